From an optimization exercise on the open Yosys and OpenROAD flow, aimed at small area; shortcuts taken in it are not production practice. Only simulation tests tie the RTL to the original design; equivalence was not proved. Order is by start time. A run may have started before the one above it ended, and the first run may already hold edits. Not every run is shown, and edits may drop behaviour that the tests do not exercise. No driver is modelled on the clock port, so clock power and skew are understated where the tree is cut down; a real chip needs a root buffer or a tree. Power is estimated from default activity; no workload was simulated.

===== flow/config.mk =====
export PLATFORM = sky130hd
export DESIGN_NAME = clock
export DESIGN_NICKNAME = clock
export VERILOG_FILES = /design/flow/design.v
export SDC_FILE = /design/flow/constraint.sdc
export NUM_CORES = 4
export LEC_CHECK = 0
export CAP_MARGIN = 20
export CORE_MARGIN = 2
export CORE_UTILIZATION = 40
export SLEW_MARGIN = 20

===== flow/constraint.sdc =====
create_clock -name core_clock -period 10.0 [get_ports {clk}]
set_input_delay 2.0000 -clock core_clock [delete_from_list [all_inputs] [get_ports {clk}]]
set_output_delay 2.0000 -clock core_clock [all_outputs]
set_load 0.01 [all_outputs]

===== flow/design.v =====
`timescale 1ns / 1ps
module counter10(en,clr,clk,q);
input en,clr,clk;
output [3:0] q;
reg [3:0] q;
always@(posedge clk)
begin
if(clr) q<=4'd0; 
else if(~en) q<=q; 
else if (q==4'b1001) q<=4'b0000;
else q<=q+1; 
end
endmodule
`timescale 1ns / 1ps
module counter6(en,clr,clk,q);
input en,clr,clk;
output [3:0] q;
reg [3:0] q;
always@(posedge clk)
begin
if(clr) q<=4'b0000; 
else if(~en) q<=q; 
else if(q==4'b0101) q<=4'b0000;
else q<=q+1'b1; 
end
endmodule
`timescale 1ns / 1ps
module counter10_h(en,clr,clk,q,p);
input en,clr,clk;
input [3:0]p;
output [3:0] q;
reg [3:0] q;
always@(posedge clk)
begin
if(clr) q<=4'd0; 
else if(~en) q<=q; 
else if(p==4'b0010&q==4'b0011) q<=4'b0000;
else if ((q==4'b1001)&~(p==4'b0010)) q<=4'b0000;
else q<=q+1; 
end
endmodule
`timescale 1ns / 1ps
module counter3(en,ncr,clk,q);
input en,ncr,clk;
output [3:0] q;
reg [3:0] q;
always@(posedge clk)
begin
if(ncr) q<=4'b0000; 
else if(en==0) q<=q; 
else if(q==4'd2) q<=4'b0000;
else q<=q+1'b1; 
end
endmodule
`timescale 1ns / 1ps
module in50MHz_out1Hz(in_50MHz,clr,out_1Hz,tick);
input in_50MHz;
input clr;
output out_1Hz;
output tick;
reg out_1Hz;
reg [31:0]cnt;  
assign tick = (cnt == 32'd49) & ~out_1Hz;
always@(posedge in_50MHz)
if(clr) begin
cnt <= 32'b0;
out_1Hz <= 1'b0;
end
else begin if(cnt != 32'd49)
begin
cnt <= cnt + 1'B1;
end
else begin cnt <= 32'b0;
out_1Hz <= ~out_1Hz;
end
end
endmodule
`timescale 1ns / 1ps
module in50MHz_out_8MHz(in_50MHz,clr,out_500hz,tick);
input in_50MHz;
input clr;
output out_500hz;
output tick;
reg out_500hz;
reg [31:0]cnt;  
assign tick = (cnt == 32'd4) & ~out_500hz;
always@(posedge in_50MHz)
if(clr) begin
cnt <= 32'b0;
out_500hz <= 1'b0;
end
else begin if(cnt != 32'd4)
begin
cnt <= cnt + 1'B1;
end
else begin cnt <= 32'b0;
out_500hz <= ~out_500hz;
end
end
endmodule
`timescale 1ns / 1ps
module clock(clk,clr,switch,ad,adj,o_seg,a);
input clk,clr,switch,ad;
input [3:0]adj;
output [6:0]o_seg; 
output [3:0]a; 
reg [6:0]segs;
reg [3:0]a;
reg [15:0] temp;
wire [23:0] cnt;
wire[23:0] cnt1;
wire en0,enp1,enp2,enp3,enp4,enp5,cp1hz,cp,out_500hz;
wire tick_1hz,tick_scan;
assign cp=cp1hz, 
en0=(~ad)|(switch&adj[0]),
enp1=~ad?(cnt[3:0]==4'd9):(adj[1]&switch),
enp2=~ad?(cnt[7:4]==4'd5)&(cnt[3:0]==4'd9):(adj[0]&switch==0),
enp3=~ad?(enp2&(cnt[11:8]==4'd9)):(adj[1]&switch==0),
enp4=~ad?(enp3&(cnt[15:12]==4'd5)):(adj[2]&switch==0),
enp5=~ad?(enp4&((cnt[19:16]==4'd9)|(cnt[23:20]==4'b0010&cnt[19:16]==4'd3))):(adj[3]&switch==0),
o_seg=segs;
in50MHz_out1Hz u0(clk,clr,cp1hz,tick_1hz); 
in50MHz_out_8MHz u7(clk,clr,out_500hz,tick_scan); 
counter10 u1(en0&tick_1hz,clr,clk,cnt[3:0]);  
counter6 u2(enp1&tick_1hz,clr,clk,cnt[7:4]); 
counter10 u3(enp2&tick_1hz,clr,clk,cnt[11:8]); 
counter6 u4(enp3&tick_1hz,clr,clk,cnt[15:12]); 
counter10_h u5(enp4&tick_1hz,clr,clk,cnt[19:16],cnt[23:20]); 
counter3 u6(enp5&tick_1hz,clr,clk,cnt[23:20]);  
always@(posedge clk)
begin
if(clr)
temp<=16'd0;
else if(switch==1'b0)
temp<=cnt[23:8];
else if(switch==1'b1)
temp<=cnt[15:0];
end
always@(posedge clk)
begin
if(clr)
a<=4'b1110;
else if(~tick_scan)
a<=a;
else if(a==4'b1110)
a<=4'b1101; 
else if(a==4'b1101)
a<=4'b1011; 
else if(a==4'b1011)
a<=4'b0111; 
else
a<=4'b1110; 
end
always@(posedge clk) 
if(clr)
segs <= 7'b1111111;
else if(switch==1'b0)
begin
if(a==4'b1110) 
begin
case(temp[3:0])
4'd0: segs <= 7'b1000000; 
4'd1: segs <= 7'b1111001; 
4'd2: segs <= 7'b0100100;
4'd3: segs <= 7'b0110000;
4'd4: segs <= 7'b0011001;
4'd5: segs <= 7'b0010010;
4'd6: segs <= 7'b0000010;
4'd7: segs <= 7'b1111000;
4'd8: segs <= 7'b0000000;
4'd9: segs <= 7'b0010000; 
default segs <= 7'b1111111;
endcase
end
else if(a==4'b1101) 
begin
case(temp[7:4])
4'd0: segs <= 7'b1000000;
4'd1: segs <= 7'b1111001;
4'd2: segs <= 7'b0100100;
4'd3: segs <= 7'b0110000;
4'd4: segs <= 7'b0011001;
4'd5: segs <= 7'b0010010;
default segs <= 7'b1111111;
endcase
end
else if(a==4'b1011)
begin
case(temp[11:8]) 
4'h0: segs <= 7'b1000000;
4'h1: segs <= 7'b1111001;
4'h2: segs <= 7'b0100100;
4'h3: segs <= 7'b0110000;
4'h4: segs <= 7'b0011001;
4'h5: segs <= 7'b0010010;
4'h6: segs <= 7'b0000010;
4'h7: segs <= 7'b1111000;
4'h8: segs <= 7'b0000000;
4'h9: segs <= 7'b0010000;
4'ha: segs <= 7'b0001000;
default segs <= 7'b1111111;
endcase
end
else if(a==4'b0111)
begin
case(temp[15:12]) 
4'h0: segs <= 7'b1000000;
4'h1: segs <= 7'b1111001;
default segs <= 7'b1111111;
endcase
end
end
else if(switch==1)
begin
if(a==4'b1110)
begin
case(temp[3:0])
4'd0: segs <= 7'b1000000;
4'd1: segs <= 7'b1111001;
4'd2: segs <= 7'b0100100;
4'd3: segs <= 7'b0110000;
4'd4: segs <= 7'b0011001;
4'd5: segs <= 7'b0010010;
4'd6: segs <= 7'b0000010;
4'd7: segs <= 7'b1111000;
4'd8: segs <= 7'b0000000;
4'd9: segs <= 7'b0010000;
default segs <= 7'b1111111;
endcase
end
else if(a==4'b1101)
begin
case(temp[7:4])
4'd0: segs <= 7'b1000000;
4'd1: segs <= 7'b1111001;
4'd2: segs <= 7'b0100100;
4'd3: segs <= 7'b0110000;
4'd4: segs <= 7'b0011001;
4'd5: segs <= 7'b0010010;
default segs <= 7'b1111111;
endcase
end
else if(a==4'b1011)
begin
case(temp[11:8])
4'd0: segs <= 7'b1000000;
4'd1: segs <= 7'b1111001;
4'd2: segs <= 7'b0100100;
4'd3: segs <= 7'b0110000;
4'd4: segs <= 7'b0011001;
4'd5: segs <= 7'b0010010;
4'd6: segs <= 7'b0000010;
4'd7: segs <= 7'b1111000;
4'd8: segs <= 7'b0000000;
4'd9: segs <= 7'b0010000;
default segs <= 7'b1111111;
endcase
end
else if(a==4'b0111)
begin
case(temp[15:12])
4'd0: segs <= 7'b1000000;
4'd1: segs <= 7'b1111001;
4'd2: segs <= 7'b0100100;
4'd3: segs <= 7'b0110000;
4'd4: segs <= 7'b0011001;
4'd5: segs <= 7'b0010010;
default segs <= 7'b1111111;
endcase
end
end
endmodule

===== flow/run.sh =====
#!/bin/bash
# synth_recipe.tcl (not shown) runs the flow's synth.tcl, then flattens the netlist and writes it again
# the make line also repeats each setting of config.mk as NAME=value (left out here)
make -C /OpenROAD-flow-scripts/flow DESIGN_CONFIG=/design/flow/config.mk WORK_HOME=/design/flow/orfs CLKGATE_MAP_FILE= SYNTH_SCRIPT=/design/flow/synth_recipe.tcl finish

==> key figures, run 1 <==
Global route
  • First-pass GRT wire length: 22.6 mm
  • Vias in the first global route: 4906
  • Remaining global-route overflow: 0
  • Antenna violations before repair: 0
  • Largest net degree at the start of global routing: 62
  • Total GRT Usage: 16.4%

STA
  • Finish-stage setup viols: 0
  • Max_slew headroom: 35.1%
  • Min Tclk post-route: 3.83 ns
  • Max Freq: 261 MHz
  • Final Hold Fails: 0
  • Final period util: 38.3%
  • Total negative slack: 0 ns
  • Final slew viol count: 0
  • Worst-Margin Slew: 0.966 ns
  • Worst Slack Setup Final: 6.17 ns
  • Unrepaired setup endpoints after global routing: no
  • Layout Skew: 0.00893 ns

Clock tree
  • CTS Buf Count: 17
  • CTS tree: done
  • Setup repair bufs after CTS: 0
  • Post-CTS sizing: 0
  • Deepest clock path buffer count: 2
  • Root buffer cell: clkbuf_16
  • Clk slew on worst S/H paths: 0.05 ns
  • Worst skew pair latency: 0.41 ns
  • Hold-fix buffer count after cts: 0
  • H-tree depth: 4
  • Clock sinks: 129

Setup path
  • Crit path max fanout: 33
  • WP buf/inv: 3
  • R2R depth: 7
  • R2R Setup Slk: 7.25 ns
  • Crit start category: input pin
  • CP Data Arrival Time: 4.13 ns
  • Crit path cell chain: clkdlybuf4s50_1 > buf_4 > mux2i_1 > nor2_1 > inv_1 > ha_1 > nor2_1 > o21ai_0 > o21a_1
  • R2r startpoint: u0.cnt[0]$_SDFF_PP0_
  • Critical path type: in2reg
  • Slowest CP cell: clkdlybuf4s50_1
  • Critical Path Sink Type: register
  • CP startpoint: switch
  • Crit path top cell by count: nor2_1
  • CP required: 10.30 ns
  • Family with the most delay on the worst path: buffers and inverters
  • Logic depth of the worst path, buffers included: 9
  • Max incr delay on CP: 0.45 ns
  • FF-to-FF End: u5.q[2]$_SDFFE_PP0P_

Floorplanning
  • DIE AREA: 0.0171 mm^2
  • Die Y-Extent: 131 um
  • Initial Utilization: 40.6%
  • Core Rows: 46
  • Core area: 0.0158 mm^2
  • Die Wd: 131 um
  • IO Count: 19

Route
  • Via count: 5250
  • DRC errors left: 0
  • Detailed-route wire length: 13.3 mm
  • Avg Vias per Cell: 5.27
  • Routed len/inst: 13.3 um
  • Pre-antenna DRT Iters: 5
  • Final ANT Viol Nets: 0
  • DRT iter0 DRCs: 250

Outcome
  • Outcome: timing/DRC/antenna clean

Synth
  • Ranking of synthesized cells by area: dfxtp_1, nor2_1, xnor2_1
  • Count leader, synth: dfxtp_1
  • Ys flop type: dfxtp_1
  • Distinct cell type count after synthesis: 62
  • Register area share after synthesis: 40.3%
  • Synth top area share: 40.3%
  • Syn Inst Count: 764
  • Post-synth EDFFs: 0
  • Syn. warnings: 7
  • Commonest cells post-synth: dfxtp_1, nor2_1, nand2_1, a21oi_1, o21ai_0
  • Async S/R FF share, synth: 0%
  • FF+latch count, synth: 129
  • Post-synthesis cell area: 0.00641 mm^2
  • Area leader, netlist: dfxtp_1
  • Avg Cell Area, Syn: 8.39 um^2
  • Syn_nets: 788

Worst hold path
  • Hold WC Path Type: reg2reg
  • Hold depth: 1

Power and ir drop
  • Leakage: 0.00263 uW
  • P per Cell Area: 163 mW/mm^2
  • Maximum vdd drop: 0.117 mV

Layout
  • # fillers: 1521
  • Share of cells above drive strength 1: 6.91%
  • Antenna fix cells: 0
  • Final #Nets: 792
  • Post-route design area: 0.00731 mm^2
  • Area delta synth->final: 14.0%

Place
  • # port buffers: 18
  • Post-DP HPWL: 9.36 mm
  • Routability cong.: 0.815
  • Area after DPL: 0.00674 mm^2
  • Dpl ws: 5.75 ns

Job
  • Max Cap Viol: 0
[layout make-up]
class | count | area [um^2] | share of cell area (%)
Sequential cell | 129 | 2580 | 35.3
Timing Repair Buffer | 20 | 190 | 2.60
Multi-Input combinational cell | 574 | 3590 | 49.2
Clock buffer | 22 | 464 | 6.35
Inverter | 26 | 97.6 | 1.34
Tap cell | 216 | 270 | 3.70
Clock inverter | 10 | 110 | 1.51
[layout by cell type, fill, tap and decap left out, types with 14 or more instances in the layout]
| cell type | count |
|---|---|
| a21oi_1 | 43 |
| nand2_1 | 52 |
| xor2_1 | 31 |
| nand4_1 | 16 |
| nor2_1 | 116 |
| clkbuf_16 | 17 |
| nand3_1 | 26 |
| dfxtp_1 | 129 |
| and3_1 | 14 |
| clkdlybuf4s50_1 | 17 |
| xnor2_1 | 32 |
| nor3_1 | 19 |
| or3_1 | 21 |
| ha_1 | 16 |
| inv_1 | 26 |
| o21ai_0 | 37 |
| nor4_1 | 16 |
| mux2i_1 | 26 |
[per-layer routing]
metal  global-route usage (%)  vias to the layer above  share of wire (%)
met4                     5.76                        0                2.0
met1                     20.1                     2476                 47
met2                     27.5                       63                 48
met5                        0                        -                  0
met3                     4.97                       20                2.8
li1                         -                     2691                  -
[through the flow]
step	hold WS, ns	utilization, %	power, uW	instances
global placement	0.460	42.7	604	965
global route	0.507	46.4	1240	997
detailed placement	0.478	42.7	606	965
CTS	0.491	46.4	1210	997
finish	0.486	46.4	1190	997
floorplan	0.444	-	580	764
[logic make-up after synthesis]
family / synth area share, %
AO/OA/AOI/OAI: 12.2
XOR/XNOR: 8.61
adder cells (fa/ha/maj): 3.12
buffers and inverters: 3.63
flip-flops: 40.3
multiplexers: 4.06
AND/OR/NAND/NOR: 28.1
[report_power, final]
group	leakage, uW	switching [uW]	internal, uW	total (uW)
Sequential	0.00104	7.95	523	531
Clock	0.000284	220	378	598
Combinational	0.00131	35.6	28.0	63.5
[worst min path at each step]
stage,to,startpoint
after floorplan,u0.cnt[0]$_SDFF_PP0_,u0.cnt[0]$_SDFF_PP0_
after global placement,u0.cnt[0]$_SDFF_PP0_,u0.cnt[0]$_SDFF_PP0_
after detailed placement,u0.cnt[0]$_SDFF_PP0_,u0.cnt[0]$_SDFF_PP0_
after CTS,u0.cnt[0]$_SDFF_PP0_,u0.cnt[0]$_SDFF_PP0_
after global routing,segs[4]$_SDFFE_PP1P_,segs[4]$_SDFFE_PP1P_
final,u0.cnt[0]$_SDFF_PP0_,u0.cnt[0]$_SDFF_PP0_
==> inputs of run 2 (changes only) <==
==> flow/design.v (replaced) <==
module clock(clk,clr,switch,ad,adj,o_seg,a);
input clk,clr,switch,ad;
input [3:0] adj;
output [6:0] o_seg;
output [3:0] a;
reg [3:0] f;
reg [2:0] b;
reg [1:0] s;
wire tick_scan = (f == 4'd4);
wire tick_s = (f == 4'd9) & (b == 3'd0) & s[0];
wire [1:0] s_nx = s + {1'b0, tick_scan};
always @(posedge clk)
if (clr) begin
  f <= 4'd0;
  b <= 3'd0;
  s <= 2'd0;
end else begin
  f <= (f == 4'd9) ? 4'd0 : f + 4'd1;
  if (tick_scan) b <= (b == 3'd4) ? 3'd0 : b + 3'd1;
  s <= s_nx;
end
reg [3:0] so;    
reg [2:0] st;    
reg [3:0] mo;    
reg [2:0] mt;    
reg [3:0] ho;    
reg [1:0] ht;    
wire so9 = so[3] & so[0];
wire st5 = st[2] & st[0];
wire mo9 = mo[3] & mo[0];
wire mt5 = mt[2] & mt[0];
wire ht2 = ht[1];
wire run = ~ad;
wire c1 = so9;
wire c2 = c1 & st5;
wire c3 = c2 & mo9;
wire c4 = c3 & mt5;
wire c5 = c4 & ((ho == 4'd9) | (ht2 & (ho == 4'd3)));
wire en_so = tick_s & (run | (switch & adj[0]));
wire en_st = tick_s & (run ? c1 : (switch & adj[1]));
wire en_mo = tick_s & (run ? c2 : (~switch & adj[0]));
wire en_mt = tick_s & (run ? c3 : (~switch & adj[1]));
wire en_ho = tick_s & (run ? c4 : (~switch & adj[2]));
wire en_ht = tick_s & (run ? c5 : (~switch & adj[3]));
always @(posedge clk)
if (clr) begin
  so <= 4'd0; st <= 3'd0; mo <= 4'd0; mt <= 3'd0; ho <= 4'd0; ht <= 2'd0;
end else begin
  if (en_so) so <= so9 ? 4'd0 : so + 4'd1;
  if (en_st) st <= st5 ? 3'd0 : st + 3'd1;
  if (en_mo) mo <= mo9 ? 4'd0 : mo + 4'd1;
  if (en_mt) mt <= mt5 ? 3'd0 : mt + 3'd1;
  if (en_ho) ho <= ((ht2 & (ho == 4'd3)) | (~ht2 & (ho == 4'd9))) ? 4'd0 : ho + 4'd1;
  if (en_ht) ht <= ht2 ? 2'd0 : ht + 2'd1;
end
reg [3:0] q;
reg [3:0] p;
reg [3:0] fld;
always @* begin
  case ({switch, s_nx})
    3'b000: fld = mo;
    3'b001: fld = {1'b0, mt};
    3'b010: fld = ho;
    3'b011: fld = {2'b00, ht};
    3'b100: fld = so;
    3'b101: fld = {1'b0, st};
    3'b110: fld = mo;
    default: fld = {1'b0, mt};
  endcase
end
reg vld;
always @* begin
  case (s)
    2'd2: vld = ~q[3] | (~q[2] & ~q[1]) | (~switch & ~q[2] & q[1] & ~q[0]);
    2'd3: vld = switch | (~q[2] & ~q[1]);
    default: vld = 1'b1;
  endcase
end
always @(posedge clk)
if (clr) begin
  q <= 4'd0;
  p <= 4'd15;
end else begin
  q <= fld;
  p <= vld ? q : 4'd15;
end
reg [6:0] seg;
always @* begin
  case (p)
    4'd0: seg = 7'b1000000;
    4'd1: seg = 7'b1111001;
    4'd2: seg = 7'b0100100;
    4'd3: seg = 7'b0110000;
    4'd4: seg = 7'b0011001;
    4'd5: seg = 7'b0010010;
    4'd6: seg = 7'b0000010;
    4'd7: seg = 7'b1111000;
    4'd8: seg = 7'b0000000;
    4'd9: seg = 7'b0010000;
    4'd10: seg = 7'b0001000;
    default: seg = 7'b1111111;
  endcase
end
assign o_seg = seg;
assign a = {~(s == 2'd3), ~(s == 2'd2), ~(s == 2'd1), ~(s == 2'd0)};
endmodule
==> run 2 against run 1 <==
Utilization grew 1.1 points; die area shrank 63%; routed wire length shrank 63%; sequential share of layout area shrank 4.7 points; combinational power shrank 43%.
==> key figures, run 2 <==
Clock tree
  • Deepest clock path buffer count: 2 (unchanged)
  • Worst skew pair latency: 0.30 ns (-0.11 ns)
  • Clock sinks: 40 (-69%)
  • Clk slew on worst S/H paths: 0.08 ns (+0.03 ns)
  • Root buffer cell: clkbuf_8
  • Post-CTS sizing: 0 (unchanged)
  • H-tree depth: 2 (-2)
  • CTS Buf Count: 5 (-12)
  • Setup repair bufs after CTS: 0 (unchanged)
  • CTS tree: done
  • Hold-fix buffer count after cts: 0 (unchanged)

Layout
  • Final #Nets: 306 (-61%)
  • Finished Layout Cells: 358 (-64%)
  • Commonest non-fill, non-tap cells in the layout: dfxtp_1, a21oi_1, o21ai_0, nor2_1, clkdlybuf4s50_1
  • Post-route design area: 0.00262 mm^2 (-64%)
  • # fillers: 531 (-65%)
  • Max reg flops: 7
  • Area delta synth->final: 14.5%
  • Most common cell after layout, fill and taps aside: dfxtp_1
  • Antenna fix cells: 0 (unchanged)
  • Share of cells above drive strength 1: 8.04% (+1.1 points)

Setup path
  • Max incr delay on CP: 0.67 ns (+0.22 ns)
  • Crit start category: input pin
  • WP buf/inv: 1 (-2)
  • CP Data Arrival Time: 4.63 ns (+0.50 ns)
  • Crit path top cell by count: nand2b_1
  • Slowest CP cell: clkdlybuf4s50_1
  • Family with the most delay on the worst path: compound AO/OA/AOI/OAI gates
  • Critical Path Sink Type: register
  • CP required: 10.17 ns (-0.13 ns)
  • Crit path max fanout: 17 (-48%)
  • Critical path type: in2reg
  • Crit path cell chain: clkdlybuf4s50_1 > a211o_1 > a21o_1 > a21oi_1 > nand2b_1 > ha_1 > nand2b_1 > o21a_1 > o22ai_1 > nand2_1
  • R2R Setup Slk: 7.60 ns (+0.35 ns)

Synth
  • Commonest cells post-synth: dfxtp_1, a21oi_1, nor2_1, o21ai_0, nand2_1
  • Async S/R FF share, synth: 0% (unchanged)
  • Syn Inst Count: 270 (-65%)
  • Post-synth EDFFs: 0 (unchanged)
  • Syn. warnings: 1 (-6)
  • Post-synthesis cell area: 0.00228 mm^2 (-64%)
  • Synth top area share: 35.0% (-5.2 points)
  • Syn_nets: 291 (-63%)
  • Ranking of synthesized cells by area: dfxtp_1, ha_1, a21oi_1
  • Avg Cell Area, Syn: 8.46 um^2 (+0.86%)
  • FF+latch count, synth: 40 (-69%)
  • Area leader, netlist: dfxtp_1
  • Ys flop type: dfxtp_1
  • Distinct cell type count after synthesis: 51 (-18%)
  • Register area share after synthesis: 35.0% (-5.2 points)
  • Count leader, synth: dfxtp_1

STA
  • Worst Slack Setup Final: 5.53 ns (-0.638 ns)
  • Min Tclk post-route: 4.47 ns (+0.638 ns)
  • Finish-stage setup viols: 0 (unchanged)
  • Final slew viol count: 0 (unchanged)
  • Max_slew headroom: 57.3% (+22 points)
  • Final Hold Fails: 0 (unchanged)
  • Final period util: 44.7% (+6.4 points)
  • Worst-Margin Slew: 0.641 ns (-0.326 ns)
  • Total negative slack: 0 ns (unchanged)
  • Layout Skew: 0.00633 ns (-0.00260 ns)
  • Unrepaired setup endpoints after global routing: no
  • Max Freq: 224 MHz (-14%)

Floorplanning
  • Die Wd: 79.6 um (-39%)
  • Core area: 0.00551 mm^2 (-65%)
  • Die Y-Extent: 79.6 um (-39%)
  • Core Rows: 27 (-41%)
  • Initial Utilization: 41.5% (+0.84 points)
  • IO Count: 19 (unchanged)
  • DIE AREA: 0.00633 mm^2 (-63%)

Global route
  • Largest net degree at the start of global routing: 40 (-35%)
  • Antenna violations before repair: 0 (unchanged)
  • First-pass GRT wire length: 8.38 mm (-63%)
  • Remaining global-route overflow: 0 (unchanged)
  • Total GRT Usage: 16.6% (+0.16 points)
  • Vias in the first global route: 1770 (-64%)

Route
  • Pre-antenna DRT Iters: 4 (-1)
  • Final ANT Viol Nets: 0 (unchanged)
  • Detailed-route wire length: 4.87 mm (-63%)
  • Routed len/inst: 13.6 um (+2.3%)
  • Avg Vias per Cell: 5.51 (+4.7%)
  • DRC errors left: 0 (unchanged)
  • Via count: 1974 (-62%)
  • DRT iter0 DRCs: 95 (-62%)

Place
  • Post-DP HPWL: 3.41 mm (-64%)
  • Area after DPL: 0.00251 mm^2 (-63%)
  • # port buffers: 18 (unchanged)
  • Dpl ws: 5.29 ns (-0.459 ns)
  • Cells after DPL: 350 (-64%)
  • Routability cong.: 0.840 (+3.2%)

Power and ir drop
  • Leakage: 0.000962 uW (-63%)
  • Pwr Total: 336 uW (-72%)
  • P per Cell Area: 129 mW/mm^2 (-21%)
  • Maximum vdd drop: 0.0733 mV (-37%)

Outcome
  • Outcome: timing/DRC/antenna clean

Worst hold path
  • Hold WC Path Type: reg2reg

Job
  • Max Cap Viol: 0 (unchanged)
-- run 2: cell count changes after synthesis, sizes merged, moves of 22 or more --
| cell | before | now |
|---|---|---|
| clkbuf | 29 | 6 |
| dfxtp | 129 | 40 |
| mux2i | 26 | 3 |
| nand2 | 52 | 17 |
| nor2 | 116 | 18 |
| o21ai | 40 | 18 |
| xnor2 | 32 | 2 |
| xor2 | 31 | 0 |
-- run 2: final timing paths --
path                            depth (start not counted)                 end               start
worst max register to register                          9    o_seg[0]$_DFF_P_     s[0]$_SDFF_PP0_
worst min register to register                          2  so[1]$_SDFFE_PP0P_  so[1]$_SDFFE_PP0P_
worst max-delay path                                   10    o_seg[0]$_DFF_P_              switch
worst min-delay path                                    2  so[1]$_SDFFE_PP0P_  so[1]$_SDFFE_PP0P_
-- run 2: worst register-to-register path: stages, from the launching register on --
cell and delay, ns:
dfxtp_1 0.38, a211o_1 0.31, a21o_1 0.17, a21oi_1 0.50, nand2b_1 0.14, ha_1 0.25, nand2b_1 0.19, o21a_1 0.14
o22ai_1 0.12, nand2_1 0.06
-- run 2: routing by layer --
metal,up-vias,GRT usage [%],share of wire [%]
met1,925,22.1,49
met2,28,26.5,47
li1,1019,-,-
met5,-,0,0
met3,2,3.39,3.4
met4,0,5.69,0.35
-- run 2: final cells by class --
class | count | area [um^2] | share of cell area [%]
tap | 72 | 90.1 | 3.44
timing repair buffer | 20 | 195 | 7.46
multi-input combinational | 207 | 1380 | 52.8
clock inverter | 2 | 35.0 | 1.34
sequential | 40 | 801 | 30.6
clock buffer | 6 | 72.6 | 2.78
inverter | 11 | 41.3 | 1.58
-- run 2: logic make-up (layout without fill, tap and decap cells) --
family | after synthesis | count (layout) | synth area share, %
AO/OA/AOI/OAI | 76 | 76 | 21.1
XOR/XNOR | 3 | 3 | 1.75
adder cells (fa/ha/maj) | 13 | 13 | 7.12
buffers and inverters | 23 | 39 | 4.55
flip-flops | 40 | 40 | 35.0
multiplexers | 6 | 6 | 2.79
AND/OR/NAND/NOR | 109 | 109 | 27.6
-- run 2: report_power, final --
part | leakage, uW | total, uW | internal, uW | switching (uW)
clock | 0.0000552 | 132 | 74.1 | 58.3
sequential | 0.000326 | 168 | 164 | 4.01
combinational | 0.000581 | 35.9 | 18.1 | 17.8
total | 0.000962 | 336 | 256 | 80.1
-- run 2: per-stage QoR --
step	utilization, %	hold slack [ns]
floorplan	-	0.462
global placement	45.5	0.482
detailed placement	45.5	0.492
CTS	47.5	0.505
global route	47.5	0.520
finish	47.5	0.503
==> inputs of run 3 (changes only) <==
--- a/flow/design.v
+++ b/flow/design.v
@@ -42,16 +42,20 @@
 wire en_mt = tick_s & (run ? c3 : (~switch & adj[1]));
 wire en_ho = tick_s & (run ? c4 : (~switch & adj[2]));
 wire en_ht = tick_s & (run ? c5 : (~switch & adj[3]));
-always @(posedge clk)
-if (clr) begin
-  so <= 4'd0; st <= 3'd0; mo <= 4'd0; mt <= 3'd0; ho <= 4'd0; ht <= 2'd0;
-end else begin
-  if (en_so) so <= so9 ? 4'd0 : so + 4'd1;
-  if (en_st) st <= st5 ? 3'd0 : st + 3'd1;
-  if (en_mo) mo <= mo9 ? 4'd0 : mo + 4'd1;
-  if (en_mt) mt <= mt5 ? 3'd0 : mt + 3'd1;
-  if (en_ho) ho <= ((ht2 & (ho == 4'd3)) | (~ht2 & (ho == 4'd9))) ? 4'd0 : ho + 4'd1;
-  if (en_ht) ht <= ht2 ? 2'd0 : ht + 2'd1;
+wire [3:0] t_so = {so[0] & (so[3] | (so[2] & so[1])), so[1] & so[0], so[0] & ~so[3], 1'b1};
+wire [2:0] t_st = {st[0] & (st[1] | st[2]), st[0] & ~st[2], 1'b1};
+wire [3:0] t_mo = {mo[0] & (mo[3] | (mo[2] & mo[1])), mo[1] & mo[0], mo[0] & ~mo[3], 1'b1};
+wire [2:0] t_mt = {mt[0] & (mt[1] | mt[2]), mt[0] & ~mt[2], 1'b1};
+wire w3 = ht2 & (ho == 4'd3);
+wire w9 = ~ht2 & (ho == 4'd9);
+wire [3:0] t_ho = {(ho[0] & ho[1] & ho[2]) | w9, ho[0] & ho[1] & ~w3, ho[0] & ~w9, 1'b1};
+always @(posedge clk) begin
+  so <= {4{~clr}} & (so ^ ({4{en_so}} & t_so));
+  st <= {3{~clr}} & (st ^ ({3{en_st}} & t_st));
+  mo <= {4{~clr}} & (mo ^ ({4{en_mo}} & t_mo));
+  mt <= {3{~clr}} & (mt ^ ({3{en_mt}} & t_mt));
+  ho <= {4{~clr}} & (ho ^ ({4{en_ho}} & t_ho));
+  ht <= {2{~clr}} & (en_ht ? {ht[0], ~ht[1] & ~ht[0]} : ht);
 end
 reg [3:0] q;
 reg [3:0] p;
@@ -82,25 +86,16 @@
   p <= 4'd15;
 end else begin
   q <= fld;
-  p <= vld ? q : 4'd15;
+  p <= q | {4{~vld}};
 end
-reg [6:0] seg;
-always @* begin
-  case (p)
-    4'd0: seg = 7'b1000000;
-    4'd1: seg = 7'b1111001;
-    4'd2: seg = 7'b0100100;
-    4'd3: seg = 7'b0110000;
-    4'd4: seg = 7'b0011001;
-    4'd5: seg = 7'b0010010;
-    4'd6: seg = 7'b0000010;
-    4'd7: seg = 7'b1111000;
-    4'd8: seg = 7'b0000000;
-    4'd9: seg = 7'b0010000;
-    4'd10: seg = 7'b0001000;
-    default: seg = 7'b1111111;
-  endcase
-end
+wire [6:0] seg;
+assign seg[0] = (~p[3] & ~p[2] & ~p[1] & p[0]) | (p[3] & p[2]) | (p[2] & ~p[1] & ~p[0]);
+assign seg[1] = (p[2] & p[1] & ~p[0]) | (p[3] & p[2]) | (p[2] & ~p[1] & p[0]);
+assign seg[2] = (~p[3] & ~p[2] & p[1] & ~p[0]) | (p[3] & p[2]);
+assign seg[3] = (p[3] & p[1]) | (p[2] & ~p[1] & ~p[0]) | (~p[3] & ~p[2] & ~p[1] & p[0]) | (p[2] & p[1] & p[0]);
+assign seg[4] = (p[2] & ~p[1]) | p[0];
+assign seg[5] = (p[1] & p[0]) | (~p[3] & ~p[2] & p[0]) | (~p[3] & ~p[2] & p[1]);
+assign seg[6] = (~p[3] & ~p[2] & ~p[1]) | (p[2] & p[1] & p[0]);
 assign o_seg = seg;
 assign a = {~(s == 2'd3), ~(s == 2'd2), ~(s == 2'd1), ~(s == 2'd0)};
 endmodule
==> flow/flow/run.sh (new file) <==
#!/bin/bash
# Standard ORFS layout, with minimum-size port buffers and a small clock tree.
set -euo pipefail
export BUFFER_PORTS_ARGS="-buffer_cell sky130_fd_sc_hd__buf_1"
export CTS_ARGS="-buf_list sky130_fd_sc_hd__clkbuf_4 -root_buf sky130_fd_sc_hd__clkbuf_4 -dont_use_dummy_load -repair_clock_nets"
bash standard.sh > standard.log 2>&1
==> flow/standard.sh (new file) <==
#!/bin/bash
# synth_recipe.tcl (not shown) runs the flow's synth.tcl, then flattens the netlist and writes it again
# the make line also repeats each setting of config.mk as NAME=value (left out here)
make -C /OpenROAD-flow-scripts/flow DESIGN_CONFIG=/design/flow/config.mk WORK_HOME=/design/flow/orfs CLKGATE_MAP_FILE= SYNTH_SCRIPT=/design/flow/synth_recipe.tcl "${@:-finish}"
removed: flow/run.sh
==> run 3 against run 2 <==
Routed wire length fell by 12%; final cell count fell by 4.7%; clock-buffer cell count fell by 1; synthesized cell count fell by 4.1%; critical endpoint is now so[2]$_DFF_P_; largest cell class unchanged; largest power group unchanged.
==> key figures, run 3 <==
Outcome
  • Outcome: timing/DRC/antenna clean

Floorplanning
  • Die Wd: 77.3 um (-2.9%)
  • Initial Utilization: 41.8% (+0.33 points)
  • Core Rows: 26 (-3.7%)
  • Core area: 0.00514 mm^2 (-6.7%)
  • IO Count: 19 (unchanged)
  • Die Y-Extent: 77.3 um (-2.9%)
  • DIE AREA: 0.00598 mm^2 (-5.6%)

Route
  • Via count: 1838 (-6.9%)
  • DRC errors left: 0 (unchanged)
  • Routed length on met1: 2.10 mm (-12%)
  • DRT iter0 DRCs: 81 (-15%)
  • Final ANT Viol Nets: 0 (unchanged)
  • Detailed-route wire length: 4.31 mm (-12%)
  • Top routing layer used: met4
  • Avg Vias per Cell: 5.39 (-2.2%)
  • Wire length on met2: 1.90 mm (-18%)
  • Routed len/inst: 12.6 um (-7.1%)
  • Pre-antenna DRT Iters: 6 (+2)
  • Met3 wire length: 245 um (+48%)

Worst hold path
  • Hold WC Path Type: reg2reg
  • Hold depth: 2 (unchanged)

Layout
  • Area delta synth->final: 6.75%
  • Final #Nets: 287 (-6.2%)
  • Share of cells above drive strength 1: 7.38% (-0.66 points)
  • Most common cell after layout, fill and taps aside: dfxtp_1
  • Antenna fix cells: 0 (unchanged)
  • Finished Layout Cells: 341 (-4.7%)
  • Commonest non-fill, non-tap cells in the layout: dfxtp_1, nand2_1, nor2_1

Clock tree
  • Root buffer cell: clkbuf_4
  • Clock sinks: 37 (-7.5%)
  • Clk slew on worst S/H paths: 0.11 ns (+0.03 ns)
  • Hold-fix buffer count after cts: 0 (unchanged)
  • Worst skew pair latency: 0.34 ns (+0.04 ns)
  • H-tree depth: 2 (unchanged)
  • CTS tree: done
  • Setup repair bufs after CTS: 0 (unchanged)
  • CTS Buf Count: 5 (unchanged)
  • Post-CTS sizing: 0 (unchanged)
  • Deepest clock path buffer count: 2 (unchanged)

Setup path
  • WP buf/inv: 1 (unchanged)
  • Max incr delay on CP: 0.64 ns (-0.03 ns)
  • Crit start category: input pin
  • Logic depth of the worst path, buffers included: 5 (-5)
  • CP required: 10.23 ns (+0.06 ns)
  • CP Data Arrival Time: 3.83 ns (-0.80 ns)
  • Slowest CP cell: buf_1
  • Crit path cell chain: buf_1 > nand2_1 > a211oi_1 > and3_1 > mux2_2
  • Crit path max fanout: 22 (+5)
  • Critical Path Sink Type: register
  • Family with the most delay on the worst path: buffers and inverters
  • R2R depth: 9 (unchanged)
  • Critical path type: in2reg

Synth
  • Count leader, synth: dfxtp_1
  • Post-synthesis cell area: 0.00215 mm^2 (-5.9%)
  • Ys flop type: dfxtp_1
  • Syn Inst Count: 259 (-4.1%)
  • Adder-Cell Fraction of Synth Area: 3.49% (-3.6 points)
  • Synth Area in Compound Gates: 18.1% (-3.0 points)
  • Post-synth EDFFs: 0 (unchanged)
  • Synth top area share: 34.5% (-0.59 points)
  • FF+latch count, synth: 37 (-7.5%)
  • Syn_nets: 273 (-6.2%)
  • Largest family of logic cells by synthesized area: simple AND/OR/NAND/NOR gates
  • Post-Synth XOR/XNOR Area: 2.79% (+1.0 points)
  • Avg Cell Area, Syn: 8.30 um^2 (-1.9%)
  • Distinct cell type count after synthesis: 56 (+9.8%)
  • Mux share of post-synthesis cell area: 7.80% (+5.0 points)
  • Ranking of synthesized cells by area: dfxtp_1, mux2i_1, nand2_1
  • Area leader, netlist: dfxtp_1
  • Syn. warnings: 1 (unchanged)
  • Simple-Gate Fraction of Synth Area: 28.0% (+0.40 points)
  • Async S/R FF share, synth: 0% (unchanged)
  • Commonest cells post-synth: dfxtp_1, nand2_1, nor2_1, inv_1, nand2b_1
  • Register area share after synthesis: 34.5% (-0.59 points)

Power and ir drop
  • P per Cell Area: 110 mW/mm^2 (-14%)
  • Combinational Power Share: 11.7% (+1.0 points)
  • Leakage: 0.000866 uW (-9.9%)
  • Clock network power share: 27.0% (-12 points)
  • Maximum vdd drop: 0.0522 mV (-29%)
  • Switch Pwr: 66.8 uW (-17%)
  • Switching share of power: 26.4% (+2.6 points)
  • Sequential group share of total power: 61.3% (+11 points)
  • Cell internal pwr: 186 uW (-27%)

Global route
  • Vias in the first global route: 1658 (-6.3%)
  • First-pass GRT wire length: 7.58 mm (-9.5%)
  • Largest net degree at the start of global routing: 38 (-5.0%)
  • Antenna violations before repair: 0 (unchanged)
  • Remaining global-route overflow: 0 (unchanged)
  • Total GRT Usage: 15.5% (-1.1 points)

STA
  • Final Hold Fails: 0 (unchanged)
  • Final period util: 36.0% (-8.7 points)
  • Layout Skew: 0.0114 ns (+0.00503 ns)
  • Max Freq: 278 MHz (+24%)
  • Unrepaired setup endpoints after global routing: no
  • Finish-stage setup viols: 0 (unchanged)
  • Total negative slack: 0 ns (unchanged)
  • Final slew viol count: 0 (unchanged)
  • Min Tclk post-route: 3.60 ns (-0.867 ns)
  • Max_slew headroom: 41.3% (-16 points)
  • Worst-Margin Slew: 0.881 ns (+0.240 ns)

Place
  • # port buffers: 18 (unchanged)
  • Cells after DPL: 336 (-4.0%)
  • Routability cong.: 0.790 (-6.0%)
  • Post-DP HPWL: 3.08 mm (-9.6%)

Job
  • Max Cap Viol: 0 (unchanged)
[run 3: final timing paths]
kind	endpoint	from	slack (ns)
hold / removal	p[3]$_SDFF_PP1_	q[3]$_SDFF_PP0_	0.43
setup / recovery	so[2]$_DFF_P_	switch	6.40
hold reg to reg	p[3]$_SDFF_PP1_	q[3]$_SDFF_PP0_	0.43
setup reg to reg	q[1]$_SDFF_PP0_	f[0]$_SDFF_PP0_	7.50
[run 3: stage by stage]
| stage | setup WS [ns] | instance area [um^2] | util, % | hold WS (ns) | total power (uW) |
|---|---|---|---|---|---|
| after floorplan | 6.68 | 2150 | - | 0.392 | 180 |
| after global placement | 6.10 | 2260 | 43.9 | 0.414 | 188 |
| after detailed placement | 6.08 | 2260 | 43.9 | 0.406 | 188 |
| after CTS | 6.44 | 2290 | 44.6 | 0.432 | 256 |
| after global routing | 6.23 | 2290 | 44.6 | 0.459 | 267 |
| final | 6.40 | 2290 | 44.6 | 0.430 | 253 |
[run 3: routing by layer]
| metal | global-route usage [%] | vias to the layer above |
|---|---|---|
| met2 | 24.5 | 39 |
| li1 | - | 947 |
| met5 | 0 | - |
| met3 | 4.12 | 8 |
| met1 | 20.5 | 844 |
| met4 | 4.82 | 0 |
[run 3: power groups by stage]
| stage | Clock, uW | Combinational (uW) | Sequential (uW) |
|---|---|---|---|
| after floorplan | 0 | 23.4 | 157 |
| after global placement | 0 | 29.2 | 159 |
| after detailed placement | 0 | 29.4 | 159 |
| after CTS | 71.3 | 29.5 | 155 |
| after global routing | 78.1 | 33.1 | 156 |
| final | 68.3 | 29.5 | 155 |
[run 3: final cells by class]
class / count / area [um^2]
multi-input cells: 194 / 1290
fillers: 548 / 2850
flip-flops and latches: 37 / 741
well taps: 70 / 87.6
repair buffers: 19 / 75.1
clock buffers: 5 / 37.5
inverters: 16 / 60.1
[run 3: kinds of logic (layout without fill, tap and decap cells)]
family                     Yosys count  count (layout)
adders and majority gates            6               6
buffers and inverters               28              40
xor gates and xnor gates             6               6
AOI/OAI and AO/OA                   54              54
and+or+nand+nor                    112             112
muxes                               16              16
DFF                                 37              37
[run 3: worst register-to-register path, stage by stage, from the launching register on]
cell and delay (ns):
dfxtp_1 0.39, inv_1 0.07, ha_1 0.20, nand3b_1 0.19, inv_1 0.10, ha_1 0.24
xor2_1 0.56, mux2i_1 0.26, a22oi_1 0.10, a221oi_1 0.30
==> inputs of run 4 (changes only) <==
==> flow/flow/run.sh (replaced) <==
#!/bin/bash
# Standard ORFS layout with three changes: the synthesized netlist's
# combinational logic is re-mapped for area (registers untouched, proven
# equivalent), ports get minimum-size buffers, and the clock tree uses
# small buffers.
set -euo pipefail
W=$PWD
R=$W/orfs/results/sky130hd/clock/base
export BUFFER_PORTS_ARGS="-buffer_cell sky130_fd_sc_hd__buf_1"
export CTS_ARGS="-buf_list sky130_fd_sc_hd__clkbuf_4 -root_buf sky130_fd_sc_hd__clkbuf_4 -dont_use_dummy_load -repair_clock_nets"
bash standard.sh synth > synth.log 2>&1
cp $R/1_2_yosys.v $W/synth_std.v
if bash flow/reopt.sh $W/synth_std.v $W/synth_reopt.v > reopt.log 2>&1; then
  cp $W/synth_reopt.v $R/1_2_yosys.v
  rm -f $R/1_synth.odb $R/1_synth.sdc
  echo "re-mapped netlist in use" >> reopt.log
else
  echo "re-mapping failed or not proven; standard netlist kept" >> reopt.log
fi
bash standard.sh > layout.log 2>&1
==> flow/flow/deep.abc (new file) <==
strash
&get -n
&deepsyn -T 60
&put
dch -f
map -a
mfs2 -a
strash
dch -f
map -a
==> flow/flow/reopt.sh (new file) <==
#!/bin/bash
# reopt.sh IN.v OUT.v : re-map the combinational logic of a synthesized
# netlist for area with ABC; registers (instances, names, cell types) are kept.
set -euo pipefail
IN=$1; OUT=$2; HERE=$(cd "$(dirname "$0")" && pwd)
LIB=$FLOW_HOME/platforms/sky130hd/lib/sky130_fd_sc_hd__tt_025C_1v80.lib
DU=$(sed -n '/DONT_USE_CELLS/,/^#/p' $FLOW_HOME/platforms/sky130hd/config.mk | grep -o 'sky130_fd_sc_hd__[a-z0-9_]*' | sed 's/^/-dont_use /' | tr '\n' ' ')
cat > reopt.ys <<EOY
read_liberty -ignore_miss_func $LIB
read_verilog $IN
hierarchy -top clock
setattr -mod -set keep_hierarchy 1 sky130_fd_sc_hd__*df* sky130_fd_sc_hd__*dl*
flatten
delete t:\$scopeinfo
opt_clean
select -module clock
abc -liberty $LIB $DU -script $HERE/deep.abc
opt_clean
rename -hide w:*.*
opt_clean -purge
hilomap -singleton -hicell sky130_fd_sc_hd__conb_1 HI -locell sky130_fd_sc_hd__conb_1 LO
opt_clean -purge
write_verilog -noattr -nohex -nodec -selected $OUT
EOY
yosys -l reopt_yosys.log reopt.ys > /dev/null
# prove the new netlist equal to the old one, register by register
cat > reopt_eq.ys <<EOY
read_liberty -ignore_miss_func $LIB
read_verilog $IN
rename clock gold
read_verilog $OUT
rename clock gate
rename -hide gold/w:_* gate/w:_* gold/c:* gate/c:*
flatten gold gate
delete t:\$scopeinfo
opt_clean
equiv_make gold gate eq
hierarchy -top eq
equiv_simple -seq 2
equiv_induct -seq 2
equiv_status -assert
EOY
yosys -l reopt_eq.log reopt_eq.ys > /dev/null
==> run 4 against run 3 <==
Via count fell by 15%; non-clock buffer count fell by 1; cell area fell by 21%; clock-buffer cell count did not move; routed wire length fell by 18%; still clean on timing, DRC and antenna; sequential share of layout area rose by 8.4 points; area after synthesis fell by 23%; utilization rose by 0.93 points; register-to-register slack got worse by 0.49 ns.
==> key figures, run 4 <==
Outcome
  • Outcome: timing/DRC/antenna clean

STA
  • Max Freq: 240 MHz (-13%)
  • Worst-Margin Slew: 0.949 ns (+0.0680 ns)
  • Max_slew headroom: 35.1% (-6.2 points)
  • Layout Skew: 0.0128 ns (+0.00149 ns)
  • Final Hold Fails: 0 (unchanged)
  • Finish-stage setup viols: 0 (unchanged)
  • Unrepaired setup endpoints after global routing: no
  • Final slew viol count: 0 (unchanged)
  • Final period util: 41.6% (+5.6 points)
  • Total negative slack: 0 ns (unchanged)
  • Min Tclk post-route: 4.16 ns (+0.560 ns)
  • Hold WS: 0.433 ns (+0.00294 ns)

Layout
  • Finished Layout Cells: 311 (-8.8%)
  • Share of cells above drive strength 1: 3.83% (-3.5 points)
  • Most common cell after layout, fill and taps aside: nand2_1
  • Antenna fix cells: 0 (unchanged)
  • # fillers: 419 (-24%)
  • Commonest non-fill, non-tap cells in the layout: nand2_1, nor2_1, clkinv_1, dfxtp_1, a21oi_1
  • Area delta synth->final: 10.1%
  • Final #Nets: 271 (-5.6%)
  • Post-route design area: 0.00182 mm^2 (-21%)

Power and ir drop
  • Leakage: 0.000670 uW (-23%)
  • Sequential group share of total power: 60.4% (-0.9 points)
  • Switching share of power: 28.0% (+1.7 points)
  • Cell internal pwr: 184 uW (-1.1%)
  • P per Cell Area: 140 mW/mm^2 (+27%)
  • Switch Pwr: 71.8 uW (+7.5%)
  • Clock network power share: 26.9% (about the same)
  • Combinational Power Share: 12.6% (+0.9 points)
  • Maximum vdd drop: 0.0644 mV (+23%)

Route
  • Final ANT Viol Nets: 0 (unchanged)
  • Detailed-route wire length: 3.54 mm (-18%)
  • Avg Vias per Cell: 5.01 (-7.1%)
  • Routed len/inst: 11.4 um (-9.9%)
  • Via count: 1557 (-15%)
  • DRC errors left: 0 (unchanged)
  • DRT iter0 DRCs: 90 (+11%)
  • Pre-antenna DRT Iters: 4 (-2)

Floorplanning
  • Initial Utilization: 41.4% (-0.44 points)
  • Die Y-Extent: 68.3 um (-12%)
  • DIE AREA: 0.00467 mm^2 (-22%)
  • Core area: 0.00400 mm^2 (-22%)
  • IO Count: 19 (unchanged)
  • Die Wd: 68.3 um (-12%)
  • Core Rows: 23 (-12%)

Synth
  • Syn_nets: 246 (-9.9%)
  • Syn. warnings: 1 (unchanged)
  • Avg Cell Area, Syn: 6.96 um^2 (-16%)
  • Syn Inst Count: 238 (-8.1%)
  • Post-synthesis cell area: 0.00166 mm^2 (-23%)

Setup path
  • Critical Path Sink Type: register
  • CP Data Arrival Time: 4.38 ns (+0.55 ns)
  • Crit start category: input pin
  • Crit path top cell by count: nor2_1
  • Crit path max fanout: 16 (-27%)
  • FF-to-FF End: ho[3]$_DFF_P_
  • R2R depth: 15 (+6)
  • Slowest CP cell: buf_1
  • Family with the most delay on the worst path: buffers and inverters
  • Critical path type: in2reg
  • Max incr delay on CP: 0.57 ns (-0.07 ns)
  • WP buf/inv: 4 (+3)
  • Crit path cell chain: buf_1 > nor2_1 > nand3_1 > clkinv_1 > nor2_1 > nor2_1 > o32ai_1 > clkinv_1 > nor2_1 > clkinv_1 > nand2_1 > nor2_1 > a22oi_1 > nand3_1
  • R2r startpoint: s[0]$_SDFF_PP0_
  • Critical Path End: q[1]$_SDFF_PP0_
  • CP startpoint: clr
  • R2R Setup Slk: 7.01 ns (-0.49 ns)
  • CP required: 10.22 ns (about the same)
  • Logic depth of the worst path, buffers included: 14 (+9)

Clock tree
  • Clk slew on worst S/H paths: 0.10 ns (about the same)
  • Clock sinks: 37 (unchanged)
  • Hold-fix buffer count after cts: 0 (unchanged)
  • Deepest clock path buffer count: 2 (unchanged)
  • CTS tree: done
  • Setup repair bufs after CTS: 0 (unchanged)
  • CTS Buf Count: 5 (unchanged)
  • Root buffer cell: clkbuf_4
  • Worst skew pair latency: 0.34 ns (about the same)
  • H-tree depth: 2 (unchanged)
  • Post-CTS sizing: 0 (unchanged)

Global route
  • First-pass GRT wire length: 6.24 mm (-18%)
  • Vias in the first global route: 1437 (-13%)
  • Antenna violations before repair: 0 (unchanged)
  • Remaining global-route overflow: 0 (unchanged)
  • Total GRT Usage: 18.2% (+2.8 points)
  • Largest net degree at the start of global routing: 17 (-55%)

Place
  • Cells after DPL: 306 (-8.9%)
  • Post-DP HPWL: 2.74 mm (-11%)
  • Area after DPL: 0.00179 mm^2 (-21%)
  • # port buffers: 18 (unchanged)
  • Routability cong.: 0.891 (+13%)

Job
  • Max Cap Viol: 0 (unchanged)

Worst hold path
  • Hold WC Path Type: reg2reg
## run 4: cell type report
cell class | instances | area [um^2] | area share (%)
multi-input cells | 164 | 776 | 42.6
flip-flops and latches | 37 | 741 | 40.6
inverters | 37 | 139 | 7.62
repair buffers | 18 | 67.6 | 3.71
well taps | 50 | 62.6 | 3.43
clock buffers | 5 | 37.5 | 2.06
## run 4: stage by stage
step,utilization [%],setup WS [ns],total power (uW)
finish,45.6,5.84,256
global route,45.6,5.49,271
CTS,45.6,5.84,259
detailed placement,44.6,5.48,191
global placement,44.6,5.58,191
floorplan,-,6.42,179
## run 4: worst min path at each step
| stage | startpoint | end | cells past startpoint | slack, ns |
|---|---|---|---|---|
| 2_1_floorplan | f[0]$_SDFF_PP0_ | f[0]$_SDFF_PP0_ | 1 | 0.41 |
| 3_3_place_gp | q[2]$_SDFF_PP0_ | p[2]$_SDFF_PP1_ | 2 | 0.42 |
| 3_5_place_dp | q[2]$_SDFF_PP0_ | p[2]$_SDFF_PP1_ | 2 | 0.42 |
| 4_1_cts | q[2]$_SDFF_PP0_ | p[2]$_SDFF_PP1_ | 2 | 0.44 |
| 5_1_grt | q[3]$_SDFF_PP0_ | p[3]$_SDFF_PP1_ | 2 | 0.45 |
| 6_report | q[2]$_SDFF_PP0_ | p[2]$_SDFF_PP1_ | 2 | 0.43 |
## run 4: power by group through the flow
stage / clock network, uW / logic [uW] / registers (uW)
6_report: 69.0 / 32.4 / 155
3_3_place_gp: 0 / 32.8 / 158
4_1_cts: 71.4 / 32.8 / 155
5_1_grt: 77.4 / 38.4 / 156
2_1_floorplan: 0 / 22.1 / 157
3_5_place_dp: 0 / 32.5 / 158
## run 4: worst register-to-register path, cell delays in order, from the launching register on
cell      delay, ns
dfxtp_1        0.39
clkinv_1       0.15
nor3_1         0.15
nand2_1        0.08
nor3_1         0.24
clkinv_1       0.17
nor4_1         0.33
clkinv_1       0.12
nor3_1         0.21
and3_2         0.25
nand3_1        0.09
a21oi_1        0.23
nand2_1        0.10
nor2_1         0.17
nor2_1         0.06
nor3b_1        0.17
## run 4: routing by layer
layer / routed length [um] / vias up / global-route usage, %
met3: 162 / 7 / 5.43
met4: 86 / 0 / 7.75
met1: 1710 / 676 / 22.1
li1: - / 837 / -
met2: 1580 / 37 / 29.9
met5: 0 / - / 0
==> inputs of run 5 (changes only) <==
--- a/flow/flow/run.sh
+++ b/flow/flow/run.sh
@@ -7,7 +7,7 @@
 W=$PWD
 R=$W/orfs/results/sky130hd/clock/base
 export BUFFER_PORTS_ARGS="-buffer_cell sky130_fd_sc_hd__buf_1"
-export CTS_ARGS="-buf_list sky130_fd_sc_hd__clkbuf_4 -root_buf sky130_fd_sc_hd__clkbuf_4 -dont_use_dummy_load -repair_clock_nets"
+export CTS_ARGS="-buf_list sky130_fd_sc_hd__clkbuf_8 -root_buf sky130_fd_sc_hd__clkbuf_8 -sink_clustering_enable -sink_clustering_size 40 -sink_clustering_max_diameter 300 -dont_use_dummy_load -repair_clock_nets"
 bash standard.sh synth > synth.log 2>&1
 cp $R/1_2_yosys.v $W/synth_std.v
 if bash flow/reopt.sh $W/synth_std.v $W/synth_reopt.v > reopt.log 2>&1; then
==> run 5 against run 4 <==
Routed wire length rose by 0.82%; combinational power barely moved; sequential share of layout area fell by 0.69 points; register-to-register slack barely moved; via count fell by 0.19%; clock-buffer cell count did not move; utilization rose by 0.78 points; highest routed layer unchanged.
==> key figures, run 5 <==
Global route
  • Total GRT Usage: 18.3% (+0.10 points)
  • First-pass GRT wire length: 6.23 mm (-0.22%)
  • Remaining global-route overflow: 0 (unchanged)
  • Vias in the first global route: 1427 (-0.70%)
  • Antenna violations before repair: 0 (unchanged)
  • Largest net degree at the start of global routing: 17 (unchanged)

Layout
  • Final #Nets: 271 (unchanged)
  • Antenna fix cells: 0 (unchanged)
  • Commonest non-fill, non-tap cells in the layout: nand2_1, nor2_1, clkinv_1, dfxtp_1, a21oi_1
  • Most common cell after layout, fill and taps aside: nand2_1
  • Share of cells above drive strength 1: 3.83% (unchanged)
  • Area delta synth->final: 12.0%

Floorplanning
  • Core Rows: 23 (unchanged)
  • IO Count: 19 (unchanged)
  • DIE AREA: 0.00467 mm^2 (unchanged)
  • Initial Utilization: 41.4% (unchanged)
  • Die Wd: 68.3 um (unchanged)
  • Die Y-Extent: 68.3 um (unchanged)
  • Core area: 0.00400 mm^2 (unchanged)

Route
  • Detailed-route wire length: 3.57 mm (+0.82%)
  • Final ANT Viol Nets: 0 (unchanged)
  • Wire length on met2: 1.57 mm (-1.1%)
  • Top routing layer used: met4
  • Avg Vias per Cell: 5.00 (-0.19%)
  • Via count: 1554 (-0.19%)
  • Pre-antenna DRT Iters: 4 (unchanged)
  • Met3 wire length: 160 um (-1.2%)
  • Routed len/inst: 11.5 um (+0.82%)
  • DRT iter0 DRCs: 62 (-31%)
  • Routed length on met1: 1.77 mm (+3.5%)
  • DRC errors left: 0 (unchanged)

Setup path
  • R2R depth: 15 (unchanged)
  • Critical path type: in2reg
  • Critical Path Sink Type: register
  • Crit start category: input pin
  • CP Data Arrival Time: 4.39 ns (about the same)
  • Crit path max fanout: 16 (unchanged)
  • CP required: 10.16 ns (-0.06 ns)

STA
  • Final slew viol count: 0 (unchanged)
  • Unrepaired setup endpoints after global routing: no
  • Total negative slack: 0 ns (unchanged)
  • Max Freq: 237 MHz (-1.5%)
  • Layout Skew: 0.00763 ns (-0.00522 ns)
  • Worst-Margin Slew: 0.921 ns (-0.0272 ns)
  • Hold WS: 0.428 ns (-0.00507 ns)
  • Final Hold Fails: 0 (unchanged)
  • Max_slew headroom: 37.0% (+1.9 points)
  • Finish-stage setup viols: 0 (unchanged)
  • Min Tclk post-route: 4.23 ns (+0.0652 ns)
  • Final period util: 42.3% (+0.65 points)

Clock tree
  • CTS tree: done
  • Root buffer cell: clkbuf_8
  • Post-CTS sizing: 0 (unchanged)
  • Hold-fix buffer count after cts: 0 (unchanged)
  • Clock sinks: 37 (unchanged)
  • H-tree depth: 2 (unchanged)
  • Clk slew on worst S/H paths: 0.06 ns (-0.04 ns)
  • Setup repair bufs after CTS: 0 (unchanged)
  • CTS Buf Count: 5 (unchanged)
  • Worst skew pair latency: 0.29 ns (-0.05 ns)
  • Deepest clock path buffer count: 2 (unchanged)

Power and ir drop
  • Clock network power share: 33.0% (+6.1 points)
  • Leakage: 0.000683 uW (+1.9%)
  • Sequential group share of total power: 55.3% (-5.1 points)
  • Combinational Power Share: 11.6% (-1.0 points)
  • P per Cell Area: 151 mW/mm^2 (+7.4%)
  • Cell internal pwr: 206 uW (+12%)
  • Switching share of power: 26.5% (-1.6 points)
  • Maximum vdd drop: 0.0609 mV (-5.4%)
  • Switch Pwr: 74.1 uW (+3.2%)

Worst hold path
  • Hold WC Path Type: reg2reg
  • Hold depth: 2 (unchanged)

Synth
  • Avg Cell Area, Syn: 6.96 um^2 (unchanged)
  • Syn_nets: 246 (unchanged)
  • Syn. warnings: 1 (unchanged)
  • Post-synthesis cell area: 0.00166 mm^2 (unchanged)
  • Syn Inst Count: 238 (unchanged)

Place
  • Routability cong.: 0.891 (unchanged)
  • # port buffers: 18 (unchanged)
  • Post-DP HPWL: 2.74 mm (unchanged)

Job
  • Max Cap Viol: 0 (unchanged)

Outcome
  • Outcome: timing/DRC/antenna clean
==> run 5: power by group through the flow <==
| stage | Sequential, uW | Clock [uW] | Combinational [uW] |
|---|---|---|---|
| after floorplan | 157 | 0 | 22.1 |
| after global placement | 158 | 0 | 32.8 |
| after detailed placement | 158 | 0 | 32.5 |
| after CTS | 155 | 96.5 | 32.7 |
| after global routing | 155 | 102 | 38.3 |
| final | 155 | 92.4 | 32.5 |
==> run 5: final timing paths <==
check,start,endpoint,slack (ns)
max reg2reg,s[0]$_SDFF_PP0_,ho[3]$_DFF_P_,7.02
max,clr,q[1]$_SDFF_PP0_,5.77
min,q[2]$_SDFF_PP0_,p[2]$_SDFF_PP1_,0.43
min reg2reg,q[2]$_SDFF_PP0_,p[2]$_SDFF_PP1_,0.43
==> run 5: worst max-delay path, stage by stage <==
cell and delay, ns:
buf_1 0.58, nor2_1 0.14, nand3_1 0.20, clkinv_1 0.11, nor2_1 0.14, nor2_1 0.08, o32ai_1 0.36, clkinv_1 0.12
nor2_1 0.11, clkinv_1 0.10, nand2_1 0.09, nor2_1 0.07, a22oi_1 0.20, nand3_1 0.09
==> run 5: metrics by stage <==
step / utilization [%] / area [um^2] / setup WS (ns) / power (uW) / std cells
4_1_cts: 46.4 / 1850 / 5.77 / 284 / 311
6_report: 46.4 / 1850 / 5.77 / 280 / 311
2_1_floorplan: - / 1660 / 6.42 / 179 / 238
5_1_grt: 46.4 / 1850 / 5.42 / 296 / 311
3_5_place_dp: 44.6 / 1790 / 5.48 / 191 / 306
3_3_place_gp: 44.6 / 1790 / 5.58 / 191 / 306
==> run 5: metal layers <==
layer / vias up / track usage (%)
met5: - / 0
li1: 837 / -
met2: 36 / 29.9
met1: 672 / 22.2
met4: 0 / 7.75
met3: 9 / 5.76
==> run 5: cell type report <==
class / instances / area (um^2)
Timing Repair Buffer: 18 / 67.6
Tap cell: 50 / 62.6
Clock buffer: 5 / 68.8
Fill cell: 415 / 2150
Multi-Input combinational cell: 164 / 776
Inverter: 37 / 139
Sequential cell: 37 / 741
==> inputs of run 6 (changes only) <==
--- a/flow/flow/run.sh
+++ b/flow/flow/run.sh
@@ -7,7 +7,7 @@
 W=$PWD
 R=$W/orfs/results/sky130hd/clock/base
 export BUFFER_PORTS_ARGS="-buffer_cell sky130_fd_sc_hd__buf_1"
-export CTS_ARGS="-buf_list sky130_fd_sc_hd__clkbuf_8 -root_buf sky130_fd_sc_hd__clkbuf_8 -sink_clustering_enable -sink_clustering_size 40 -sink_clustering_max_diameter 300 -dont_use_dummy_load -repair_clock_nets"
+export CTS_ARGS="-buf_list sky130_fd_sc_hd__clkbuf_4 -root_buf sky130_fd_sc_hd__clkbuf_4 -sink_clustering_enable -sink_clustering_size 20 -sink_clustering_max_diameter 300 -dont_use_dummy_load -repair_clock_nets"
 bash standard.sh synth > synth.log 2>&1
 cp $R/1_2_yosys.v $W/synth_std.v
 if bash flow/reopt.sh $W/synth_std.v $W/synth_reopt.v > reopt.log 2>&1; then
==> run 6 against run 5 <==
First-iteration DRC count increased by 45%; routed wire length decreased by 0.81%; cell area decreased by 1.7%; still clean; largest cell class unchanged; register-to-register slack about the same; critical endpoint unchanged; worst setup slack improved by 0.065 ns; die area unchanged; combinational power about the same.
==> key figures, run 6 <==
Setup path
  • Crit start category: input pin
  • Critical Path Sink Type: register
  • R2R Setup Slk: 7.01 ns (about the same)
  • CP Data Arrival Time: 4.38 ns (about the same)
  • CP required: 10.22 ns (+0.06 ns)
  • Crit path max fanout: 16 (unchanged)
  • Critical path type: in2reg

STA
  • Worst Slack Setup Final: 5.84 ns (+0.0652 ns)
  • Hold WS: 0.433 ns (+0.00507 ns)
  • Final Hold Fails: 0 (unchanged)
  • Layout Skew: 0.0128 ns (+0.00522 ns)
  • Final slew viol count: 0 (unchanged)
  • Finish-stage setup viols: 0 (unchanged)
  • Worst-Margin Slew: 0.949 ns (+0.0272 ns)
  • Min Tclk post-route: 4.16 ns (-0.0652 ns)
  • Total negative slack: 0 ns (unchanged)
  • Max Freq: 240 MHz (+1.6%)
  • Max_slew headroom: 35.1% (-1.9 points)
  • Final period util: 41.6% (-0.65 points)
  • Unrepaired setup endpoints after global routing: no

Route
  • Via count: 1557 (+0.19%)
  • DRT iter0 DRCs: 90 (+45%)
  • DRC errors left: 0 (unchanged)
  • Final ANT Viol Nets: 0 (unchanged)
  • Routed len/inst: 11.4 um (-0.81%)
  • Avg Vias per Cell: 5.01 (+0.19%)
  • Detailed-route wire length: 3.54 mm (-0.81%)
  • Pre-antenna DRT Iters: 4 (unchanged)

Global route
  • Largest net degree at the start of global routing: 17 (unchanged)
  • Antenna violations before repair: 0 (unchanged)
  • First-pass GRT wire length: 6.24 mm (+0.22%)
  • Vias in the first global route: 1437 (+0.70%)
  • Remaining global-route overflow: 0 (unchanged)
  • Total GRT Usage: 18.2% (-0.10 points)

Floorplanning
  • Core area: 0.00400 mm^2 (unchanged)
  • IO Count: 19 (unchanged)
  • DIE AREA: 0.00467 mm^2 (unchanged)
  • Die Wd: 68.3 um (unchanged)
  • Die Y-Extent: 68.3 um (unchanged)
  • Initial Utilization: 41.4% (unchanged)
  • Core Rows: 23 (unchanged)

Clock tree
  • CTS tree: done
  • Clk slew on worst S/H paths: 0.10 ns (+0.04 ns)
  • Worst skew pair latency: 0.34 ns (+0.05 ns)
  • Root buffer cell: clkbuf_4
  • Post-CTS sizing: 0 (unchanged)
  • Hold-fix buffer count after cts: 0 (unchanged)
  • Setup repair bufs after CTS: 0 (unchanged)
  • H-tree depth: 2 (unchanged)
  • Deepest clock path buffer count: 2 (unchanged)
  • CTS Buf Count: 5 (unchanged)
  • Clock sinks: 37 (unchanged)

Power and ir drop
  • Switching share of power: 28.0% (+1.6 points)
  • Sequential group share of total power: 60.4% (+5.1 points)
  • Cell internal pwr: 184 uW (-10%)
  • Switch Pwr: 71.8 uW (-3.1%)
  • Combinational Power Share: 12.6% (+1.0 points)
  • Clock network power share: 26.9% (-6.1 points)
  • Pwr Total: 256 uW (-8.5%)
  • Maximum vdd drop: 0.0644 mV (+5.7%)
  • P per Cell Area: 140 mW/mm^2 (-6.9%)
  • Leakage: 0.000670 uW (-1.9%)

Layout
  • Share of cells above drive strength 1: 3.83% (unchanged)
  • Final #Nets: 271 (unchanged)
  • Commonest non-fill, non-tap cells in the layout: nand2_1, nor2_1, clkinv_1, dfxtp_1, a21oi_1
  • Antenna fix cells: 0 (unchanged)
  • Area delta synth->final: 10.1%
  • Finished Layout Cells: 311 (unchanged)
  • # fillers: 419 (+0.96%)
  • Most common cell after layout, fill and taps aside: nand2_1

Place
  • Cells after DPL: 306 (unchanged)
  • Post-DP HPWL: 2.74 mm (unchanged)
  • Dpl ws: 5.48 ns (unchanged)
  • # port buffers: 18 (unchanged)
  • Routability cong.: 0.891 (unchanged)

Outcome
  • Outcome: timing/DRC/antenna clean

Synth
  • Syn_nets: 246 (unchanged)
  • Syn. warnings: 1 (unchanged)
  • Post-synthesis cell area: 0.00166 mm^2 (unchanged)
  • Avg Cell Area, Syn: 6.96 um^2 (unchanged)
  • Syn Inst Count: 238 (unchanged)

Worst hold path
  • Hold WC Path Type: reg2reg

Job
  • Max Cap Viol: 0 (unchanged)
[run 6: final timing paths]
| path | startpoint | endpoint | cells past startpoint |
|---|---|---|---|
| worst max-delay path | clr | q[1]$_SDFF_PP0_ | 14 |
| worst min-delay path | q[2]$_SDFF_PP0_ | p[2]$_SDFF_PP1_ | 2 |
| worst max register to register | s[0]$_SDFF_PP0_ | ho[3]$_DFF_P_ | 15 |
| worst min register to register | q[2]$_SDFF_PP0_ | p[2]$_SDFF_PP1_ | 2 |
[run 6: power groups by stage]
| stage | Sequential (uW) | Combinational, uW | Clock (uW) |
|---|---|---|---|
| global route | 156 | 38.4 | 77.4 |
| floorplan | 157 | 22.1 | 0 |
| finish | 155 | 32.4 | 69.0 |
| global placement | 158 | 32.8 | 0 |
| CTS | 155 | 32.8 | 71.4 |
| detailed placement | 158 | 32.5 | 0 |
[run 6: cell type report]
cell class / instances / area, um^2 / share of cell area, %
clock buffers: 5 / 37.5 / 2.06
inverters: 37 / 139 / 7.62
multi-input cells: 164 / 776 / 42.6
flip-flops and latches: 37 / 741 / 40.6
well taps: 50 / 62.6 / 3.43
repair buffers: 18 / 67.6 / 3.71
[run 6: layer usage]
| layer | part of all wire [%] | global-route usage (%) |
|---|---|---|
| met1 | 48 | 22.1 |
| met2 | 45 | 29.9 |
| met3 | 4.6 | 5.43 |
| met4 | 2.4 | 7.75 |
| met5 | 0 | 0 |
[run 6: worst max-delay path: stages]
cell	delay, ns
buf_1	0.57
nor2_1	0.14
nand3_1	0.19
clkinv_1	0.11
nor2_1	0.14
nor2_1	0.07
o32ai_1	0.36
clkinv_1	0.12
nor2_1	0.11
clkinv_1	0.11
nand2_1	0.09
nor2_1	0.07
a22oi_1	0.20
nand3_1	0.09
[run 6: per-stage QoR]
step                cell area (um^2)  utilization [%]
floorplan                       1660                -
global placement                1790             44.6
detailed placement              1790             44.6
CTS                             1820             45.6
global route                    1820             45.6
finish                          1820             45.6
==> inputs of run 7 (changes only) <==
--- a/flow/design.v
+++ b/flow/design.v
@@ -3,21 +3,21 @@
 input [3:0] adj;
 output [6:0] o_seg;
 output [3:0] a;
-reg [3:0] f;
+reg ph;
+reg [2:0] c5;
 reg [2:0] b;
 reg [1:0] s;
-wire tick_scan = (f == 4'd4);
-wire tick_s = (f == 4'd9) & (b == 3'd0) & s[0];
-wire [1:0] s_nx = s + {1'b0, tick_scan};
-always @(posedge clk)
-if (clr) begin
-  f <= 4'd0;
-  b <= 3'd0;
-  s <= 2'd0;
-end else begin
-  f <= (f == 4'd9) ? 4'd0 : f + 4'd1;
-  if (tick_scan) b <= (b == 3'd4) ? 3'd0 : b + 3'd1;
-  s <= s_nx;
+wire c54 = c5[2];                        
+wire tick_scan = c54 & ~ph;
+wire tick_s = c54 & ph & ~b[2] & ~b[1] & ~b[0] & s[0];
+wire [1:0] s_nx = {s[1] ^ (s[0] & tick_scan), s[0] ^ tick_scan};
+wire [2:0] t_c5 = {c5[2] | (c5[1] & c5[0]), c5[0], ~c5[2]};
+wire [2:0] t_b = {b[2] | (b[1] & b[0]), b[0], ~b[2]};
+always @(posedge clk) begin
+  ph <= ~clr & ~ph;
+  c5 <= {3{~clr}} & (c5 ^ t_c5);
+  b <= {3{~clr}} & (b ^ ({3{tick_scan}} & t_b));
+  s <= {2{~clr}} & s_nx;
 end
 reg [3:0] so;    
 reg [2:0] st;    
@@ -31,17 +31,17 @@
 wire mt5 = mt[2] & mt[0];
 wire ht2 = ht[1];
 wire run = ~ad;
-wire c1 = so9;
-wire c2 = c1 & st5;
-wire c3 = c2 & mo9;
-wire c4 = c3 & mt5;
-wire c5 = c4 & ((ho == 4'd9) | (ht2 & (ho == 4'd3)));
+wire k1 = so9;
+wire k2 = k1 & st5;
+wire k3 = k2 & mo9;
+wire k4 = k3 & mt5;
+wire k5 = k4 & ((ho == 4'd9) | (ht2 & (ho == 4'd3)));
 wire en_so = tick_s & (run | (switch & adj[0]));
-wire en_st = tick_s & (run ? c1 : (switch & adj[1]));
-wire en_mo = tick_s & (run ? c2 : (~switch & adj[0]));
-wire en_mt = tick_s & (run ? c3 : (~switch & adj[1]));
-wire en_ho = tick_s & (run ? c4 : (~switch & adj[2]));
-wire en_ht = tick_s & (run ? c5 : (~switch & adj[3]));
+wire en_st = tick_s & (run ? k1 : (switch & adj[1]));
+wire en_mo = tick_s & (run ? k2 : (~switch & adj[0]));
+wire en_mt = tick_s & (run ? k3 : (~switch & adj[1]));
+wire en_ho = tick_s & (run ? k4 : (~switch & adj[2]));
+wire en_ht = tick_s & (run ? k5 : (~switch & adj[3]));
 wire [3:0] t_so = {so[0] & (so[3] | (so[2] & so[1])), so[1] & so[0], so[0] & ~so[3], 1'b1};
 wire [2:0] t_st = {st[0] & (st[1] | st[2]), st[0] & ~st[2], 1'b1};
 wire [3:0] t_mo = {mo[0] & (mo[3] | (mo[2] & mo[1])), mo[1] & mo[0], mo[0] & ~mo[3], 1'b1};
--- a/flow/flow/run.sh
+++ b/flow/flow/run.sh
@@ -7,7 +7,7 @@
 W=$PWD
 R=$W/orfs/results/sky130hd/clock/base
 export BUFFER_PORTS_ARGS="-buffer_cell sky130_fd_sc_hd__buf_1"
-export CTS_ARGS="-buf_list sky130_fd_sc_hd__clkbuf_4 -root_buf sky130_fd_sc_hd__clkbuf_4 -sink_clustering_enable -sink_clustering_size 20 -sink_clustering_max_diameter 300 -dont_use_dummy_load -repair_clock_nets"
+export CTS_ARGS="-buf_list sky130_fd_sc_hd__clkbuf_4 -root_buf sky130_fd_sc_hd__clkbuf_4 -dont_use_dummy_load -repair_clock_nets"
 bash standard.sh synth > synth.log 2>&1
 cp $R/1_2_yosys.v $W/synth_std.v
 if bash flow/reopt.sh $W/synth_std.v $W/synth_reopt.v > reopt.log 2>&1; then
==> flow/flow/reopt.sh (replaced) <==
#!/bin/bash
# reopt.sh IN.v OUT.v : re-map the combinational logic of a synthesized
# netlist for area with ABC; registers (instances, names, cell types) are
# kept. Several ABC seeds are tried; the smallest result that yosys proves
# equivalent to IN.v (register by register) is written to OUT.v.
set -uo pipefail
IN=$(readlink -f $1); OUT=$2
SEEDS=${REOPT_SEEDS:-"0 1 2 3 4 5 6 7"}
JOBS=${NUM_CORES:-4}
LIB=$FLOW_HOME/platforms/sky130hd/lib/sky130_fd_sc_hd__tt_025C_1v80.lib
DU=$(sed -n '/DONT_USE_CELLS/,/^#/p' $FLOW_HOME/platforms/sky130hd/config.mk | grep -o 'sky130_fd_sc_hd__[a-z0-9_]*' | sed 's/^/-dont_use /' | tr '\n' ' ')
mkdir -p reopt
one() {
  local S=$1 D=reopt/s$1
  mkdir -p $D
  cat > $D/deep.abc <<EOA
strash
&get -n
&deepsyn -T 60 -S $S
&put
&get -n
&nf -R 1000
&put
EOA
  cat > $D/map.ys <<EOY
read_liberty -ignore_miss_func $LIB
read_verilog $IN
hierarchy -top clock
setattr -mod -set keep_hierarchy 1 sky130_fd_sc_hd__*df* sky130_fd_sc_hd__*dl*
flatten
delete t:\$scopeinfo
opt_clean
select -module clock
abc -liberty $LIB $DU -script $D/deep.abc
opt_clean
rename -hide w:*.*
opt_clean -purge
hilomap -singleton -hicell sky130_fd_sc_hd__conb_1 HI -locell sky130_fd_sc_hd__conb_1 LO
opt_clean -purge
write_verilog -noattr -nohex -nodec -selected $D/out.v
select -clear
EOY
  cat > $D/eq.ys <<EOY
read_liberty -ignore_miss_func $LIB
read_verilog $IN
rename clock gold
read_verilog $D/out.v
rename clock gate
rename -hide gold/w:_* gate/w:_* gold/c:* gate/c:*
flatten gold gate
delete t:\$scopeinfo
opt_clean
equiv_make gold gate eq
hierarchy -top eq
equiv_simple -seq 2
equiv_induct -seq 2
equiv_status -assert
EOY
  cat > $D/area.ys <<EOY
read_liberty -lib $LIB
read_verilog $D/out.v
hierarchy -top clock
tee -o $D/area.txt stat -liberty $LIB
EOY
  yosys -l $D/map.log $D/map.ys > /dev/null 2>&1 || { echo "seed $S: mapping failed"; return; }
  yosys -l $D/eq.log $D/eq.ys > /dev/null 2>&1 || { echo "seed $S: not proven"; return; }
  yosys -l $D/area.log $D/area.ys > /dev/null 2>&1 || { echo "seed $S: no area"; return; }
  echo "seed $S: proven, area $(grep 'Chip area' $D/area.txt | awk '{print $NF}')"
  grep 'Chip area' $D/area.txt | awk '{print $NF}' > $D/ok
}
n=0
for S in $SEEDS; do
  one $S &
  n=$((n+1)); if [ $n -ge $JOBS ]; then wait -n; n=$((n-1)); fi
done
wait
best=""; barea=""
for S in $SEEDS; do
  f=reopt/s$S/ok; [ -f $f ] || continue
  a=$(cat $f)
  if [ -z "$best" ] || awk "BEGIN{exit !($a < $barea)}"; then best=$S; barea=$a; fi
done
[ -n "$best" ] || { echo "no proven result"; exit 1; }
echo "best: seed $best, area $barea"
cp reopt/s$best/out.v $OUT
removed: flow/flow/deep.abc
==> run 7 against run 6 <==
Still clean; global-route usage decreased by 2.9 points; clock power down 3.5%; sequential power about the same; total power shrank 8.7%; worst setup slack gained 0.71 ns; largest cell class unchanged; highest routed layer unchanged.
==> key figures, run 7 <==
Setup path
  • R2r startpoint: c5[2]$_DFF_P_
  • Max incr delay on CP: 0.26 ns (-0.31 ns)
  • Critical Path Sink Type: register
  • Crit path top cell by count: and3_1
  • Crit start category: input pin
  • CP required: 10.22 ns (about the same)
  • Crit path cell chain: buf_1 > nor3_1 > and3_1 > and3_1 > and3_1 > a21o_1 > and2_0 > and3_1 > xnor2_1 > nor2_1
  • Slowest CP cell: and2_0
  • Critical path type: in2reg
  • Crit path max fanout: 5 (-11)
  • CP Data Arrival Time: 3.68 ns (-0.70 ns)
  • R2R depth: 12 (-3)
  • FF-to-FF End: ho[3]$_DFF_P_
  • R2R Setup Slk: 7.36 ns (+0.35 ns)

Clock tree
  • Deepest clock path buffer count: 2 (unchanged)
  • Root buffer cell: clkbuf_4
  • Clk slew on worst S/H paths: 0.10 ns (about the same)
  • Worst skew pair latency: 0.34 ns (about the same)
  • H-tree depth: 2 (unchanged)
  • Setup repair bufs after CTS: 0 (unchanged)
  • CTS Buf Count: 5 (unchanged)
  • CTS tree: done
  • Hold-fix buffer count after cts: 0 (unchanged)
  • Post-CTS sizing: 0 (unchanged)
  • Clock sinks: 37 (unchanged)

Global route
  • Antenna violations before repair: 0 (unchanged)
  • Remaining global-route overflow: 0 (unchanged)
  • Largest net degree at the start of global routing: 31 (+14)
  • Total GRT Usage: 15.3% (-2.9 points)
  • First-pass GRT wire length: 5.18 mm (-17%)
  • Vias in the first global route: 1211 (-16%)

Worst hold path
  • Hold WC Path Type: reg2reg
  • Worst Hold Path EP: p[3]$_SDFF_PP1_
  • Hold depth: 2 (unchanged)
  • HP Start: q[3]$_SDFF_PP0_

Route
  • DRC errors left: 0 (unchanged)
  • Pre-antenna DRT Iters: 5 (+1)
  • Final ANT Viol Nets: 0 (unchanged)
  • Avg Vias per Cell: 5.19 (+3.8%)
  • DRT iter0 DRCs: 52 (-42%)
  • Detailed-route wire length: 3.13 mm (-12%)
  • Via count: 1413 (-9.2%)
  • Routed len/inst: 11.5 um (+1.1%)

Place
  • Post-DP HPWL: 2.39 mm (-13%)
  • Routability cong.: 0.776 (-13%)
  • Dpl ws: 6.21 ns (+0.730 ns)
  • # port buffers: 18 (unchanged)

Floorplanning
  • IO Count: 19 (unchanged)
  • Core area: 0.00394 mm^2 (-1.4%)
  • Die Y-Extent: 67.4 um (-1.4%)
  • Die Wd: 67.4 um (-1.4%)
  • Core Rows: 23 (unchanged)
  • Initial Utilization: 40.7% (-0.63 points)
  • DIE AREA: 0.00454 mm^2 (-2.8%)

Synth
  • Syn. warnings: 1 (unchanged)
  • Syn_nets: 206 (-16%)
  • Avg Cell Area, Syn: 8.11 um^2 (+17%)
  • Syn Inst Count: 198 (-17%)
  • Post-synthesis cell area: 0.00161 mm^2 (-2.9%)

STA
  • Final slew viol count: 0 (unchanged)
  • Layout Skew: 0.0199 ns (+0.00704 ns)
  • Unrepaired setup endpoints after global routing: no
  • Final period util: 34.5% (-7.1 points)
  • Max_slew headroom: 65.7% (+31 points)
  • Worst Slack Setup Final: 6.55 ns (+0.710 ns)
  • Total negative slack: 0 ns (unchanged)
  • Min Tclk post-route: 3.45 ns (-0.710 ns)
  • Max Freq: 290 MHz (+21%)
  • Worst-Margin Slew: 0.512 ns (-0.437 ns)
  • Final Hold Fails: 0 (unchanged)
  • Finish-stage setup viols: 0 (unchanged)

Layout
  • Most common cell after layout, fill and taps aside: dfxtp_1
  • Share of cells above drive strength 1: 2.70% (-1.1 points)
  • Final #Nets: 232 (-14%)
  • # fillers: 410 (-2.1%)
  • Area delta synth->final: 10.9%
  • Antenna fix cells: 0 (unchanged)
  • Commonest non-fill, non-tap cells in the layout: dfxtp_1, nor2_1, a21oi_1, nand2_1, buf_1

Job
  • Max Cap Viol: 0 (unchanged)

Power and ir drop
  • Leakage: 0.000712 uW (+6.2%)
  • Maximum vdd drop: 0.0832 mV (+29%)
  • P per Cell Area: 131 mW/mm^2 (-6.6%)

Outcome
  • Outcome: timing/DRC/antenna clean
## run 7: power breakdown
part | switching [uW] | internal [uW]
logic | 9.67 | 5.55
clock network | 43.1 | 23.5
registers | 2.33 | 150
total | 55.1 | 179
## run 7: layout make-up
cell class / count / area, um^2 / share of cell area [%]
Clock buffer: 5 / 37.5 / 2.11
Inverter: 12 / 45.0 / 2.53
Multi-Input combinational cell: 149 / 821 / 46.1
Sequential cell: 37 / 741 / 41.6
Tap cell: 50 / 62.6 / 3.51
Timing Repair Buffer: 19 / 75.1 / 4.21
## run 7: metrics by stage
step / std cells / power, uW / instance area [um^2] / utilization (%) / hold slack, ns
after floorplan: 198 / 164 / 1610 / - / 0.393
after global placement: 267 / 171 / 1740 / 44.2 / 0.406
after detailed placement: 267 / 171 / 1740 / 44.2 / 0.417
after CTS: 272 / 237 / 1780 / 45.2 / 0.433
after global routing: 272 / 244 / 1780 / 45.2 / 0.457
final: 272 / 234 / 1780 / 45.2 / 0.429
## run 7: how the worst max path moves through the flow
| stage | startpoint | endpoint | slack (ns) | depth (start not counted) |
|---|---|---|---|---|
| 2_1_floorplan | ad | ho[3]$_DFF_P_ | 6.49 | 9 |
| 3_3_place_gp | ad | ho[3]$_DFF_P_ | 6.25 | 10 |
| 3_5_place_dp | ad | ho[3]$_DFF_P_ | 6.21 | 10 |
| 4_1_cts | ad | ho[3]$_DFF_P_ | 6.56 | 10 |
| 5_1_grt | ad | ho[3]$_DFF_P_ | 6.42 | 10 |
| 6_report | ad | ho[3]$_DFF_P_ | 6.55 | 10 |
## run 7: critical path, delay by kind of cell
family                    cells  cell delay (ns)
and+or+nand+nor               7             1.33
xor gates and xnor gates      1             0.12
buffers and inverters         1             0.11
AOI/OAI and AO/OA             1             0.10
## run 7: layer usage
metal | wire (um) | share of wire [%] | global-route usage [%]
met5 | 0 | 0 | 0
met4 | 52 | 1.7 | 6.12
met3 | 120 | 3.8 | 5.50
met2 | 1330 | 42 | 23.1
met1 | 1630 | 52 | 19.8
==> inputs of run 8 (changes only) <==
--- a/flow/design.v
+++ b/flow/design.v
@@ -3,21 +3,21 @@
 input [3:0] adj;
 output [6:0] o_seg;
 output [3:0] a;
-reg ph;
-reg [2:0] c5;
+reg [3:0] f;
 reg [2:0] b;
 reg [1:0] s;
-wire c54 = c5[2];                        
-wire tick_scan = c54 & ~ph;
-wire tick_s = c54 & ph & ~b[2] & ~b[1] & ~b[0] & s[0];
-wire [1:0] s_nx = {s[1] ^ (s[0] & tick_scan), s[0] ^ tick_scan};
-wire [2:0] t_c5 = {c5[2] | (c5[1] & c5[0]), c5[0], ~c5[2]};
-wire [2:0] t_b = {b[2] | (b[1] & b[0]), b[0], ~b[2]};
-always @(posedge clk) begin
-  ph <= ~clr & ~ph;
-  c5 <= {3{~clr}} & (c5 ^ t_c5);
-  b <= {3{~clr}} & (b ^ ({3{tick_scan}} & t_b));
-  s <= {2{~clr}} & s_nx;
+wire tick_scan = (f == 4'd4);
+wire tick_s = (f == 4'd9) & (b == 3'd0) & s[0];
+wire [1:0] s_nx = s + {1'b0, tick_scan};
+always @(posedge clk)
+if (clr) begin
+  f <= 4'd0;
+  b <= 3'd0;
+  s <= 2'd0;
+end else begin
+  f <= (f == 4'd9) ? 4'd0 : f + 4'd1;
+  if (tick_scan) b <= (b == 3'd4) ? 3'd0 : b + 3'd1;
+  s <= s_nx;
 end
 reg [3:0] so;    
 reg [2:0] st;    
@@ -31,17 +31,17 @@
 wire mt5 = mt[2] & mt[0];
 wire ht2 = ht[1];
 wire run = ~ad;
-wire k1 = so9;
-wire k2 = k1 & st5;
-wire k3 = k2 & mo9;
-wire k4 = k3 & mt5;
-wire k5 = k4 & ((ho == 4'd9) | (ht2 & (ho == 4'd3)));
+wire c1 = so9;
+wire c2 = c1 & st5;
+wire c3 = c2 & mo9;
+wire c4 = c3 & mt5;
+wire c5 = c4 & ((ho == 4'd9) | (ht2 & (ho == 4'd3)));
 wire en_so = tick_s & (run | (switch & adj[0]));
-wire en_st = tick_s & (run ? k1 : (switch & adj[1]));
-wire en_mo = tick_s & (run ? k2 : (~switch & adj[0]));
-wire en_mt = tick_s & (run ? k3 : (~switch & adj[1]));
-wire en_ho = tick_s & (run ? k4 : (~switch & adj[2]));
-wire en_ht = tick_s & (run ? k5 : (~switch & adj[3]));
+wire en_st = tick_s & (run ? c1 : (switch & adj[1]));
+wire en_mo = tick_s & (run ? c2 : (~switch & adj[0]));
+wire en_mt = tick_s & (run ? c3 : (~switch & adj[1]));
+wire en_ho = tick_s & (run ? c4 : (~switch & adj[2]));
+wire en_ht = tick_s & (run ? c5 : (~switch & adj[3]));
 wire [3:0] t_so = {so[0] & (so[3] | (so[2] & so[1])), so[1] & so[0], so[0] & ~so[3], 1'b1};
 wire [2:0] t_st = {st[0] & (st[1] | st[2]), st[0] & ~st[2], 1'b1};
 wire [3:0] t_mo = {mo[0] & (mo[3] | (mo[2] & mo[1])), mo[1] & mo[0], mo[0] & ~mo[3], 1'b1};
--- a/flow/flow/run.sh
+++ b/flow/flow/run.sh
@@ -7,7 +7,7 @@
 W=$PWD
 R=$W/orfs/results/sky130hd/clock/base
 export BUFFER_PORTS_ARGS="-buffer_cell sky130_fd_sc_hd__buf_1"
-export CTS_ARGS="-buf_list sky130_fd_sc_hd__clkbuf_4 -root_buf sky130_fd_sc_hd__clkbuf_4 -dont_use_dummy_load -repair_clock_nets"
+export CTS_ARGS="-buf_list sky130_fd_sc_hd__clkbuf_2 -root_buf sky130_fd_sc_hd__clkbuf_4 -dont_use_dummy_load -repair_clock_nets"
 bash standard.sh synth > synth.log 2>&1
 cp $R/1_2_yosys.v $W/synth_std.v
 if bash flow/reopt.sh $W/synth_std.v $W/synth_reopt.v > reopt.log 2>&1; then
==> flow/flow/deep.abc (new file) <==
strash
&get -n
&deepsyn -T 60
&put
dch -f
map -a
mfs2 -a
strash
dch -f
map -a
==> flow/flow/reopt.sh (replaced) <==
#!/bin/bash
# reopt.sh IN.v OUT.v : re-map the combinational logic of a synthesized
# netlist for area with ABC; registers (instances, names, cell types) are kept.
set -euo pipefail
IN=$1; OUT=$2; HERE=$(cd "$(dirname "$0")" && pwd)
LIB=$FLOW_HOME/platforms/sky130hd/lib/sky130_fd_sc_hd__tt_025C_1v80.lib
DU=$(sed -n '/DONT_USE_CELLS/,/^#/p' $FLOW_HOME/platforms/sky130hd/config.mk | grep -o 'sky130_fd_sc_hd__[a-z0-9_]*' | sed 's/^/-dont_use /' | tr '\n' ' ')
cat > reopt.ys <<EOY
read_liberty -ignore_miss_func $LIB
read_verilog $IN
hierarchy -top clock
setattr -mod -set keep_hierarchy 1 sky130_fd_sc_hd__*df* sky130_fd_sc_hd__*dl*
flatten
delete t:\$scopeinfo
opt_clean
select -module clock
abc -liberty $LIB $DU -script $HERE/deep.abc
opt_clean
rename -hide w:*.*
opt_clean -purge
hilomap -singleton -hicell sky130_fd_sc_hd__conb_1 HI -locell sky130_fd_sc_hd__conb_1 LO
opt_clean -purge
write_verilog -noattr -nohex -nodec -selected $OUT
EOY
yosys -l reopt_yosys.log reopt.ys > /dev/null
# prove the new netlist equal to the old one, register by register
cat > reopt_eq.ys <<EOY
read_liberty -ignore_miss_func $LIB
read_verilog $IN
rename clock gold
read_verilog $OUT
rename clock gate
rename -hide gold/w:_* gate/w:_* gold/c:* gate/c:*
flatten gold gate
delete t:\$scopeinfo
opt_clean
equiv_make gold gate eq
hierarchy -top eq
equiv_simple -seq 2
equiv_induct -seq 2
equiv_status -assert
EOY
yosys -l reopt_eq.log reopt_eq.ys > /dev/null
==> run 8 against run 7 <==
Combinational power up 110%; utilization up 0.38 points; die area up 2.9%; worst setup slack worse by 0.71 ns; total power up 9.5%; largest power group unchanged; non-clock buffer count down 1; register-to-register slack worse by 0.35 ns; final cell count up 14%; sequential power about the same; cell area up 2.3%; critical endpoint is now q[1]$_SDFF_PP0_; highest routed layer unchanged; synthesized cell count up 20%.
==> key figures, run 8 <==
Layout
  • Most common cell after layout, fill and taps aside: nand2_1
  • Area delta synth->final: 10.1%
  • Antenna fix cells: 0 (unchanged)
  • # fillers: 419 (+2.2%)
  • Final Util: 45.6% (+0.38 points)
  • Commonest non-fill, non-tap cells in the layout: nand2_1, nor2_1, clkinv_1, dfxtp_1, a21oi_1
  • Share of cells above drive strength 1: 3.83% (+1.1 points)
  • Final #Nets: 271 (+17%)
  • Register Area: 741 um^2 (unchanged)
  • Multi-input logic area: 776 um^2 (-5.5%)

Route
  • Avg Vias per Cell: 5.01 (-3.6%)
  • Detailed-route wire length: 3.54 mm (+13%)
  • Pre-antenna DRT Iters: 4 (-1)
  • Via count: 1557 (+10%)
  • Final ANT Viol Nets: 0 (unchanged)
  • Routed len/inst: 11.4 um (-1.1%)
  • DRT iter0 DRCs: 90 (+73%)
  • DRC errors left: 0 (unchanged)

Clock tree
  • Hold-fix buffer count after cts: 0 (unchanged)
  • Clk slew on worst S/H paths: 0.10 ns (about the same)
  • Deepest clock path buffer count: 2 (unchanged)
  • Setup repair bufs after CTS: 0 (unchanged)
  • CTS tree: done
  • Root buffer cell: clkbuf_4
  • H-tree depth: 2 (unchanged)
  • Post-CTS sizing: 0 (unchanged)
  • Clock sinks: 37 (unchanged)
  • Worst skew pair latency: 0.34 ns (about the same)
  • CTS Buf Count: 5 (unchanged)

Setup path
  • CP required: 10.22 ns (about the same)
  • Crit path cell chain: buf_1 > nor2_1 > nand3_1 > clkinv_1 > nor2_1 > nor2_1 > o32ai_1 > clkinv_1 > nor2_1 > clkinv_1 > nand2_1 > nor2_1 > a22oi_1 > nand3_1
  • Crit start category: input pin
  • Critical Path Sink Type: register
  • Crit path max fanout: 16 (+11)
  • Critical path type: in2reg
  • Max incr delay on CP: 0.57 ns (+0.31 ns)
  • Crit path top cell by count: nor2_1
  • CP Data Arrival Time: 4.38 ns (+0.70 ns)
  • Slowest CP cell: buf_1

STA
  • Layout Skew: 0.0128 ns (-0.00704 ns)
  • Total negative slack: 0 ns (unchanged)
  • Final Hold Fails: 0 (unchanged)
  • Final slew viol count: 0 (unchanged)
  • Final period util: 41.6% (+7.1 points)
  • Max Freq: 240 MHz (-17%)
  • Unrepaired setup endpoints after global routing: no
  • Worst-Margin Slew: 0.949 ns (+0.437 ns)
  • Finish-stage setup viols: 0 (unchanged)
  • Worst Slack Setup Final: 5.84 ns (-0.710 ns)
  • Max_slew headroom: 35.1% (-31 points)
  • Min Tclk post-route: 4.16 ns (+0.710 ns)

Floorplanning
  • Core area: 0.00400 mm^2 (+1.5%)
  • Die Y-Extent: 68.3 um (+1.4%)
  • DIE AREA: 0.00467 mm^2 (+2.9%)
  • Initial Utilization: 41.4% (+0.63 points)
  • Core Rows: 23 (unchanged)
  • IO Count: 19 (unchanged)
  • Die Wd: 68.3 um (+1.4%)

Synth
  • Post-synthesis cell area: 0.00166 mm^2 (+3.0%)
  • Syn. warnings: 1 (unchanged)
  • Avg Cell Area, Syn: 6.96 um^2 (-14%)
  • Syn_nets: 246 (+19%)
  • Syn Inst Count: 238 (+20%)

Place
  • Routability cong.: 0.891 (+15%)
  • # port buffers: 18 (unchanged)
  • Dpl ws: 5.48 ns (-0.730 ns)
  • Post-DP HPWL: 2.74 mm (+15%)

Global route
  • Largest net degree at the start of global routing: 17 (-45%)
  • Total GRT Usage: 18.2% (+2.9 points)
  • Antenna violations before repair: 0 (unchanged)
  • First-pass GRT wire length: 6.24 mm (+21%)
  • Vias in the first global route: 1437 (+19%)
  • Remaining global-route overflow: 0 (unchanged)

Power and ir drop
  • Pwr Total: 256 uW (+9.5%)
  • Maximum vdd drop: 0.0644 mV (-23%)
  • Leakage: 0.000670 uW (-5.9%)
  • P per Cell Area: 140 mW/mm^2 (+7.1%)

Outcome
  • Outcome: timing/DRC/antenna clean

Job
  • Max Cap Viol: 0 (unchanged)

Worst hold path
  • Hold WC Path Type: reg2reg
run 8: worst paths after layout:
check | endpoint | depth (start not counted) | start | slack, ns
min reg2reg | p[2]$_SDFF_PP1_ | 2 | q[2]$_SDFF_PP0_ | 0.43
max | q[1]$_SDFF_PP0_ | 14 | clr | 5.84
max reg2reg | ho[3]$_DFF_P_ | 15 | s[0]$_SDFF_PP0_ | 7.01
min | p[2]$_SDFF_PP1_ | 2 | q[2]$_SDFF_PP0_ | 0.43
run 8: per-layer routing:
layer,GRT usage [%],share of wire (%),vias to the layer above
li1,-,-,837
met1,22.1,48,676
met2,29.9,45,37
met3,5.43,4.6,7
met4,7.75,2.4,0
met5,0,0,-
run 8: where the power goes:
part | leakage, uW | switching, uW | internal, uW | total [uW]
Sequential | 0.000300 | 3.45 | 151 | 155
Combinational | 0.000347 | 22.9 | 9.49 | 32.4
Clock | 0.0000230 | 45.5 | 23.5 | 69.0
Total | 0.000670 | 71.8 | 184 | 256
run 8: metrics by stage:
stage / hold WS [ns] / instances / cell area [um^2]
floorplan: 0.406 / 238 / 1660
global placement: 0.415 / 306 / 1790
detailed placement: 0.423 / 306 / 1790
CTS: 0.437 / 311 / 1820
global route: 0.455 / 311 / 1820
finish: 0.433 / 311 / 1820
run 8: worst max-delay path: cells and delay by family:
kind / cells / cell delay (ns)
simple gates: 8 / 0.90
compound gates: 2 / 0.56
buf+inv: 4 / 0.91
run 8: area by class of cell:
| cell class | count | area share, % |
|---|---|---|
| timing repair buffer | 18 | 3.71 |
| clock buffer | 5 | 2.06 |
| multi-input combinational | 164 | 42.6 |
| tap | 50 | 3.43 |
| sequential | 37 | 40.6 |
| inverter | 37 | 7.62 |
==> inputs of run 9 (changes only) <==
--- a/flow/flow/run.sh
+++ b/flow/flow/run.sh
@@ -7,7 +7,9 @@
 W=$PWD
 R=$W/orfs/results/sky130hd/clock/base
 export BUFFER_PORTS_ARGS="-buffer_cell sky130_fd_sc_hd__buf_1"
-export CTS_ARGS="-buf_list sky130_fd_sc_hd__clkbuf_2 -root_buf sky130_fd_sc_hd__clkbuf_4 -dont_use_dummy_load -repair_clock_nets"
+export CTS_ARGS="-buf_list sky130_fd_sc_hd__clkbuf_4 -root_buf sky130_fd_sc_hd__clkbuf_4 -dont_use_dummy_load -repair_clock_nets"
+export POST_CTS_TCL=$W/flow/post_cts.tcl
+export CLOCK_ROOT_BUF=sky130_fd_sc_hd__clkbuf_16
 bash standard.sh synth > synth.log 2>&1
 cp $R/1_2_yosys.v $W/synth_std.v
 if bash flow/reopt.sh $W/synth_std.v $W/synth_reopt.v > reopt.log 2>&1; then
==> flow/flow/post_cts.tcl (new file) <==
# After CTS: fold the leaf clock buffers into the root buffer, so one
# buffer drives every register clock pin, and size that buffer.
set db [ord::get_db]
set block [ord::get_db_block]
set clk_net [[$block findBTerm clk] getNet]
set root ""
foreach it [$clk_net getITerms] {
  set inst [$it getInst]
  if {[string match "sky130_fd_sc_hd__clkbuf_*" [[$inst getMaster] getName]]} { set root $inst }
}
if {$root ne ""} {
  set root_out [[$root findITerm X] getNet]
  set leaves {}
  foreach it [$root_out getITerms] {
    set inst [$it getInst]
    if {$inst ne $root && [string match "sky130_fd_sc_hd__clkbuf_*" [[$inst getMaster] getName]]} { lappend leaves $inst }
  }
  foreach leaf $leaves {
    set out [[$leaf findITerm X] getNet]
    foreach it [$out getITerms] {
      if {[$it getInst] eq $leaf} { continue }
      $it disconnect
      $it connect $root_out
    }
    puts "removed clock buffer [$leaf getName]"
    odb::dbInst_destroy $leaf
    odb::dbNet_destroy $out
  }
  $root swapMaster [$db findMaster $::env(CLOCK_ROOT_BUF)]
  puts "clock root [$root getName] is $::env(CLOCK_ROOT_BUF)"
  detailed_placement
  estimate_parasitics -placement
  report_clock_min_period
  report_check_types -max_slew -max_capacitance
}
--- a/flow/config.mk
+++ b/flow/config.mk
@@ -7,5 +7,5 @@
 export LEC_CHECK = 0
 export CAP_MARGIN = 20
 export CORE_MARGIN = 2
-export CORE_UTILIZATION = 40
+export CORE_UTILIZATION = 55
 export SLEW_MARGIN = 20
==> run 9 against run 8 <==
Global-route usage rose by 4.9 points; worst hold slack about the same; critical path depth stayed put; utilization grew 18 points; worst setup slack improved by 0.27 ns; area after synthesis unchanged; non-clock buffer count grew 1; critical endpoint unchanged; largest power group unchanged.
==> key figures, run 9 <==
Outcome
  • Outcome: timing/DRC/antenna clean

STA
  • Max Freq: 257 MHz (+7.0%)
  • Finish-stage setup viols: 0 (unchanged)
  • Min Tclk post-route: 3.89 ns (-0.273 ns)
  • Total negative slack: 0 ns (unchanged)
  • Final period util: 38.9% (-2.7 points)
  • Final slew viol count: 0 (unchanged)
  • Final Hold Fails: 0 (unchanged)
  • Hold WS: 0.433 ns (+0.000394 ns)
  • Max_slew headroom: 42.2% (+7.1 points)
  • Worst-Margin Slew: 0.845 ns (-0.103 ns)
  • Unrepaired setup endpoints after global routing: no
  • Layout Skew: 0.00545 ns (-0.00739 ns)

Worst hold path
  • Hold WC Path Type: reg2reg

Layout
  • Final Util: 64.0% (+18 points)
  • Post-route design area: 0.00179 mm^2 (-1.6%)
  • Area delta synth->final: 8.39%
  • Antenna fix cells: 0 (unchanged)
  • Commonest non-fill, non-tap cells in the layout: nand2_1, nor2_1, clkinv_1, dfxtp_1, a21oi_1
  • Final #Nets: 268 (-1.1%)
  • Share of cells above drive strength 1: 2.71% (-1.1 points)
  • Most common cell after layout, fill and taps aside: nand2_1

Power and ir drop
  • Switch Pwr: 61.9 uW (-14%)
  • Pwr Total: 242 uW (-5.5%)
  • Clock network power share: 22.5% (-4.4 points)
  • Leakage: 0.000665 uW (-0.88%)
  • Sequential group share of total power: 64.0% (+3.6 points)
  • Combinational Power Share: 13.5% (+0.9 points)
  • P per Cell Area: 135 mW/mm^2 (-4.0%)
  • Maximum vdd drop: 0.0846 mV (+31%)
  • Cell internal pwr: 180 uW (-2.3%)
  • Switching share of power: 25.6% (-2.4 points)

Route
  • Routed length on met1: 1.56 mm (-8.8%)
  • Avg Vias per Cell: 5.21 (+4.1%)
  • Top routing layer used: met4
  • Via count: 1506 (-3.3%)
  • Detailed-route wire length: 3.20 mm (-9.6%)
  • Met3 wire length: 211 um (+30%)
  • Final ANT Viol Nets: 0 (unchanged)
  • Routed len/inst: 11.1 um (-2.8%)
  • Pre-antenna DRT Iters: 16 (+12)
  • Wire length on met2: 1.41 mm (-11%)
  • DRC errors left: 0 (unchanged)
  • DRT iter0 DRCs: 118 (+31%)

Setup path
  • Crit path max fanout: 16 (unchanged)
  • Critical path type: in2reg
  • CP required: 10.13 ns (-0.09 ns)
  • Critical Path End: q[1]$_SDFF_PP0_
  • R2R Setup Slk: 7.03 ns (+0.02 ns)
  • CP startpoint: clr
  • CP Data Arrival Time: 4.02 ns (-0.36 ns)
  • R2R depth: 15 (unchanged)
  • R2r startpoint: s[0]$_SDFF_PP0_
  • FF-to-FF End: ho[3]$_DFF_P_
  • Critical Path Sink Type: register
  • Crit start category: input pin

Global route
  • First-pass GRT wire length: 5.33 mm (-15%)
  • Vias in the first global route: 1250 (-13%)
  • Antenna violations before repair: 0 (unchanged)
  • Total GRT Usage: 23.1% (+4.9 points)
  • Largest net degree at the start of global routing: 38 (+21)
  • Remaining global-route overflow: 0 (unchanged)

Floorplanning
  • Core Rows: 19 (-17%)
  • Die Y-Extent: 58.9 um (-14%)
  • IO Count: 19 (unchanged)
  • Die Wd: 58.9 um (-14%)
  • DIE AREA: 0.00346 mm^2 (-26%)
  • Initial Utilization: 59.0% (+18 points)
  • Core area: 0.00281 mm^2 (-30%)

Place
  • Area after DPL: 0.00177 mm^2 (-0.91%)
  • Routability cong.: 0.858 (-3.7%)
  • Post-DP HPWL: 2.51 mm (-8.5%)
  • # port buffers: 18 (unchanged)

Clock tree
  • Clk slew on worst S/H paths: 0.12 ns (+0.02 ns)
  • Clock sinks: 37 (unchanged)
  • Worst skew pair latency: 0.18 ns (-0.16 ns)

Synth
  • Syn. warnings: 1 (unchanged)
  • Syn_nets: 246 (unchanged)
  • Post-synthesis cell area: 0.00166 mm^2 (unchanged)
  • Avg Cell Area, Syn: 6.96 um^2 (unchanged)
  • Syn Inst Count: 238 (unchanged)

Job
  • Max Cap Viol: 0 (unchanged)
[run 9: changes by cell type in the layout (fill, tap and decap cells not counted), sizes merged]
cell    delta
clkbuf     -4
buf        +1
[run 9: how the worst min path moves through the flow]
stage	start	end	slack, ns	cells after the start
floorplan	f[0]$_SDFF_PP0_	f[0]$_SDFF_PP0_	0.41	1
global placement	q[2]$_SDFF_PP0_	p[2]$_SDFF_PP1_	0.42	2
detailed placement	q[2]$_SDFF_PP0_	p[2]$_SDFF_PP1_	0.42	2
global route	q[2]$_SDFF_PP0_	p[2]$_SDFF_PP1_	0.46	2
finish	q[2]$_SDFF_PP0_	p[2]$_SDFF_PP1_	0.43	2
[run 9: final cells by class]
cell class / instances / area, um^2
Sequential cell: 37 / 741
Inverter: 37 / 139
Clock buffer: 1 / 25.0
Multi-Input combinational cell: 164 / 776
Timing Repair Buffer: 19 / 75.1
Tap cell: 31 / 38.8
Fill cell: 288 / 1010
[run 9: critical path: stages]
cell      delay, ns
buf_1          0.06
buf_4          0.21
nor2_1         0.08
nand3_1        0.16
clkinv_1       0.11
nor2_1         0.13
nor2_1         0.07
o32ai_1        0.37
clkinv_1       0.11
nor2_1         0.11
clkinv_1       0.10
nor2_1         0.25
a22oi_1        0.14
nand3_1        0.10
[run 9: layer usage]
metal  track usage, %  vias up
met3             3.08        2
met5                0        -
met4             3.90        0
met2             39.5       45
li1                 -      824
met1             31.7      635
[run 9: power by group through the flow]
| stage | logic (uW) | registers [uW] | clock network (uW) |
|---|---|---|---|
| after detailed placement | 32.5 | 158 | 0 |
| after global routing | 36.0 | 155 | 61.4 |
| after floorplan | 22.1 | 157 | 0 |
| after global placement | 32.6 | 158 | 0 |
| final | 32.6 | 155 | 54.5 |
[run 9: per-stage QoR]
| stage | cells | setup slack [ns] |
|---|---|---|
| after global placement | 288 | 5.99 |
| after global routing | 289 | 5.78 |
| after detailed placement | 288 | 5.92 |
| after floorplan | 238 | 6.42 |
| final | 289 | 6.11 |
==> inputs of run 10 (changes only) <==
--- a/flow/design.v
+++ b/flow/design.v
@@ -3,21 +3,21 @@
 input [3:0] adj;
 output [6:0] o_seg;
 output [3:0] a;
-reg [3:0] f;
+reg ph;
+reg [2:0] c5;
 reg [2:0] b;
 reg [1:0] s;
-wire tick_scan = (f == 4'd4);
-wire tick_s = (f == 4'd9) & (b == 3'd0) & s[0];
-wire [1:0] s_nx = s + {1'b0, tick_scan};
-always @(posedge clk)
-if (clr) begin
-  f <= 4'd0;
-  b <= 3'd0;
-  s <= 2'd0;
-end else begin
-  f <= (f == 4'd9) ? 4'd0 : f + 4'd1;
-  if (tick_scan) b <= (b == 3'd4) ? 3'd0 : b + 3'd1;
-  s <= s_nx;
+wire c54 = c5[2];                        
+wire tick_scan = c54 & ~ph;
+wire tick_s = c54 & ph & ~b[2] & ~b[1] & ~b[0] & s[0];
+wire [1:0] s_nx = {s[1] ^ (s[0] & tick_scan), s[0] ^ tick_scan};
+wire [2:0] t_c5 = {c5[2] | (c5[1] & c5[0]), c5[0], ~c5[2]};
+wire [2:0] t_b = {b[2] | (b[1] & b[0]), b[0], ~b[2]};
+always @(posedge clk) begin
+  ph <= ~clr & ~ph;
+  c5 <= {3{~clr}} & (c5 ^ t_c5);
+  b <= {3{~clr}} & (b ^ ({3{tick_scan}} & t_b));
+  s <= {2{~clr}} & s_nx;
 end
 reg [3:0] so;    
 reg [2:0] st;    
@@ -31,17 +31,17 @@
 wire mt5 = mt[2] & mt[0];
 wire ht2 = ht[1];
 wire run = ~ad;
-wire c1 = so9;
-wire c2 = c1 & st5;
-wire c3 = c2 & mo9;
-wire c4 = c3 & mt5;
-wire c5 = c4 & ((ho == 4'd9) | (ht2 & (ho == 4'd3)));
+wire k1 = so9;
+wire k2 = k1 & st5;
+wire k3 = k2 & mo9;
+wire k4 = k3 & mt5;
+wire k5 = k4 & ((ho == 4'd9) | (ht2 & (ho == 4'd3)));
 wire en_so = tick_s & (run | (switch & adj[0]));
-wire en_st = tick_s & (run ? c1 : (switch & adj[1]));
-wire en_mo = tick_s & (run ? c2 : (~switch & adj[0]));
-wire en_mt = tick_s & (run ? c3 : (~switch & adj[1]));
-wire en_ho = tick_s & (run ? c4 : (~switch & adj[2]));
-wire en_ht = tick_s & (run ? c5 : (~switch & adj[3]));
+wire en_st = tick_s & (run ? k1 : (switch & adj[1]));
+wire en_mo = tick_s & (run ? k2 : (~switch & adj[0]));
+wire en_mt = tick_s & (run ? k3 : (~switch & adj[1]));
+wire en_ho = tick_s & (run ? k4 : (~switch & adj[2]));
+wire en_ht = tick_s & (run ? k5 : (~switch & adj[3]));
 wire [3:0] t_so = {so[0] & (so[3] | (so[2] & so[1])), so[1] & so[0], so[0] & ~so[3], 1'b1};
 wire [2:0] t_st = {st[0] & (st[1] | st[2]), st[0] & ~st[2], 1'b1};
 wire [3:0] t_mo = {mo[0] & (mo[3] | (mo[2] & mo[1])), mo[1] & mo[0], mo[0] & ~mo[3], 1'b1};
--- a/flow/flow/run.sh
+++ b/flow/flow/run.sh
@@ -8,8 +8,6 @@
 R=$W/orfs/results/sky130hd/clock/base
 export BUFFER_PORTS_ARGS="-buffer_cell sky130_fd_sc_hd__buf_1"
 export CTS_ARGS="-buf_list sky130_fd_sc_hd__clkbuf_4 -root_buf sky130_fd_sc_hd__clkbuf_4 -dont_use_dummy_load -repair_clock_nets"
-export POST_CTS_TCL=$W/flow/post_cts.tcl
-export CLOCK_ROOT_BUF=sky130_fd_sc_hd__clkbuf_16
 bash standard.sh synth > synth.log 2>&1
 cp $R/1_2_yosys.v $W/synth_std.v
 if bash flow/reopt.sh $W/synth_std.v $W/synth_reopt.v > reopt.log 2>&1; then
==> flow/flow/reopt.sh (replaced) <==
#!/bin/bash
# reopt.sh IN.v OUT.v : re-map the combinational logic of a synthesized
# netlist for area with ABC; registers (instances, names, cell types) are
# kept. Several ABC seeds are tried; the smallest result that yosys proves
# equivalent to IN.v (register by register) is written to OUT.v.
set -uo pipefail
IN=$(readlink -f $1); OUT=$2
SEEDS=${REOPT_SEEDS:-"0 1 2 3 4 5 6 7 8 9 10 11"}
JOBS=${NUM_CORES:-4}
LIB=$FLOW_HOME/platforms/sky130hd/lib/sky130_fd_sc_hd__tt_025C_1v80.lib
DU=$(sed -n '/DONT_USE_CELLS/,/^#/p' $FLOW_HOME/platforms/sky130hd/config.mk | grep -o 'sky130_fd_sc_hd__[a-z0-9_]*' | sed 's/^/-dont_use /' | tr '\n' ' ')
mkdir -p reopt
one() {
  local S=$1 D=reopt/s$1
  mkdir -p $D
  cat > $D/deep.abc <<EOA
strash
&get -n
&deepsyn -T 60 -S $S
&put
&get -n
&nf -R 1000
&put
EOA
  cat > $D/map.ys <<EOY
read_liberty -ignore_miss_func $LIB
read_verilog $IN
hierarchy -top clock
setattr -mod -set keep_hierarchy 1 sky130_fd_sc_hd__*df* sky130_fd_sc_hd__*dl*
flatten
delete t:\$scopeinfo
opt_clean
select -module clock
abc -liberty $LIB $DU -script $D/deep.abc
opt_clean
rename -hide w:*.*
opt_clean -purge
hilomap -singleton -hicell sky130_fd_sc_hd__conb_1 HI -locell sky130_fd_sc_hd__conb_1 LO
opt_clean -purge
write_verilog -noattr -nohex -nodec -selected $D/out.v
select -clear
EOY
  cat > $D/eq.ys <<EOY
read_liberty -ignore_miss_func $LIB
read_verilog $IN
rename clock gold
read_verilog $D/out.v
rename clock gate
rename -hide gold/w:_* gate/w:_* gold/c:* gate/c:*
flatten gold gate
delete t:\$scopeinfo
opt_clean
equiv_make gold gate eq
hierarchy -top eq
equiv_simple -seq 2
equiv_induct -seq 2
equiv_status -assert
EOY
  cat > $D/area.ys <<EOY
read_liberty -lib $LIB
read_verilog $D/out.v
hierarchy -top clock
tee -o $D/area.txt stat -liberty $LIB
EOY
  yosys -l $D/map.log $D/map.ys > /dev/null 2>&1 || { echo "seed $S: mapping failed"; return; }
  yosys -l $D/eq.log $D/eq.ys > /dev/null 2>&1 || { echo "seed $S: not proven"; return; }
  yosys -l $D/area.log $D/area.ys > /dev/null 2>&1 || { echo "seed $S: no area"; return; }
  echo "seed $S: proven, area $(grep 'Chip area' $D/area.txt | awk '{print $NF}')"
  grep 'Chip area' $D/area.txt | awk '{print $NF}' > $D/ok
}
n=0
for S in $SEEDS; do
  one $S &
  n=$((n+1)); if [ $n -ge $JOBS ]; then wait -n; n=$((n-1)); fi
done
wait
best=""; barea=""
for S in $SEEDS; do
  f=reopt/s$S/ok; [ -f $f ] || continue
  a=$(cat $f)
  if [ -z "$best" ] || awk "BEGIN{exit !($a < $barea)}"; then best=$S; barea=$a; fi
done
[ -n "$best" ] || { echo "no proven result"; exit 1; }
echo "best: seed $best, area $barea"
cp reopt/s$best/out.v $OUT
==> flow/config.mk (replaced) <==
export PLATFORM = sky130hd
export DESIGN_NAME = clock
export DESIGN_NICKNAME = clock
export VERILOG_FILES = /design/flow/design.v
export SDC_FILE = /design/flow/constraint.sdc
export NUM_CORES = 4
export LEC_CHECK = 0
export CAP_MARGIN = 0
export CORE_MARGIN = 2
export CORE_UTILIZATION = 40
export SLEW_MARGIN = 0
removed: flow/flow/deep.abc
removed: flow/flow/post_cts.tcl
==> run 10 against run 9 <==
Clock power up 22%; combinational power shrank 53%; fmax increased by 13%; first-iteration DRC count decreased by 56%; total power down 3.4%; utilization down 19 points; critical endpoint is now ho[3]$_DFF_P_; largest cell class unchanged.
==> key figures, run 10 <==
Floorplanning
  • DIE AREA: 0.00454 mm^2 (+31%)
  • IO Count: 19 (unchanged)
  • Die Wd: 67.4 um (+14%)
  • Core area: 0.00394 mm^2 (+41%)
  • Core Rows: 23 (+4)
  • Initial Utilization: 40.7% (-18 points)
  • Die Y-Extent: 67.4 um (+14%)

Synth
  • Post-synthesis cell area: 0.00161 mm^2 (-2.9%)
  • Syn Inst Count: 198 (-17%)
  • Avg Cell Area, Syn: 8.11 um^2 (+17%)
  • Syn_nets: 206 (-16%)
  • Syn. warnings: 1 (unchanged)

Setup path
  • Critical path type: in2reg
  • Critical Path Sink Type: register
  • WP buf/inv: 1 (-4)
  • Crit path cell chain: buf_1 > nor3_1 > and3_1 > and3_1 > and3_1 > a21o_1 > and2_0 > and3_1 > xnor2_1 > nor2_1
  • R2r startpoint: c5[2]$_DFF_P_
  • Crit path max fanout: 5 (-11)
  • Max incr delay on CP: 0.26 ns (-0.11 ns)
  • CP required: 10.22 ns (+0.09 ns)
  • Family with the most delay on the worst path: simple AND/OR/NAND/NOR gates
  • R2R depth: 12 (-3)
  • CP Data Arrival Time: 3.68 ns (-0.34 ns)
  • Crit start category: input pin
  • Crit path top cell by count: and3_1
  • R2R Setup Slk: 7.36 ns (+0.33 ns)
  • FF-to-FF End: ho[3]$_DFF_P_
  • Slowest CP cell: and2_0

Place
  • Routability cong.: 0.776 (-9.6%)
  • # port buffers: 18 (unchanged)
  • Post-DP HPWL: 2.39 mm (-5.0%)

Clock tree
  • Clk slew on worst S/H paths: 0.10 ns (-0.02 ns)
  • Hold-fix buffer count after cts: 0
  • Root buffer cell: clkbuf_4
  • Clock sinks: 37 (unchanged)
  • Post-CTS sizing: 0
  • CTS Buf Count: 5
  • CTS tree: done
  • Setup repair bufs after CTS: 0
  • H-tree depth: 2
  • Deepest clock path buffer count: 2
  • Worst skew pair latency: 0.34 ns (+0.16 ns)

Layout
  • Antenna fix cells: 0 (unchanged)
  • Final #Nets: 232 (-13%)
  • Area delta synth->final: 10.9%
  • # fillers: 410 (+42%)
  • Commonest non-fill, non-tap cells in the layout: dfxtp_1, nor2_1, a21oi_1, nand2_1, buf_1
  • Most common cell after layout, fill and taps aside: dfxtp_1
  • Share of cells above drive strength 1: 2.70% (-0.010 points)

Route
  • Pre-antenna DRT Iters: 5 (-11)
  • Detailed-route wire length: 3.13 mm (-2.2%)
  • Final ANT Viol Nets: 0 (unchanged)
  • DRT iter0 DRCs: 52 (-56%)
  • Routed len/inst: 11.5 um (+3.9%)
  • Via count: 1413 (-6.2%)
  • DRC errors left: 0 (unchanged)
  • Avg Vias per Cell: 5.19 (-0.31%)

STA
  • Max Freq: 290 MHz (+13%)
  • Max_slew headroom: 65.7% (+24 points)
  • Layout Skew: 0.0199 ns (+0.0144 ns)
  • Unrepaired setup endpoints after global routing: no
  • Worst-Margin Slew: 0.512 ns (-0.333 ns)
  • Total negative slack: 0 ns (unchanged)
  • Finish-stage setup viols: 0 (unchanged)
  • Final Hold Fails: 0 (unchanged)
  • Final period util: 34.5% (-4.4 points)
  • Hold WS: 0.429 ns (-0.00382 ns)
  • Final slew viol count: 0 (unchanged)
  • Min Tclk post-route: 3.45 ns (-0.437 ns)

Worst hold path
  • HP Start: q[3]$_SDFF_PP0_
  • Hold depth: 2 (unchanged)
  • Worst Hold Path EP: p[3]$_SDFF_PP1_
  • Hold WC Path Type: reg2reg

Power and ir drop
  • Maximum vdd drop: 0.0832 mV (-1.6%)
  • Leakage: 0.000712 uW (+7.2%)
  • P per Cell Area: 131 mW/mm^2 (-2.7%)
  • Pwr Total: 234 uW (-3.4%)

Global route
  • First-pass GRT wire length: 5.18 mm (-2.8%)
  • Total GRT Usage: 15.3% (-7.9 points)
  • Largest net degree at the start of global routing: 31 (-18%)
  • Remaining global-route overflow: 0 (unchanged)
  • Vias in the first global route: 1211 (-3.1%)
  • Antenna violations before repair: 0 (unchanged)

Outcome
  • Outcome: timing/DRC/antenna clean

Job
  • Max Cap Viol: 0 (unchanged)
## run 10: worst max-delay path by stage
stage               start            end  slack (ns)  cells after the start
CTS                    ad  ho[3]$_DFF_P_        6.56                     10
floorplan              ad  ho[3]$_DFF_P_        6.49                      9
detailed placement     ad  ho[3]$_DFF_P_        6.21                     10
finish                 ad  ho[3]$_DFF_P_        6.55                     10
global route           ad  ho[3]$_DFF_P_        6.42                     10
global placement       ad  ho[3]$_DFF_P_        6.25                     10
## run 10: stage by stage
stage	instances	worst slack, ns	utilization, %	area, um^2
6_report	272	6.55	45.2	1780
5_1_grt	272	6.42	45.2	1780
4_1_cts	272	6.56	45.2	1780
3_5_place_dp	267	6.21	44.2	1740
3_3_place_gp	267	6.25	44.2	1740
2_1_floorplan	198	6.49	-	1610
## run 10: worst register-to-register path: stages, from the launching register on
cell and delay, ns:
dfxtp_1 0.35, clkinv_1 0.11, nor4b_1 0.29, nand3_1 0.19, nor3_1 0.26, and3_1 0.20
and3_1 0.18, and3_1 0.18, a21o_1 0.10, and2_0 0.26, and3_1 0.23, xnor2_1 0.12
nor2_1 0.05
## run 10: routing by layer
| layer | global-route usage (%) | part of all wire, % |
|---|---|---|
| met1 | 19.8 | 52 |
| met2 | 23.1 | 42 |
| met3 | 5.50 | 3.8 |
| met4 | 6.12 | 1.7 |
| met5 | 0 | 0 |
## run 10: area by class of cell
cell class / count / area [um^2] / area share [%]
clock buffer: 5 / 37.5 / 2.11
inverter: 12 / 45.0 / 2.53
multi-input combinational: 149 / 821 / 46.1
sequential: 37 / 741 / 41.6
tap: 50 / 62.6 / 3.51
timing repair buffer: 19 / 75.1 / 4.21
## run 10: power breakdown
group / internal (uW) / switching, uW
Combinational: 5.55 / 9.67
Sequential: 150 / 2.33
Clock: 23.5 / 43.1
Total: 179 / 55.1
==> inputs of run 11 (changes only) <==
--- a/flow/flow/reopt.sh
+++ b/flow/flow/reopt.sh
@@ -5,7 +5,7 @@
 # equivalent to IN.v (register by register) is written to OUT.v.
 set -uo pipefail
 IN=$(readlink -f $1); OUT=$2
-SEEDS=${REOPT_SEEDS:-"0 1 2 3 4 5 6 7 8 9 10 11"}
+SEEDS=${REOPT_SEEDS:-"0 1 2 3 4 5 6 7"}
 JOBS=${NUM_CORES:-4}
 LIB=$FLOW_HOME/platforms/sky130hd/lib/sky130_fd_sc_hd__tt_025C_1v80.lib
 DU=$(sed -n '/DONT_USE_CELLS/,/^#/p' $FLOW_HOME/platforms/sky130hd/config.mk | grep -o 'sky130_fd_sc_hd__[a-z0-9_]*' | sed 's/^/-dont_use /' | tr '\n' ' ')
--- a/flow/config.mk
+++ b/flow/config.mk
@@ -8,4 +8,5 @@
 export CAP_MARGIN = 0
 export CORE_MARGIN = 2
 export CORE_UTILIZATION = 40
+export GPL_TIMING_DRIVEN = 0
 export SLEW_MARGIN = 0
==> run 11 against run 10 <==
Largest cell class unchanged; first-iteration DRC count grew 96%; clock power grew 2%; area after synthesis is the same; highest routed layer unchanged; worst hold slack lost 0.015 ns; worst setup slack lost 0.0089 ns; flip-flop and latch count is the same.
==> key figures, run 11 <==
Outcome
  • Outcome: timing/DRC/antenna clean

Setup path
  • WP buf/inv: 1 (unchanged)
  • Crit start category: input pin
  • Crit path top cell by count: and3_1
  • Crit path cell chain: buf_1 > nor3_1 > and3_1 > and3_1 > and3_1 > a21o_1 > and2_0 > and3_1 > xnor2_1 > nor2_1
  • Critical Path Sink Type: register
  • Crit path max fanout: 5 (unchanged)
  • Max incr delay on CP: 0.26 ns (about the same)
  • Slowest CP cell: and2_0
  • Critical path type: in2reg
  • CP required: 10.24 ns (+0.02 ns)
  • CP Data Arrival Time: 3.70 ns (+0.02 ns)
  • Family with the most delay on the worst path: simple AND/OR/NAND/NOR gates

Layout
  • Most common cell after layout, fill and taps aside: dfxtp_1
  • Final #Nets: 231 (-0.43%)
  • Finished Layout Cells: 271 (-0.37%)
  • # fillers: 417 (+1.7%)
  • Area delta synth->final: 10.5%
  • Antenna fix cells: 0 (unchanged)
  • Share of cells above drive strength 1: 2.71% (+0.012 points)
  • Commonest non-fill, non-tap cells in the layout: dfxtp_1, nor2_1, a21oi_1, nand2_1, buf_1
  • Final Util: 45.0% (-0.16 points)

Place
  • Post-DP HPWL: 2.40 mm (+0.42%)
  • Routability cong.: 0.731 (-5.8%)
  • Cells after DPL: 266 (-0.37%)
  • # port buffers: 18 (unchanged)

STA
  • Max_slew headroom: 59.2% (-6.5 points)
  • Final slew viol count: 0 (unchanged)
  • Final Hold Fails: 0 (unchanged)
  • Max Freq: 289 MHz (-0.26%)
  • Final period util: 34.6% (+0.089 points)
  • Unrepaired setup endpoints after global routing: no
  • Hold WS: 0.415 ns (-0.0146 ns)
  • Min Tclk post-route: 3.46 ns (+0.00895 ns)
  • Finish-stage setup viols: 0 (unchanged)
  • Total negative slack: 0 ns (unchanged)
  • Layout Skew: 0.0349 ns (+0.0150 ns)
  • Worst-Margin Slew: 0.612 ns (+0.100 ns)

Worst hold path
  • Hold WC Path Type: reg2reg

Global route
  • Vias in the first global route: 1152 (-4.9%)
  • Remaining global-route overflow: 0 (unchanged)
  • M2 GR Usage: 24.8% (+1.6 points)
  • Grt met1 use: 21.2% (+1.5 points)
  • Largest net degree at the start of global routing: 31 (unchanged)
  • Busiest grt layer: met2
  • First-pass GRT wire length: 5.35 mm (+3.5%)
  • Total GRT Usage: 16.2% (+0.95 points)
  • Met3 usage: 5.50% (unchanged)
  • Antenna violations before repair: 0 (unchanged)

Synth
  • Post-synthesis cell area: 0.00161 mm^2 (unchanged)
  • Syn. warnings: 1 (unchanged)
  • Syn_nets: 206 (unchanged)
  • Syn Inst Count: 198 (unchanged)
  • Avg Cell Area, Syn: 8.11 um^2 (unchanged)

Clock tree
  • Post-CTS sizing: 0 (unchanged)
  • Deepest clock path buffer count: 2 (unchanged)
  • H-tree depth: 2 (unchanged)
  • CTS Buf Count: 5 (unchanged)
  • Hold-fix buffer count after cts: 0 (unchanged)
  • Clk slew on worst S/H paths: 0.12 ns (+0.02 ns)
  • CTS tree: done
  • Root buffer cell: clkbuf_4
  • Worst skew pair latency: 0.35 ns (about the same)
  • Clock sinks: 37 (unchanged)
  • Setup repair bufs after CTS: 0 (unchanged)

Floorplanning
  • Die Wd: 67.4 um (unchanged)
  • Core area: 0.00394 mm^2 (unchanged)
  • Initial Utilization: 40.7% (unchanged)
  • IO Count: 19 (unchanged)
  • Core Rows: 23 (unchanged)
  • Die Y-Extent: 67.4 um (unchanged)
  • DIE AREA: 0.00454 mm^2 (unchanged)

Job
  • Max Cap Viol: 0 (unchanged)

Route
  • Via count: 1413 (unchanged)
  • Detailed-route wire length: 3.30 mm (+5.4%)
  • Pre-antenna DRT Iters: 5 (unchanged)
  • Routed len/inst: 12.2 um (+5.8%)
  • Avg Vias per Cell: 5.21 (+0.37%)
  • DRT iter0 DRCs: 102 (+96%)
  • Final ANT Viol Nets: 0 (unchanged)
  • DRC errors left: 0 (unchanged)

Power and ir drop
  • P per Cell Area: 132 mW/mm^2 (+0.92%)
  • Switching share of power: 24.1% (+0.50 points)
  • Sequential group share of total power: 64.7% (-0.3 points)
  • Cell internal pwr: 178 uW (about the same)
  • Leakage: 0.000710 uW (-0.26%)
  • Maximum vdd drop: 0.0687 mV (-17%)
  • Pwr Total: 235 uW (+0.57%)
  • Switch Pwr: 56.6 uW (+2.7%)
  • Combinational Power Share: 6.4% (about the same)
  • Clock network power share: 28.9% (+0.4 points)
-- run 11: per-stage QoR --
stage	setup WS, ns	cell area (um^2)
4_1_cts	6.21	1770
6_report	6.54	1780
3_3_place_gp	5.85	1740
5_1_grt	6.34	1780
2_1_floorplan	6.49	1610
3_5_place_dp	5.83	1740
-- run 11: power groups by stage --
stage / clock [uW] / sequential (uW) / combinational, uW
floorplan: 0 / 155 / 9.01
global placement: 0 / 155 / 15.1
detailed placement: 0 / 155 / 15.2
CTS: 71.0 / 152 / 15.2
global route: 76.5 / 152 / 17.5
finish: 67.9 / 152 / 15.0
-- run 11: cell type report --
| type | count | area [um^2] | area share (%) |
|---|---|---|---|
| multi-input combinational | 149 | 821 | 46.2 |
| clock buffer | 5 | 37.5 | 2.11 |
| sequential | 37 | 741 | 41.7 |
| tap | 50 | 62.6 | 3.52 |
| timing repair buffer | 18 | 68.8 | 3.88 |
| inverter | 12 | 45.0 | 2.54 |
-- run 11: worst register-to-register path, cell delays in order, from the launching register on --
cell and delay, ns:
dfxtp_1 0.34, clkinv_1 0.11, nor4b_1 0.32, nand3_1 0.19
nor3_1 0.26, and3_1 0.20, and3_1 0.17, and3_1 0.20
a21o_1 0.11, and2_0 0.26, and3_1 0.24, xnor2_1 0.12
nor2_1 0.05
-- run 11: final timing paths --
| kind | startpoint | cells after the start | slack [ns] | to |
|---|---|---|---|---|
| setup reg to reg | c5[2]$_DFF_P_ | 12 | 7.34 | ho[3]$_DFF_P_ |
| hold / removal | q[3]$_SDFF_PP0_ | 2 | 0.41 | p[3]$_SDFF_PP1_ |
| hold reg to reg | q[3]$_SDFF_PP0_ | 2 | 0.41 | p[3]$_SDFF_PP1_ |
| setup / recovery | ad | 10 | 6.54 | ho[3]$_DFF_P_ |
-- run 11: metal layers --
layer,routed length (um),vias to the layer above
li1,-,756
met3,148,5
met4,53,0
met2,1440,31
met1,1660,621
met5,0,-
==> inputs of run 12 (changes only) <==
--- a/flow/design.v
+++ b/flow/design.v
@@ -7,16 +7,15 @@
 reg [2:0] c5;
 reg [2:0] b;
 reg [1:0] s;
-wire c54 = c5[2];                        
-wire tick_scan = c54 & ~ph;
-wire tick_s = c54 & ph & ~b[2] & ~b[1] & ~b[0] & s[0];
+wire c5_last = c5[2] & ~c5[0];           
+wire b_first = ~b[1] & ~b[0];            
+wire tick_scan = c5_last & ~ph;
+wire tick_s = c5_last & ph & b_first & s[0];
 wire [1:0] s_nx = {s[1] ^ (s[0] & tick_scan), s[0] ^ tick_scan};
-wire [2:0] t_c5 = {c5[2] | (c5[1] & c5[0]), c5[0], ~c5[2]};
-wire [2:0] t_b = {b[2] | (b[1] & b[0]), b[0], ~b[2]};
 always @(posedge clk) begin
   ph <= ~clr & ~ph;
-  c5 <= {3{~clr}} & (c5 ^ t_c5);
-  b <= {3{~clr}} & (b ^ ({3{tick_scan}} & t_b));
+  c5 <= {3{~clr}} & {c5[1] & c5[0], c5[0], ~c5[2]};
+  b <= {3{~clr}} & (tick_scan ? {b[1] & b[0], b[0], ~b[2]} : b);
   s <= {2{~clr}} & s_nx;
 end
 reg [3:0] so;    
==> flow/config.mk (replaced) <==
export PLATFORM = sky130hd
export DESIGN_NAME = clock
export DESIGN_NICKNAME = clock
export VERILOG_FILES = /design/flow/design.v
export SDC_FILE = /design/flow/constraint.sdc
export NUM_CORES = 4
export LEC_CHECK = 0
export CAP_MARGIN = 20
export CORE_MARGIN = 2
export CORE_UTILIZATION = 40
export SLEW_MARGIN = 20
==> run 12 against run 11 <==
Global-route usage rose by 1.4 points; clock-buffer cell count did not move; synthesized cell count fell by 6.6%; fmax fell by 15%; clock power fell by 1%; routed wire length fell by 0.36%; critical path type unchanged; total power rose by 5.2%; clock skew fell by 0.014 ns; final cell count fell by 5.2%; still clean; first-iteration DRC count fell by 8.8%; sequential share of layout area rose by 1.1 points.
==> key figures, run 12 <==
Floorplanning
  • Initial Utilization: 42.0% (+1.2 points)
  • Die Y-Extent: 66.4 um (-1.4%)
  • IO Count: 19 (unchanged)
  • Die Wd: 66.4 um (-1.4%)
  • Core area: 0.00372 mm^2 (-5.7%)
  • Core Rows: 22 (-4.3%)
  • DIE AREA: 0.00441 mm^2 (-2.8%)

STA
  • Total negative slack: 0 ns (unchanged)
  • Worst-Margin Slew: 0.591 ns (-0.0210 ns)
  • Final slew viol count: 0 (unchanged)
  • Final Hold Fails: 0 (unchanged)
  • Final period util: 40.7% (+6.0 points)
  • Worst Slack Setup Final: 5.93 ns (-0.605 ns)
  • Finish-stage setup viols: 0 (unchanged)
  • Min Tclk post-route: 4.07 ns (+0.605 ns)
  • Layout Skew: 0.0204 ns (-0.0145 ns)
  • Max Freq: 246 MHz (-15%)
  • Max_slew headroom: 60.2% (+1.0 points)
  • Unrepaired setup endpoints after global routing: no

Route
  • Final ANT Viol Nets: 0 (unchanged)
  • Pre-antenna DRT Iters: 5 (unchanged)
  • DRT iter0 DRCs: 93 (-8.8%)
  • Routed len/inst: 12.8 um (+5.1%)
  • Detailed-route wire length: 3.29 mm (-0.36%)
  • Avg Vias per Cell: 5.42 (+4.0%)
  • DRC errors left: 0 (unchanged)
  • Via count: 1393 (-1.4%)

Clock tree
  • CTS tree: done
  • CTS Buf Count: 5 (unchanged)
  • H-tree depth: 2 (unchanged)
  • Clk slew on worst S/H paths: 0.11 ns (about the same)
  • Deepest clock path buffer count: 2 (unchanged)
  • Hold-fix buffer count after cts: 0 (unchanged)
  • Post-CTS sizing: 0 (unchanged)
  • Clock sinks: 37 (unchanged)
  • Root buffer cell: clkbuf_4
  • Worst skew pair latency: 0.34 ns (about the same)
  • Setup repair bufs after CTS: 0 (unchanged)

Layout
  • Area delta synth->final: 11.1%
  • Commonest non-fill, non-tap cells in the layout: dfxtp_1, nor2_1, a21oi_1, buf_1, nand2_1
  • Most common cell after layout, fill and taps aside: dfxtp_1
  • Antenna fix cells: 0 (unchanged)
  • Final #Nets: 219 (-5.2%)
  • Share of cells above drive strength 1: 2.87% (+0.16 points)
  • Final Util: 46.6% (+1.6 points)

Place
  • # port buffers: 18 (unchanged)
  • Routability cong.: 0.823 (+13%)
  • Dpl ws: 5.61 ns (-0.224 ns)
  • Post-DP HPWL: 2.46 mm (+2.8%)

Synth
  • Syn. warnings: 1 (unchanged)
  • Syn_nets: 193 (-6.3%)
  • Syn Inst Count: 185 (-6.6%)
  • Post-synthesis cell area: 0.00156 mm^2 (-3.0%)
  • Avg Cell Area, Syn: 8.43 um^2 (+3.9%)

Setup path
  • Crit start category: input pin
  • Critical path type: in2reg
  • Crit path cell chain: buf_1 > buf_4 > nor3_1 > o21ai_0 > a31oi_1 > and2_0 > nor4_1 > a222oi_1 > o21ai_0
  • CP Data Arrival Time: 4.27 ns (+0.57 ns)
  • Critical Path Sink Type: register
  • WP buf/inv: 2 (+1)
  • Family with the most delay on the worst path: simple AND/OR/NAND/NOR gates
  • Slowest CP cell: nor3_1
  • Max incr delay on CP: 0.52 ns (+0.26 ns)
  • Crit path top cell by count: o21ai_0
  • CP required: 10.20 ns (-0.04 ns)
  • Crit path max fanout: 27 (+22)

Worst hold path
  • Hold WC Path Type: reg2reg

Global route
  • Largest net degree at the start of global routing: 28 (-9.7%)
  • First-pass GRT wire length: 5.82 mm (+8.6%)
  • Vias in the first global route: 1325 (+15%)
  • Total GRT Usage: 17.6% (+1.4 points)
  • Antenna violations before repair: 0 (unchanged)
  • Remaining global-route overflow: 0 (unchanged)

Job
  • Max Cap Viol: 0 (unchanged)

Power and ir drop
  • Maximum vdd drop: 0.0587 mV (-15%)
  • P per Cell Area: 143 mW/mm^2 (+7.9%)
  • Leakage: 0.000666 uW (-6.3%)

Outcome
  • Outcome: timing/DRC/antenna clean
run 12: cell types whose count changed in the layout (fill, tap and decap cells not counted), moves of 3 or more:
cell,previous run,this run
nand2_1,21,14
o21ai_0,4,10
a22oi_1,5,1
nand3_1,4,0
nor2b_1,1,5
a211oi_1,2,5
a21oi_1,21,18
a22o_1,0,3
and2_0,2,5
nor2_1,29,26
run 12: stage by stage:
step / cells / hold slack [ns] / cell area [um^2] / total power [uW]
6_report: 257 / 0.430 / 1730 / 247
5_1_grt: 257 / 0.449 / 1730 / 262
4_1_cts: 257 / 0.428 / 1730 / 250
3_5_place_dp: 252 / 0.401 / 1690 / 184
3_3_place_gp: 252 / 0.407 / 1690 / 183
2_1_floorplan: 185 / 0.386 / 1560 / 173
run 12: area by class of cell:
| type | count | area [um^2] |
|---|---|---|
| Sequential cell | 37 | 741 |
| Timing Repair Buffer | 19 | 75.1 |
| Tap cell | 48 | 60.1 |
| Clock buffer | 5 | 37.5 |
| Fill cell | 398 | 1980 |
| Inverter | 10 | 37.5 |
| Multi-Input combinational cell | 138 | 781 |
run 12: power breakdown:
group	switching [uW]	internal, uW
registers	4.59	151
logic	16.5	8.43
clock network	43.6	23.5
run 12: path summary, 6_finish.rpt:
kind            startpoint              end  slack [ns]  cells past startpoint
min          c5[2]$_DFF_P_    c5[0]$_DFF_P_        0.43                      1
max reg2reg   s[0]$_DFF_P_    ho[3]$_DFF_P_        7.38                     11
max                    clr  q[2]$_SDFF_PP0_        5.93                      9
min reg2reg  c5[2]$_DFF_P_    c5[0]$_DFF_P_        0.43                      1
run 12: layer usage:
layer	global-route usage (%)	vias to the layer above	routed length, um
met5	0	-	0
met4	8.42	0	62
met3	4.26	7	178
met2	31.4	43	1540
met1	19.5	621	1500
li1	-	722	-
==> inputs of run 13 (changes only) <==
--- a/flow/flow/reopt.sh
+++ b/flow/flow/reopt.sh
@@ -9,10 +9,16 @@
 JOBS=${NUM_CORES:-4}
 LIB=$FLOW_HOME/platforms/sky130hd/lib/sky130_fd_sc_hd__tt_025C_1v80.lib
 DU=$(sed -n '/DONT_USE_CELLS/,/^#/p' $FLOW_HOME/platforms/sky130hd/config.mk | grep -o 'sky130_fd_sc_hd__[a-z0-9_]*' | sed 's/^/-dont_use /' | tr '\n' ' ')
-mkdir -p reopt
+rm -rf reopt; mkdir -p reopt
 one() {
   local S=$1 D=reopt/s$1
   mkdir -p $D
+  mapone $S $D "mfs3 -ae -H 6 -K 8" && return
+  echo "seed $S: retrying without mfs3"
+  mapone $S $D "" && return
+}
+mapone() {
+  local S=$1 D=$2 POST=$3
   cat > $D/deep.abc <<EOA
 strash
 &get -n
@@ -21,6 +27,7 @@
 &get -n
 &nf -R 1000
 &put
+$POST
 EOA
   cat > $D/map.ys <<EOY
 read_liberty -ignore_miss_func $LIB
@@ -62,9 +69,9 @@
 hierarchy -top clock
 tee -o $D/area.txt stat -liberty $LIB
 EOY
-  yosys -l $D/map.log $D/map.ys > /dev/null 2>&1 || { echo "seed $S: mapping failed"; return; }
-  yosys -l $D/eq.log $D/eq.ys > /dev/null 2>&1 || { echo "seed $S: not proven"; return; }
-  yosys -l $D/area.log $D/area.ys > /dev/null 2>&1 || { echo "seed $S: no area"; return; }
+  yosys -l $D/map.log $D/map.ys > /dev/null 2>&1 || { echo "seed $S: mapping failed"; return 1; }
+  yosys -l $D/eq.log $D/eq.ys > /dev/null 2>&1 || { echo "seed $S: not proven"; return 1; }
+  yosys -l $D/area.log $D/area.ys > /dev/null 2>&1 || { echo "seed $S: no area"; return 1; }
   echo "seed $S: proven, area $(grep 'Chip area' $D/area.txt | awk '{print $NF}')"
   grep 'Chip area' $D/area.txt | awk '{print $NF}' > $D/ok
 }
==> run 13 against run 12 <==
Sequential share of layout area up 0.37 points; synthesized cell count down 1.6%; area after synthesis down 0.96%.
==> key figures, run 13 <==
Clock tree
  • H-tree depth: 2 (unchanged)
  • Deepest clock path buffer count: 2 (unchanged)
  • Post-CTS sizing: 0 (unchanged)
  • Clock sinks: 37 (unchanged)
  • CTS tree: done
  • Root buffer cell: clkbuf_4
  • Worst skew pair latency: 0.33 ns (about the same)
  • Hold-fix buffer count after cts: 0 (unchanged)
  • CTS Buf Count: 5 (unchanged)
  • Setup repair bufs after CTS: 0 (unchanged)
  • Clk slew on worst S/H paths: 0.10 ns (about the same)

Global route
  • Antenna violations before repair: 0 (unchanged)
  • Total GRT Usage: 16.0% (-1.6 points)
  • Remaining global-route overflow: 0 (unchanged)
  • Busiest grt layer: met2
  • Vias in the first global route: 1183 (-11%)
  • Grt met1 use: 19.0% (-0.45 points)
  • First-pass GRT wire length: 5.22 mm (-10%)
  • Met3 usage: 6.13% (+1.9 points)
  • M2 GR Usage: 26.1% (-5.2 points)
  • Largest net degree at the start of global routing: 28 (unchanged)

Layout
  • Antenna fix cells: 0 (unchanged)
  • Area delta synth->final: 11.2% (about the same)
  • Most common cell after layout, fill and taps aside: dfxtp_1
  • Commonest non-fill, non-tap cells in the layout: dfxtp_1, nor2_1, buf_1
  • Finished Layout Cells: 254 (-1.2%)
  • Share of cells above drive strength 1: 2.91% (+0.042 points)
  • Final #Nets: 216 (-1.4%)
  • Post-route design area: 0.00172 mm^2 (-0.87%)

Place
  • Area after DPL: 0.00168 mm^2 (-0.89%)
  • # port buffers: 18 (unchanged)
  • Post-DP HPWL: 2.33 mm (-5.3%)
  • Cells after DPL: 249 (-1.2%)
  • Routability cong.: 0.750 (-8.9%)

Floorplanning
  • Core area: 0.00369 mm^2 (-0.74%)
  • Die Y-Extent: 66.1 um (-0.45%)
  • Die Wd: 66.1 um (-0.45%)
  • IO Count: 19 (unchanged)
  • DIE AREA: 0.00437 mm^2 (-0.90%)
  • Core Rows: 22 (unchanged)
  • Initial Utilization: 41.9% (-0.094 points)

Route
  • Detailed-route wire length: 3.06 mm (-6.9%)
  • Final ANT Viol Nets: 0 (unchanged)
  • DRC errors left: 0 (unchanged)
  • Avg Vias per Cell: 5.29 (-2.5%)
  • Pre-antenna DRT Iters: 6 (+1)
  • Routed len/inst: 12.0 um (-5.8%)
  • DRT iter0 DRCs: 76 (-18%)
  • Via count: 1343 (-3.6%)

Power and ir drop
  • Pwr Total: 245 uW (-1.1%)
  • P per Cell Area: 143 mW/mm^2 (-0.19%)
  • Maximum vdd drop: 0.0732 mV (+25%)
  • Leakage: 0.000655 uW (-1.6%)

Worst hold path
  • Hold WC Path Type: reg2reg

Synth
  • Syn. warnings: 1 (unchanged)
  • Avg Cell Area, Syn: 8.48 um^2 (+0.67%)
  • Post-synthesis cell area: 0.00154 mm^2 (-0.96%)
  • Syn_nets: 190 (-1.6%)
  • Syn Inst Count: 182 (-1.6%)

Setup path
  • CP Data Arrival Time: 4.44 ns (+0.17 ns)
  • Critical Path Sink Type: register
  • Crit start category: input pin
  • CP required: 10.26 ns (+0.06 ns)
  • Critical path type: in2reg
  • Crit path max fanout: 27 (unchanged)

Outcome
  • Outcome: timing/DRC/antenna clean

STA
  • Final period util: 41.8% (+1.1 points)
  • Max Freq: 239 MHz (-2.6%)
  • Finish-stage setup viols: 0 (unchanged)
  • Final Hold Fails: 0 (unchanged)
  • Max_slew headroom: 55.5% (-4.7 points)
  • Total negative slack: 0 ns (unchanged)
  • Final slew viol count: 0 (unchanged)
  • Worst-Margin Slew: 0.661 ns (+0.0699 ns)
  • Layout Skew: 0.0127 ns (-0.00778 ns)
  • Min Tclk post-route: 4.18 ns (+0.109 ns)
  • Unrepaired setup endpoints after global routing: no

Job
  • Max Cap Viol: 0 (unchanged)
[run 13: power breakdown]
group | total [uW] | switching (uW) | internal [uW]
clock network | 64.4 | 40.9 | 23.5
registers | 155 | 4.75 | 151
logic | 24.9 | 16.5 | 8.34
[run 13: final timing paths]
kind | from | endpoint | slack (ns) | cells after the start
max | clr | q[2]$_SDFF_PP0_ | 5.82 | 9
min | c5[2]$_DFF_P_ | c5[0]$_DFF_P_ | 0.42 | 1
max reg2reg | c5[0]$_DFF_P_ | q[2]$_SDFF_PP0_ | 7.35 | 8
min reg2reg | c5[2]$_DFF_P_ | c5[0]$_DFF_P_ | 0.42 | 1
[run 13: final cells by class]
class / count / area (um^2)
Timing Repair Buffer: 19 / 75.1
Tap cell: 48 / 60.1
Clock buffer: 5 / 37.5
Fill cell: 393 / 1970
Sequential cell: 37 / 741
Inverter: 8 / 30.0
Multi-Input combinational cell: 137 / 773
[run 13: per-stage QoR]
step | hold WS, ns | setup slack [ns] | utilization [%]
final | 0.420 | 5.82 | 46.5
after global routing | 0.443 | 5.42 | 46.5
after CTS | 0.421 | 5.92 | 46.5
after detailed placement | 0.406 | 5.54 | 45.5
after global placement | 0.396 | 5.72 | 45.5
after floorplan | 0.386 | 6.23 | -
[run 13: per-layer routing]
layer	wire (um)	vias to the layer above
met2	1400	24
li1	-	710
met5	0	-
met1	1450	603
met4	48	0
met3	156	6
[run 13: worst max-delay path, stage by stage]
cell	delay [ns]
buf_1	0.07
buf_4	0.21
nor3_1	0.54
o21ai_0	0.19
a31oi_1	0.36
nor2_1	0.14
nor4_1	0.59
a222oi_1	0.23
o21ai_0	0.11
==> inputs of run 14 (changes only) <==
--- a/flow/flow/run.sh
+++ b/flow/flow/run.sh
@@ -8,6 +8,8 @@
 R=$W/orfs/results/sky130hd/clock/base
 export BUFFER_PORTS_ARGS="-buffer_cell sky130_fd_sc_hd__buf_1"
 export CTS_ARGS="-buf_list sky130_fd_sc_hd__clkbuf_4 -root_buf sky130_fd_sc_hd__clkbuf_4 -dont_use_dummy_load -repair_clock_nets"
+export POST_CTS_TCL=$W/flow/post_cts.tcl
+export CLOCK_ROOT_BUF=sky130_fd_sc_hd__clkbuf_1
 bash standard.sh synth > synth.log 2>&1
 cp $R/1_2_yosys.v $W/synth_std.v
 if bash flow/reopt.sh $W/synth_std.v $W/synth_reopt.v > reopt.log 2>&1; then
==> flow/flow/post_cts.tcl (new file) <==
# After CTS: the root clock buffer drives only the leaf clock buffers, so
# give it the smallest clock buffer.
set db [ord::get_db]
set block [ord::get_db_block]
set clk_net [[$block findBTerm clk] getNet]
foreach it [$clk_net getITerms] {
  set inst [$it getInst]
  if {![string match "sky130_fd_sc_hd__clkbuf_*" [[$inst getMaster] getName]]} { continue }
  set out [[$inst findITerm X] getNet]
  set only_bufs 1
  foreach o [$out getITerms] {
    if {[$o getInst] eq $inst} { continue }
    if {![string match "sky130_fd_sc_hd__clkbuf_*" [[[$o getInst] getMaster] getName]]} { set only_bufs 0 }
  }
  if {$only_bufs} {
    $inst swapMaster [$db findMaster $::env(CLOCK_ROOT_BUF)]
    puts "clock root [$inst getName] is $::env(CLOCK_ROOT_BUF)"
  }
}
detailed_placement
estimate_parasitics -placement
==> run 14 against run 13 <==
Still clean on timing, DRC and antenna; die area unchanged; non-clock buffer count unchanged; synthesized cell count unchanged; worst hold slack about the same; total power down 1.3%; sequential share of layout area up 0.095 points; routed wire length up 0.36%; critical path type unchanged.
==> key figures, run 14 <==
STA
  • Min Tclk post-route: 4.03 ns (-0.149 ns)
  • Final period util: 40.3% (-1.5 points)
  • Final slew viol count: 0 (unchanged)
  • Finish-stage setup viols: 0 (unchanged)
  • Max Freq: 248 MHz (+3.7%)
  • Max_slew headroom: 55.3% (-0.26 points)
  • Layout Skew: 0.0124 ns (-0.000258 ns)
  • Total negative slack: 0 ns (unchanged)
  • Worst-Margin Slew: 0.665 ns (+0.00394 ns)
  • Worst Slack Setup Final: 5.97 ns (+0.149 ns)
  • Unrepaired setup endpoints after global routing: no
  • Final Hold Fails: 0 (unchanged)

Setup path
  • CP required: 10.41 ns (+0.15 ns)
  • CP Data Arrival Time: 4.44 ns (about the same)
  • R2r startpoint: c5[0]$_DFF_P_
  • CP startpoint: clr
  • Crit start category: input pin
  • Crit path max fanout: 27 (unchanged)
  • Critical Path Sink Type: register
  • Critical path type: in2reg

Floorplanning
  • Die Wd: 66.1 um (unchanged)
  • Die Y-Extent: 66.1 um (unchanged)
  • DIE AREA: 0.00437 mm^2 (unchanged)
  • Core Rows: 22 (unchanged)
  • Initial Utilization: 41.9% (unchanged)
  • IO Count: 19 (unchanged)
  • Core area: 0.00369 mm^2 (unchanged)

Layout
  • Commonest non-fill, non-tap cells in the layout: dfxtp_1, nor2_1, buf_1
  • Final Util: 46.4% (-0.10 points)
  • # fillers: 394 (+0.25%)
  • Most common cell after layout, fill and taps aside: dfxtp_1
  • Multi-input logic area: 773 um^2 (unchanged)
  • Register Area: 741 um^2 (unchanged)
  • Antenna fix cells: 0 (unchanged)
  • Final #Nets: 216 (unchanged)
  • Share of cells above drive strength 1: 2.43% (-0.49 points)
  • Area delta synth->final: 10.9%

Power and ir drop
  • P per Cell Area: 141 mW/mm^2 (-1.1%)
  • Leakage: 0.000652 uW (-0.52%)
  • Pwr Total: 241 uW (-1.3%)
  • Maximum vdd drop: 0.0726 mV (-0.78%)

Outcome
  • Outcome: timing/DRC/antenna clean

Synth
  • Avg Cell Area, Syn: 8.48 um^2 (unchanged)
  • Post-synthesis cell area: 0.00154 mm^2 (unchanged)
  • Syn Inst Count: 182 (unchanged)
  • Syn. warnings: 1 (unchanged)
  • Syn_nets: 190 (unchanged)

Clock tree
  • Worst skew pair latency: 0.48 ns (+0.15 ns)
  • CTS tree: done
  • Clock sinks: 37 (unchanged)
  • Clk slew on worst S/H paths: 0.10 ns (about the same)

Place
  • Post-DP HPWL: 2.33 mm (unchanged)
  • Routability cong.: 0.750 (unchanged)
  • Dpl ws: 5.54 ns (unchanged)
  • # port buffers: 18 (unchanged)

Global route
  • Grt met1 use: 19.0% (unchanged)
  • First-pass GRT wire length: 5.22 mm (unchanged)
  • Antenna violations before repair: 0 (unchanged)
  • Busiest grt layer: met2
  • Vias in the first global route: 1183 (unchanged)
  • Met3 usage: 6.13% (unchanged)
  • Total GRT Usage: 16.0% (unchanged)
  • Remaining global-route overflow: 0 (unchanged)
  • Largest net degree at the start of global routing: 28 (unchanged)
  • M2 GR Usage: 26.1% (unchanged)

Route
  • Detailed-route wire length: 3.07 mm (+0.36%)
  • Via count: 1344 (+0.074%)
  • Pre-antenna DRT Iters: 7 (+1)
  • DRC errors left: 0 (unchanged)
  • DRT iter0 DRCs: 76 (unchanged)
  • Routed len/inst: 12.1 um (+0.36%)
  • Avg Vias per Cell: 5.29 (about the same)
  • Final ANT Viol Nets: 0 (unchanged)

Worst hold path
  • HP Start: c5[2]$_DFF_P_
  • Hold WC Path Type: reg2reg

Job
  • Max Cap Viol: 0 (unchanged)
[run 14: final cells by class]
class	instances	share of cell area (%)
clock buffer	5	1.97
inverter	8	1.75
multi-input combinational	137	45.1
sequential	37	43.2
tap	48	3.51
timing repair buffer	19	4.38
[run 14: path summary, 6_finish.rpt]
path	endpoint	slack [ns]	cells past startpoint
setup / recovery	q[0]$_SDFF_PP0_	5.97	9
hold / removal	c5[0]$_DFF_P_	0.42	1
setup reg to reg	q[0]$_SDFF_PP0_	7.35	8
hold reg to reg	c5[0]$_DFF_P_	0.42	1
[run 14: where the power goes]
| part | total [uW] | switching (uW) | internal, uW | leakage, uW |
|---|---|---|---|---|
| combinational | 24.9 | 16.5 | 8.34 | 0.000332 |
| clock | 61.1 | 41.2 | 19.9 | 0.0000196 |
| sequential | 155 | 4.78 | 151 | 0.000301 |
| total | 241 | 62.5 | 179 | 0.000652 |
[run 14: metrics by stage]
| step | std cells | hold WS (ns) | instance area (um^2) |
|---|---|---|---|
| after floorplan | 182 | 0.386 | 1540 |
| after global placement | 249 | 0.396 | 1680 |
| after detailed placement | 249 | 0.406 | 1680 |
| after global routing | 254 | 0.443 | 1710 |
| final | 254 | 0.420 | 1710 |
[run 14: worst max-delay path: stages]
cell	delay (ns)
buf_1	0.07
buf_4	0.21
nor3_1	0.54
o21ai_0	0.19
a31oi_1	0.36
nor2_1	0.14
nor4_1	0.59
a222oi_1	0.23
o21ai_0	0.11
[run 14: layer usage]
metal | routed length (um) | up-vias
met2 | 1420 | 26
met3 | 165 | 5
li1 | - | 710
met1 | 1440 | 603
met5 | 0 | -
met4 | 46 | 0
==> inputs of run 15 (changes only) <==
--- a/flow/flow/reopt.sh
+++ b/flow/flow/reopt.sh
@@ -5,7 +5,7 @@
 # equivalent to IN.v (register by register) is written to OUT.v.
 set -uo pipefail
 IN=$(readlink -f $1); OUT=$2
-SEEDS=${REOPT_SEEDS:-"0 1 2 3 4 5 6 7"}
+SEEDS=${REOPT_SEEDS:-"0 1 2 3 4 5 6 7 8 9 10 11 12 13 14 15"}
 JOBS=${NUM_CORES:-4}
 LIB=$FLOW_HOME/platforms/sky130hd/lib/sky130_fd_sc_hd__tt_025C_1v80.lib
 DU=$(sed -n '/DONT_USE_CELLS/,/^#/p' $FLOW_HOME/platforms/sky130hd/config.mk | grep -o 'sky130_fd_sc_hd__[a-z0-9_]*' | sed 's/^/-dont_use /' | tr '\n' ' ')
==> run 15 against run 14 <==
Still clean on timing, DRC and antenna; first-iteration DRC count stayed put; register-to-register slack hardly changed; via count stayed put; combinational power hardly changed; routed wire length stayed put; global-route usage stayed put; total power stayed put; clock power hardly changed.
==> key figures, run 15 <==
STA
  • Worst-Margin Slew: 0.665 ns (unchanged)
  • Final slew viol count: 0 (unchanged)
  • Total negative slack: 0 ns (unchanged)
  • Worst Slack Setup Final: 5.97 ns (unchanged)
  • Finish-stage setup viols: 0 (unchanged)
  • Final Hold Fails: 0 (unchanged)
  • Max Freq: 248 MHz (unchanged)
  • Min Tclk post-route: 4.03 ns (unchanged)
  • Unrepaired setup endpoints after global routing: no
  • Layout Skew: 0.0124 ns (unchanged)
  • Final period util: 40.3% (unchanged)
  • Max_slew headroom: 55.3% (unchanged)

Outcome
  • Outcome: timing/DRC/antenna clean

Worst hold path
  • Hold depth: 1 (unchanged)
  • Worst Hold Path EP: c5[0]$_DFF_P_
  • Hold WC Path Type: reg2reg
  • HP Start: c5[2]$_DFF_P_

Route
  • Pre-antenna DRT Iters: 7 (unchanged)
  • Routed len/inst: 12.1 um (unchanged)
  • Detailed-route wire length: 3.07 mm (unchanged)
  • DRT iter0 DRCs: 76 (unchanged)
  • Via count: 1344 (unchanged)
  • Avg Vias per Cell: 5.29 (unchanged)
  • Final ANT Viol Nets: 0 (unchanged)
  • DRC errors left: 0 (unchanged)

Layout
  • Antenna fix cells: 0 (unchanged)
  • Final #Nets: 216 (unchanged)
  • Commonest non-fill, non-tap cells in the layout: dfxtp_1, nor2_1, buf_1
  • Most common cell after layout, fill and taps aside: dfxtp_1
  • Share of cells above drive strength 1: 2.43% (unchanged)
  • Area delta synth->final: 10.9% (unchanged)
  • Finished Layout Cells: 254 (unchanged)
  • # fillers: 394 (unchanged)

Synth
  • Syn. warnings: 1 (unchanged)
  • Syn Inst Count: 182 (unchanged)
  • Post-synthesis cell area: 0.00154 mm^2 (unchanged)
  • Avg Cell Area, Syn: 8.48 um^2 (unchanged)
  • Syn_nets: 190 (unchanged)

Global route
  • Antenna violations before repair: 0 (unchanged)
  • Total GRT Usage: 16.0% (unchanged)
  • Vias in the first global route: 1183 (unchanged)
  • First-pass GRT wire length: 5.22 mm (unchanged)
  • Remaining global-route overflow: 0 (unchanged)
  • Largest net degree at the start of global routing: 28 (unchanged)

Setup path
  • Critical path type: in2reg
  • CP Data Arrival Time: 4.44 ns (about the same)
  • Crit start category: input pin
  • R2R depth: 8 (unchanged)
  • Crit path max fanout: 27 (unchanged)
  • R2R Setup Slk: 7.35 ns (about the same)
  • Critical Path Sink Type: register
  • FF-to-FF End: q[0]$_SDFF_PP0_
  • CP required: 10.41 ns (about the same)
  • R2r startpoint: c5[0]$_DFF_P_

Floorplanning
  • Core area: 0.00369 mm^2 (unchanged)
  • IO Count: 19 (unchanged)
  • Die Y-Extent: 66.1 um (unchanged)
  • Die Wd: 66.1 um (unchanged)
  • Initial Utilization: 41.9% (unchanged)
  • Core Rows: 22 (unchanged)
  • DIE AREA: 0.00437 mm^2 (unchanged)

Power and ir drop
  • P per Cell Area: 141 mW/mm^2 (unchanged)
  • Maximum vdd drop: 0.0726 mV (unchanged)
  • Leakage: 0.000652 uW (unchanged)

Place
  • Dpl ws: 5.54 ns (unchanged)
  • Post-DP HPWL: 2.33 mm (unchanged)
  • Cells after DPL: 249 (unchanged)
  • Routability cong.: 0.750 (unchanged)
  • # port buffers: 18 (unchanged)

Clock tree
  • Clk slew on worst S/H paths: 0.10 ns (about the same)
  • Worst skew pair latency: 0.48 ns (about the same)
  • Clock sinks: 37 (unchanged)
  • CTS tree: done

Job
  • Max Cap Viol: 0 (unchanged)
run 15: cell counts in the layout (fill, tap and decap cells not counted):
Identical to the previous run, type by type.
run 15: routing by layer:
metal,global-route usage (%),vias to the layer above,part of all wire (%)
met5,0,-,0
met4,6.12,0,1.5
met3,6.13,5,5.4
met2,26.1,26,46
met1,19.0,603,47
li1,-,710,-
run 15: layout make-up:
| type | count | area (um^2) | area share [%] |
|---|---|---|---|
| multi-input cells | 137 | 773 | 45.1 |
| inverters | 8 | 30.0 | 1.75 |
| flip-flops and latches | 37 | 741 | 43.2 |
| clock buffers | 5 | 33.8 | 1.97 |
| well taps | 48 | 60.1 | 3.51 |
| repair buffers | 19 | 75.1 | 4.38 |
run 15: power breakdown:
| group | leakage (uW) | switching (uW) | total (uW) | internal [uW] |
|---|---|---|---|---|
| registers | 0.000301 | 4.78 | 155 | 151 |
| clock network | 0.0000196 | 41.2 | 61.1 | 19.9 |
| logic | 0.000332 | 16.5 | 24.9 | 8.34 |
run 15: per-stage QoR:
step | hold slack (ns) | power, uW | instance area [um^2] | util, %
detailed placement | 0.406 | 184 | 1680 | 45.5
global route | 0.443 | 257 | 1710 | 46.4
global placement | 0.396 | 183 | 1680 | 45.5
floorplan | 0.386 | 173 | 1540 | -
finish | 0.420 | 241 | 1710 | 46.4
run 15: worst max-delay path, cell delays in order:
cell and delay [ns]:
buf_1 0.07, buf_4 0.21, nor3_1 0.54, o21ai_0 0.19, a31oi_1 0.36, nor2_1 0.14
nor4_1 0.59, a222oi_1 0.23, o21ai_0 0.11
run 15: how the worst max path moves through the flow:
stage | startpoint | endpoint | slack [ns] | cells past startpoint
6_report | clr | q[0]$_SDFF_PP0_ | 5.97 | 9
5_1_grt | clr | q[0]$_SDFF_PP0_ | 5.60 | 9
3_5_place_dp | clr | q[0]$_SDFF_PP0_ | 5.54 | 9
3_3_place_gp | clr | q[2]$_SDFF_PP0_ | 5.72 | 9
2_1_floorplan | clr | q[3]$_SDFF_PP0_ | 6.23 | 7
==> inputs of run 16 (changes only) <==
--- a/flow/config.mk
+++ b/flow/config.mk
@@ -8,4 +8,5 @@
 export CAP_MARGIN = 20
 export CORE_MARGIN = 2
 export CORE_UTILIZATION = 40
+export GPL_TIMING_DRIVEN = 0
 export SLEW_MARGIN = 20
==> run 16 against run 15 <==
Non-clock buffer count fell by 1; flip-flop and latch count is the same; area after synthesis unchanged; clock-buffer cell count unchanged; via count increased by 2.3%; final cell count shrank 0.39%; global-route usage is 0.94 points higher; largest power group unchanged; worst hold slack improved by 0.0068 ns; total power rose by 0.93%; synthesized cell count is the same; die area is the same; clock power is 3.3% higher.
==> key figures, run 16 <==
Power and ir drop
  • Combinational Power Share: 10.4% (about the same)
  • P per Cell Area: 143 mW/mm^2 (+1.3%)
  • Cell internal pwr: 179 uW (-0.10%)
  • Switching share of power: 26.6% (+0.75 points)
  • Switch Pwr: 64.9 uW (+3.9%)
  • Clock network power share: 25.9% (+0.6 points)
  • Maximum vdd drop: 0.0800 mV (+10%)
  • Sequential group share of total power: 63.7% (-0.7 points)
  • Leakage: 0.000650 uW (-0.28%)

Synth
  • Syn Inst Count: 182 (unchanged)
  • Syn_nets: 190 (unchanged)
  • Syn. warnings: 1 (unchanged)
  • Post-synthesis cell area: 0.00154 mm^2 (unchanged)
  • Avg Cell Area, Syn: 8.48 um^2 (unchanged)

Route
  • DRC errors left: 0 (unchanged)
  • DRT iter0 DRCs: 114 (+50%)
  • Pre-antenna DRT Iters: 4 (-3)
  • Detailed-route wire length: 3.21 mm (+4.7%)
  • Routed len/inst: 12.7 um (+5.1%)
  • Final ANT Viol Nets: 0 (unchanged)
  • Via count: 1375 (+2.3%)
  • Avg Vias per Cell: 5.43 (+2.7%)

Layout
  • Final #Nets: 215 (-0.46%)
  • Commonest non-fill, non-tap cells in the layout: dfxtp_1, nor2_1, buf_1
  • Final Util: 46.3% (-0.17 points)
  • Share of cells above drive strength 1: 2.44% (+0.012 points)
  • Area delta synth->final: 10.5%
  • Most common cell after layout, fill and taps aside: dfxtp_1
  • Antenna fix cells: 0 (unchanged)

Setup path
  • Crit path max fanout: 27 (unchanged)
  • Critical Path Sink Type: register
  • Crit path top cell by count: o21ai_0
  • Family with the most delay on the worst path: simple AND/OR/NAND/NOR gates
  • R2R depth: 8 (unchanged)
  • Slowest CP cell: nor3_1
  • CP required: 10.43 ns (+0.02 ns)
  • CP Data Arrival Time: 4.61 ns (+0.17 ns)
  • Max incr delay on CP: 0.59 ns (about the same)
  • R2R Setup Slk: 7.31 ns (-0.04 ns)
  • R2r startpoint: c5[0]$_DFF_P_
  • WP buf/inv: 1 (-1)
  • Critical path type: in2reg
  • FF-to-FF End: q[2]$_SDFF_PP0_
  • Crit path cell chain: clkbuf_2 > nor3_1 > o21ai_0 > a31oi_1 > nor2_1 > nor4_1 > a222oi_1 > o21ai_0
  • Crit start category: input pin

Clock tree
  • Worst skew pair latency: 0.50 ns (+0.02 ns)
  • Clock sinks: 37 (unchanged)
  • Clk slew on worst S/H paths: 0.11 ns (about the same)
  • CTS tree: done

STA
  • Unrepaired setup endpoints after global routing: no
  • Max_slew headroom: 56.8% (+1.5 points)
  • Final period util: 41.8% (+1.5 points)
  • Min Tclk post-route: 4.18 ns (+0.154 ns)
  • Final Hold Fails: 0 (unchanged)
  • Worst-Margin Slew: 0.642 ns (-0.0229 ns)
  • Final slew viol count: 0 (unchanged)
  • Max Freq: 239 MHz (-3.7%)
  • Hold WS: 0.427 ns (+0.00678 ns)
  • Layout Skew: 0.0234 ns (+0.0110 ns)
  • Total negative slack: 0 ns (unchanged)
  • Finish-stage setup viols: 0 (unchanged)

Floorplanning
  • Die Wd: 66.1 um (unchanged)
  • IO Count: 19 (unchanged)
  • DIE AREA: 0.00437 mm^2 (unchanged)
  • Die Y-Extent: 66.1 um (unchanged)
  • Core Rows: 22 (unchanged)
  • Core area: 0.00369 mm^2 (unchanged)
  • Initial Utilization: 41.9% (unchanged)

Worst hold path
  • Hold WC Path Type: reg2reg
  • Hold depth: 1 (unchanged)
  • HP Start: c5[2]$_DFF_P_
  • Worst Hold Path EP: c5[0]$_DFF_P_

Outcome
  • Outcome: timing/DRC/antenna clean

Global route
  • Remaining global-route overflow: 0 (unchanged)
  • Vias in the first global route: 1314 (+11%)
  • Antenna violations before repair: 0 (unchanged)
  • Largest net degree at the start of global routing: 28 (unchanged)
  • First-pass GRT wire length: 5.69 mm (+9.0%)
  • Total GRT Usage: 17.0% (+0.94 points)

Place
  • # port buffers: 18 (unchanged)
  • Routability cong.: 0.767 (+2.2%)
  • Post-DP HPWL: 2.40 mm (+2.8%)

Job
  • Max Cap Viol: 0 (unchanged)
## run 16: cell type report
class | instances | area, um^2
tap | 48 | 60.1
clock buffer | 5 | 33.8
fill | 382 | 1980
timing repair buffer | 18 | 68.8
multi-input combinational | 137 | 773
inverter | 8 | 30.0
sequential | 37 | 741
## run 16: how the worst max path moves through the flow
| stage | start | cells after the start | slack [ns] | to |
|---|---|---|---|---|
| after floorplan | clr | 7 | 6.23 | q[3]$_SDFF_PP0_ |
| after global placement | clr | 7 | 5.09 | q[2]$_SDFF_PP0_ |
| after detailed placement | clr | 7 | 5.06 | q[2]$_SDFF_PP0_ |
| after global routing | clr | 8 | 5.52 | q[2]$_SDFF_PP0_ |
| final | clr | 8 | 5.82 | q[2]$_SDFF_PP0_ |
## run 16: metal layers
metal / wire length (um) / share of wire [%] / vias up / GRT usage (%)
met3: 211 / 6.6 / 7 / 3.92
met4: 77 / 2.4 / 0 / 9.44
li1: - / - / 712 / -
met5: 0 / 0 / - / 0
met1: 1380 / 43 / 616 / 19.7
met2: 1540 / 48 / 40 / 28.6
## run 16: through the flow
stage | setup WS, ns | cells | power [uW] | instance area (um^2)
after global routing | 5.52 | 253 | 257 | 1710
final | 5.82 | 253 | 244 | 1710
after global placement | 5.09 | 248 | 183 | 1670
after detailed placement | 5.06 | 248 | 184 | 1670
after floorplan | 6.23 | 182 | 173 | 1540
## run 16: power by group through the flow
stage                     Combinational, uW  Clock [uW]  Sequential, uW
after global routing                   29.1        71.6             156
after floorplan                        15.6           0             158
after global placement                 24.2           0             158
after detailed placement               25.2           0             159
final                                  25.3        63.1             155
==> inputs of run 17 (changes only) <==
==> flow/flow/post_cts.tcl (replaced) <==
set db [ord::get_db]
set block [ord::get_db_block]
set clk_net [[$block findBTerm clk] getNet]
foreach it [$clk_net getITerms] {
  set inst [$it getInst]
  if {![string match "sky130_fd_sc_hd__clkbuf_*" [[$inst getMaster] getName]]} { continue }
  set out [[$inst findITerm X] getNet]
  set leaves {}
  set only_bufs 1
  foreach o [$out getITerms] {
    if {[$o getInst] eq $inst} { continue }
    lappend leaves $o
    if {![string match "sky130_fd_sc_hd__clkbuf_*" [[[$o getInst] getMaster] getName]]} { set only_bufs 0 }
  }
  if {!$only_bufs} { continue }
  if {[llength $leaves] + [llength [$clk_net getITerms]] - 1 <= 4} {
    foreach o $leaves {
      $o disconnect
      $o connect $clk_net
    }
    puts "removed clock root [$inst getName]; clk drives [llength $leaves] leaf buffers"
    odb::dbInst_destroy $inst
    odb::dbNet_destroy $out
  } else {
    $inst swapMaster [$db findMaster $::env(CLOCK_ROOT_BUF)]
    puts "clock root [$inst getName] is $::env(CLOCK_ROOT_BUF)"
  }
  break
}
detailed_placement
estimate_parasitics -placement
==> run 17 against run 16 <==
Non-clock buffer count stayed put; clock skew hardly changed; critical path depth unchanged; die area unchanged; worst hold slack worse by 0.0016 ns; worst setup slack worse by 0.36 ns; clock-buffer cell count fell by 1; utilization decreased by 0.10 points; critical endpoint unchanged; largest power group unchanged; highest routed layer unchanged.
==> key figures, run 17 <==
Outcome
  • Outcome: timing/DRC/antenna clean

Power and ir drop
  • P per Cell Area: 138 mW/mm^2 (-3.2%)
  • Maximum vdd drop: 0.0807 mV (+0.96%)
  • Leakage: 0.000649 uW (-0.18%)

Clock tree
  • Worst skew pair latency: 0.17 ns (-0.33 ns)
  • Clk slew on worst S/H paths: 0.11 ns (about the same)
  • Clock sinks: 37 (unchanged)

Global route
  • Largest net degree at the start of global routing: 28 (unchanged)
  • Grt met1 use: 19.7% (unchanged)
  • Remaining global-route overflow: 0 (unchanged)
  • Vias in the first global route: 1294 (-1.5%)
  • Antenna violations before repair: 0 (unchanged)
  • Met3 usage: 4.43% (+0.51 points)
  • M2 GR Usage: 28.6% (unchanged)
  • First-pass GRT wire length: 5.64 mm (-0.84%)
  • Total GRT Usage: 16.4% (-0.54 points)
  • Busiest grt layer: met2

STA
  • Max_slew headroom: 54.5% (-2.3 points)
  • Finish-stage setup viols: 0 (unchanged)
  • Final slew viol count: 0 (unchanged)
  • Layout Skew: 0.0230 ns (-0.000335 ns)
  • Worst-Margin Slew: 0.676 ns (+0.0340 ns)
  • Max Freq: 220 MHz (-8.0%)
  • Worst Slack Setup Final: 5.46 ns (-0.362 ns)
  • Min Tclk post-route: 4.54 ns (+0.362 ns)
  • Final Hold Fails: 0 (unchanged)
  • Final period util: 45.4% (+3.6 points)
  • Total negative slack: 0 ns (unchanged)
  • Unrepaired setup endpoints after global routing: no

Setup path
  • Crit path cell chain: clkbuf_2 > nor3_1 > o21ai_0 > a31oi_1 > nor2_1 > nor4_1 > a222oi_1 > o21ai_0
  • Crit path max fanout: 27 (unchanged)
  • Crit path top cell by count: o21ai_0
  • CP Data Arrival Time: 4.64 ns (+0.03 ns)
  • Slowest CP cell: nor4_1
  • Critical path type: in2reg
  • WP buf/inv: 1 (unchanged)
  • Critical Path Sink Type: register
  • Crit start category: input pin
  • Family with the most delay on the worst path: simple AND/OR/NAND/NOR gates
  • CP required: 10.10 ns (-0.33 ns)
  • Max incr delay on CP: 0.60 ns (about the same)

Place
  • Routability cong.: 0.767 (unchanged)
  • Post-DP HPWL: 2.40 mm (unchanged)
  • Dpl ws: 5.06 ns (unchanged)
  • # port buffers: 18 (unchanged)

Floorplanning
  • DIE AREA: 0.00437 mm^2 (unchanged)
  • Core Rows: 22 (unchanged)
  • Core area: 0.00369 mm^2 (unchanged)
  • Die Y-Extent: 66.1 um (unchanged)
  • Initial Utilization: 41.9% (unchanged)
  • Die Wd: 66.1 um (unchanged)
  • IO Count: 19 (unchanged)

Route
  • DRT iter0 DRCs: 104 (-8.8%)
  • DRC errors left: 0 (unchanged)
  • Pre-antenna DRT Iters: 6 (+2)
  • Detailed-route wire length: 3.17 mm (-1.4%)
  • Avg Vias per Cell: 5.37 (-1.2%)
  • Final ANT Viol Nets: 0 (unchanged)
  • Via count: 1353 (-1.6%)
  • Routed len/inst: 12.6 um (-0.98%)

Layout
  • Share of cells above drive strength 1: 2.45% (+0.012 points)
  • Antenna fix cells: 0 (unchanged)
  • Final #Nets: 214 (-0.47%)
  • Area delta synth->final: 10.3%
  • Commonest non-fill, non-tap cells in the layout: dfxtp_1, nor2_1, buf_1
  • Most common cell after layout, fill and taps aside: dfxtp_1

Worst hold path
  • Hold WC Path Type: reg2reg

Synth
  • Syn. warnings: 1 (unchanged)
  • Syn_nets: 190 (unchanged)
  • Syn Inst Count: 182 (unchanged)
  • Avg Cell Area, Syn: 8.48 um^2 (unchanged)
  • Post-synthesis cell area: 0.00154 mm^2 (unchanged)

Job
  • Max Cap Viol: 0 (unchanged)
-- run 17: per-layer routing --
layer / share of wire [%] / up-vias / routed length (um)
met5: 0 / - / 0
met4: 0.85 / 0 / 27
met3: 5.7 / 3 / 180
met2: 49 / 33 / 1540
met1: 45 / 609 / 1420
li1: - / 708 / -
-- run 17: stage by stage --
| stage | power [uW] | utilization, % | instance area [um^2] | std cells | hold WS [ns] |
|---|---|---|---|---|---|
| floorplan | 173 | - | 1540 | 182 | 0.386 |
| global placement | 183 | 45.3 | 1670 | 248 | 0.397 |
| detailed placement | 184 | 45.3 | 1670 | 248 | 0.406 |
| global route | 249 | 46.2 | 1700 | 252 | 0.435 |
| finish | 235 | 46.2 | 1700 | 252 | 0.425 |
-- run 17: area by class of cell --
cell class / instances / area [um^2]
inverters: 8 / 30.0
multi-input cells: 137 / 773
flip-flops and latches: 37 / 741
fillers: 384 / 1990
well taps: 48 / 60.1
clock buffers: 4 / 30.0
repair buffers: 18 / 68.8
-- run 17: final timing paths --
check	from	to	slack, ns	depth (start not counted)
setup / recovery	clr	q[2]$_SDFF_PP0_	5.46	8
hold / removal	c5[2]$_DFF_P_	c5[0]$_DFF_P_	0.43	1
setup reg to reg	c5[0]$_DFF_P_	q[2]$_SDFF_PP0_	7.28	8
hold reg to reg	c5[2]$_DFF_P_	c5[0]$_DFF_P_	0.43	1
-- run 17: worst reg2reg max path, delay by kind of cell, from the launching register on --
kind | cells | cell delay [ns]
flip-flops | 1 | 0.32
AO/OA/AOI/OAI | 4 | 0.94
AND/OR/NAND/NOR | 4 | 1.39
-- run 17: power breakdown --
group	switching [uW]	internal, uW
Clock	35.4	19.2
Sequential	4.52	151
Combinational	17.4	8.14
Total	57.3	178

==> what the ideal ports hide <==
The results above use ideal ports. As a check the final layouts listed here were re-extracted and re-timed, cells and wires unchanged. Step 1 sets driving cells, clkbuf_16 on the clock port and buf_2 on the other inputs (assumed; they add their load-dependent delay and slew). Step 2 adds t to the input delays and takes it off the output delays; t is the mean of the earliest and latest rising clock arrival at the registers after step 1. Input paths then give back, and output paths get back, about the clock's delay inside the block. Slacks: ideal ports / drivers / drivers and shift; pairs: ideal ports / drivers.
run	t, ns	slack for setup (ns)	worst hold slack (ns)	worst setup path at the end	cell pins on the clock port's net
run 1	0.453	6.170 / 6.190 / 5.738	0.486 / 0.486 / 0.486	input to register	1
run 2	0.320	5.532 / 5.534 / 5.214	0.503 / 0.503 / 0.503	input to register	1
run 3	0.357	6.398 / 6.390 / 6.033	0.430 / 0.430 / 0.430	input to register	1
run 4	0.354	5.838 / 5.839 / 5.485	0.433 / 0.433 / 0.433	input to register	1
run 5	0.308	5.773 / 5.774 / 5.466	0.428 / 0.428 / 0.428	input to register	1
run 6	0.354	5.838 / 5.839 / 5.485	0.433 / 0.433 / 0.433	input to register	1
run 7	0.354	6.548 / 6.542 / 6.188	0.429 / 0.429 / 0.429	input to register	1
run 8	0.354	5.838 / 5.839 / 5.485	0.433 / 0.433 / 0.433	input to register	1
run 9	0.212	6.111 / 6.121 / 5.909	0.433 / 0.433 / 0.433	input to register	1
run 10	0.354	6.548 / 6.542 / 6.188	0.429 / 0.429 / 0.429	input to register	1
run 11	0.357	6.539 / 6.533 / 6.177	0.415 / 0.415 / 0.415	input to register	1
run 12	0.357	5.934 / 5.939 / 5.581	0.430 / 0.430 / 0.430	input to register	1
run 13	0.347	5.825 / 5.828 / 5.482	0.420 / 0.420 / 0.420	input to register	1
run 14	0.495	5.973 / 5.976 / 5.481	0.420 / 0.420 / 0.420	input to register	1
run 15	0.495	5.973 / 5.976 / 5.481	0.420 / 0.420 / 0.420	input to register	1
run 16	0.510	5.819 / 5.822 / 5.311	0.427 / 0.427 / 0.427	input to register	1
run 17	0.199	5.457 / 5.475 / 5.277	0.425 / 0.425 / 0.425	input to register	4
After both steps setup and hold are still met in every run listed. For run 16, which loses most, drivers alone change the setup slack by +0.003 ns; drivers and shift together by -0.508 ns.
